From an optimization exercise on the open Yosys and OpenROAD flow, aimed at small area; shortcuts taken in it are not production practice. RTL that was checked went through simulation tests only; none was proved equivalent to the original. Runs are listed by start time; runs that overlapped did not see each other's results, and the first one shown may already differ from the original design. Some runs may be left out. An edit can pass the tests and still lose a function that they never use. For runs 2 and 6 to 8, only the layout was checked, not whether the RTL still works. No driver is modelled on the clock port, so clocking that relies on it looks cheaper here than on a real chip. No activity file was given, so power comes from the tool's default toggle rates.

==> design/flow/design.v <==
module ethernet_crc32 #(
  parameter DATA_WIDTH = 8,
  parameter POLY_WIDTH = 32,
  parameter POLYNOMIAL = 33'h104C11DB7
  ) (
  input  logic                  clk,
  input  logic                  reset,
  input  logic                  crc_en,
  input  logic [DATA_WIDTH-1:0] data_in,
  output logic [POLY_WIDTH-1:0] crc_out
  );
  function [POLY_WIDTH-1:0] update_crc;
    input [POLY_WIDTH-1:0] old_crc;
    input data_in;
    input [POLY_WIDTH-0:0] polynomial;
    reg [POLY_WIDTH-1:0] new_crc;
    reg feedback;
    begin
      feedback = old_crc[POLY_WIDTH-1] ^ data_in;
      new_crc = old_crc << 1;
      update_crc = feedback ? new_crc ^ polynomial[POLY_WIDTH-1:0] : new_crc;
    end
  endfunction
  function [POLY_WIDTH-1:0] update_crc_parallel;
    input [POLY_WIDTH-1:0] old_crc;
    input [DATA_WIDTH-1:0] data_in;
    input [POLY_WIDTH-0:0] polynomial;
    reg [POLY_WIDTH-1:0] new_crc;
    integer i;
    begin
      new_crc = old_crc;
      for (i=0; i<DATA_WIDTH; i=i+1) begin
        new_crc = update_crc(new_crc, data_in[i], polynomial);
      end
      update_crc_parallel = new_crc;
    end
  endfunction
  always_ff @(posedge clk) begin
    if (reset) begin
      crc_out <= {32{1'b1}};
    end else if (crc_en) begin
      crc_out <= update_crc_parallel(crc_out,data_in,POLYNOMIAL);
    end
  end
endmodule
module ethernet_mac_encap #(
  parameter MIN_PAYLOAD_LENGTH = 46,
  parameter MAX_PAYLOAD_LENGTH = 1500
  ) (
  input  logic        clk,
  input  logic        reset,
  input  logic [7:0]  tdata,
  input  logic        tvalid,
  output logic        tready,
  input  logic        tuser,
  input  logic        tlast,
  input  logic [1:0]  speed_mode,  
  input  logic [47:0] mac_address,
  output logic        clk_enable,  
  output logic [7:0]  gmii_txd,    
  output logic        gmii_txen,   
  output logic        gmii_txer    
  );
  localparam MIN_FRAME_LENGTH = MIN_PAYLOAD_LENGTH+6+6+2;
  localparam MAX_FRAME_LENGTH = MAX_PAYLOAD_LENGTH+6+6+2;
  localparam PREAMBLE_LENGTH = 7;
  localparam FCS_LENGTH = 4;
  localparam IFG_LENGTH = 12;
  localparam PREAMBLE_DATA = 8'h55;
  localparam SFD_DATA = 8'hD5;
  localparam IFG_DATA = 8'h00;
  localparam CLOCK_DIVIDER_100M = 10;
  localparam CLOCK_DIVIDER_10M = 100;
  localparam CLKDIV_WIDTH = $clog2(CLOCK_DIVIDER_10M);
  logic [CLKDIV_WIDTH-1:0] clk_div;
  always_ff @(posedge clk) begin
    if (reset) begin
      clk_div <= {CLKDIV_WIDTH{1'b0}};
    end else begin
      if (clk_div >= CLOCK_DIVIDER_100M-1 && speed_mode[0]) begin
        clk_div <= {CLKDIV_WIDTH{1'b0}};
      end else if (clk_div >= CLOCK_DIVIDER_10M-1) begin
        clk_div <= {CLKDIV_WIDTH{1'b0}};
      end else begin
        clk_div <= clk_div + 1;
      end
    end
  end
  typedef enum {
    IDLE,
    PREAMBLE,
    SFD,
    DATA,
    FCS,
    PAD,
    IFG
  } state_type;
  state_type state;
  localparam COUNT_WDTH = $clog2(MAX_FRAME_LENGTH);
  logic [COUNT_WDTH-1:0] count;
  logic [FCS_LENGTH*8-1:0] crc_cal;
  logic [7:0] fcs [FCS_LENGTH];
  genvar i;
  generate
    for (i=0; i<FCS_LENGTH; i++) begin
      assign fcs[FCS_LENGTH-1-i] = ~{crc_cal[8*i+0],crc_cal[8*i+1],crc_cal[8*i+2],crc_cal[8*i+3],
                                     crc_cal[8*i+4],crc_cal[8*i+5],crc_cal[8*i+6],crc_cal[8*i+7]};
    end
  endgenerate
  logic frame_valid;
  assign frame_valid = state == PREAMBLE 
              | state == SFD 
              | state == DATA 
              | state == FCS 
              | state == PAD 
              | (state == IDLE && ~tready && tvalid);
  assign tready = state == DATA && clk_enable;
  always_ff @(posedge clk) begin
    if (reset) begin
      clk_enable <= 1'b0;
    end else if (speed_mode[1]) begin
      clk_enable <= 1'b1;  
    end else if (speed_mode[0]) begin
      clk_enable <= clk_div >= CLOCK_DIVIDER_100M-1;  
    end else begin
      clk_enable <= clk_div >= CLOCK_DIVIDER_10M-1;  
    end
  end
  always_ff @(posedge clk) begin
    if (reset) begin
      gmii_txd <= IFG_DATA;
    end else if (clk_enable) begin
      case (state)
        IDLE     : gmii_txd <= ~tready && tvalid ? PREAMBLE_DATA : IFG_DATA;
        PREAMBLE : gmii_txd <= PREAMBLE_DATA;
        SFD      : gmii_txd <= SFD_DATA;
        DATA     : gmii_txd <= tready && tvalid ? tdata : IFG_DATA;
        FCS      : gmii_txd <= fcs[count[$clog2(FCS_LENGTH)-1:0]];
        default  : gmii_txd <= IFG_DATA;
      endcase
    end
  end
  always_ff @(posedge clk) begin
    if (reset) begin
      gmii_txen <= 1'b0;
    end else if (clk_enable) begin
      gmii_txen <= frame_valid;
    end
  end
  always_ff @(posedge clk) begin
    if (reset) begin
      gmii_txer <= 1'b0;
    end else if (clk_enable) begin
      gmii_txer <= tready && tvalid && tuser;
    end
  end
  always_ff @(posedge clk) begin
    if (reset) begin
      state <= IDLE;
      count <= {COUNT_WDTH{1'b0}};
    end else if (clk_enable) begin
      case (state)
        IDLE : begin
          if (~tready && tvalid) begin
            state <= PREAMBLE;
          end
        end
        PREAMBLE : begin
          if (count >= PREAMBLE_LENGTH-2) begin
            count <= {COUNT_WDTH{1'b0}};
            state <= SFD;
          end else begin
            count <= count + 1;
          end
        end
        SFD : begin
          state <= DATA;
        end
        DATA : begin
          if (count >= MAX_FRAME_LENGTH-1) begin
            count <= {COUNT_WDTH{1'b0}};
            state <= FCS;
          end else if (tready && tvalid && tlast && count >= MIN_FRAME_LENGTH-1) begin
            count <= {COUNT_WDTH{1'b0}};
            state <= FCS;
          end else if (tready && tvalid && tlast) begin
            count <= count + 1;
            state <= PAD;
          end else begin
            count <= count + 1;
          end
        end
        PAD : begin
          if (count >= MIN_FRAME_LENGTH-1) begin
            count <= {COUNT_WDTH{1'b0}};
            state <= FCS;
          end else begin
            count <= count + 1;
          end
        end
        FCS : begin
          if (count >= FCS_LENGTH-1) begin
            count <= {COUNT_WDTH{1'b0}};
            state <= IFG;
          end else begin
            count <= count + 1;
          end
        end
        IFG : begin
          if (count >= IFG_LENGTH-1) begin
            count <= {COUNT_WDTH{1'b0}};
            state <= IDLE;
          end else begin
            count <= count + 1;
          end
        end
        default : begin
          state <= IDLE;
          count <= {COUNT_WDTH{1'b0}};
        end
      endcase
    end
  end
  ethernet_crc32 ethernet_crc32_inst (
    .clk     (clk),
    .reset   (state == IDLE),
    .crc_en  (clk_enable && (state == DATA || state == PAD)),
    .data_in (tready && tvalid ? tdata : IFG_DATA),
    .crc_out (crc_cal)
  );
endmodule
module ethernet_mac_decap #(
  parameter MIN_PAYLOAD_LENGTH = 46,
  parameter MAX_PAYLOAD_LENGTH = 1500
  ) (
  input  logic        clk,
  input  logic        reset,
  output logic [7:0]  tdata,
  output logic        tvalid,
  output logic        tuser,
  output logic        tlast,
  input  logic [1:0]  speed_mode,  
  input  logic        mac_address_filter,
  input  logic [47:0] mac_address,
  input  logic        clk_enable,
  input  logic [7:0]  gmii_rxd,        
  input  logic        gmii_rxdv,       
  input  logic        gmii_rxer        
  );
  localparam MIN_FRAME_LENGTH = MIN_PAYLOAD_LENGTH+6+6+2;
  localparam MAX_FRAME_LENGTH = MAX_PAYLOAD_LENGTH+6+6+2;
  localparam PREAMBLE_LENGTH = 7;
  localparam FCS_LENGTH = 4;
  localparam IFG_LENGTH = 12;
  localparam PREAMBLE_DATA = 8'h55;
  localparam SFD_DATA = 8'hD5;
  localparam IFG_DATA = 8'h00;
  localparam CRC32_RESIDUE = 32'hC704DD7B;  
  typedef enum {
    IDLE,  
    DATA,
    SKIP_FRAME
  } state_type;
  state_type state;
  localparam COUNT_WDTH = $clog2(MAX_FRAME_LENGTH);
  logic [COUNT_WDTH-1:0] count;
  logic [FCS_LENGTH*8-1:0] crc_cal;
  logic [7:0] hold;
  logic       rx_error;      
  logic       da_mismatch;   
  logic       da_bcast;      
  logic [7:0] mac_byte;
  always_comb begin
    case (count[2:0])
      3'd0    : mac_byte = mac_address[47:40];
      3'd1    : mac_byte = mac_address[39:32];
      3'd2    : mac_byte = mac_address[31:24];
      3'd3    : mac_byte = mac_address[23:16];
      3'd4    : mac_byte = mac_address[15:8];
      default : mac_byte = mac_address[7:0];
    endcase
  end
  always_ff @(posedge clk) begin
    if (reset) begin
      state  <= IDLE;
      count  <= {COUNT_WDTH{1'b0}};
      tvalid <= 1'b0;
      tlast  <= 1'b0;
      tuser  <= 1'b0;
    end else begin
      tvalid <= 1'b0;
      tlast  <= 1'b0;
      tuser  <= 1'b0;
      if (clk_enable) begin
        case (state)
          IDLE : begin
            rx_error    <= 1'b0;
            da_mismatch <= 1'b0;
            da_bcast    <= 1'b1;
            count       <= {COUNT_WDTH{1'b0}};
            if (gmii_rxdv && gmii_rxer) begin
              state <= SKIP_FRAME;
            end else if (gmii_rxdv && gmii_rxd == SFD_DATA) begin
              state <= DATA;
            end else if (gmii_rxdv && gmii_rxd == PREAMBLE_DATA) begin
              state <= IDLE;
            end else if (gmii_rxdv) begin
              state <= SKIP_FRAME;
            end
          end
          DATA : begin
            if (gmii_rxdv && count >= MAX_FRAME_LENGTH+FCS_LENGTH) begin
              state  <= SKIP_FRAME;
              count  <= {COUNT_WDTH{1'b0}};
              tdata  <= hold;
              tvalid <= 1'b1;
              tlast  <= 1'b1;
              tuser  <= 1'b1;
            end else if (gmii_rxdv) begin
              count    <= count + 1;
              hold     <= gmii_rxd;
              rx_error <= rx_error | gmii_rxer;
              if (count < 6) begin
                if (gmii_rxd != mac_byte) da_mismatch <= 1'b1;
                if (gmii_rxd != 8'hFF)    da_bcast    <= 1'b0;
              end
              if (count != 0) begin
                tdata  <= hold;
                tvalid <= 1'b1;
              end
            end else begin
              state <= IDLE;
              count <= {COUNT_WDTH{1'b0}};
              if (count != 0) begin
                tdata  <= hold;
                tvalid <= 1'b1;
                tlast  <= 1'b1;
                tuser  <= rx_error
                        | count < MIN_FRAME_LENGTH+FCS_LENGTH
                        | crc_cal != CRC32_RESIDUE
                        | (mac_address_filter & da_mismatch & ~da_bcast);
              end
            end
          end
          SKIP_FRAME : begin
            if (~gmii_rxdv) begin
              state <= IDLE;
            end
          end
          default : begin
            state <= IDLE;
            count <= {COUNT_WDTH{1'b0}};
          end
        endcase
      end
    end
  end
  ethernet_crc32 ethernet_crc32_inst (
    .clk     (clk),
    .reset   (state == IDLE),
    .crc_en  (clk_enable && gmii_rxdv && state == DATA),
    .data_in (gmii_rxd),
    .crc_out (crc_cal)
  );
endmodule
module ethernet_mac_top #(
  parameter MIN_PAYLOAD_LENGTH = 46,
  parameter MAX_PAYLOAD_LENGTH = 1500
  ) (
  input  logic        clk,
  input  logic        reset,
  output logic [7:0]  rx_tdata,
  output logic        rx_tvalid,
  output logic        rx_tuser,
  output logic        rx_tlast,
  input  logic [7:0]  tx_tdata,
  input  logic        tx_tvalid,
  output logic        tx_tready,
  input  logic        tx_tuser,
  input  logic        tx_tlast,
  input  logic [1:0]  speed_mode,      
  input  logic        mac_address_filter,
  input  logic [47:0] mac_address,
  input  logic        rx_clk_enable,   
  output logic        tx_clk_enable,   
  output logic [7:0]  gmii_txd,        
  output logic        gmii_txen,       
  output logic        gmii_txer,       
  input  logic [7:0]  gmii_rxd,        
  input  logic        gmii_rxdv,       
  input  logic        gmii_rxer        
  );
  ethernet_mac_decap #(
    .MIN_PAYLOAD_LENGTH (MIN_PAYLOAD_LENGTH),
    .MAX_PAYLOAD_LENGTH (MAX_PAYLOAD_LENGTH)
  ) ethernet_mac_decap_inst (
    .clk                (clk),
    .reset              (reset),
    .tdata              (rx_tdata),
    .tvalid             (rx_tvalid),
    .tuser              (rx_tuser),
    .tlast              (rx_tlast),
    .speed_mode         (speed_mode),
    .mac_address_filter (mac_address_filter),
    .mac_address        (mac_address),
    .clk_enable         (rx_clk_enable),
    .gmii_rxd           (gmii_rxd),
    .gmii_rxdv          (gmii_rxdv),
    .gmii_rxer          (gmii_rxer)
  );
  ethernet_mac_encap #(
    .MIN_PAYLOAD_LENGTH (MIN_PAYLOAD_LENGTH),
    .MAX_PAYLOAD_LENGTH (MAX_PAYLOAD_LENGTH)
  ) ethernet_mac_encap_inst (
    .clk                (clk),
    .reset              (reset),
    .tdata              (tx_tdata),
    .tvalid             (tx_tvalid),
    .tready             (tx_tready),
    .tuser              (tx_tuser),
    .tlast              (tx_tlast),
    .speed_mode         (speed_mode),
    .mac_address        (mac_address),
    .clk_enable         (tx_clk_enable),
    .gmii_txd           (gmii_txd),
    .gmii_txen          (gmii_txen),
    .gmii_txer          (gmii_txer)
  );
endmodule
module mdio_clause45_controller #(
  parameter integer CLAUSE_45 = 1,  
  parameter integer ACCESS_LENGTH = 2,
  parameter integer PHYADDR_LENGTH = 5,
  parameter integer DEVTYPE_LENGTH = 5,
  parameter integer DATA_LENGTH = 16,
  parameter integer CLOCK_DIVIDER = 50  
  ) (
  input  logic                      clk,
  input  logic                      reset,
  output logic                      mdc_o,
  input  logic                      mdio_i,
  output logic                      mdio_o,
  output logic                      mdio_oe,
  input  logic                      access_request,
  input  logic [ACCESS_LENGTH-1:0]  access_type,
  input  logic [DEVTYPE_LENGTH-1:0] dev_type,
  input  logic [PHYADDR_LENGTH-1:0] phy_address,
  input  logic [DATA_LENGTH-1:0]    write_data,
  output logic [DATA_LENGTH-1:0]    read_data,
  output logic                      access_complete,
  output logic                      busy
  );
  typedef enum {
    IDLE,
    TX_PREAMBLE,
    TX_COMMAND,
    RX_TURNAROUND_Z,
    RX_TURNAROUND_Z_READLOW,
    RX_DATA,
    TX_TURNAROUND_HIGH,
    TX_TURNAROUND_LOW,
    TX_DATA,
    DONE
  } state_type;
  state_type state;
  localparam PREAMBLE_LENGTH = 32;
  localparam START_LENGTH = 2;
  localparam TURNAROUND_LENGTH = 2;
  localparam COMMAND_LENGTH = START_LENGTH+ACCESS_LENGTH+PHYADDR_LENGTH+DEVTYPE_LENGTH;
  localparam bit [1:0] SOF = CLAUSE_45 ? 2'b00 : 2'b01;
  localparam COUNT_WIDTH = $clog2(PREAMBLE_LENGTH);
  logic [COUNT_WIDTH-1:0] count;
  logic [COMMAND_LENGTH-1:0] command;
  logic [DATA_LENGTH-1:0] data;
  localparam CLKDIV_WIDTH = $clog2(CLOCK_DIVIDER);
  logic [CLKDIV_WIDTH-1:0] clk_div;
  always_ff @(posedge clk) begin
    if (reset) begin
      clk_div <= {CLKDIV_WIDTH{1'b0}};
    end else begin
      if (clk_div >= CLOCK_DIVIDER-1) begin
        clk_div <= {CLKDIV_WIDTH{1'b0}};
      end else begin
        clk_div <= clk_div + 1;
      end
    end
  end
  logic request_pending;
  logic write_operation;
  always_ff @(posedge clk) begin
    if (reset) begin
      request_pending <= 0;
      write_operation <= 0;
    end else if (state == DONE) begin
      request_pending <= 0;
      write_operation <= 0;
    end else if (!request_pending && state == IDLE && access_request) begin
      request_pending <= 1;
      write_operation <= !access_type[1];
    end
  end
  assign busy = request_pending;
  always_ff @(posedge clk) begin
    if (!request_pending && state == IDLE && access_request) begin
      command <= {SOF,access_type,phy_address,dev_type};
    end else if (state == TX_COMMAND && clk_div == CLOCK_DIVIDER-1) begin
      command <= {command[COMMAND_LENGTH-2:0],1'b0};
    end
  end
  always_ff @(posedge clk) begin
    if (!request_pending && state == IDLE && access_request) begin
      data <= write_data;
    end else if (state == TX_DATA && clk_div == CLOCK_DIVIDER-1) begin
      data <= {data[DATA_LENGTH-2:0],1'b0};
    end
  end
  always_ff @(posedge clk) begin
    if (state == RX_DATA && clk_div == CLOCK_DIVIDER/4) begin
      read_data <= {read_data[DATA_LENGTH-2:0],mdio_i};
    end
  end
  always_ff @(posedge clk) begin
    if (state == DONE && clk_div == CLOCK_DIVIDER-1) begin
      access_complete <= 1'b1;
    end else begin
      access_complete <= 1'b0;
    end
  end
  always_ff @(posedge clk) begin
    if (!(state == IDLE | state == DONE) && clk_div >= CLOCK_DIVIDER/2) begin
      mdc_o <= 1'b1;
    end else begin
      mdc_o <= 1'b0;
    end
  end
  always_ff @(posedge clk) begin
    case (state)
      TX_PREAMBLE : begin
        mdio_o  <= 1'b1;
        mdio_oe <= 1'b1;
      end
      TX_COMMAND : begin
        mdio_o  <= command[COMMAND_LENGTH-1];
        mdio_oe <= 1'b1;
      end
      TX_TURNAROUND_HIGH : begin
        mdio_o  <= 1'b1;
        mdio_oe <= 1'b1;
      end
      TX_TURNAROUND_LOW : begin
        mdio_o  <= 1'b0;
        mdio_oe <= 1'b1;
      end
      TX_DATA : begin
        mdio_o  <= data[DATA_LENGTH-1];
        mdio_oe <= 1'b1;
      end
      default : begin
        mdio_o  <= 1'b0;
        mdio_oe <= 1'b0;
      end
    endcase
  end
  always_ff @(posedge clk) begin
    if (reset) begin
      state <= IDLE;
      count <= {COUNT_WIDTH{1'b0}};
    end else if (clk_div == CLOCK_DIVIDER-1) begin
      case (state)
        IDLE : begin
          if (request_pending) begin
            state <= TX_PREAMBLE;
          end
        end
        TX_PREAMBLE : begin
          if (count >= PREAMBLE_LENGTH-1) begin
            state <= TX_COMMAND;
            count <= {COUNT_WIDTH{1'b0}};
          end else begin
            count <= count + 1;
          end
        end
        TX_COMMAND : begin
          if (count >= COMMAND_LENGTH-1 && write_operation) begin
            state <= TX_TURNAROUND_HIGH;
            count <= {COUNT_WIDTH{1'b0}};
          end else if (count >= COMMAND_LENGTH-1) begin
            state <= RX_TURNAROUND_Z;
            count <= {COUNT_WIDTH{1'b0}};
          end else begin
            count <= count + 1;
          end
        end
        RX_TURNAROUND_Z : begin
          state <= RX_TURNAROUND_Z_READLOW;
        end
        RX_TURNAROUND_Z_READLOW : begin
          state <= RX_DATA;
        end
        TX_TURNAROUND_HIGH : begin
          state <= TX_TURNAROUND_LOW;
        end
        TX_TURNAROUND_LOW : begin
          state <= TX_DATA;
        end
        RX_DATA, TX_DATA : begin
          if (count >= DATA_LENGTH-1) begin
            state <= DONE;
            count <= {COUNT_WIDTH{1'b0}};
          end else begin
            count <= count + 1;
          end
        end
        DONE : begin
          state <= IDLE;
        end
        default : begin
          state <= IDLE;
        end
      endcase
    end
  end
endmodule
module tri_mode_mac (
  input  logic        clk,
  input  logic        reset,
  output logic [7:0]  rx_tdata,
  output logic        rx_tvalid,
  output logic        rx_tuser,
  output logic        rx_tlast,
  input  logic [7:0]  tx_tdata,
  input  logic        tx_tvalid,
  output logic        tx_tready,
  input  logic        tx_tuser,
  input  logic        tx_tlast,
  input  logic [1:0]  speed_mode,
  input  logic        mac_address_filter,
  input  logic [47:0] mac_address,
  input  logic        rx_clk_enable,
  output logic        tx_clk_enable,
  output logic [7:0]  gmii_txd,
  output logic        gmii_txen,
  output logic        gmii_txer,
  input  logic [7:0]  gmii_rxd,
  input  logic        gmii_rxdv,
  input  logic        gmii_rxer,
  output logic        mdc_o,
  input  logic        mdio_i,
  output logic        mdio_o,
  output logic        mdio_oe,
  input  logic        mdio_access_request,
  input  logic [1:0]  mdio_access_type,
  input  logic [4:0]  mdio_dev_type,
  input  logic [4:0]  mdio_phy_address,
  input  logic [15:0] mdio_write_data,
  output logic [15:0] mdio_read_data,
  output logic        mdio_access_complete,
  output logic        mdio_busy
  );
  ethernet_mac_top ethernet_mac_top_inst (
    .clk                (clk),
    .reset              (reset),
    .rx_tdata           (rx_tdata),
    .rx_tvalid          (rx_tvalid),
    .rx_tuser           (rx_tuser),
    .rx_tlast           (rx_tlast),
    .tx_tdata           (tx_tdata),
    .tx_tvalid          (tx_tvalid),
    .tx_tready          (tx_tready),
    .tx_tuser           (tx_tuser),
    .tx_tlast           (tx_tlast),
    .speed_mode         (speed_mode),
    .mac_address_filter (mac_address_filter),
    .mac_address        (mac_address),
    .rx_clk_enable      (rx_clk_enable),
    .tx_clk_enable      (tx_clk_enable),
    .gmii_txd           (gmii_txd),
    .gmii_txen          (gmii_txen),
    .gmii_txer          (gmii_txer),
    .gmii_rxd           (gmii_rxd),
    .gmii_rxdv          (gmii_rxdv),
    .gmii_rxer          (gmii_rxer)
  );
  mdio_clause45_controller mdio_inst (
    .clk             (clk),
    .reset           (reset),
    .mdc_o           (mdc_o),
    .mdio_i          (mdio_i),
    .mdio_o          (mdio_o),
    .mdio_oe         (mdio_oe),
    .access_request  (mdio_access_request),
    .access_type     (mdio_access_type),
    .dev_type        (mdio_dev_type),
    .phy_address     (mdio_phy_address),
    .write_data      (mdio_write_data),
    .read_data       (mdio_read_data),
    .access_complete (mdio_access_complete),
    .busy            (mdio_busy)
  );
endmodule
==> design/flow/run.sh <==
#!/bin/bash
# synth_recipe.tcl (not shown) runs the flow's synth.tcl, then flattens the netlist and writes it again
# the make line also repeats each setting of config.mk as NAME=value (left out here)
make -C /OpenROAD-flow-scripts/flow DESIGN_CONFIG=/design/flow/config.mk WORK_HOME=/design/flow/orfs CLKGATE_MAP_FILE= SYNTH_SCRIPT=/design/flow/synth_recipe.tcl finish
==> design/flow/config.mk <==
export PLATFORM = sky130hd
export DESIGN_NAME = tri_mode_mac
export DESIGN_NICKNAME = tri_mode_mac
export VERILOG_FILES = /design/flow/design.v
export SDC_FILE = /design/flow/constraint.sdc
export NUM_CORES = 4
export LEC_CHECK = 0
export CAP_MARGIN = 20
export CORE_MARGIN = 2
export CORE_UTILIZATION = 40
export SLEW_MARGIN = 20
==> design/flow/constraint.sdc <==
create_clock -name core_clock -period 8.0 [get_ports {clk}]
set_input_delay 1.6000 -clock core_clock [delete_from_list [all_inputs] [get_ports {clk}]]
set_output_delay 1.6000 -clock core_clock [all_outputs]
set_load 0.01 [all_outputs]
==> results by group, run 1 <==
Synthesis
  • Top cells by count, synth: nand2_1 (199), dfxtp_1 (165), xnor2_1 (101)
  • Area leader, netlist: dfxtp_1
  • Syn nets: 1361
  • Synth area leaders: dfxtp_1 (29%), edfxtp_1 (16%), xnor2_1 (7.7%), nand2_1 (6.5%), xor2_1 (5.5%)
  • Async SR Flop Fraction: 0
  • Syn avg cell area: 9.27 µm²
  • Flops & latches, synth: 228
  • Number of synthesized flops with an enable pin: 63
  • Sequential-to-total area share from yosys stat: 0.453
  • Mapped cell area: 11500 µm²
  • Warnings from Yosys: 5
  • Count leader, synth: nand2_1
  • Mapped Cells: 1238
  • Unique masters post-synth: 80
  • Top-area cell type share of the netlist area: 0.288
  • Synth Flop Type: dfxtp_1

Final layout
  • Layout cells sized above 1: 0.0584
  • Layout area overhead: 23.3%
  • Layout net count: 1474

Worst hold path
  • Hold WC Path Type: reg -> reg
  • Worst Hold Depth: 0

Placed design
  • Count of buffers from port buffering: 148
  • Placer Congestion: 0.836
  • HPWL after DPL: 19.7 mm

Routing
  • Pre-antenna DRT Iters: 7
  • Via/cell ratio: 5.21
  • DRT iter0 DRCs: 691
  • Antenna Nets Post-Route: 0
  • Via count: 9112
  • Routed wire length: 27.9 mm
  • Wirelength per Cell: 15.9 µm
  • Detailed-route DRC error count: 0

Timing
  • Minimum clock period: 3.87 ns
  • Worst Clk Skew: 0.0254 ns
  • # setup viols final: 0
  • Relative slew slack: 0.332
  • RSZ-0062 raised after global routing: no
  • Period utilization: 0.484
  • Setup TNS: 0 ns
  • Final Hold Viols: 0
  • Hold Slack: 0.418 ns
  • Worst slew pin tran: 1.00 ns
  • Fmax: 258 MHz
  • Final-report max-slew violation count: 0

Clocking
  • Post-cts sizing count: 0
  • CTS buffer count: 26
  • Clock sinks: 228
  • Reg clk slew, reported paths: 0.06 ns
  • Hold-fix buffers, CTS: 0
  • Setup bufs post-CTS: 0
  • H-Tree Depth: 1
  • Clock buffer depth: 3
  • Root buf cell: clkbuf_16
  • Worst-Skew Late Latency: 0.54 ns
  • CTS tree: done

Power
  • Worst vdd ir: 0.191 mV
  • Leak: 5.46 nW
  • PwrDens: 196 nW/µm²
  • Power after layout: 2.77 mW

Floorplan
  • Die Span X: 173 µm
  • Row Count: 61
  • Core area: 28000 µm²
  • Starting density of the core: 0.410
  • Ports: 149
  • Die Y: 173 µm
  • Die area: 30000 µm²

Outcome
  • Status: finished clean

Setup path
  • CP Capture Type: primary output
  • Startpoint Class: register
  • Worst path arrival time: 2.27 ns
  • R2R depth: 9
  • CP max FO: 19
  • Worst EP required: 6.40 ns
  • Kind of critical path: reg -> out
  • R2R Setup Slk: 4.91 ns

Global routing
  • Gr ovfl total: 0
  • Largest net degree at the start of global routing: 45
  • Initial antenna violation count: 0
  • Vias in the first global route: 8763
  • Global-route wire length before repair: 45.2 mm
  • Tot GR Track Use: 0.180

Flow run
  • Max_cap viols: 0
## logic make-up after synthesis
kind of cell,share of synthesized area
AOI/OAI and AO/OA,0.138
xor gates and xnor gates,0.147
adders and majority gates,0.0196
buffers and inverters,0.0335
DFF,0.453
muxes,0.0149
and+or+nand+nor,0.194
## critical path, stage by stage (launching register included)
cell	delay [ns]
dfxtp_1	0.68
and4b_4	0.48
clkdlybuf4s50_1	0.57
## worst max path at each step
stage,from,endpoint,cells past startpoint
2_1_floorplan,gmii_rxd[2],register,6
3_3_place_gp,tx_tvalid,register,7
3_5_place_dp,tx_tvalid,register,7
4_1_cts,register,tx_tready,2
5_1_grt,register,tx_tready,2
6_report,register,tx_tready,2
## report_power, final
group,switching [mW],leakage [nW],internal (mW)
clock,0.484,0.453,0.761
combinational,0.153,3.09,0.130
sequential,0.0195,1.92,1.22
## final cells by class
| cell class | instances | area (µm²) |
|---|---|---|
| Fill cell | 2643 | 13900 |
| Clock buffer | 35 | 756 |
| Multi-Input combinational cell | 914 | 5910 |
| Tap cell | 378 | 473 |
| Timing Repair Buffer | 155 | 1550 |
| Antenna cell | 1 | 2.50 |
| Sequential cell | 228 | 5190 |
| Inverter | 26 | 97.6 |
| Clock inverter | 13 | 156 |
## stage by stage
stage | cell area, µm² | instances | util | worst slack, ns
6_report | 14100 | 1750 | 0.505 | 4.13
5_1_grt | 14100 | 1749 | 0.505 | 4.04
4_1_cts | 14100 | 1749 | 0.505 | 4.13
2_1_floorplan | 11500 | 1238 | - | 4.78
3_5_place_dp | 13200 | 1701 | 0.472 | 3.74
3_3_place_gp | 13200 | 1699 | 0.471 | 3.78
## layout by cell type (no fill, tap or decap), types with 5 or more instances in the layout
cell type	Yosys	final
nor3_1	12	12
nor4_1	12	12
a31oi_1	11	11
edfxtp_1	63	63
o2111ai_1	6	6
and3_1	9	8
mux2i_1	16	16
o21ai_1	4	5
nand2_1	199	199
nor2_1	86	86
o311ai_0	9	9
o211ai_1	61	61
nand3_1	36	34
xnor2_1	101	101
nand2b_1	6	6
xor2_1	72	72
clkbuf_16	0	27
a21oi_1	55	55
and2_1	35	35
dfxtp_1	165	165
inv_1	24	24
clkinv_2	0	5
nand3b_1	12	12
or3_1	9	9
buf_4	0	5
clkdlybuf4s50_1	0	147
a22oi_1	13	13
nand4_1	16	16
ha_1	18	18
o22ai_1	12	12
o21ai_0	23	22
clkbuf_8	0	5
## routing by layer
layer / wire length [µm] / global-route usage / up-vias
li1: - / - / 4573
met1: 12900 / 0.242 / 4314
met2: 13100 / 0.297 / 173
met3: 1150 / 0.0303 / 52
met5: 0 / 0 / -
met4: 797 / 0.0558 / 0
==> run 2: changes to the inputs <==
==> design/flow/design.v (replaced) <==
module ethernet_crc32 (
  input  logic [7:0]  fb,
  output logic [31:0] feedback
  );
  always_comb begin
    feedback = {fb, 24'd0};
    for (int i = 0; i < 8; i++) begin
      feedback = feedback[31] ? ({feedback[30:0], 1'b0} ^ 32'h04C11DB7)
                              : {feedback[30:0], 1'b0};
    end
  end
endmodule
module ethernet_mac_encap (
  input  logic        clk,
  input  logic        reset,
  input  logic [7:0]  tdata,
  input  logic        tvalid,
  output logic        tready,
  input  logic        tuser,
  input  logic        tlast,
  input  logic [1:0]  speed_mode,  
  input  logic        div_u_last,  
  input  logic        div_last,    
  output logic        clk_enable,  
  output logic [7:0]  gmii_txd,    
  output logic        gmii_txen,   
  output logic        gmii_txer    
  );
  localparam logic [2:0] IDLE     = 3'd0,
                         PREAMBLE = 3'd1,
                         SFD      = 3'd2,
                         DATA     = 3'd3,
                         PAD      = 3'd4,
                         FCS      = 3'd5,
                         IFG      = 3'd6;
  logic [2:0]  state;
  logic [10:0] count;
  logic [31:0] crc;
  logic [31:0] crc_fb;
  logic [7:0]  fb;
  logic        accept;
  always_ff @(posedge clk) begin
    if (reset) begin
      clk_enable <= 1'b0;
    end else begin
      clk_enable <= speed_mode[1] | (div_u_last & (speed_mode[0] | div_last));
    end
  end
  assign tready = state == DATA && clk_enable;
  assign accept = state == DATA && tvalid;
  always_ff @(posedge clk) begin
    if (reset) begin
      gmii_txd  <= 8'h00;
      gmii_txen <= 1'b0;
      gmii_txer <= 1'b0;
    end else if (clk_enable) begin
      case (state)
        IDLE     : gmii_txd <= tvalid ? 8'h55 : 8'h00;
        PREAMBLE : gmii_txd <= 8'h55;
        SFD      : gmii_txd <= 8'hD5;
        DATA     : gmii_txd <= tvalid ? tdata : 8'h00;
        FCS      : gmii_txd <= ~{crc[24], crc[25], crc[26], crc[27],
                                 crc[28], crc[29], crc[30], crc[31]};
        default  : gmii_txd <= 8'h00;
      endcase
      gmii_txen <= state == IDLE ? tvalid : state != IFG;
      gmii_txer <= accept & tuser;
    end
  end
  always_ff @(posedge clk) begin
    if (reset) begin
      state <= IDLE;
      count <= 11'd0;
    end else if (clk_enable) begin
      case (state)
        IDLE : begin
          if (tvalid) state <= PREAMBLE;
        end
        PREAMBLE : begin
          if (count[2] & count[0]) begin           
            count <= 11'd0;
            state <= SFD;
          end else begin
            count <= count + 11'd1;
          end
        end
        SFD : begin
          state <= DATA;
        end
        DATA : begin
          if ((count & 11'd1513) == 11'd1513) begin    
            count <= 11'd0;
            state <= FCS;
          end else if (tvalid && tlast && count >= 11'd59) begin
            count <= 11'd0;
            state <= FCS;
          end else begin
            count <= count + 11'd1;
            if (tvalid && tlast) state <= PAD;
          end
        end
        PAD : begin
          if ((count & 11'd59) == 11'd59) begin        
            count <= 11'd0;
            state <= FCS;
          end else begin
            count <= count + 11'd1;
          end
        end
        FCS : begin
          if (count[1] & count[0]) begin           
            count <= 11'd0;
            state <= IFG;
          end else begin
            count <= count + 11'd1;
          end
        end
        IFG : begin
          if (count[3] & count[1] & count[0]) begin   
            count <= 11'd0;
            state <= IDLE;
          end else begin
            count <= count + 11'd1;
          end
        end
        default : begin
          state <= IDLE;
          count <= 11'd0;
        end
      endcase
    end
  end
  always_comb begin
    fb = crc[31:24] ^ (accept ? {tdata[0], tdata[1], tdata[2], tdata[3],
                                 tdata[4], tdata[5], tdata[6], tdata[7]} : 8'h00);
    if (state == FCS) fb = 8'h00;
  end
  ethernet_crc32 ethernet_crc32_inst (
    .fb       (fb),
    .feedback (crc_fb)
  );
  always_ff @(posedge clk) begin
    if (state == IDLE) begin
      crc <= 32'hFFFFFFFF;
    end else if (clk_enable && (state == DATA || state == PAD || state == FCS)) begin
      crc <= {crc[23:0], 8'h00} ^ crc_fb;
    end
  end
endmodule
module ethernet_mac_decap (
  input  logic        clk,
  input  logic        reset,
  output logic [7:0]  tdata,
  output logic        tvalid,
  output logic        tuser,
  output logic        tlast,
  input  logic        mac_address_filter,
  input  logic [47:0] mac_address,
  input  logic        clk_enable,
  input  logic [7:0]  gmii_rxd,        
  input  logic        gmii_rxdv,       
  input  logic        gmii_rxer        
  );
  localparam logic [31:0] CRC32_RESIDUE = 32'hC704DD7B;
  localparam logic [1:0] IDLE       = 2'd0,    
                         DATA       = 2'd1,
                         SKIP_FRAME = 2'd2;
  logic [1:0]  state;
  logic [10:0] count;
  logic [31:0] crc;
  logic [31:0] crc_fb;
  logic [7:0] hold;
  logic       rx_error;      
  logic       da_mismatch;   
  logic       da_bcast;      
  logic [7:0] mac_byte;
  logic       too_long;
  always_comb begin
    case (count[2:0])
      3'd0    : mac_byte = mac_address[47:40];
      3'd1    : mac_byte = mac_address[39:32];
      3'd2    : mac_byte = mac_address[31:24];
      3'd3    : mac_byte = mac_address[23:16];
      3'd4    : mac_byte = mac_address[15:8];
      default : mac_byte = mac_address[7:0];
    endcase
  end
  assign too_long = (count & 11'd1518) == 11'd1518;
  always_ff @(posedge clk) begin
    if (clk_enable) begin
      hold  <= gmii_rxd;
      tdata <= hold;
    end
  end
  always_ff @(posedge clk) begin
    if (reset) begin
      tvalid <= 1'b0;
    end else begin
      tvalid <= clk_enable && state == DATA && count != 11'd0;
    end
  end
  assign tlast = state != DATA;
  assign tuser = state[1]
               | rx_error
               | count < 11'd64
               | crc != CRC32_RESIDUE
               | (mac_address_filter & da_mismatch & ~da_bcast);
  always_ff @(posedge clk) begin
    if (reset) begin
      state <= IDLE;
    end else if (clk_enable) begin
      case (state)
        IDLE : begin
          if (gmii_rxdv && (gmii_rxer || gmii_rxd != 8'hD5 && gmii_rxd != 8'h55)) begin
            state <= SKIP_FRAME;
          end else if (gmii_rxdv && gmii_rxd == 8'hD5) begin
            state <= DATA;
          end
        end
        DATA : begin
          if (!gmii_rxdv) begin
            state <= IDLE;
          end else if (too_long) begin
            state <= SKIP_FRAME;
          end
        end
        default : begin
          if (!gmii_rxdv) begin
            state <= IDLE;
          end
        end
      endcase
    end
  end
  always_ff @(posedge clk) begin
    if (clk_enable) begin
      if (state == IDLE) begin
        count       <= 11'd0;
        rx_error    <= 1'b0;
        da_mismatch <= 1'b0;
        da_bcast    <= 1'b1;
      end else if (state == DATA && gmii_rxdv && !too_long) begin
        count    <= count + 11'd1;
        rx_error <= rx_error | gmii_rxer;
        if (count < 11'd6) begin
          if (gmii_rxd != mac_byte) da_mismatch <= 1'b1;
          if (gmii_rxd != 8'hFF)    da_bcast    <= 1'b0;
        end
      end
    end
  end
  ethernet_crc32 ethernet_crc32_inst (
    .fb       (crc[31:24] ^ {gmii_rxd[0], gmii_rxd[1], gmii_rxd[2], gmii_rxd[3],
                             gmii_rxd[4], gmii_rxd[5], gmii_rxd[6], gmii_rxd[7]}),
    .feedback (crc_fb)
  );
  always_ff @(posedge clk) begin
    if (state == IDLE) begin
      crc <= 32'hFFFFFFFF;
    end else if (clk_enable && gmii_rxdv && state == DATA) begin
      crc <= {crc[23:0], 8'h00} ^ crc_fb;
    end
  end
endmodule
module ethernet_mac_top (
  input  logic        clk,
  input  logic        reset,
  output logic [7:0]  rx_tdata,
  output logic        rx_tvalid,
  output logic        rx_tuser,
  output logic        rx_tlast,
  input  logic [7:0]  tx_tdata,
  input  logic        tx_tvalid,
  output logic        tx_tready,
  input  logic        tx_tuser,
  input  logic        tx_tlast,
  input  logic [1:0]  speed_mode,      
  input  logic        mac_address_filter,
  input  logic [47:0] mac_address,
  input  logic        div_u_last,      
  input  logic        div_last,        
  input  logic        rx_clk_enable,
  output logic        tx_clk_enable,
  output logic [7:0]  gmii_txd,
  output logic        gmii_txen,
  output logic        gmii_txer,
  input  logic [7:0]  gmii_rxd,
  input  logic        gmii_rxdv,
  input  logic        gmii_rxer
  );
  ethernet_mac_decap ethernet_mac_decap_inst (
    .clk                (clk),
    .reset              (reset),
    .tdata              (rx_tdata),
    .tvalid             (rx_tvalid),
    .tuser              (rx_tuser),
    .tlast              (rx_tlast),
    .mac_address_filter (mac_address_filter),
    .mac_address        (mac_address),
    .clk_enable         (rx_clk_enable),
    .gmii_rxd           (gmii_rxd),
    .gmii_rxdv          (gmii_rxdv),
    .gmii_rxer          (gmii_rxer)
  );
  ethernet_mac_encap ethernet_mac_encap_inst (
    .clk                (clk),
    .reset              (reset),
    .tdata              (tx_tdata),
    .tvalid             (tx_tvalid),
    .tready             (tx_tready),
    .tuser              (tx_tuser),
    .tlast              (tx_tlast),
    .speed_mode         (speed_mode),
    .div_u_last         (div_u_last),
    .div_last           (div_last),
    .clk_enable         (tx_clk_enable),
    .gmii_txd           (gmii_txd),
    .gmii_txen          (gmii_txen),
    .gmii_txer          (gmii_txer)
  );
endmodule
module mdio_clause45_controller (
  input  logic        clk,
  input  logic        reset,
  input  logic [3:0]  div_u,           
  input  logic [2:0]  div_t,           
  output logic        mdc_o,
  input  logic        mdio_i,
  output logic        mdio_o,
  output logic        mdio_oe,
  input  logic        access_request,
  input  logic [1:0]  access_type,
  input  logic [4:0]  dev_type,
  input  logic [4:0]  phy_address,
  input  logic [15:0] write_data,
  output logic [15:0] read_data,
  output logic        access_complete,
  output logic        busy
  );
  logic [6:0]  pos;
  logic        request_pending;
  logic        write_operation;
  logic [27:0] shreg;
  logic tick, sample, mdc_high;
  logic st_idle, st_done, active, accept;
  logic in_cmd, in_ta, in_data;
  assign tick     = div_t[2] & div_u[3] & div_u[0];                   
  assign sample   = div_t == 3'd1 && div_u == 4'd2;                    
  assign mdc_high = div_t[2] | (div_t[1] & (div_t[0] | div_u >= 4'd5));  
  assign st_idle = pos[6] & pos[0];
  assign st_done = pos[6] & ~pos[0];
  assign active  = ~pos[6];
  assign in_cmd  = pos[6:4] == 3'b010 && pos[3:1] != 3'b111;
  assign in_ta   = pos[6:1] == 6'b010111;
  assign in_data = pos[6:4] == 3'b011;
  assign accept  = ~request_pending & st_idle & access_request;
  assign busy      = request_pending;
  assign read_data = shreg[15:0];
  always_ff @(posedge clk) begin
    if (reset) begin
      request_pending <= 1'b0;
    end else if (st_done) begin
      request_pending <= 1'b0;
    end else if (accept) begin
      request_pending <= 1'b1;
    end
  end
  always_ff @(posedge clk) begin
    if (accept) begin
      write_operation <= ~access_type[1];
      shreg <= {access_type, phy_address, dev_type, write_data};
    end else if ((tick & ((in_cmd & pos[3:1] != 3'b000) | (in_data & write_operation)))
               | (sample & in_data & ~write_operation)) begin
      shreg <= {shreg[26:0], mdio_i};
    end
  end
  always_ff @(posedge clk) begin
    if (reset) begin
      pos <= 7'd65;
    end else if (tick) begin
      if (st_idle) begin
        if (request_pending) pos <= 7'd0;
      end else begin
        pos <= pos + 7'd1;
      end
    end
  end
  always_ff @(posedge clk) begin
    access_complete <= st_done & tick;
    mdc_o           <= active & mdc_high;
    mdio_oe         <= active & (write_operation | ~(in_ta | in_data));
    mdio_o          <= (active & ~pos[5])
                     | (in_cmd & pos[3:1] != 3'b000 & shreg[27])
                     | (write_operation & ((in_ta & ~pos[0]) | (in_data & shreg[27])));
  end
endmodule
module tri_mode_mac (
  input  logic        clk,
  input  logic        reset,
  output logic [7:0]  rx_tdata,
  output logic        rx_tvalid,
  output logic        rx_tuser,
  output logic        rx_tlast,
  input  logic [7:0]  tx_tdata,
  input  logic        tx_tvalid,
  output logic        tx_tready,
  input  logic        tx_tuser,
  input  logic        tx_tlast,
  input  logic [1:0]  speed_mode,
  input  logic        mac_address_filter,
  input  logic [47:0] mac_address,
  input  logic        rx_clk_enable,
  output logic        tx_clk_enable,
  output logic [7:0]  gmii_txd,
  output logic        gmii_txen,
  output logic        gmii_txer,
  input  logic [7:0]  gmii_rxd,
  input  logic        gmii_rxdv,
  input  logic        gmii_rxer,
  output logic        mdc_o,
  input  logic        mdio_i,
  output logic        mdio_o,
  output logic        mdio_oe,
  input  logic        mdio_access_request,
  input  logic [1:0]  mdio_access_type,
  input  logic [4:0]  mdio_dev_type,
  input  logic [4:0]  mdio_phy_address,
  input  logic [15:0] mdio_write_data,
  output logic [15:0] mdio_read_data,
  output logic        mdio_access_complete,
  output logic        mdio_busy
  );
  logic [3:0] cnt_u;
  logic [2:0] cnt_t;
  logic       cnt_h;
  logic       u_last, t_last;
  assign u_last = cnt_u[3] & cnt_u[0];           
  assign t_last = cnt_t[2];                      
  always_ff @(posedge clk) begin
    if (reset) begin
      cnt_u <= 4'd0;
      cnt_t <= 3'd0;
      cnt_h <= 1'b0;
    end else begin
      cnt_u <= u_last ? 4'd0 : cnt_u + 4'd1;
      if (u_last) begin
        cnt_t <= t_last ? 3'd0 : cnt_t + 3'd1;
        if (t_last) cnt_h <= ~cnt_h;
      end
    end
  end
  ethernet_mac_top ethernet_mac_top_inst (
    .clk                (clk),
    .reset              (reset),
    .rx_tdata           (rx_tdata),
    .rx_tvalid          (rx_tvalid),
    .rx_tuser           (rx_tuser),
    .rx_tlast           (rx_tlast),
    .tx_tdata           (tx_tdata),
    .tx_tvalid          (tx_tvalid),
    .tx_tready          (tx_tready),
    .tx_tuser           (tx_tuser),
    .tx_tlast           (tx_tlast),
    .speed_mode         (speed_mode),
    .mac_address_filter (mac_address_filter),
    .mac_address        (mac_address),
    .div_u_last         (u_last),
    .div_last           (u_last & t_last & cnt_h),
    .rx_clk_enable      (rx_clk_enable),
    .tx_clk_enable      (tx_clk_enable),
    .gmii_txd           (gmii_txd),
    .gmii_txen          (gmii_txen),
    .gmii_txer          (gmii_txer),
    .gmii_rxd           (gmii_rxd),
    .gmii_rxdv          (gmii_rxdv),
    .gmii_rxer          (gmii_rxer)
  );
  mdio_clause45_controller mdio_inst (
    .clk             (clk),
    .reset           (reset),
    .div_u           (cnt_u),
    .div_t           (cnt_t),
    .mdc_o           (mdc_o),
    .mdio_i          (mdio_i),
    .mdio_o          (mdio_o),
    .mdio_oe         (mdio_oe),
    .access_request  (mdio_access_request),
    .access_type     (mdio_access_type),
    .dev_type        (mdio_dev_type),
    .phy_address     (mdio_phy_address),
    .write_data      (mdio_write_data),
    .read_data       (mdio_read_data),
    .access_complete (mdio_access_complete),
    .busy            (mdio_busy)
  );
endmodule
==> run 2 against run 1 <==
Compared with the run above: still clean on timing, DRC and antenna; power is 26% lower; flip-flop and latch count fell by 57; maximum frequency shrank 15%; sequential share of layout area is 1.7 points lower; routed wire length decreased by 19%; clock power fell by 34%; cell count is 22% lower; highest routed layer unchanged.
==> results by group, run 2 <==
Outcome
  • Status: finished clean (unchanged)

Placed design
  • HPWL after DPL: 16.0 mm (was 19.7 mm)
  • Placer Congestion: 0.797 (was 0.836)
  • Count of buffers from port buffering: 148 (unchanged)

Synthesis
  • Synth area leaders: dfxtp_1 (24%), edfxtp_1 (19%), xnor2_1 (8.7%), xor2_1 (5.0%), mux2_2 (4.4%) (was dfxtp_1 (29%), edfxtp_1 (16%), xnor2_1 (7.7%), nand2_1 (6.5%), xor2_1 (5.5%))
  • Top-area cell type share of the netlist area: 0.242 (was 0.288)
  • Warnings from Yosys: 5 (unchanged)
  • Syn avg cell area: 9.58 µm² (was 9.27 µm²)
  • XOR/XNOR Fraction of Synth Area: 0.153 (was 0.147)
  • Top cells by count, synth: dfxtp_1 (112), nand2_1 (102), xnor2_1 (92) (was nand2_1 (199), dfxtp_1 (165), xnor2_1 (101))
  • Largest family of logic cells by synthesized area: simple AND/OR/NAND/NOR gates (unchanged)
  • Mapped Cells: 968 (was 1238)
  • Count leader, synth: dfxtp_1 (was nand2_1)
  • Area leader, netlist: dfxtp_1 (unchanged)
  • Number of synthesized flops with an enable pin: 59 (was 63)
  • Sequential-to-total area share from yosys stat: 0.433 (was 0.453)
  • Synth Area in Compound Gates: 0.151 (was 0.138)
  • Syn nets: 1087 (was 1361)
  • Unique masters post-synth: 64 (was 80)
  • Flops & latches, synth: 171 (was 228)
  • Async SR Flop Fraction: 0 (unchanged)
  • Mapped cell area: 9270 µm² (was 11500 µm²)
  • Synth Flop Type: dfxtp_1 (unchanged)
  • Post-synthesis mux area share: 0.0474 (was 0.0149)
  • Post-synthesis adder-cell area fraction: 0.0189 (was 0.0196)
  • Post-synthesis simple-gate area fraction: 0.154 (was 0.194)

Power
  • Leak: 4.13 nW (was 5.46 nW)
  • Net Switching: 0.548 mW (was 0.657 mW)
  • PwrDens: 178 nW/µm² (was 196 nW/µm²)
  • Logic pwr share: 0.131 (was 0.102)
  • Pint: 1.49 mW (was 2.11 mW)
  • Worst vdd ir: 0.115 mV (was 0.191 mV)
  • Clock share of power: 0.403 (was 0.450)
  • Seq pwr share: 0.465 (was 0.448)
  • Sw Share: 0.269 (was 0.238)
  • Power after layout: 2.04 mW (was 2.77 mW)

Final layout
  • Commonest non-fill, non-tap cell in the layout: clkdlybuf4s50_1 (was nand2_1)
  • Layout net count: 1194 (was 1474)
  • Layout area overhead: 23.5% (was 23.3%)
  • Antenna diodes: 0 (was 1)
  • Largest regs: ethernet_mac_top_inst.ethernet_mac_decap_inst.crc (32), ethernet_mac_top_inst.ethernet_mac_encap_inst.crc (32), mdio_inst.shreg (28)
  • Most frequent cells in the layout: clkdlybuf4s50_1 (148), dfxtp_1 (112), nand2_1 (102) (was nand2_1 (199), dfxtp_1 (165), clkdlybuf4s50_1 (147))
  • Layout cells sized above 1: 0.0882 (was 0.0584)

Setup path
  • R2R Setup Slk: 4.87 ns (was 4.91 ns)
  • Kind of critical path: in -> out (was reg -> out)
  • Most Frequent Cell on Critical Path: clkdlybuf4s50_1
  • CP Capture Type: primary output (unchanged)
  • Slowest cell on crit path: clkdlybuf4s50_1 (was dfxtp_1)
  • CP Launch Point: mac_address_filter
  • CP Cell Sequence: clkdlybuf4s50_1 > nand2_1 > o2111a_1 > nand4_1 > clkdlybuf4s50_1 (was and4b_4 > clkdlybuf4s50_1)
  • Worst EP required: 6.40 ns (about the same)
  • Startpoint Class: input port (was register)
  • CP max FO: 1 (was 19)
  • Worst path max stage delay: 0.54 ns (was 0.68 ns)
  • Worst path arrival time: 2.95 ns (was 2.27 ns)

Routing
  • Routed wire length: 22.7 mm (was 27.9 mm)
  • Antenna Nets Post-Route: 0 (unchanged)
  • Wirelength per Cell: 16.5 µm (was 15.9 µm)
  • Pre-antenna DRT Iters: 6 (was 7)
  • DRT iter0 DRCs: 690 (was 691)
  • Detailed-route DRC error count: 0 (unchanged)
  • Via/cell ratio: 5.33 (was 5.21)
  • Via count: 7321 (was 9112)

Floorplan
  • Die Span X: 156 µm (was 173 µm)
  • Starting density of the core: 0.408 (was 0.410)
  • Die Y: 156 µm (was 173 µm)
  • Ports: 149 (unchanged)
  • Row Count: 55 (was 61)
  • Core area: 22700 µm² (was 28000 µm²)
  • Die area: 24400 µm² (was 30000 µm²)

Clocking
  • CTS tree: done (unchanged)
  • Clock sinks: 171 (was 228)
  • Root buf cell: clkbuf_16 (unchanged)
  • Post-cts sizing count: 0 (unchanged)
  • Reg clk slew, reported paths: 0.07 ns (was 0.06 ns)
  • Setup bufs post-CTS: 0 (unchanged)
  • Hold-fix buffers, CTS: 0 (unchanged)
  • Worst-Skew Late Latency: 0.45 ns (was 0.54 ns)
  • H-Tree Depth: 4 (was 1)
  • Clock buffer depth: 2 (was 3)
  • CTS buffer count: 17 (was 26)

Flow run
  • Max_cap viols: 0 (unchanged)

Global routing
  • Initial antenna violation count: 0 (unchanged)
  • Largest net degree at the start of global routing: 65 (was 45)
  • Gr ovfl total: 0 (unchanged)
  • Tot GR Track Use: 0.185 (was 0.180)
  • Global-route wire length before repair: 35.9 mm (was 45.2 mm)
  • Vias in the first global route: 6718 (was 8763)

Timing
  • Setup TNS: 0 ns (unchanged)
  • Minimum clock period: 4.55 ns (was 3.87 ns)
  • Fmax: 220 MHz (was 258 MHz)
  • RSZ-0062 raised after global routing: no (unchanged)
  • # setup viols final: 0 (unchanged)
  • Period utilization: 0.569 (was 0.484)
  • Final Hold Viols: 0 (unchanged)
  • Worst Clk Skew: 0.0185 ns (was 0.0254 ns)
  • Relative slew slack: 0.354 (was 0.332)
  • Hold Slack: 0.422 ns (was 0.418 ns)
  • Final-report max-slew violation count: 0 (unchanged)
  • Worst slew pin tran: 0.962 ns (was 1.00 ns)

Worst hold path
  • Hold WC Path Type: reg -> reg (unchanged)
==> run 2: layer usage <==
layer | global-route usage | wire length, µm | vias to the layer above
met5 | 0 | 0 | -
met4 | 0.0489 | 244 | 0
met3 | 0.0313 | 1020 | 18
met2 | 0.283 | 10300 | 163
met1 | 0.270 | 11200 | 3461
li1 | - | - | 3679
==> run 2: kinds of logic after synthesis <==
logic type / after synthesis
simple gates: 294
compound gates: 211
flops: 171
xor+xnor: 153
buf+inv: 86
mux: 39
fa+ha+maj: 14
==> run 2: critical path, delay by kind of cell <==
| kind | cells | cell delay [ns] |
|---|---|---|
| compound gates | 1 | 0.23 |
| buf+inv | 2 | 0.99 |
| simple gates | 2 | 0.13 |
==> run 2: power groups by stage <==
stage / clock, mW / sequential (mW) / combinational, mW
final: 0.823 / 0.949 / 0.267
after global routing: 0.875 / 0.953 / 0.293
after CTS: 0.838 / 0.949 / 0.270
after detailed placement: 0 / 0.969 / 0.267
after global placement: 0 / 0.968 / 0.268
after floorplan: 0 / 0.966 / 0.158
==> run 2: cell type report <==
class                      count  area [µm²]
inverter                      16        60.1
fill                        2075       11300
sequential                   171        4010
timing repair buffer         158        1560
clock buffer                  17         425
multi-input combinational    711        4880
clock inverter                15         160
tap                          285         357
==> run 2: final timing paths <==
kind,to,cells past startpoint
worst min register to register,register,0
worst min-delay path,register,0
worst max-delay path,rx_tuser,5
worst max register to register,register,7
==> run 2: stage by stage <==
step           area (µm²)  std cells   util  setup slack, ns
5_1_grt             11400       1373  0.504             3.40
3_3_place_gp        10900       1341  0.478             3.46
2_1_floorplan        9270        968      -             4.43
3_5_place_dp        10900       1341  0.478             3.44
6_report            11400       1373  0.504             3.45
4_1_cts             11400       1373  0.504             3.44
==> run 3: changes to the inputs <==
--- a/design/flow/design.v
+++ b/design/flow/design.v
@@ -187,10 +187,14 @@
   end
   assign too_long = (count & 11'd1518) == 11'd1518;
+  logic [7:0] rxd_q;
+  logic       enable_q;
   always_ff @(posedge clk) begin
-    if (clk_enable) begin
-      hold  <= gmii_rxd;
-      tdata <= hold;
+    rxd_q    <= gmii_rxd;
+    enable_q <= clk_enable;
+    if (enable_q) begin
+      hold <= rxd_q;
     end
   end
+  assign tdata = hold;
   always_ff @(posedge clk) begin
     if (reset) begin
==> design/flow/flow/run.sh (new file) <==
#!/bin/bash
# Standard ORFS layout, with port buffers of the smallest buffer cell and a
# clock tree built from small clock buffers without dummy loads.
set -euo pipefail
export BUFFER_PORTS_ARGS="-buffer_cell sky130_fd_sc_hd__buf_1"
export CTS_ARGS="-sink_clustering_enable -repair_clock_nets -dont_use_dummy_load -buf_list {sky130_fd_sc_hd__clkbuf_4 sky130_fd_sc_hd__clkbuf_8}"
bash standard.sh > flow.log 2>&1
==> design/flow/standard.sh (new file) <==
#!/bin/bash
# synth_recipe.tcl (not shown) runs the flow's synth.tcl, then flattens the netlist and writes it again
# the make line also repeats each setting of config.mk as NAME=value (left out here)
make -C /OpenROAD-flow-scripts/flow DESIGN_CONFIG=/design/flow/config.mk WORK_HOME=/design/flow/orfs CLKGATE_MAP_FILE= SYNTH_SCRIPT=/design/flow/synth_recipe.tcl "${@:-finish}"
--- a/design/flow/config.mk
+++ b/design/flow/config.mk
@@ -8,4 +8,4 @@
 export CAP_MARGIN = 20
 export CORE_MARGIN = 2
-export CORE_UTILIZATION = 40
+export CORE_UTILIZATION = 50
 export SLEW_MARGIN = 20
removed: design/flow/run.sh
==> run 3 against run 2 <==
Compared with the run above: still clean on timing, DRC and antenna; core utilization increased by 5.3 points; sequential share of layout area increased by 4.2 points; first-iteration DRC count down 21%; largest cell class unchanged.
==> results by group, run 3 <==
Clocking
  • Clock buffer depth: 2 (unchanged)
  • Clock sinks: 172 (was 171)
  • Post-cts sizing count: 0 (unchanged)
  • H-Tree Depth: 4 (unchanged)
  • CTS buffer count: 17 (unchanged)
  • Reg clk slew, reported paths: 0.07 ns (about the same)
  • Root buf cell: clkbuf_8 (was clkbuf_16)
  • Worst-Skew Late Latency: 0.46 ns (was 0.45 ns)
  • Hold-fix buffers, CTS: 0 (unchanged)
  • Setup bufs post-CTS: 0 (unchanged)
  • CTS tree: done (unchanged)

Setup path
  • Worst EP required: 6.40 ns (about the same)
  • Top Family by Delay on Critical Path: compound AO/OA/AOI/OAI gates (was buffers and inverters)
  • R2R Setup Slk: 4.95 ns (was 4.87 ns)
  • Most Frequent Cell on Critical Path: buf_1 (was clkdlybuf4s50_1)
  • Worst path max stage delay: 0.25 ns (was 0.54 ns)
  • Worst path arrival time: 2.29 ns (was 2.95 ns)
  • Startpoint Class: input port (unchanged)
  • CP Capture Type: primary output (unchanged)
  • R2R depth: 7 (unchanged)
  • Slowest cell on crit path: o2111a_1 (was clkdlybuf4s50_1)
  • CP max FO: 1 (unchanged)
  • CP Cell Sequence: buf_1 > nand2_1 > o2111a_1 > nand4_1 > buf_1 (was clkdlybuf4s50_1 > nand2_1 > o2111a_1 > nand4_1 > clkdlybuf4s50_1)
  • WP buf/inv: 2 (unchanged)
  • Kind of critical path: in -> out (unchanged)

Synthesis
  • Synth area leaders: dfxtp_1 (26%), edfxtp_1 (16%), xnor2_1 (9.5%), mux2_2 (4.4%), xor2_1 (4.3%) (was dfxtp_1 (24%), edfxtp_1 (19%), xnor2_1 (8.7%), xor2_1 (5.0%), mux2_2 (4.4%))
  • Sequential-to-total area share from yosys stat: 0.426 (was 0.433)
  • Syn avg cell area: 9.42 µm² (was 9.58 µm²)
  • Async SR Flop Fraction: 0 (unchanged)
  • Number of synthesized flops with an enable pin: 51 (was 59)
  • Mapped cell area: 9280 µm² (was 9270 µm²)
  • Count leader, synth: dfxtp_1 (unchanged)
  • Syn nets: 1105 (was 1087)
  • Area leader, netlist: dfxtp_1 (unchanged)
  • Top-area cell type share of the netlist area: 0.261 (was 0.242)
  • Synth Flop Type: dfxtp_1 (unchanged)
  • Unique masters post-synth: 62 (was 64)
  • Warnings from Yosys: 5 (unchanged)
  • Top cells by count, synth: dfxtp_1 (121), nand2_1 (105), xnor2_1 (101) (was dfxtp_1 (112), nand2_1 (102), xnor2_1 (92))
  • Mapped Cells: 986 (was 968)
  • Flops & latches, synth: 172 (was 171)

Timing
  • Relative slew slack: 0.314 (was 0.354)
  • Final Hold Viols: 0 (unchanged)
  • Setup ws final: 4.11 ns (was 3.45 ns)
  • Period utilization: 0.487 (was 0.569)
  • Minimum clock period: 3.89 ns (was 4.55 ns)
  • Worst slew pin tran: 1.03 ns (was 0.962 ns)
  • Setup TNS: 0 ns (unchanged)
  • RSZ-0062 raised after global routing: no (unchanged)
  • # setup viols final: 0 (unchanged)
  • Final-report max-slew violation count: 0 (unchanged)
  • Worst Clk Skew: 0.0248 ns (was 0.0185 ns)
  • Fmax: 257 MHz (was 220 MHz)

Final layout
  • Layout cells sized above 1: 0.0777 (was 0.0882)
  • Most frequent cells in the layout: buf_1 (147), dfxtp_1 (121), nand2_1 (105) (was clkdlybuf4s50_1 (148), dfxtp_1 (112), nand2_1 (102))
  • Finished Cell Area: 10100 µm² (was 11400 µm²)
  • Largest regs: ethernet_mac_top_inst.ethernet_mac_decap_inst.crc (32), ethernet_mac_top_inst.ethernet_mac_encap_inst.crc (32), mdio_inst.shreg (28) (unchanged)
  • Layout area overhead: 8.49% (was 23.5%)
  • Commonest non-fill, non-tap cell in the layout: buf_1 (was clkdlybuf4s50_1)
  • Non-Filler Instances: 1311 (was 1373)
  • Layout net count: 1202 (was 1194)

Floorplan
  • Ports: 149 (unchanged)
  • Die Y: 140 µm (was 156 µm)
  • Die area: 19700 µm² (was 24400 µm²)
  • Starting density of the core: 0.513 (was 0.408)
  • Die Span X: 140 µm (was 156 µm)
  • Core area: 18100 µm² (was 22700 µm²)
  • Row Count: 49 (was 55)

Routing
  • Via count: 7288 (was 7321)
  • Wirelength per Cell: 16.3 µm (was 16.5 µm)
  • Pre-antenna DRT Iters: 5 (was 6)
  • Routed wire length: 21.4 mm (was 22.7 mm)
  • DRT iter0 DRCs: 548 (was 690)
  • Via/cell ratio: 5.56 (was 5.33)
  • Detailed-route DRC error count: 0 (unchanged)
  • Antenna Nets Post-Route: 0 (unchanged)

Power
  • Leak: 3.49 nW (was 4.13 nW)
  • Seq pwr share: 0.585 (was 0.465)
  • Logic pwr share: 0.134 (was 0.131)
  • Pint: 1.21 mW (was 1.49 mW)
  • Worst vdd ir: 0.113 mV (was 0.115 mV)
  • Clock share of power: 0.281 (was 0.403)
  • Sw Share: 0.253 (was 0.269)
  • Power after layout: 1.62 mW (was 2.04 mW)
  • PwrDens: 161 nW/µm² (was 178 nW/µm²)
  • Net Switching: 0.410 mW (was 0.548 mW)

Global routing
  • Gr ovfl total: 0 (unchanged)
  • Vias in the first global route: 6632 (was 6718)
  • Largest net degree at the start of global routing: 50 (was 65)
  • Tot GR Track Use: 0.217 (was 0.185)
  • Initial antenna violation count: 1 (was 0)
  • Global-route wire length before repair: 34.5 mm (was 35.9 mm)

Placed design
  • Post-DP Area: 9840 µm² (was 10900 µm²)
  • Cells after DPL: 1293 (was 1341)
  • Placer Congestion: 0.805 (was 0.797)
  • HPWL after DPL: 15.3 mm (was 16.0 mm)
  • Dpl ws: 3.86 ns (was 3.44 ns)
  • Count of buffers from port buffering: 148 (unchanged)

Worst hold path
  • Hold WC Path Type: reg -> reg (unchanged)
  • Worst Hold Depth: 0 (unchanged)

Flow run
  • Max_cap viols: 0 (unchanged)

Outcome
  • Status: finished clean (unchanged)
-- run 3: kinds of logic after synthesis --
logic type               synth area share
buffers and inverters              0.0491
AO/OA/AOI/OAI                       0.152
XOR/XNOR                            0.155
adder cells (fa/ha/maj)            0.0189
flip-flops                          0.426
AND/OR/NAND/NOR                     0.154
multiplexers                       0.0447
-- run 3: how the worst max path moves through the flow --
stage                  startpoint  cells past startpoint       end
6_report       mac_address_filter                      5  rx_tuser
3_3_place_gp            tx_tvalid                      8  register
4_1_cts        mac_address_filter                      5  rx_tuser
5_1_grt                 tx_tvalid                      8  register
2_1_floorplan  mac_address_filter                      3  rx_tuser
3_5_place_dp            tx_tvalid                      7  register
-- run 3: metrics by stage --
stage	util	hold slack (ns)
final	0.557	0.408
after global routing	0.557	0.402
after CTS	0.557	0.401
after global placement	0.543	0.386
after detailed placement	0.544	0.389
after floorplan	-	0.386
-- run 3: final cells by class --
class	instances	area [µm²]
antenna	1	2.50
clock buffer	17	234
fill	1683	8010
inverter	19	71.3
multi-input combinational	716	4890
sequential	172	3950
tap	229	287
timing repair buffer	157	637
-- run 3: power by group through the flow --
stage               logic [mW]  clock network [mW]  registers (mW)
finish                   0.217               0.456           0.946
global route             0.239               0.506           0.950
CTS                      0.218               0.473           0.947
detailed placement       0.217                   0           0.966
global placement         0.216                   0           0.966
floorplan                0.162                   0           0.961
-- run 3: metal layers --
metal	share of wire	up-vias	GRT usage
met5	0	-	0
met4	0.0067	0	0.0473
met2	0.44	147	0.316
li1	-	3669	-
met1	0.51	3464	0.329
met3	0.041	8	0.0482
==> run 4: changes to the inputs <==
==> design/flow/flow/run.sh (replaced) <==
#!/bin/bash
# Standard ORFS layout, with port buffers of the smallest buffer cell and a
# clock tree built from small clock buffers without dummy loads.
set -euo pipefail
export BUFFER_PORTS_ARGS="-buffer_cell sky130_fd_sc_hd__buf_1"
export CTS_ARGS="-sink_clustering_enable -repair_clock_nets -dont_use_dummy_load -sink_clustering_size 30 -sink_clustering_max_diameter 100 -buf_list {sky130_fd_sc_hd__clkbuf_8 sky130_fd_sc_hd__clkbuf_16}"
bash standard.sh > flow.log 2>&1
==> run 4 against run 3 <==
Compared with the run above: cell count is the same; clock skew fell by 0.013 ns; die area did not move; flip-flop and latch count is the same; sequential power about the same; largest cell class unchanged; still clean; non-clock buffer count stayed put; clock-buffer cell count unchanged; routed wire length grew 0.22%; synthesized area stayed put; global-route usage is 0.072 points higher; combinational power about the same.
==> results by group, run 4 <==
Global routing
  • Initial antenna violation count: 1 (unchanged)
  • Largest net degree at the start of global routing: 50 (unchanged)
  • Tot GR Track Use: 0.218 (was 0.217)
  • Global-route wire length before repair: 34.6 mm (was 34.5 mm)
  • Gr ovfl total: 0 (unchanged)
  • Vias in the first global route: 6651 (was 6632)

Clocking
  • Root buf cell: clkbuf_16 (was clkbuf_8)
  • Clock sinks: 172 (unchanged)
  • CTS tree: done (unchanged)
  • Post-cts sizing count: 0 (unchanged)
  • CTS buffer count: 17 (unchanged)
  • Clock buffer depth: 2 (unchanged)
  • H-Tree Depth: 4 (unchanged)
  • Reg clk slew, reported paths: 0.06 ns (was 0.07 ns)
  • Setup bufs post-CTS: 0 (unchanged)
  • Worst-Skew Late Latency: 0.42 ns (was 0.46 ns)
  • Hold-fix buffers, CTS: 0 (unchanged)

Floorplan
  • Ports: 149 (unchanged)
  • Die Y: 140 µm (unchanged)
  • Core area: 18100 µm² (unchanged)
  • Die area: 19700 µm² (unchanged)
  • Die Span X: 140 µm (unchanged)
  • Starting density of the core: 0.513 (unchanged)
  • Row Count: 49 (unchanged)

Synthesis
  • Top-area cell type share of the netlist area: 0.261 (unchanged)
  • Area leader, netlist: dfxtp_1 (unchanged)
  • Warnings from Yosys: 5 (unchanged)
  • Mapped Cells: 986 (unchanged)
  • Sequential-to-total area share from yosys stat: 0.426 (unchanged)
  • Unique masters post-synth: 62 (unchanged)
  • Syn avg cell area: 9.42 µm² (unchanged)
  • Synth area leaders: dfxtp_1 (26%), edfxtp_1 (16%), xnor2_1 (9.5%), mux2_2 (4.4%), xor2_1 (4.3%) (unchanged)
  • Flops & latches, synth: 172 (unchanged)
  • Top cells by count, synth: dfxtp_1 (121), nand2_1 (105), xnor2_1 (101) (unchanged)
  • Number of synthesized flops with an enable pin: 51 (unchanged)
  • Mapped cell area: 9280 µm² (unchanged)
  • Synth Flop Type: dfxtp_1 (unchanged)
  • Count leader, synth: dfxtp_1 (unchanged)
  • Async SR Flop Fraction: 0 (unchanged)
  • Syn nets: 1105 (unchanged)

Routing
  • Via count: 7316 (was 7288)
  • Via/cell ratio: 5.58 (was 5.56)
  • Routed wire length: 21.4 mm (about the same)
  • Pre-antenna DRT Iters: 6 (was 5)
  • Detailed-route DRC error count: 0 (unchanged)
  • Antenna Nets Post-Route: 0 (unchanged)
  • Wirelength per Cell: 16.3 µm (about the same)
  • DRT iter0 DRCs: 582 (was 548)

Timing
  • Setup TNS: 0 ns (unchanged)
  • Fmax: 257 MHz (about the same)
  • Minimum clock period: 3.89 ns (about the same)
  • Final-report max-slew violation count: 0 (unchanged)
  • Worst slew pin tran: 1.01 ns (was 1.03 ns)
  • Worst Clk Skew: 0.0123 ns (was 0.0248 ns)
  • Relative slew slack: 0.324 (was 0.314)
  • # setup viols final: 0 (unchanged)
  • Period utilization: 0.487 (about the same)
  • Final Hold Viols: 0 (unchanged)
  • RSZ-0062 raised after global routing: no (unchanged)

Final layout
  • Commonest non-fill, non-tap cell in the layout: buf_1 (unchanged)
  • Most frequent cells in the layout: buf_1 (147), dfxtp_1 (121), nand2_1 (105) (unchanged)
  • Fillers: 1668 (was 1683)
  • Reg area: 3950 µm² (unchanged)
  • Layout area overhead: 10.6% (was 8.49%)
  • Layout cells sized above 1: 0.0777 (unchanged)
  • Largest regs: ethernet_mac_top_inst.ethernet_mac_decap_inst.crc (32), ethernet_mac_top_inst.ethernet_mac_encap_inst.crc (32), mdio_inst.shreg (28) (unchanged)
  • Area of the multi-input gates: 4890 µm² (unchanged)
  • Layout net count: 1202 (unchanged)

Setup path
  • Worst EP required: 6.40 ns (about the same)
  • R2R depth: 7 (unchanged)
  • R2R Setup Slk: 4.96 ns (was 4.95 ns)
  • Kind of critical path: in -> out (unchanged)
  • CP max FO: 1 (unchanged)
  • Worst path arrival time: 2.29 ns (about the same)
  • Startpoint Class: input port (unchanged)
  • CP Capture Type: primary output (unchanged)

Placed design
  • Placer Congestion: 0.805 (unchanged)
  • Count of buffers from port buffering: 148 (unchanged)
  • HPWL after DPL: 15.3 mm (unchanged)

Power
  • Leak: 3.57 nW (was 3.49 nW)
  • PwrDens: 178 nW/µm² (was 161 nW/µm²)
  • Power after layout: 1.83 mW (was 1.62 mW)
  • Worst vdd ir: 0.152 mV (was 0.113 mV)

Flow run
  • Max_cap viols: 0 (unchanged)

Worst hold path
  • Worst Hold Depth: 0 (unchanged)
  • Hold WC Path Type: reg -> reg (unchanged)

Outcome
  • Status: finished clean (unchanged)
run 4: cell count changes in the layout (fill, tap and decap cells not counted):
cell,previous run,this run
clkbuf_16,0,17
clkbuf_8,17,0
run 4: through the flow:
stage          cell area, µm²  hold WS (ns)  worst slack [ns]  cells   util
2_1_floorplan            9280         0.386              4.43    986      -
3_3_place_gp             9820         0.386              3.92   1292  0.543
3_5_place_dp             9840         0.389              3.86   1293  0.544
4_1_cts                 10300         0.402              4.12   1310  0.567
5_1_grt                 10300         0.405              4.02   1310  0.567
6_report                10300         0.403              4.11   1311  0.567
run 4: cell type report:
cell class              instances  area share
flip-flops and latches        172       0.385
multi-input cells             716       0.476
repair buffers                157      0.0621
diodes                          1    0.000244
clock buffers                  17      0.0414
inverters                      19     0.00695
well taps                     229      0.0279
run 4: worst max path at each step:
| stage | startpoint | end | slack (ns) | cells after the start |
|---|---|---|---|---|
| floorplan | mac_address_filter | rx_tuser | 4.43 | 3 |
| global placement | tx_tvalid | register | 3.92 | 8 |
| detailed placement | tx_tvalid | register | 3.86 | 7 |
| CTS | mac_address_filter | rx_tuser | 4.12 | 5 |
| global route | tx_tvalid | register | 4.02 | 8 |
| finish | mac_address_filter | rx_tuser | 4.11 | 5 |
run 4: cell families after synthesis:
group                      synth area share
xor gates and xnor gates              0.155
DFF                                   0.426
AOI/OAI and AO/OA                     0.152
and+or+nand+nor                       0.154
adders and majority gates            0.0189
muxes                                0.0447
buffers and inverters                0.0491
run 4: power breakdown:
group,internal [mW],switching [mW]
clock network,0.369,0.293
registers,0.928,0.0193
logic,0.0936,0.123
run 4: worst max-delay path: stages:
cell and delay, ns:
buf_1 0.07, nand2_1 0.06, o2111a_1 0.25, nand4_1 0.14, buf_1 0.16
run 4: metal layers:
metal  routed length, µm  part of all wire  vias to the layer above  track usage
li1                    -                 -                     3674            -
met1               11000              0.51                     3479        0.329
met2                9390              0.44                      149        0.320
met3                 880             0.041                       14       0.0414
met4                 202            0.0094                        0       0.0542
met5                   0                 0                        -            0
==> run 5: changes to the inputs <==
==> design/flow/flow/run.sh (replaced) <==
#!/bin/bash
# ORFS layout with three changes from the standard one:
#  - synthesis is the standard synthesis script, except that ABC maps the
#    logic with an area-oriented script (flow/area.abc); the flip-flops are
#    mapped before ABC runs, so they are the standard synthesis's;
#  - port buffers use the smallest buffer cell;
#  - the clock tree uses small clock buffers and no dummy loads.
set -euo pipefail
WORK=$PWD
FLOW=$WORK/flow

# synthesis script: ORFS's synth.tcl with ABC's script replaced
sed '/^source .*synth_preamble.tcl/a set abc_args [lreplace $abc_args 1 1 '"$FLOW"'/area.abc]' \
  "$FLOW_HOME/scripts/synth.tcl" > "$WORK/area_synth.tcl"
grep -q 'area.abc' "$WORK/area_synth.tcl"
sed "s#\$::env(SCRIPTS_DIR)/synth.tcl#$WORK/area_synth.tcl#" "$WORK/synth_recipe.tcl" > "$WORK/area_synth_recipe.tcl"
grep -q 'area_synth.tcl' "$WORK/area_synth_recipe.tcl"

export BUFFER_PORTS_ARGS="-buffer_cell sky130_fd_sc_hd__buf_1"
export CTS_ARGS="-sink_clustering_enable -repair_clock_nets -dont_use_dummy_load -buf_list {sky130_fd_sc_hd__clkbuf_4 sky130_fd_sc_hd__clkbuf_8}"

make -C "$FLOW_HOME" DESIGN_CONFIG="$WORK/config.mk" WORK_HOME="$WORK/orfs" CLKGATE_MAP_FILE= \
  SYNTH_SCRIPT="$WORK/area_synth_recipe.tcl" synth > synth.log 2>&1
bash standard.sh > flow.log 2>&1
==> design/flow/flow/area.abc (new file) <==
&get -n
&st
&deepsyn -T 60
&nf -R 1000 -p
&put
topo
dnsize -c
==> run 5 against run 4 <==
Compared with the run above: still clean; sequential share of layout area rose by 3.7 points; clock skew rose by 0.026 ns; cell count fell by 5.3%; register-to-register slack got worse by 0.39 ns; combinational power rose by 16%; hold slack improved by 0.0013 ns; power fell by 8.5%; critical path depth rose by 7; core utilization rose by 0.14 points; largest cell class unchanged; highest routed layer unchanged.
==> results by group, run 5 <==
Placed design
  • HPWL after DPL: 15.1 mm (was 15.3 mm)
  • Placer Congestion: 0.895 (was 0.805)
  • Dpl ws: 3.33 ns (was 3.86 ns)
  • Post-DP Area: 9130 µm² (was 9840 µm²)
  • Cells after DPL: 1224 (was 1293)
  • Count of buffers from port buffering: 148 (unchanged)

Clocking
  • Worst-Skew Late Latency: 0.46 ns (was 0.42 ns)
  • CTS buffer count: 17 (unchanged)
  • H-Tree Depth: 4 (unchanged)
  • Clock sinks: 172 (unchanged)
  • Post-cts sizing count: 0 (unchanged)
  • Reg clk slew, reported paths: 0.07 ns (was 0.06 ns)
  • Hold-fix buffers, CTS: 0 (unchanged)
  • CTS tree: done (unchanged)
  • Setup bufs post-CTS: 0 (unchanged)
  • Clock buffer depth: 2 (unchanged)
  • Root buf cell: clkbuf_8 (was clkbuf_16)

Synthesis
  • Synth area leaders: dfxtp_1 (29%), edfxtp_1 (18%), xnor2_1 (4.8%), a21oi_1 (4.4%), xor2_1 (4.0%) (was dfxtp_1 (26%), edfxtp_1 (16%), xnor2_1 (9.5%), mux2_2 (4.4%), xor2_1 (4.3%))
  • Flops & latches, synth: 172 (unchanged)
  • Number of synthesized flops with an enable pin: 51 (unchanged)
  • Mapped cell area: 8350 µm² (was 9280 µm²)
  • Async SR Flop Fraction: 0 (unchanged)
  • Synth Flop Type: dfxtp_1 (unchanged)
  • Warnings from Yosys: 5 (unchanged)
  • Syn nets: 984 (was 1105)
  • Syn avg cell area: 9.65 µm² (was 9.42 µm²)
  • Unique masters post-synth: 57 (was 62)
  • Top cells by count, synth: dfxtp_1 (121), nor2_1 (88), a21oi_1 (74) (was dfxtp_1 (121), nand2_1 (105), xnor2_1 (101))
  • Mapped Cells: 865 (was 986)
  • Top-area cell type share of the netlist area: 0.290 (was 0.261)
  • Count leader, synth: dfxtp_1 (unchanged)
  • Area leader, netlist: dfxtp_1 (unchanged)
  • Sequential-to-total area share from yosys stat: 0.474 (was 0.426)

Floorplan
  • Ports: 149 (unchanged)
  • Row Count: 47 (was 49)
  • Core area: 16500 µm² (was 18100 µm²)
  • Die area: 17700 µm² (was 19700 µm²)
  • Starting density of the core: 0.507 (was 0.513)
  • Die Span X: 133 µm (was 140 µm)
  • Die Y: 133 µm (was 140 µm)

Final layout
  • Layout cells sized above 1: 0.0264 (was 0.0777)
  • Antenna diodes: 0 (was 1)
  • Non-Filler Instances: 1241 (was 1311)
  • Finished Cell Area: 9370 µm² (was 10300 µm²)
  • Commonest non-fill, non-tap cell in the layout: buf_1 (unchanged)
  • Fillers: 1518 (was 1668)
  • Most frequent cells in the layout: buf_1 (148), dfxtp_1 (121), nor2_1 (88) (was buf_1 (147), dfxtp_1 (121), nand2_1 (105))
  • Layout area overhead: 12.2% (was 10.6%)
  • Layout net count: 1142 (was 1202)
  • Largest regs: ethernet_mac_top_inst.ethernet_mac_decap_inst.crc (32), ethernet_mac_top_inst.ethernet_mac_encap_inst.crc (32), mdio_inst.shreg (28) (unchanged)

Timing
  • Worst Clk Skew: 0.0383 ns (was 0.0123 ns)
  • Setup ws final: 3.77 ns (was 4.11 ns)
  • Final-report max-slew violation count: 0 (unchanged)
  • Minimum clock period: 4.23 ns (was 3.89 ns)
  • RSZ-0062 raised after global routing: no (unchanged)
  • Final Hold Viols: 0 (unchanged)
  • Relative slew slack: 0.345 (was 0.324)
  • Setup TNS: 0 ns (unchanged)
  • # setup viols final: 0 (unchanged)
  • Fmax: 236 MHz (was 257 MHz)
  • Worst slew pin tran: 0.979 ns (was 1.01 ns)
  • Period utilization: 0.529 (was 0.487)

Routing
  • DRT iter0 DRCs: 511 (was 582)
  • Detailed-route DRC error count: 0 (unchanged)
  • Pre-antenna DRT Iters: 7 (was 6)
  • Wirelength per Cell: 16.3 µm (about the same)
  • Routed wire length: 20.2 mm (was 21.4 mm)
  • Via/cell ratio: 5.58 (about the same)
  • Via count: 6926 (was 7316)
  • Antenna Nets Post-Route: 0 (unchanged)

Setup path
  • WP buf/inv: 1 (was 2)
  • Most Frequent Cell on Critical Path: xnor2_1 (was buf_1)
  • Startpoint Class: input port (unchanged)
  • Slowest cell on crit path: o22ai_1 (was o2111a_1)
  • CP max FO: 8 (was 1)
  • Worst path max stage delay: 0.48 ns (was 0.25 ns)
  • Worst path arrival time: 4.57 ns (was 2.29 ns)
  • Kind of critical path: in -> reg (was in -> out)
  • CP Capture Type: register (was primary output)
  • Top Family by Delay on Critical Path: simple AND/OR/NAND/NOR gates (was compound AO/OA/AOI/OAI gates)
  • Worst EP required: 8.34 ns (was 6.40 ns)
  • CP Cell Sequence: buf_1 > nor2b_1 > nor2b_1 > nand2_1 > xnor2_1 > xnor2_1 > nand2_1 > o22ai_1 > xnor2_1 > a21oi_1 > o21ai_0 > o21a_1 (was buf_1 > nand2_1 > o2111a_1 > nand4_1 > buf_1)

Global routing
  • Global-route wire length before repair: 33.0 mm (was 34.6 mm)
  • Tot GR Track Use: 0.232 (was 0.218)
  • Largest net degree at the start of global routing: 33 (was 50)
  • Gr ovfl total: 0 (unchanged)
  • Initial antenna violation count: 0 (was 1)
  • Vias in the first global route: 6389 (was 6651)

Power
  • Worst vdd ir: 0.108 mV (was 0.152 mV)
  • Power after layout: 1.67 mW (was 1.83 mW)
  • Leak: 3.16 nW (was 3.57 nW)
  • PwrDens: 178 nW/µm² (about the same)

Worst hold path
  • Hold WC Path Type: reg -> reg (unchanged)

Outcome
  • Status: finished clean (unchanged)

Flow run
  • Max_cap viols: 0 (unchanged)
==> run 5: cell types whose count changed after synthesis, moves of 13 or more <==
cell      change
xnor2_1      -55
clkbuf_1     -49
o211ai_1     -40
nand2_1      -39
mux2_2       -36
o21a_1       +32
mux2_1       +27
nor2_1       +25
a21oi_1      +21
clkinv_1     +18
inv_1        -18
nand3_1      -18
o21ai_0      +18
and2_0       +13
==> run 5: layout make-up <==
type / count / area, µm² / share of cell area
clock buffer: 17 / 234 / 0.0250
inverter: 19 / 71.3 / 0.00761
multi-input combinational: 658 / 4230 / 0.451
sequential: 172 / 3950 / 0.422
tap: 220 / 275 / 0.0294
timing repair buffer: 155 / 608 / 0.0649
==> run 5: path summary, 6_finish.rpt <==
path              from        to  slack [ns]  cells after the start
max          tx_tvalid  register        3.77                     12
min           register  register        0.40                      0
max reg2reg   register  register        4.57                     11
min reg2reg   register  register        0.40                      0
==> run 5: kinds of logic after synthesis <==
family | share of synthesized area
flops | 0.474
simple gates | 0.159
xor+xnor | 0.0881
buf+inv | 0.0229
compound gates | 0.197
mux | 0.0376
fa+ha+maj | 0.0210
==> run 5: worst reg2reg max path: stages (launching register included) <==
cell and delay, ns:
dfxtp_1 0.58, nand2_1 0.17, nor2b_1 0.44, nand2_1 0.21, xnor2_1 0.23, xnor2_1 0.40
nand2_1 0.22, o22ai_1 0.48, xnor2_1 0.21, a21oi_1 0.17, o21ai_0 0.11, o21a_1 0.11
==> run 5: stage by stage <==
step	hold slack, ns	utilization
2_1_floorplan	0.386	-
3_3_place_gp	0.385	0.554
3_5_place_dp	0.389	0.554
4_1_cts	0.404	0.569
5_1_grt	0.416	0.569
6_report	0.404	0.569
==> run 5: metal layers <==
layer  share of wire  track usage  up-vias
met1            0.49        0.333     3198
met5               0            0        -
met2            0.45        0.363      211
met4           0.011       0.0544        0
met3           0.050       0.0457       23
li1                -            -     3494
==> run 5: where the power goes <==
part | switching, mW | leakage (nW) | total, mW | internal [mW]
Clock | 0.266 | 0.122 | 0.454 | 0.188
Sequential | 0.0283 | 1.48 | 0.965 | 0.936
Combinational | 0.159 | 1.56 | 0.252 | 0.0935
==> run 6: changes to the inputs <==
--- a/design/flow/design.v
+++ b/design/flow/design.v
@@ -30,8 +30,8 @@
                          PREAMBLE = 3'd1,
                          SFD      = 3'd2,
-                         DATA     = 3'd3,
-                         PAD      = 3'd4,
-                         FCS      = 3'd5,
-                         IFG      = 3'd6;
+                         DATA     = 3'd4,
+                         PAD      = 3'd5,
+                         FCS      = 3'd6,
+                         IFG      = 3'd7;
   logic [2:0]  state;
   logic [10:0] count;
@@ -141,7 +141,7 @@
   );
   always_ff @(posedge clk) begin
-    if (state == IDLE) begin
+    if (!state[2]) begin
       crc <= 32'hFFFFFFFF;
-    end else if (clk_enable && (state == DATA || state == PAD || state == FCS)) begin
+    end else if (clk_enable) begin
       crc <= {crc[23:0], 8'h00} ^ crc_fb;
     end
==> design/flow/flow/run.sh (replaced) <==
#!/bin/bash
# ORFS layout with three changes from the standard one:
#  - synthesis is the standard synthesis script, except that ABC maps the
#    logic with an area-oriented script (flow/area.abc, &deepsyn). It is run
#    with four random seeds and the smallest result is kept. The flip-flops
#    are mapped before ABC runs, so they are the standard synthesis's;
#  - port buffers use the smallest buffer cell;
#  - the clock tree uses small clock buffers and no dummy loads.
set -euo pipefail
WORK=$PWD
FLOW=$WORK/flow
SEEDS="1 2 3 4"

# synthesis script: ORFS's synth.tcl with ABC's script replaced
for s in $SEEDS; do
  sed "s/@SEED@/$s/" "$FLOW/area.abc" > "$WORK/area_$s.abc"
  sed '/^source .*synth_preamble.tcl/a set abc_args [lreplace $abc_args 1 1 '"$WORK/area_$s.abc"']' \
    "$FLOW_HOME/scripts/synth.tcl" > "$WORK/area_synth_$s.tcl"
  grep -q "area_$s.abc" "$WORK/area_synth_$s.tcl"
  sed "s#\$::env(SCRIPTS_DIR)/synth.tcl#$WORK/area_synth_$s.tcl#" "$WORK/synth_recipe.tcl" > "$WORK/area_synth_recipe_$s.tcl"
  grep -q "area_synth_$s.tcl" "$WORK/area_synth_recipe_$s.tcl"
done

for s in $SEEDS; do
  make -C "$FLOW_HOME" DESIGN_CONFIG="$WORK/config.mk" WORK_HOME="$WORK/orfs_seed$s" CLKGATE_MAP_FILE= \
    SYNTH_SCRIPT="$WORK/area_synth_recipe_$s.tcl" synth > "synth_seed$s.log" 2>&1 &
done
wait

best=""; best_area=""
for s in $SEEDS; do
  stat="$WORK/orfs_seed$s/reports/$FLOW_PLATFORM/tri_mode_mac/base/synth_stat.txt"
  [[ -f "$WORK/orfs_seed$s/results/$FLOW_PLATFORM/tri_mode_mac/base/1_synth.odb" && -f "$stat" ]] || continue
  area=$(sed -nE "s/.*Chip area for module .*: ([0-9.]+).*/\1/p" "$stat" | head -1)
  echo "seed $s: synthesized area $area" | tee -a synth_choice.log
  if [[ -z "$best" ]] || awk -v a="$area" -v b="$best_area" 'BEGIN { exit !(a < b) }'; then
    best=$s; best_area=$area
  fi
done
[[ -n "$best" ]]
echo "kept seed $best" | tee -a synth_choice.log
mv "$WORK/orfs_seed$best" "$WORK/orfs"

export BUFFER_PORTS_ARGS="-buffer_cell sky130_fd_sc_hd__buf_1"
export CTS_ARGS="-sink_clustering_enable -repair_clock_nets -dont_use_dummy_load -buf_list {sky130_fd_sc_hd__clkbuf_4 sky130_fd_sc_hd__clkbuf_8}"
bash standard.sh > flow.log 2>&1
==> design/flow/flow/area.abc (replaced) <==
&get -n
&st
&deepsyn -T 30 -S @SEED@
&nf -R 1000 -p
&put
topo
dnsize -c
==> run 6 against run 5 <==
Compared with the run above: still clean on timing, DRC and antenna; clock skew decreased by 0.010 ns; synthesized area decreased by 0.34%; sequential power decreased by 2%; synthesized cell count decreased by 0.81%; power decreased by 5.6%; cell area decreased by 0.29%; critical path type unchanged; largest cell class unchanged.
==> results by group, run 6 <==
Setup path
  • Kind of critical path: in -> reg (unchanged)
  • CP Capture Type: register (unchanged)
  • Startpoint Class: input port (unchanged)
  • Worst path arrival time: 4.65 ns (was 4.57 ns)
  • R2R depth: 12 (was 11)
  • CP max FO: 9 (was 8)
  • Worst EP required: 8.33 ns (was 8.34 ns)

Worst hold path
  • Worst Hold Depth: 0 (unchanged)
  • Hold WC Path Type: reg -> reg (unchanged)

Global routing
  • Largest net degree at the start of global routing: 32 (was 33)
  • Vias in the first global route: 6242 (was 6389)
  • Gr ovfl total: 0 (unchanged)
  • Tot GR Track Use: 0.228 (was 0.232)
  • Global-route wire length before repair: 32.1 mm (was 33.0 mm)
  • Initial antenna violation count: 0 (unchanged)

Timing
  • Fmax: 231 MHz (was 236 MHz)
  • Relative slew slack: 0.316 (was 0.345)
  • Worst slew pin tran: 1.02 ns (was 0.979 ns)
  • Worst Clk Skew: 0.0280 ns (was 0.0383 ns)
  • Final-report max-slew violation count: 0 (unchanged)
  • Setup TNS: 0 ns (unchanged)
  • RSZ-0062 raised after global routing: no (unchanged)
  • Final Hold Viols: 0 (unchanged)
  • Minimum clock period: 4.33 ns (was 4.23 ns)
  • Setup ws final: 3.67 ns (was 3.77 ns)
  • # setup viols final: 0 (unchanged)
  • Period utilization: 0.541 (was 0.529)

Floorplan
  • Die area: 17700 µm² (about the same)
  • Ports: 149 (unchanged)
  • Row Count: 47 (unchanged)
  • Die Span X: 133 µm (about the same)
  • Core area: 16400 µm² (was 16500 µm²)
  • Starting density of the core: 0.507 (about the same)
  • Die Y: 133 µm (about the same)

Power
  • Leak: 3.12 nW (was 3.16 nW)
  • PwrDens: 169 nW/µm² (was 178 nW/µm²)
  • Logic pwr share: 0.112 (was 0.151)
  • Worst vdd ir: 0.110 mV (was 0.108 mV)
  • Sw Share: 0.249 (was 0.271)
  • Pint: 1.18 mW (was 1.22 mW)
  • Net Switching: 0.392 mW (was 0.453 mW)
  • Clock share of power: 0.288 (was 0.272)
  • Seq pwr share: 0.600 (was 0.577)

Synthesis
  • Top-area cell type share of the netlist area: 0.291 (was 0.290)
  • Warnings from Yosys: 5 (unchanged)
  • Area leader, netlist: dfxtp_1 (unchanged)
  • Syn avg cell area: 9.70 µm² (was 9.65 µm²)
  • Count leader, synth: dfxtp_1 (unchanged)
  • Flops & latches, synth: 172 (unchanged)
  • Async SR Flop Fraction: 0 (unchanged)
  • Synth Flop Type: dfxtp_1 (unchanged)
  • Top cells by count, synth: dfxtp_1 (121), nor2_1 (84), a21oi_1 (77) (was dfxtp_1 (121), nor2_1 (88), a21oi_1 (74))
  • Sequential-to-total area share from yosys stat: 0.475 (was 0.474)
  • Syn nets: 977 (was 984)
  • Unique masters post-synth: 55 (was 57)
  • Synth area leaders: dfxtp_1 (29%), edfxtp_1 (18%), xnor2_1 (5.1%), a21oi_1 (4.6%), xor2_1 (4.2%) (was dfxtp_1 (29%), edfxtp_1 (18%), xnor2_1 (4.8%), a21oi_1 (4.4%), xor2_1 (4.0%))
  • Mapped Cells: 858 (was 865)
  • Number of synthesized flops with an enable pin: 51 (unchanged)
  • Mapped cell area: 8320 µm² (was 8350 µm²)

Final layout
  • Layout area overhead: 12.3% (was 12.2%)
  • Most frequent cells in the layout: buf_1 (148), dfxtp_1 (121), nor2_1 (84) (was buf_1 (148), dfxtp_1 (121), nor2_1 (88))
  • Layout net count: 1136 (was 1142)
  • Largest regs: ethernet_mac_top_inst.ethernet_mac_decap_inst.crc (32), ethernet_mac_top_inst.ethernet_mac_encap_inst.crc (32), mdio_inst.shreg (28) (unchanged)
  • Finished Cell Area: 9340 µm² (was 9370 µm²)
  • Commonest non-fill, non-tap cell in the layout: buf_1 (unchanged)
  • Antenna diodes: 0 (unchanged)
  • Layout cells sized above 1: 0.0266 (was 0.0264)

Outcome
  • Status: finished clean (unchanged)

Routing
  • Routed wire length: 19.9 mm (was 20.2 mm)
  • DRT iter0 DRCs: 503 (was 511)
  • Via count: 6855 (was 6926)
  • Wirelength per Cell: 16.1 µm (was 16.3 µm)
  • Detailed-route DRC error count: 0 (unchanged)
  • Via/cell ratio: 5.55 (was 5.58)
  • Pre-antenna DRT Iters: 7 (unchanged)
  • Antenna Nets Post-Route: 0 (unchanged)

Clocking
  • Worst-Skew Late Latency: 0.45 ns (was 0.46 ns)
  • CTS buffer count: 17 (unchanged)
  • H-Tree Depth: 4 (unchanged)
  • Reg clk slew, reported paths: 0.09 ns (was 0.07 ns)
  • CTS tree: done (unchanged)
  • Hold-fix buffers, CTS: 0 (unchanged)
  • Setup bufs post-CTS: 0 (unchanged)
  • Root buf cell: clkbuf_8 (unchanged)
  • Clock buffer depth: 2 (unchanged)
  • Clock sinks: 172 (unchanged)
  • Post-cts sizing count: 0 (unchanged)

Placed design
  • Post-DP Area: 9110 µm² (was 9130 µm²)
  • Placer Congestion: 0.835 (was 0.895)
  • Dpl ws: 3.24 ns (was 3.33 ns)
  • Count of buffers from port buffering: 148 (unchanged)
  • HPWL after DPL: 14.7 mm (was 15.1 mm)

Flow run
  • Max_cap viols: 0 (unchanged)
run 6: cell count changes after synthesis, sizes merged, moves of 4 or more:
cell / previous run / this run
nor3: 24 / 18
a31oi: 10 / 15
nand2b: 9 / 16
o22ai: 8 / 17
o211ai: 6 / 1
nand3: 16 / 11
nor2b: 17 / 12
nor2: 88 / 84
run 6: cell type report:
type,instances,area [µm²]
Clock buffer,17,234
Fill cell,1541,7070
Inverter,18,67.6
Multi-Input combinational cell,652,4190
Sequential cell,172,3950
Tap cell,220,275
Timing Repair Buffer,156,623
run 6: path summary, 6_finish.rpt:
path / start / to / slack [ns]
max: tx_tvalid / register / 3.67
min: register / register / 0.41
max reg2reg: register / register / 4.19
min reg2reg: register / register / 0.41
run 6: critical path, cell delays in order:
cell	delay (ns)
buf_1	0.18
nor3b_1	0.81
nand2_1	0.28
xor2_1	0.36
nor2_1	0.10
a22o_1	0.28
xor2_1	0.28
xnor2_1	0.21
xnor2_1	0.15
a21oi_1	0.16
o21ai_0	0.12
o21a_1	0.11
run 6: power groups by stage:
| stage | clock network (mW) | logic [mW] | registers, mW |
|---|---|---|---|
| after floorplan | 0 | 0.114 | 0.964 |
| after detailed placement | 0 | 0.177 | 0.966 |
| after global routing | 0.497 | 0.197 | 0.949 |
| after global placement | 0 | 0.176 | 0.965 |
| after CTS | 0.475 | 0.178 | 0.946 |
| final | 0.454 | 0.177 | 0.946 |
run 6: metrics by stage:
step	hold WS, ns	util	cells	power (mW)
2_1_floorplan	0.386	-	858	1.08
3_3_place_gp	0.388	0.554	1217	1.14
3_5_place_dp	0.389	0.555	1218	1.14
4_1_cts	0.410	0.569	1235	1.60
5_1_grt	0.429	0.569	1235	1.64
6_report	0.410	0.569	1235	1.58
run 6: routing by layer:
layer  global-route usage  wire (µm)
met5                    0          0
met3               0.0437       1070
met1                0.328       9720
met4               0.0544        146
met2                0.355       8910
run 6: logic make-up after synthesis:
group,share of synthesized area
compound gates,0.195
mux,0.0429
buf+inv,0.0226
xor+xnor,0.0926
fa+ha+maj,0.0211
simple gates,0.151
flops,0.475
==> run 7: changes to the inputs <==
--- a/design/flow/config.mk
+++ b/design/flow/config.mk
@@ -8,4 +8,4 @@
 export CAP_MARGIN = 20
 export CORE_MARGIN = 2
-export CORE_UTILIZATION = 50
+export CORE_UTILIZATION = 65
 export SLEW_MARGIN = 20
==> run 7 against run 6 <==
Compared with the run above: still clean on timing, DRC and antenna; critical path depth did not move; maximum frequency grew 8.2%; via count up 2.7%; critical path type unchanged; cell count fell by 4.0%; non-clock buffer count down 2; hold slack is essentially flat.
==> results by group, run 7 <==
Synthesis
  • Mapped cell area: 8320 µm² (unchanged)
  • Number of synthesized flops with an enable pin: 51 (unchanged)
  • Top cells by count, synth: dfxtp_1 (121), nor2_1 (84), a21oi_1 (77) (unchanged)
  • Syn avg cell area: 9.70 µm² (unchanged)
  • Count leader, synth: dfxtp_1 (unchanged)
  • Warnings from Yosys: 5 (unchanged)
  • Flops & latches, synth: 172 (unchanged)
  • Area leader, netlist: dfxtp_1 (unchanged)
  • Mapped Cells: 858 (unchanged)
  • Sequential-to-total area share from yosys stat: 0.475 (unchanged)
  • Unique masters post-synth: 55 (unchanged)
  • Syn nets: 977 (unchanged)
  • Async SR Flop Fraction: 0 (unchanged)
  • Top-area cell type share of the netlist area: 0.291 (unchanged)
  • Synth Flop Type: dfxtp_1 (unchanged)
  • Synth area leaders: dfxtp_1 (29%), edfxtp_1 (18%), xnor2_1 (5.1%), a21oi_1 (4.6%), xor2_1 (4.2%) (unchanged)

Routing
  • Via/cell ratio: 5.94 (was 5.55)
  • Pre-antenna DRT Iters: 8 (was 7)
  • Detailed-route DRC error count: 0 (unchanged)
  • Met1 Wirelength: 8.36 mm (was 9.72 mm)
  • Met2 WL: 9.39 mm (was 8.91 mm)
  • Antenna Nets Post-Route: 0 (unchanged)
  • Metal3 WL: 1.34 mm (was 1.07 mm)
  • Top sig layer: met4 (unchanged)
  • Via count: 7037 (was 6855)
  • Routed wire length: 19.5 mm (was 19.9 mm)
  • DRT iter0 DRCs: 586 (was 503)
  • Wirelength per Cell: 16.4 µm (was 16.1 µm)

Timing
  • Fmax: 250 MHz (was 231 MHz)
  • Final Hold Viols: 0 (unchanged)
  • Minimum clock period: 4.00 ns (was 4.33 ns)
  • # setup viols final: 0 (unchanged)
  • Setup TNS: 0 ns (unchanged)
  • Worst Clk Skew: 0.0209 ns (was 0.0280 ns)
  • Period utilization: 0.500 (was 0.541)
  • Final-report max-slew violation count: 0 (unchanged)
  • Relative slew slack: 0.271 (was 0.316)
  • Worst slew pin tran: 1.09 ns (was 1.02 ns)
  • RSZ-0062 raised after global routing: no (unchanged)

Power
  • Pint: 1.18 mW (about the same)
  • Worst vdd ir: 0.125 mV (was 0.110 mV)
  • PwrDens: 169 nW/µm² (about the same)
  • Power after layout: 1.57 mW (was 1.58 mW)
  • Sw Share: 0.246 (was 0.249)
  • Leak: 3.11 nW (was 3.12 nW)
  • Net Switching: 0.385 mW (was 0.392 mW)
  • Clock share of power: 0.286 (was 0.288)
  • Logic pwr share: 0.111 (was 0.112)
  • Seq pwr share: 0.603 (was 0.600)

Setup path
  • CP Capture Type: register (unchanged)
  • Worst EP required: 8.35 ns (was 8.33 ns)
  • Startpoint Class: input port (unchanged)
  • Worst path arrival time: 4.35 ns (was 4.65 ns)
  • CP max FO: 9 (unchanged)
  • Kind of critical path: in -> reg (unchanged)

Floorplan
  • Die Y: 117 µm (was 133 µm)
  • Ports: 149 (unchanged)
  • Row Count: 41 (was 47)
  • Core area: 12600 µm² (was 16400 µm²)
  • Die Span X: 117 µm (was 133 µm)
  • Die area: 13700 µm² (was 17700 µm²)
  • Starting density of the core: 0.662 (was 0.507)

Clocking
  • Root buf cell: clkbuf_8 (unchanged)
  • Worst-Skew Late Latency: 0.46 ns (was 0.45 ns)
  • Reg clk slew, reported paths: 0.08 ns (was 0.09 ns)
  • Hold-fix buffers, CTS: 0 (unchanged)
  • H-Tree Depth: 4 (unchanged)
  • CTS buffer count: 17 (unchanged)
  • CTS tree: done (unchanged)
  • Clock sinks: 172 (unchanged)
  • Clock buffer depth: 2 (unchanged)
  • Setup bufs post-CTS: 0 (unchanged)
  • Post-cts sizing count: 0 (unchanged)

Worst hold path
  • Hold WC Path Type: reg -> reg (unchanged)

Global routing
  • Initial antenna violation count: 0 (unchanged)
  • Largest net degree at the start of global routing: 33 (was 32)
  • Vias in the first global route: 6698 (was 6242)
  • Tot GR Track Use: 0.292 (was 0.228)
  • Global-route wire length before repair: 31.5 mm (was 32.1 mm)
  • Gr ovfl total: 0 (unchanged)

Final layout
  • Largest regs: ethernet_mac_top_inst.ethernet_mac_decap_inst.crc (32), ethernet_mac_top_inst.ethernet_mac_encap_inst.crc (32), mdio_inst.shreg (28) (unchanged)
  • Layout cells sized above 1: 0.0257 (was 0.0266)
  • Commonest non-fill, non-tap cell in the layout: buf_1 (unchanged)
  • Most frequent cells in the layout: buf_1 (148), dfxtp_1 (121), nor2_1 (84) (unchanged)
  • Antenna diodes: 0 (unchanged)
  • Fillers: 960 (was 1541)
  • Layout net count: 1134 (was 1136)
  • Layout area overhead: 11.3% (was 12.3%)

Outcome
  • Status: finished clean (unchanged)

Placed design
  • Placer Congestion: 0.939 (was 0.835)
  • Count of buffers from port buffering: 148 (unchanged)
  • HPWL after DPL: 14.3 mm (was 14.7 mm)

Flow run
  • Max_cap viols: 0 (unchanged)
## run 7: cell counts after synthesis
Identical to the previous run, type by type.
## run 7: power groups by stage
stage | Sequential (mW) | Clock, mW | Combinational [mW]
global route | 0.950 | 0.484 | 0.192
detailed placement | 0.966 | 0 | 0.172
global placement | 0.964 | 0 | 0.166
CTS | 0.947 | 0.458 | 0.173
floorplan | 0.964 | 0 | 0.114
finish | 0.947 | 0.448 | 0.174
## run 7: metrics by stage
stage / worst slack [ns] / hold slack (ns) / cells / instance area (µm²) / util
global placement: 3.37 / 0.392 / 1168 / 9020 / 0.718
floorplan: 3.90 / 0.386 / 858 / 8320 / -
global route: 3.63 / 0.414 / 1185 / 9260 / 0.737
detailed placement: 3.22 / 0.389 / 1168 / 9020 / 0.718
CTS: 3.68 / 0.409 / 1185 / 9250 / 0.736
finish: 4.00 / 0.410 / 1185 / 9260 / 0.737
## run 7: metal layers
layer	up-vias	GRT usage
met5	-	0
met4	0	0.0886
met3	38	0.0644
met2	282	0.500
met1	3268	0.373
li1	3449	-
## run 7: cell families (layout without fill, tap and decap cells)
family,after synthesis,count (layout),share of synthesized area
compound gates,259,259,0.195
simple gates,259,259,0.151
flops,172,172,0.475
xor+xnor,88,88,0.0926
buf+inv,34,189,0.0226
mux,32,32,0.0429
fa+ha+maj,14,14,0.0211
## run 7: layout make-up
| cell class | count | area (µm²) | area share |
|---|---|---|---|
| repair buffers | 154 | 601 | 0.0649 |
| multi-input cells | 652 | 4190 | 0.452 |
| clock buffers | 17 | 234 | 0.0253 |
| flip-flops and latches | 172 | 3950 | 0.427 |
| well taps | 172 | 215 | 0.0232 |
| inverters | 18 | 67.6 | 0.00730 |
## run 7: worst paths after layout
path,startpoint,end,slack [ns],cells past startpoint
setup / recovery,tx_tvalid,register,4.00,12
hold / removal,register,register,0.41,0
setup reg to reg,register,register,4.46,12
hold reg to reg,register,register,0.41,0
## run 7: worst max-delay path, cell delays in order
cell and delay [ns]:
buf_1 0.19, nor3b_2 0.54, nand2_1 0.23, xor2_1 0.38, nor2_1 0.10, a22o_1 0.26
xor2_1 0.27, xnor2_1 0.21, xnor2_1 0.16, a21oi_1 0.18, o21ai_0 0.12, o21a_1 0.11
==> run 8: changes to the inputs <==
--- a/design/flow/flow/run.sh
+++ b/design/flow/flow/run.sh
@@ -2,5 +2,6 @@
 # ORFS layout with three changes from the standard one:
 #  - synthesis is the standard synthesis script, except that ABC maps the
-#    logic with an area-oriented script (flow/area.abc, &deepsyn). It is run
+#    logic with an area-oriented script (flow/area.abc, &deepsyn), and the
+#    adders (counters) are left to ABC instead of half-adder cells. It is run
 #    with four random seeds and the smallest result is kept. The flip-flops
 #    are mapped before ABC runs, so they are the standard synthesis's;
@@ -18,5 +19,6 @@
     "$FLOW_HOME/scripts/synth.tcl" > "$WORK/area_synth_$s.tcl"
   grep -q "area_$s.abc" "$WORK/area_synth_$s.tcl"
-  sed "s#\$::env(SCRIPTS_DIR)/synth.tcl#$WORK/area_synth_$s.tcl#" "$WORK/synth_recipe.tcl" > "$WORK/area_synth_recipe_$s.tcl"
+  { echo 'set ::env(ADDER_MAP_FILE) ""'
+    sed "s#\$::env(SCRIPTS_DIR)/synth.tcl#$WORK/area_synth_$s.tcl#" "$WORK/synth_recipe.tcl"; } > "$WORK/area_synth_recipe_$s.tcl"
   grep -q "area_synth_$s.tcl" "$WORK/area_synth_recipe_$s.tcl"
 done
--- a/design/flow/config.mk
+++ b/design/flow/config.mk
@@ -8,4 +8,4 @@
 export CAP_MARGIN = 20
 export CORE_MARGIN = 2
-export CORE_UTILIZATION = 65
+export CORE_UTILIZATION = 50
 export SLEW_MARGIN = 20
==> run 8 against run 7 <==
Compared with the run above: still clean on timing, DRC and antenna; critical path depth stayed put; synthesized cell count is 2.8% lower; first-iteration DRC count is 23% lower; largest power group unchanged.
==> results by group, run 8 <==
Outcome
  • Status: finished clean (unchanged)

Clocking
  • Clock buffer depth: 2 (unchanged)
  • H-Tree Depth: 4 (unchanged)
  • CTS buffer count: 17 (unchanged)
  • Post-cts sizing count: 0 (unchanged)
  • Clock sinks: 172 (unchanged)
  • Worst-Skew Late Latency: 0.44 ns (was 0.46 ns)
  • Hold-fix buffers, CTS: 0 (unchanged)
  • Root buf cell: clkbuf_8 (unchanged)
  • Reg clk slew, reported paths: 0.08 ns (about the same)
  • Setup bufs post-CTS: 0 (unchanged)
  • CTS tree: done (unchanged)

Timing
  • # setup viols final: 0 (unchanged)
  • Setup ws final: 4.05 ns (was 4.00 ns)
  • Minimum clock period: 3.95 ns (was 4.00 ns)
  • RSZ-0062 raised after global routing: no (unchanged)
  • Period utilization: 0.494 (was 0.500)
  • Worst slew pin tran: 1.09 ns (about the same)
  • Worst Clk Skew: 0.0201 ns (was 0.0209 ns)
  • Final Hold Viols: 0 (unchanged)
  • Setup TNS: 0 ns (unchanged)
  • Fmax: 253 MHz (was 250 MHz)
  • Relative slew slack: 0.272 (was 0.271)
  • Final-report max-slew violation count: 0 (unchanged)

Global routing
  • Largest net degree at the start of global routing: 33 (unchanged)
  • Initial antenna violation count: 0 (unchanged)
  • Gr ovfl total: 0 (unchanged)
  • Tot GR Track Use: 0.218 (was 0.292)
  • Vias in the first global route: 6301 (was 6698)
  • Global-route wire length before repair: 31.0 mm (was 31.5 mm)

Final layout
  • Fillers: 1446 (was 960)
  • Commonest non-fill, non-tap cell in the layout: buf_1 (unchanged)
  • Layout cells sized above 1: 0.0263 (was 0.0257)
  • Largest regs: ethernet_mac_top_inst.ethernet_mac_decap_inst.crc (32), ethernet_mac_top_inst.ethernet_mac_encap_inst.crc (32), mdio_inst.shreg (28) (unchanged)
  • Layout net count: 1095 (was 1134)
  • Finished Cell Area: 9100 µm² (was 9260 µm²)
  • Antenna diodes: 0 (unchanged)
  • Layout area overhead: 12.3% (was 11.3%)
  • Most frequent cells in the layout: buf_1 (148), dfxtp_1 (121), a21oi_1 (83) (was buf_1 (148), dfxtp_1 (121), nor2_1 (84))

Floorplan
  • Die Span X: 131 µm (was 117 µm)
  • Die area: 17300 µm² (was 13700 µm²)
  • Die Y: 131 µm (was 117 µm)
  • Ports: 149 (unchanged)
  • Core area: 15900 µm² (was 12600 µm²)
  • Row Count: 46 (was 41)
  • Starting density of the core: 0.510 (was 0.662)

Synthesis
  • Syn avg cell area: 9.72 µm² (was 9.70 µm²)
  • Top-area cell type share of the netlist area: 0.299 (was 0.291)
  • Synth Flop Type: dfxtp_1 (unchanged)
  • Warnings from Yosys: 5 (unchanged)
  • Number of synthesized flops with an enable pin: 51 (unchanged)
  • Mapped cell area: 8110 µm² (was 8320 µm²)
  • Sequential-to-total area share from yosys stat: 0.488 (was 0.475)
  • Synth area leaders: dfxtp_1 (30%), edfxtp_1 (19%), a21oi_1 (5.1%), xnor2_1 (4.4%), xor2_1 (4.4%) (was dfxtp_1 (29%), edfxtp_1 (18%), xnor2_1 (5.1%), a21oi_1 (4.6%), xor2_1 (4.2%))
  • Top cells by count, synth: dfxtp_1 (121), a21oi_1 (83), nor2_1 (72) (was dfxtp_1 (121), nor2_1 (84), a21oi_1 (77))
  • Unique masters post-synth: 54 (was 55)
  • Area leader, netlist: dfxtp_1 (unchanged)
  • Flops & latches, synth: 172 (unchanged)
  • Syn nets: 939 (was 977)
  • Async SR Flop Fraction: 0 (unchanged)
  • Mapped Cells: 834 (was 858)
  • Count leader, synth: dfxtp_1 (unchanged)

Routing
  • Via count: 6803 (was 7037)
  • Met1 Wirelength: 9.08 mm (was 8.36 mm)
  • Via/cell ratio: 5.65 (was 5.94)
  • DRT iter0 DRCs: 449 (was 586)
  • Metal3 WL: 1.10 mm (was 1.34 mm)
  • Pre-antenna DRT Iters: 5 (was 8)
  • Top sig layer: met4 (unchanged)
  • Routed wire length: 18.9 mm (was 19.5 mm)
  • Wirelength per Cell: 15.7 µm (was 16.4 µm)
  • Met2 WL: 8.46 mm (was 9.39 mm)
  • Detailed-route DRC error count: 0 (unchanged)
  • Antenna Nets Post-Route: 0 (unchanged)

Placed design
  • Count of buffers from port buffering: 148 (unchanged)
  • HPWL after DPL: 13.9 mm (was 14.3 mm)
  • Placer Congestion: 0.950 (was 0.939)
  • Dpl ws: 3.61 ns (was 3.22 ns)
  • Post-DP Area: 8860 µm² (was 9020 µm²)

Setup path
  • Worst path arrival time: 4.29 ns (was 4.35 ns)
  • Kind of critical path: in -> reg (unchanged)
  • CP max FO: 9 (unchanged)
  • WP buf/inv: 1 (unchanged)
  • Top Family by Delay on Critical Path: XOR/XNOR gates (unchanged)
  • CP Cell Sequence: buf_1 > and3_1 > nand2_1 > xor2_1 > nor2_1 > a22o_1 > xnor2_1 > xor2_1 > xnor2_1 > a21oi_1 > o21ai_0 > o21a_1 (was buf_1 > nor3b_2 > nand2_1 > xor2_1 > nor2_1 > a22o_1 > xor2_1 > xnor2_1 > xnor2_1 > a21oi_1 > o21ai_0 > o21a_1)
  • Slowest cell on crit path: a22o_1 (was nor3b_2)
  • Worst EP required: 8.34 ns (was 8.35 ns)
  • Startpoint Class: input port (unchanged)
  • Worst path max stage delay: 0.39 ns (was 0.54 ns)
  • CP Capture Type: register (unchanged)

Power
  • Leak: 3.03 nW (was 3.11 nW)
  • PwrDens: 176 nW/µm² (was 169 nW/µm²)
  • Worst vdd ir: 0.136 mV (was 0.125 mV)

Worst hold path
  • Hold WC Path Type: reg -> reg (unchanged)

Flow run
  • Max_cap viols: 0 (unchanged)
-- run 8: worst paths after layout --
path | from | endpoint | slack (ns) | cells past startpoint
setup / recovery | tx_tvalid | register | 4.05 | 12
hold / removal | register | register | 0.41 | 0
setup reg to reg | register | register | 4.68 | 11
hold reg to reg | register | register | 0.41 | 0
-- run 8: logic make-up after synthesis --
family / after synthesis / share of synthesized area
DFF: 172 / 0.488
AOI/OAI and AO/OA: 284 / 0.221
buffers and inverters: 33 / 0.0227
xor gates and xnor gates: 82 / 0.0886
muxes: 28 / 0.0389
and+or+nand+nor: 235 / 0.141
-- run 8: metal layers --
layer / track usage / vias up
li1: - / 3393
met1: 0.301 / 3174
met2: 0.346 / 220
met3: 0.0513 / 16
met4: 0.0598 / 0
met5: 0 / -
-- run 8: where the power goes --
part	internal (mW)	switching [mW]
combinational	0.0769	0.123
clock	0.188	0.260
sequential	0.935	0.0238
-- run 8: area by class of cell --
cell class                 instances  area [µm²]  area share
tap                              216         270      0.0297
clock buffer                      17         234      0.0257
inverter                          17        63.8     0.00701
multi-input combinational        629        3990       0.438
timing repair buffer             153         593      0.0652
sequential                       172        3950       0.434
-- run 8: per-stage QoR --
stage / utilization / power, mW / std cells / hold slack (ns)
4_1_cts: 0.573 / 1.62 / 1204 / 0.406
6_report: 0.573 / 1.61 / 1204 / 0.405
3_3_place_gp: 0.558 / 1.17 / 1187 / 0.387
2_1_floorplan: - / 1.11 / 834 / 0.386
5_1_grt: 0.573 / 1.69 / 1204 / 0.417
3_5_place_dp: 0.558 / 1.18 / 1187 / 0.390
==> run 9: changes to the inputs <==
--- a/design/flow/design.v
+++ b/design/flow/design.v
@@ -48,9 +48,9 @@
   end
   assign tready = state == DATA && clk_enable;
+  assign gmii_txen = state != IDLE && (state != IFG || count[3:0] == 4'd0);
   assign accept = state == DATA && tvalid;
   always_ff @(posedge clk) begin
     if (reset) begin
       gmii_txd  <= 8'h00;
-      gmii_txen <= 1'b0;
       gmii_txer <= 1'b0;
     end else if (clk_enable) begin
@@ -64,5 +64,4 @@
         default  : gmii_txd <= 8'h00;
       endcase
-      gmii_txen <= state == IDLE ? tvalid : state != IFG;
       gmii_txer <= accept & tuser;
     end
--- a/design/flow/flow/run.sh
+++ b/design/flow/flow/run.sh
@@ -4,5 +4,5 @@
 #    logic with an area-oriented script (flow/area.abc, &deepsyn), and the
 #    adders (counters) are left to ABC instead of half-adder cells. It is run
-#    with four random seeds and the smallest result is kept. The flip-flops
+#    with eight random seeds, four at a time, and the smallest result is kept. The flip-flops
 #    are mapped before ABC runs, so they are the standard synthesis's;
 #  - port buffers use the smallest buffer cell;
@@ -11,5 +11,5 @@
 WORK=$PWD
 FLOW=$WORK/flow
-SEEDS="1 2 3 4"
+SEEDS="1 2 3 4 5 6 7 8"
 
 # synthesis script: ORFS's synth.tcl with ABC's script replaced
@@ -24,7 +24,10 @@
 done
 
+n=0
 for s in $SEEDS; do
   make -C "$FLOW_HOME" DESIGN_CONFIG="$WORK/config.mk" WORK_HOME="$WORK/orfs_seed$s" CLKGATE_MAP_FILE= \
     SYNTH_SCRIPT="$WORK/area_synth_recipe_$s.tcl" synth > "synth_seed$s.log" 2>&1 &
+  n=$((n + 1))
+  if (( n % 4 == 0 )); then wait; fi
 done
 wait
--- a/design/flow/config.mk
+++ b/design/flow/config.mk
@@ -8,4 +8,4 @@
 export CAP_MARGIN = 20
 export CORE_MARGIN = 2
-export CORE_UTILIZATION = 50
+export CORE_UTILIZATION = 60
 export SLEW_MARGIN = 20
==> run 9 against run 8 <==
Compared with the run above: largest cell class is now sequential cells; core utilization grew 11 points; clock skew grew 0.012 ns; cell area shrank 2.2%; sequential power shrank 0.7%; die area shrank 18%; setup slack lost 0.20 ns; synthesized cell count shrank 0.84%; still clean; sequential share of layout area grew 0.76 points; hold slack gained 0.0040 ns.
==> results by group, run 9 <==
Clocking
  • Worst-Skew Late Latency: 0.45 ns (was 0.44 ns)
  • CTS buffer count: 17 (unchanged)
  • Clock sinks: 171 (was 172)
  • Hold-fix buffers, CTS: 0 (unchanged)
  • H-Tree Depth: 4 (unchanged)
  • Clock buffer depth: 2 (unchanged)
  • Reg clk slew, reported paths: 0.07 ns (was 0.08 ns)
  • Setup bufs post-CTS: 0 (unchanged)
  • CTS tree: done (unchanged)
  • Root buf cell: clkbuf_8 (unchanged)
  • Post-cts sizing count: 0 (unchanged)

Timing
  • Final Hold Viols: 0 (unchanged)
  • Hold Slack: 0.409 ns (was 0.405 ns)
  • Worst Clk Skew: 0.0322 ns (was 0.0201 ns)
  • Relative slew slack: 0.314 (was 0.272)
  • Final-report max-slew violation count: 0 (unchanged)
  • Setup TNS: 0 ns (unchanged)
  • RSZ-0062 raised after global routing: no (unchanged)
  • Worst slew pin tran: 1.02 ns (was 1.09 ns)
  • Setup ws final: 3.85 ns (was 4.05 ns)
  • Period utilization: 0.519 (was 0.494)
  • Minimum clock period: 4.15 ns (was 3.95 ns)
  • Fmax: 241 MHz (was 253 MHz)
  • # setup viols final: 0 (unchanged)

Floorplan
  • Core area: 13100 µm² (was 15900 µm²)
  • Die Span X: 119 µm (was 131 µm)
  • Die Y: 119 µm (was 131 µm)
  • Die area: 14200 µm² (was 17300 µm²)
  • Starting density of the core: 0.609 (was 0.510)
  • Row Count: 42 (was 46)
  • Ports: 149 (unchanged)

Setup path
  • CP Cell Sequence: buf_1 > and3_1 > nand2_1 > xor2_1 > xnor2_1 > xor2_1 > xor2_1 > xor2_1 > o21ai_0 > a21oi_1 > nor2_1 (was buf_1 > and3_1 > nand2_1 > xor2_1 > nor2_1 > a22o_1 > xnor2_1 > xor2_1 > xnor2_1 > a21oi_1 > o21ai_0 > o21a_1)
  • Slowest cell on crit path: xnor2_1 (was a22o_1)
  • Worst path max stage delay: 0.65 ns (was 0.39 ns)
  • CP Capture Type: register (unchanged)
  • Top Family by Delay on Critical Path: XOR/XNOR gates (unchanged)
  • Worst EP required: 8.32 ns (was 8.34 ns)
  • Worst path arrival time: 4.47 ns (was 4.29 ns)
  • Crit. path cell count: 11 (was 12)
  • R2R Setup Slk: 4.36 ns (was 4.68 ns)
  • CP max FO: 8 (was 9)
  • WP buf/inv: 1 (unchanged)
  • R2R depth: 11 (unchanged)
  • CP Launch Point: tx_tvalid (unchanged)
  • Kind of critical path: in -> reg (unchanged)
  • Most Frequent Cell on Critical Path: xor2_1
  • Startpoint Class: input port (unchanged)

Power
  • PwrDens: 178 nW/µm² (was 176 nW/µm²)
  • Power after layout: 1.59 mW (was 1.61 mW)
  • Leak: 2.97 nW (was 3.03 nW)
  • Worst vdd ir: 0.163 mV (was 0.136 mV)

Synthesis
  • Syn nets: 932 (was 939)
  • Mapped cell area: 7970 µm² (was 8110 µm²)
  • Async SR Flop Fraction: 0 (unchanged)
  • Synth area leaders: dfxtp_1 (30%), edfxtp_1 (19%), a21oi_1 (5.5%), xor2_1 (4.6%), nor2_1 (4.4%) (was dfxtp_1 (30%), edfxtp_1 (19%), a21oi_1 (5.1%), xnor2_1 (4.4%), xor2_1 (4.4%))
  • Warnings from Yosys: 5 (unchanged)
  • Unique masters post-synth: 49 (was 54)
  • Sequential-to-total area share from yosys stat: 0.493 (was 0.488)
  • Count leader, synth: dfxtp_1 (unchanged)
  • Number of synthesized flops with an enable pin: 51 (unchanged)
  • Syn avg cell area: 9.64 µm² (was 9.72 µm²)
  • Mapped Cells: 827 (was 834)
  • Synth Flop Type: dfxtp_1 (unchanged)
  • Flops & latches, synth: 171 (was 172)
  • Top cells by count, synth: dfxtp_1 (120), nor2_1 (94), a21oi_1 (88) (was dfxtp_1 (121), a21oi_1 (83), nor2_1 (72))
  • Top-area cell type share of the netlist area: 0.301 (was 0.299)
  • Area leader, netlist: dfxtp_1 (unchanged)

Placed design
  • Placer Congestion: 0.888 (was 0.950)
  • HPWL after DPL: 13.8 mm (was 13.9 mm)
  • Cells after DPL: 1139 (was 1187)
  • Post-DP Area: 8660 µm² (was 8860 µm²)
  • Count of buffers from port buffering: 148 (unchanged)
  • Dpl ws: 3.50 ns (was 3.61 ns)

Final layout
  • Layout net count: 1087 (was 1095)
  • Antenna diodes: 0 (unchanged)
  • Layout area overhead: 11.6% (was 12.3%)
  • Reg area: 3930 µm² (was 3950 µm²)
  • Largest regs: ethernet_mac_top_inst.ethernet_mac_decap_inst.crc (32), ethernet_mac_top_inst.ethernet_mac_encap_inst.crc (32), mdio_inst.shreg (28) (unchanged)
  • Final core occ: 0.680 (was 0.573)
  • Layout cells sized above 1: 0.0245 (was 0.0263)
  • Most frequent cells in the layout: buf_1 (148), dfxtp_1 (120), nor2_1 (94) (was buf_1 (148), dfxtp_1 (121), a21oi_1 (83))
  • Commonest non-fill, non-tap cell in the layout: buf_1 (unchanged)
  • Fillers: 1070 (was 1446)
  • Non-Filler Instances: 1156 (was 1204)
  • Finished Cell Area: 8900 µm² (was 9100 µm²)
  • Area of the multi-input gates: 3890 µm² (was 3990 µm²)

Routing
  • DRT iter0 DRCs: 492 (was 449)
  • Detailed-route DRC error count: 0 (unchanged)
  • Routed wire length: 18.7 mm (was 18.9 mm)
  • Antenna Nets Post-Route: 0 (unchanged)
  • Via count: 6724 (was 6803)
  • Wirelength per Cell: 16.2 µm (was 15.7 µm)
  • Via/cell ratio: 5.82 (was 5.65)
  • Pre-antenna DRT Iters: 5 (unchanged)

Global routing
  • Initial antenna violation count: 0 (unchanged)
  • Tot GR Track Use: 0.267 (was 0.218)
  • Met2 Resource Use GR: 0.432 (was 0.346)
  • GRT met1 Usage: 0.365 (was 0.301)
  • Global-route wire length before repair: 30.6 mm (was 31.0 mm)
  • Largest net degree at the start of global routing: 33 (unchanged)
  • GRT Max-Usage Layer: met2 (unchanged)
  • Gr ovfl total: 0 (unchanged)
  • GR Layer Usage met3: 0.0584 (was 0.0513)
  • Vias in the first global route: 6333 (was 6301)

Flow run
  • Max_cap viols: 0 (unchanged)

Worst hold path
  • Hold WC Path Type: reg -> reg (unchanged)

Outcome
  • Status: finished clean (unchanged)
-- run 9: cell count changes after synthesis, sizes merged, moves of 5 or more --
cell,before,now
nor2b,12,5
o21a,41,31
a22oi,29,16
nand3,21,13
o22a,2,7
o21ai,70,63
clkinv,17,10
a31oi,5,10
a21oi,83,88
nor2,72,94
a221oi,1,8
o22ai,8,13
-- run 9: how the worst min path moves through the flow --
| stage | start | endpoint | slack, ns | cells past startpoint |
|---|---|---|---|---|
| after floorplan | register | register | 0.39 | 0 |
| after global placement | register | register | 0.39 | 0 |
| after detailed placement | register | register | 0.39 | 0 |
| after CTS | register | register | 0.41 | 0 |
| after global routing | register | register | 0.42 | 0 |
| final | register | register | 0.41 | 0 |
-- run 9: metal layers --
layer	vias up	wire [µm]
met5	-	0
met3	15	1170
met1	3162	8550
met2	215	8800
met4	0	155
li1	3332	-
-- run 9: layout make-up --
cell class / count / area share
multi-input cells: 630 / 0.437
clock buffers: 17 / 0.0263
inverters: 10 / 0.00422
repair buffers: 152 / 0.0658
well taps: 176 / 0.0247
flip-flops and latches: 171 / 0.442
-- run 9: power breakdown --
group	internal, mW	switching, mW	leakage (nW)
Combinational	0.0721	0.116	1.38
Clock	0.188	0.261	0.122
Sequential	0.927	0.0237	1.47
-- run 9: kinds of logic after synthesis --
family                 after synthesis  synth area share
buffers and inverters               26            0.0198
AND/OR/NAND/NOR                    259             0.158
flip-flops                         171             0.493
AO/OA/AOI/OAI                      263             0.202
XOR/XNOR                            81            0.0890
multiplexers                        27            0.0381
==> run 10: changes to the inputs <==
--- a/design/flow/flow/run.sh
+++ b/design/flow/flow/run.sh
@@ -48,4 +48,4 @@
 
 export BUFFER_PORTS_ARGS="-buffer_cell sky130_fd_sc_hd__buf_1"
-export CTS_ARGS="-sink_clustering_enable -repair_clock_nets -dont_use_dummy_load -buf_list {sky130_fd_sc_hd__clkbuf_4 sky130_fd_sc_hd__clkbuf_8}"
+export CTS_ARGS="-repair_clock_nets -dont_use_dummy_load -sink_clustering_size 30 -buf_list {sky130_fd_sc_hd__clkbuf_16}"
 bash standard.sh > flow.log 2>&1
==> run 10 against run 9 <==
Compared with the run above: still clean; routed wire length is 0.30% higher; global-route usage is 0.096 points higher; maximum frequency hardly changed; first-iteration DRC count is 11% higher; clock-buffer cell count stayed put; critical path type unchanged.
==> results by group, run 10 <==
Synthesis
  • Syn avg cell area: 9.64 µm² (unchanged)
  • Count leader, synth: dfxtp_1 (unchanged)
  • Number of synthesized flops with an enable pin: 51 (unchanged)
  • Syn nets: 932 (unchanged)
  • Warnings from Yosys: 5 (unchanged)
  • Synth Flop Type: dfxtp_1 (unchanged)
  • Area leader, netlist: dfxtp_1 (unchanged)
  • Top cells by count, synth: dfxtp_1 (120), nor2_1 (94), a21oi_1 (88) (unchanged)
  • Mapped Cells: 827 (unchanged)
  • Async SR Flop Fraction: 0 (unchanged)
  • Mapped cell area: 7970 µm² (unchanged)
  • Synth area leaders: dfxtp_1 (30%), edfxtp_1 (19%), a21oi_1 (5.5%), xor2_1 (4.6%), nor2_1 (4.4%) (unchanged)
  • Flops & latches, synth: 171 (unchanged)
  • Sequential-to-total area share from yosys stat: 0.493 (unchanged)
  • Unique masters post-synth: 49 (unchanged)
  • Top-area cell type share of the netlist area: 0.301 (unchanged)

Routing
  • Via count: 6786 (was 6724)
  • Detailed-route DRC error count: 0 (unchanged)
  • Wirelength per Cell: 16.2 µm (about the same)
  • DRT iter0 DRCs: 547 (was 492)
  • Routed wire length: 18.7 mm (about the same)
  • Pre-antenna DRT Iters: 7 (was 5)
  • Via/cell ratio: 5.87 (was 5.82)
  • Antenna Nets Post-Route: 0 (unchanged)

Power
  • Worst vdd ir: 0.151 mV (was 0.163 mV)
  • Clock share of power: 0.364 (was 0.283)
  • PwrDens: 197 nW/µm² (was 178 nW/µm²)
  • Logic pwr share: 0.105 (was 0.118)
  • Pint: 1.37 mW (was 1.19 mW)
  • Seq pwr share: 0.531 (was 0.599)
  • Leak: 3.06 nW (was 2.97 nW)
  • Net Switching: 0.424 mW (was 0.401 mW)
  • Sw Share: 0.237 (was 0.253)

Global routing
  • Initial antenna violation count: 0 (unchanged)
  • Tot GR Track Use: 0.268 (was 0.267)
  • Global-route wire length before repair: 30.7 mm (was 30.6 mm)
  • Largest net degree at the start of global routing: 33 (unchanged)
  • Vias in the first global route: 6336 (was 6333)
  • Gr ovfl total: 0 (unchanged)

Final layout
  • Largest regs: ethernet_mac_top_inst.ethernet_mac_decap_inst.crc (32), ethernet_mac_top_inst.ethernet_mac_encap_inst.crc (32), mdio_inst.shreg (28) (unchanged)
  • Most frequent cells in the layout: buf_1 (148), dfxtp_1 (120), nor2_1 (94) (unchanged)
  • Reg area: 3930 µm² (unchanged)
  • Final core occ: 0.695 (was 0.680)
  • Layout net count: 1087 (unchanged)
  • Area of the multi-input gates: 3890 µm² (unchanged)
  • Commonest non-fill, non-tap cell in the layout: buf_1 (unchanged)
  • Layout area overhead: 14.0% (was 11.6%)
  • Antenna diodes: 0 (unchanged)
  • Layout cells sized above 1: 0.0245 (unchanged)
  • Fillers: 1047 (was 1070)

Flow run
  • Max_cap viols: 0 (unchanged)

Setup path
  • Startpoint Class: input port (unchanged)
  • Worst path arrival time: 4.44 ns (was 4.47 ns)
  • CP Capture Type: register (unchanged)
  • CP max FO: 8 (unchanged)
  • Worst EP required: 8.29 ns (was 8.32 ns)
  • R2R depth: 11 (unchanged)
  • R2R Setup Slk: 4.41 ns (was 4.36 ns)
  • Kind of critical path: in -> reg (unchanged)

Outcome
  • Status: finished clean (unchanged)

Clocking
  • Reg clk slew, reported paths: 0.05 ns (was 0.07 ns)
  • Post-cts sizing count: 0 (unchanged)
  • CTS tree: done (unchanged)
  • CTS buffer count: 17 (unchanged)
  • Clock buffer depth: 2 (unchanged)
  • Clock sinks: 171 (unchanged)
  • Root buf cell: clkbuf_16 (was clkbuf_8)
  • Worst-Skew Late Latency: 0.42 ns (was 0.45 ns)
  • Setup bufs post-CTS: 0 (unchanged)
  • Hold-fix buffers, CTS: 0 (unchanged)
  • H-Tree Depth: 4 (unchanged)

Floorplan
  • Starting density of the core: 0.609 (unchanged)
  • Die area: 14200 µm² (unchanged)
  • Die Y: 119 µm (unchanged)
  • Die Span X: 119 µm (unchanged)
  • Core area: 13100 µm² (unchanged)
  • Ports: 149 (unchanged)
  • Row Count: 42 (unchanged)

Timing
  • Fmax: 241 MHz (about the same)
  • Minimum clock period: 4.15 ns (about the same)
  • Hold Slack: 0.405 ns (was 0.409 ns)
  • Period utilization: 0.519 (about the same)
  • RSZ-0062 raised after global routing: no (unchanged)
  • Worst slew pin tran: 1.01 ns (was 1.02 ns)
  • Relative slew slack: 0.321 (was 0.314)
  • # setup viols final: 0 (unchanged)
  • Final-report max-slew violation count: 0 (unchanged)
  • Setup TNS: 0 ns (unchanged)
  • Worst Clk Skew: 0.0221 ns (was 0.0322 ns)
  • Final Hold Viols: 0 (unchanged)

Placed design
  • Count of buffers from port buffering: 148 (unchanged)
  • Placer Congestion: 0.888 (unchanged)
  • HPWL after DPL: 13.8 mm (unchanged)

Worst hold path
  • Worst Hold Depth: 0 (unchanged)
  • Hold WC Path Type: reg -> reg (unchanged)
[run 10: area by class of cell]
cell class	instances	share of cell area
sequential	171	0.433
multi-input combinational	630	0.428
timing repair buffer	152	0.0644
clock buffer	17	0.0468
tap	176	0.0242
inverter	10	0.00413
[run 10: cell families after synthesis]
family	count (synthesis)	synth area share
AOI/OAI and AO/OA	263	0.202
xor gates and xnor gates	81	0.0890
buffers and inverters	26	0.0198
DFF	171	0.493
muxes	27	0.0381
and+or+nand+nor	259	0.158
[run 10: worst max-delay path by stage]
stage               depth (start not counted)  slack (ns)                  to                start
finish                                     11        3.85            register            tx_tvalid
global route                               11        3.55            register            tx_tvalid
CTS                                        11        3.90            register            tx_tvalid
detailed placement                         11        3.50            register            tx_tvalid
global placement                           11        3.64            register            tx_tvalid
floorplan                                   3        3.02  mdio_inst.shreg[0]  mdio_access_request
[run 10: per-layer routing]
layer  GRT usage  vias up  wire length [µm]
met5           0        -                 0
met2       0.436      238              8920
li1            -     3336                 -
met3      0.0560       19              1140
met1       0.368     3193              8510
met4      0.0670        0               158
[run 10: metrics by stage]
stage	cells	power (mW)	instance area, µm²	setup WS, ns
global placement	1139	1.15	8660	3.64
detailed placement	1139	1.16	8660	3.50
global route	1156	1.86	9090	3.55
CTS	1156	1.80	9090	3.90
finish	1156	1.79	9090	3.85
floorplan	827	1.09	7970	3.02
[run 10: power groups by stage]
stage	Sequential, mW	Clock (mW)	Combinational [mW]
after floorplan	0.967	0	0.125
after global placement	0.968	0	0.181
after detailed placement	0.970	0	0.185
after CTS	0.952	0.665	0.187
after global routing	0.957	0.695	0.208
final	0.952	0.653	0.188
[run 10: worst max-delay path, cell delays in order]
cell	delay, ns
buf_1	0.20
and3_1	0.36
nand2_1	0.13
xor2_1	0.22
xnor2_1	0.63
xor2_1	0.35
xor2_1	0.32
xor2_1	0.30
o21ai_0	0.12
a21oi_1	0.16
nor2_1	0.05
==> run 11: changes to the inputs <==
--- a/design/flow/flow/run.sh
+++ b/design/flow/flow/run.sh
@@ -7,5 +7,6 @@
 #    are mapped before ABC runs, so they are the standard synthesis's;
 #  - port buffers use the smallest buffer cell;
-#  - the clock tree uses small clock buffers and no dummy loads.
+#  - the clock tree uses small clock buffers and no dummy loads; after CTS,
+#    flow/post_cts.tcl upsizes the clock buffers whose loads see a slow edge.
 set -euo pipefail
 WORK=$PWD
@@ -48,4 +49,5 @@
 
 export BUFFER_PORTS_ARGS="-buffer_cell sky130_fd_sc_hd__buf_1"
-export CTS_ARGS="-repair_clock_nets -dont_use_dummy_load -sink_clustering_size 30 -buf_list {sky130_fd_sc_hd__clkbuf_16}"
+export CTS_ARGS="-sink_clustering_enable -repair_clock_nets -dont_use_dummy_load -root_buf sky130_fd_sc_hd__clkbuf_8 -buf_list {sky130_fd_sc_hd__clkbuf_4}"
+export POST_CTS_TCL="$FLOW/post_cts.tcl"
 bash standard.sh > flow.log 2>&1
==> design/flow/flow/post_cts.tcl (new file) <==
# Runs at the end of ORFS's CTS step (POST_CTS_TCL). The clock tree is built
# from clkbuf_4 cells; here each clock buffer whose loads would see a clock
# edge slower than the limits below is swapped for a stronger one, the root
# first, and the placement is legalized again.
estimate_parasitics -placement

proc worst_load_slew { name } {
  set worst 0.0
  set net [get_nets -of_objects [get_pins $name/X]]
  foreach p [get_pins -of_objects $net -filter "direction==input"] {
    set s [get_property $p slew_max]
    if { $s > $worst } { set worst $s }
  }
  return $worst
}

set block [ord::get_db_block]
set root {}
set leaves {}
foreach inst [$block getInsts] {
  if { ![string match "sky130_fd_sc_hd__clkbuf_*" [[$inst getMaster] getName]] } { continue }
  set in_net [[$inst findITerm A] getNet]
  if { $in_net ne "NULL" && [$in_net getName] eq "clk" } {
    lappend root $inst
  } else {
    lappend leaves $inst
  }
}

set sizes {sky130_fd_sc_hd__clkbuf_4 sky130_fd_sc_hd__clkbuf_8 sky130_fd_sc_hd__clkbuf_16}
proc upsize { inst limit sizes } {
  set name [$inst getName]
  while { [worst_load_slew $name] > $limit } {
    set m [[$inst getMaster] getName]
    set i [lsearch $sizes $m]
    if { $i < 0 || $i + 1 >= [llength $sizes] } { break }
    set next [lindex $sizes [expr { $i + 1 }]]
    puts "post_cts: $name $m -> $next (load slew [worst_load_slew $name])"
    replace_cell $name $next
    estimate_parasitics -placement
  }
}

foreach inst $root { upsize $inst 0.12 $sizes }
foreach inst $leaves { upsize $inst 0.10 $sizes }

detailed_placement
check_placement -verbose
estimate_parasitics -placement
report_clock_skew
==> run 11 against run 10 <==
Compared with the run above: cell count is the same; largest power group unchanged; power shrank 13%; cell area shrank 2.3%; clock-buffer cell count is the same; maximum frequency shrank 0.93%; die area is the same; register-to-register slack is essentially flat; clock skew grew 0.0048 ns; core utilization shrank 1.6 points; flip-flop and latch count is the same.
==> results by group, run 11 <==
Synthesis
  • Top cells by count, synth: dfxtp_1 (120), nor2_1 (94), a21oi_1 (88) (unchanged)
  • Warnings from Yosys: 5 (unchanged)
  • Flops & latches, synth: 171 (unchanged)
  • Post-synthesis adder-cell area fraction: 0 (unchanged)
  • Number of synthesized flops with an enable pin: 51 (unchanged)
  • Synth Flop Type: dfxtp_1 (unchanged)
  • Mapped cell area: 7970 µm² (unchanged)
  • Async SR Flop Fraction: 0 (unchanged)
  • Top-area cell type share of the netlist area: 0.301 (unchanged)
  • Area leader, netlist: dfxtp_1 (unchanged)
  • Sequential-to-total area share from yosys stat: 0.493 (unchanged)
  • Mapped Cells: 827 (unchanged)
  • XOR/XNOR Fraction of Synth Area: 0.0890 (unchanged)
  • Synth area leaders: dfxtp_1 (30%), edfxtp_1 (19%), a21oi_1 (5.5%), xor2_1 (4.6%), nor2_1 (4.4%) (unchanged)
  • Synth Area in Compound Gates: 0.202 (unchanged)
  • Syn nets: 932 (unchanged)
  • Post-synthesis mux area share: 0.0381 (unchanged)
  • Count leader, synth: dfxtp_1 (unchanged)
  • Unique masters post-synth: 49 (unchanged)
  • Syn avg cell area: 9.64 µm² (unchanged)
  • Post-synthesis simple-gate area fraction: 0.158 (unchanged)
  • Largest family of logic cells by synthesized area: compound AO/OA/AOI/OAI gates (unchanged)

Global routing
  • Met2 Resource Use GR: 0.431 (was 0.436)
  • Initial antenna violation count: 0 (unchanged)
  • Vias in the first global route: 6322 (was 6336)
  • GRT Max-Usage Layer: met2 (unchanged)
  • GRT met1 Usage: 0.367 (was 0.368)
  • Gr ovfl total: 0 (unchanged)
  • Largest net degree at the start of global routing: 33 (unchanged)
  • GR Layer Usage met3: 0.0589 (was 0.0560)
  • Tot GR Track Use: 0.267 (was 0.268)
  • Global-route wire length before repair: 30.5 mm (was 30.7 mm)

Routing
  • Wirelength per Cell: 16.1 µm (was 16.2 µm)
  • Detailed-route DRC error count: 0 (unchanged)
  • Routed wire length: 18.7 mm (about the same)
  • Pre-antenna DRT Iters: 8 (was 7)
  • Via count: 6686 (was 6786)
  • Antenna Nets Post-Route: 0 (unchanged)
  • Via/cell ratio: 5.78 (was 5.87)
  • DRT iter0 DRCs: 515 (was 547)

Power
  • PwrDens: 177 nW/µm² (was 197 nW/µm²)
  • Power after layout: 1.57 mW (was 1.79 mW)
  • Leak: 2.96 nW (was 3.06 nW)
  • Worst vdd ir: 0.233 mV (was 0.151 mV)

Final layout
  • Most frequent cells in the layout: buf_1 (148), dfxtp_1 (120), nor2_1 (94) (unchanged)
  • Layout net count: 1087 (unchanged)
  • Antenna diodes: 0 (unchanged)
  • Layout area overhead: 11.4% (was 14.0%)
  • Layout cells sized above 1: 0.0245 (unchanged)
  • Finished Cell Area: 8880 µm² (was 9090 µm²)
  • Largest regs: ethernet_mac_top_inst.ethernet_mac_decap_inst.crc (32), ethernet_mac_top_inst.ethernet_mac_encap_inst.crc (32), mdio_inst.shreg (28) (unchanged)
  • Fillers: 1073 (was 1047)
  • Commonest non-fill, non-tap cell in the layout: buf_1 (unchanged)
  • Non-Filler Instances: 1156 (unchanged)

Setup path
  • Startpoint Class: input port (unchanged)
  • Most Frequent Cell on Critical Path: xor2_1 (unchanged)
  • R2R depth: 11 (unchanged)
  • Top Family by Delay on Critical Path: XOR/XNOR gates (unchanged)
  • CP Cell Sequence: buf_1 > and3_1 > nand2_1 > xor2_1 > xnor2_1 > xor2_1 > xor2_1 > xor2_1 > o21ai_0 > a21oi_1 > nor2_1 (unchanged)
  • Worst path arrival time: 4.46 ns (was 4.44 ns)
  • WP buf/inv: 1 (unchanged)
  • Worst path max stage delay: 0.64 ns (was 0.63 ns)
  • Worst EP required: 8.27 ns (was 8.29 ns)
  • Kind of critical path: in -> reg (unchanged)
  • CP Launch Point: tx_tvalid (unchanged)
  • CP max FO: 8 (unchanged)
  • Slowest cell on crit path: xnor2_1 (unchanged)
  • CP Capture Type: register (unchanged)
  • Crit. path cell count: 11 (unchanged)

Placed design
  • Count of buffers from port buffering: 148 (unchanged)
  • Placer Congestion: 0.888 (unchanged)
  • HPWL after DPL: 13.8 mm (unchanged)
  • Dpl ws: 3.50 ns (unchanged)
  • Post-DP Area: 8660 µm² (unchanged)
  • Cells after DPL: 1139 (unchanged)

Timing
  • Period utilization: 0.524 (was 0.519)
  • RSZ-0062 raised after global routing: no (unchanged)
  • Final-report max-slew violation count: 0 (unchanged)
  • Relative slew slack: 0.316 (was 0.321)
  • Worst Clk Skew: 0.0269 ns (was 0.0221 ns)
  • Minimum clock period: 4.19 ns (was 4.15 ns)
  • Worst slew pin tran: 1.02 ns (was 1.01 ns)
  • Final Hold Viols: 0 (unchanged)
  • Fmax: 239 MHz (was 241 MHz)
  • Setup ws final: 3.81 ns (was 3.85 ns)
  • # setup viols final: 0 (unchanged)
  • Setup TNS: 0 ns (unchanged)

Floorplan
  • Ports: 149 (unchanged)
  • Core area: 13100 µm² (unchanged)
  • Die Span X: 119 µm (unchanged)
  • Starting density of the core: 0.609 (unchanged)
  • Die Y: 119 µm (unchanged)
  • Row Count: 42 (unchanged)
  • Die area: 14200 µm² (unchanged)

Clocking
  • Clock sinks: 171 (unchanged)
  • Reg clk slew, reported paths: 0.08 ns (was 0.05 ns)
  • CTS tree: done (unchanged)
  • Worst-Skew Late Latency: 0.38 ns (was 0.42 ns)

Outcome
  • Status: finished clean (unchanged)

Flow run
  • Max_cap viols: 0 (unchanged)

Worst hold path
  • Worst Hold Depth: 0 (unchanged)
  • Hold WC Path Type: reg -> reg (unchanged)
[run 11: changes by cell type in the layout (fill, tap and decap cells not counted)]
cell,previous run,this run
clkbuf_16,17,1
clkbuf_8,0,11
clkbuf_4,0,5
[run 11: cell families after synthesis]
| family | count (synthesis) |
|---|---|
| AND/OR/NAND/NOR | 259 |
| buffers and inverters | 26 |
| multiplexers | 27 |
| AO/OA/AOI/OAI | 263 |
| XOR/XNOR | 81 |
| flip-flops | 171 |
[run 11: stage by stage]
step | hold WS, ns | util
global placement | 0.386 | 0.662
floorplan | 0.386 | -
finish | 0.409 | 0.679
detailed placement | 0.391 | 0.662
global route | 0.416 | 0.679
[run 11: path summary, 6_finish.rpt]
path / to / slack, ns
max: register / 3.81
min: register / 0.41
min reg2reg: register / 0.41
max reg2reg: register / 4.40
[run 11: power breakdown]
part / internal [mW] / switching, mW
sequential: 0.927 / 0.0237
combinational: 0.0721 / 0.115
clock: 0.175 / 0.257
total: 1.17 / 0.395
[run 11: layout make-up]
cell class,count,area (µm²),share of cell area
Sequential cell,171,3930,0.443
Clock buffer,17,214,0.0241
Inverter,10,37.5,0.00423
Multi-Input combinational cell,630,3890,0.438
Tap cell,176,220,0.0248
Timing Repair Buffer,152,586,0.0659
[run 11: routing by layer]
metal | vias to the layer above | wire length [µm]
met5 | - | 0
met4 | 0 | 167
met3 | 16 | 1170
met2 | 223 | 8810
met1 | 3116 | 8510
li1 | 3331 | -
==> run 12: changes to the inputs <==
--- a/design/flow/flow/run.sh
+++ b/design/flow/flow/run.sh
@@ -4,13 +4,12 @@
 #    logic with an area-oriented script (flow/area.abc, &deepsyn), and the
 #    adders (counters) are left to ABC instead of half-adder cells. It is run
-#    with eight random seeds, four at a time, and the smallest result is kept. The flip-flops
+#    with twelve random seeds, four at a time, and the smallest result is kept. The flip-flops
 #    are mapped before ABC runs, so they are the standard synthesis's;
 #  - port buffers use the smallest buffer cell;
-#  - the clock tree uses small clock buffers and no dummy loads; after CTS,
-#    flow/post_cts.tcl upsizes the clock buffers whose loads see a slow edge.
+#  - the clock tree uses small clock buffers and no dummy loads.
 set -euo pipefail
 WORK=$PWD
 FLOW=$WORK/flow
-SEEDS="1 2 3 4 5 6 7 8"
+SEEDS="1 2 3 4 5 6 7 8 9 10 11 12"
 
 # synthesis script: ORFS's synth.tcl with ABC's script replaced
@@ -49,5 +48,4 @@
 
 export BUFFER_PORTS_ARGS="-buffer_cell sky130_fd_sc_hd__buf_1"
-export CTS_ARGS="-sink_clustering_enable -repair_clock_nets -dont_use_dummy_load -root_buf sky130_fd_sc_hd__clkbuf_8 -buf_list {sky130_fd_sc_hd__clkbuf_4}"
-export POST_CTS_TCL="$FLOW/post_cts.tcl"
+export CTS_ARGS="-sink_clustering_enable -repair_clock_nets -dont_use_dummy_load -buf_list {sky130_fd_sc_hd__clkbuf_4 sky130_fd_sc_hd__clkbuf_8}"
 bash standard.sh > flow.log 2>&1
--- a/design/flow/config.mk
+++ b/design/flow/config.mk
@@ -8,4 +8,4 @@
 export CAP_MARGIN = 20
 export CORE_MARGIN = 2
-export CORE_UTILIZATION = 60
+export CORE_UTILIZATION = 65
 export SLEW_MARGIN = 20
removed: design/flow/flow/post_cts.tcl
==> run 12 against run 11 <==
Compared with the run above: still clean on timing, DRC and antenna; setup slack gained 0.077 ns; clock power increased by 4%; clock skew shrank 0.0022 ns; sequential power hardly changed; largest cell class unchanged.
==> results by group, run 12 <==
Outcome
  • Status: finished clean (unchanged)

Final layout
  • Fillers: 955 (was 1073)
  • Largest regs: ethernet_mac_top_inst.ethernet_mac_decap_inst.crc (32), ethernet_mac_top_inst.ethernet_mac_encap_inst.crc (32), mdio_inst.shreg (28) (unchanged)
  • Area of the multi-input gates: 3890 µm² (unchanged)
  • Antenna diodes: 0 (unchanged)
  • Layout net count: 1087 (unchanged)
  • Commonest non-fill, non-tap cell in the layout: buf_1 (unchanged)
  • Layout cells sized above 1: 0.0245 (unchanged)
  • Most frequent cells in the layout: buf_1 (148), dfxtp_1 (120), nor2_1 (94) (unchanged)
  • Reg area: 3930 µm² (unchanged)
  • Layout area overhead: 11.2% (was 11.4%)
  • Finished Cell Area: 8860 µm² (was 8880 µm²)

Clocking
  • Clock buffer depth: 2
  • Post-cts sizing count: 0
  • H-Tree Depth: 4
  • Clock sinks: 171 (unchanged)
  • Hold-fix buffers, CTS: 0
  • Reg clk slew, reported paths: 0.07 ns (was 0.08 ns)
  • Worst-Skew Late Latency: 0.46 ns (was 0.38 ns)
  • Setup bufs post-CTS: 0
  • CTS buffer count: 17
  • Root buf cell: clkbuf_8
  • CTS tree: done (unchanged)

Synthesis
  • Number of synthesized flops with an enable pin: 51 (unchanged)
  • Mapped Cells: 827 (unchanged)
  • Flops & latches, synth: 171 (unchanged)
  • Top cells by count, synth: dfxtp_1 (120), nor2_1 (94), a21oi_1 (88) (unchanged)
  • Synth area leaders: dfxtp_1 (30%), edfxtp_1 (19%), a21oi_1 (5.5%), xor2_1 (4.6%), nor2_1 (4.4%) (unchanged)
  • Syn nets: 932 (unchanged)
  • Syn avg cell area: 9.64 µm² (unchanged)
  • Count leader, synth: dfxtp_1 (unchanged)
  • Synth Flop Type: dfxtp_1 (unchanged)
  • Unique masters post-synth: 49 (unchanged)
  • Warnings from Yosys: 5 (unchanged)
  • Area leader, netlist: dfxtp_1 (unchanged)
  • Top-area cell type share of the netlist area: 0.301 (unchanged)
  • Sequential-to-total area share from yosys stat: 0.493 (unchanged)
  • Async SR Flop Fraction: 0 (unchanged)
  • Mapped cell area: 7970 µm² (unchanged)

Power
  • Power after layout: 1.59 mW (was 1.57 mW)
  • Worst vdd ir: 0.152 mV (was 0.233 mV)
  • PwrDens: 179 nW/µm² (was 177 nW/µm²)
  • Leak: 2.97 nW (was 2.96 nW)

Global routing
  • Initial antenna violation count: 0 (unchanged)
  • Tot GR Track Use: 0.294 (was 0.267)
  • Gr ovfl total: 0 (unchanged)
  • Global-route wire length before repair: 30.5 mm (about the same)
  • Vias in the first global route: 6357 (was 6322)
  • Largest net degree at the start of global routing: 33 (unchanged)

Worst hold path
  • Hold WC Path Type: reg -> reg (unchanged)

Routing
  • Routed wire length: 18.8 mm (was 18.7 mm)
  • Wirelength per Cell: 16.7 µm (was 16.1 µm)
  • Detailed-route DRC error count: 0 (unchanged)
  • Via/cell ratio: 6.03 (was 5.78)
  • DRT iter0 DRCs: 574 (was 515)
  • Via count: 6799 (was 6686)
  • Pre-antenna DRT Iters: 6 (was 8)
  • Antenna Nets Post-Route: 0 (unchanged)

Timing
  • Fmax: 243 MHz (was 239 MHz)
  • RSZ-0062 raised after global routing: no (unchanged)
  • Relative slew slack: 0.286 (was 0.316)
  • Worst slew pin tran: 1.06 ns (was 1.02 ns)
  • Final-report max-slew violation count: 0 (unchanged)
  • Setup TNS: 0 ns (unchanged)
  • Period utilization: 0.514 (was 0.524)
  • Setup ws final: 3.89 ns (was 3.81 ns)
  • Hold Slack: 0.407 ns (was 0.409 ns)
  • Minimum clock period: 4.11 ns (was 4.19 ns)
  • Worst Clk Skew: 0.0247 ns (was 0.0269 ns)
  • Final Hold Viols: 0 (unchanged)
  • # setup viols final: 0 (unchanged)

Setup path
  • Worst EP required: 8.34 ns (was 8.27 ns)
  • Kind of critical path: in -> reg (unchanged)
  • Top Family by Delay on Critical Path: XOR/XNOR gates (unchanged)
  • CP Cell Sequence: buf_1 > and3_1 > nand2_1 > xor2_1 > xnor2_1 > xor2_1 > xor2_1 > xor2_1 > o21ai_0 > a21oi_1 > nor2_1 (unchanged)
  • WP buf/inv: 1 (unchanged)
  • Slowest cell on crit path: xnor2_1 (unchanged)
  • CP Capture Type: register (unchanged)
  • CP max FO: 8 (unchanged)
  • Startpoint Class: input port (unchanged)
  • Most Frequent Cell on Critical Path: xor2_1 (unchanged)
  • Worst path arrival time: 4.45 ns (was 4.46 ns)
  • Worst path max stage delay: 0.61 ns (was 0.64 ns)

Placed design
  • Count of buffers from port buffering: 148 (unchanged)
  • Placer Congestion: 0.922 (was 0.888)
  • HPWL after DPL: 13.9 mm (was 13.8 mm)
  • Dpl ws: 3.50 ns (about the same)
  • Post-DP Area: 8630 µm² (was 8660 µm²)

Floorplan
  • Starting density of the core: 0.664 (was 0.609)
  • Ports: 149 (unchanged)
  • Die area: 13200 µm² (was 14200 µm²)
  • Core area: 12000 µm² (was 13100 µm²)
  • Die Span X: 115 µm (was 119 µm)
  • Row Count: 40 (was 42)
  • Die Y: 115 µm (was 119 µm)

Flow run
  • Max_cap viols: 0 (unchanged)
==> run 12: path summary, 6_finish.rpt <==
kind / from / to / slack [ns] / cells past startpoint
max: tx_tvalid / register / 3.89 / 11
min: register / register / 0.41 / 0
max reg2reg: register / register / 4.33 / 11
min reg2reg: register / register / 0.41 / 0
==> run 12: cell type report <==
cell class	instances	area share
Sequential cell	171	0.444
Multi-Input combinational cell	630	0.439
Timing Repair Buffer	152	0.0661
Clock buffer	17	0.0264
Tap cell	147	0.0207
Inverter	10	0.00423
==> run 12: stage by stage <==
step | cells | util
global route | 1127 | 0.738
finish | 1127 | 0.738
global placement | 1110 | 0.718
floorplan | 827 | -
detailed placement | 1110 | 0.718
CTS | 1127 | 0.738
==> run 12: cell families (layout without fill, tap and decap cells) <==
| kind of cell | Yosys count | count (layout) | synth area share |
|---|---|---|---|
| AOI/OAI and AO/OA | 263 | 263 | 0.202 |
| and+or+nand+nor | 259 | 259 | 0.158 |
| DFF | 171 | 171 | 0.493 |
| xor gates and xnor gates | 81 | 81 | 0.0890 |
| muxes | 27 | 27 | 0.0381 |
| buffers and inverters | 26 | 179 | 0.0198 |
==> run 12: metal layers <==
layer	part of all wire	global-route usage
met3	0.062	0.0585
met2	0.48	0.474
met4	0.021	0.116
met1	0.44	0.393
met5	0	0
==> run 12: worst reg2reg max path, delay by kind of cell, from the launching register on <==
kind                      cells  cell delay, ns
AOI/OAI and AO/OA             2            0.32
xor gates and xnor gates      5            1.83
and+or+nand+nor               4            0.91
DFF                           1            0.49
==> run 12: where the power goes <==
part           switching (mW)  leakage (nW)  internal [mW]
Clock                   0.261         0.122          0.188
Combinational           0.116          1.38         0.0721
Sequential             0.0240          1.47          0.927
==> run 13: changes to the inputs <==
--- a/design/flow/flow/run.sh
+++ b/design/flow/flow/run.sh
@@ -7,5 +7,6 @@
 #    are mapped before ABC runs, so they are the standard synthesis's;
 #  - port buffers use the smallest buffer cell;
-#  - the clock tree uses small clock buffers and no dummy loads.
+#  - the clock tree uses small clock buffers and no dummy loads; after CTS,
+#    flow/post_cts.tcl upsizes the clock buffers whose loads see a slow edge.
 set -euo pipefail
 WORK=$PWD
@@ -48,4 +49,5 @@
 
 export BUFFER_PORTS_ARGS="-buffer_cell sky130_fd_sc_hd__buf_1"
-export CTS_ARGS="-sink_clustering_enable -repair_clock_nets -dont_use_dummy_load -buf_list {sky130_fd_sc_hd__clkbuf_4 sky130_fd_sc_hd__clkbuf_8}"
+export CTS_ARGS="-sink_clustering_enable -repair_clock_nets -dont_use_dummy_load -root_buf sky130_fd_sc_hd__clkbuf_8 -buf_list {sky130_fd_sc_hd__clkbuf_4}"
+export POST_CTS_TCL="$FLOW/post_cts.tcl"
 bash standard.sh > flow.log 2>&1
==> design/flow/flow/post_cts.tcl (new file) <==
# Runs at the end of ORFS's CTS step (POST_CTS_TCL). The clock tree is built
# from clkbuf_4 cells; here each clock buffer whose loads would see a clock
# edge slower than the limits below is swapped for a stronger one, the root
# first, and the placement is legalized again.
estimate_parasitics -placement

proc worst_load_slew { name } {
  set worst 0.0
  set net [get_nets -of_objects [get_pins $name/X]]
  foreach p [get_pins -of_objects $net -filter "direction==input"] {
    set s [get_property $p slew_max]
    if { $s > $worst } { set worst $s }
  }
  return $worst
}

set block [ord::get_db_block]
set root {}
set leaves {}
foreach inst [$block getInsts] {
  if { ![string match "sky130_fd_sc_hd__clkbuf_*" [[$inst getMaster] getName]] } { continue }
  set in_net [[$inst findITerm A] getNet]
  if { $in_net ne "NULL" && [$in_net getName] eq "clk" } {
    lappend root $inst
  } else {
    lappend leaves $inst
  }
}

set sizes {sky130_fd_sc_hd__clkbuf_4 sky130_fd_sc_hd__clkbuf_8 sky130_fd_sc_hd__clkbuf_16}
proc upsize { inst limit sizes } {
  set name [$inst getName]
  while { [worst_load_slew $name] > $limit } {
    set m [[$inst getMaster] getName]
    set i [lsearch $sizes $m]
    if { $i < 0 || $i + 1 >= [llength $sizes] } { break }
    set next [lindex $sizes [expr { $i + 1 }]]
    puts "post_cts: $name $m -> $next (load slew [worst_load_slew $name])"
    replace_cell $name $next
    estimate_parasitics -placement
  }
}

foreach inst $root { upsize $inst 0.25 $sizes }
foreach inst $leaves { upsize $inst 0.115 $sizes }

detailed_placement
check_placement -verbose
estimate_parasitics -placement
report_clock_skew
==> run 13 against run 12 <==
Compared with the run above: still clean; sequential power is essentially flat; die area is the same; cell area shrank 0.58%; setup slack lost 0.012 ns; cell count is essentially flat; flip-flop and latch count is the same; core utilization shrank 0.43 points; largest cell class unchanged.
==> results by group, run 13 <==
Outcome
  • Status: finished clean (unchanged)

Floorplan
  • Die Span X: 115 µm (unchanged)
  • Die Y: 115 µm (unchanged)
  • Row Count: 40 (unchanged)
  • Core area: 12000 µm² (unchanged)
  • Die area: 13200 µm² (unchanged)
  • Starting density of the core: 0.664 (unchanged)
  • Ports: 149 (unchanged)

Synthesis
  • Mapped cell area: 7970 µm² (unchanged)
  • Flops & latches, synth: 171 (unchanged)
  • Syn nets: 932 (unchanged)
  • Count leader, synth: dfxtp_1 (unchanged)
  • Syn avg cell area: 9.64 µm² (unchanged)
  • Unique masters post-synth: 49 (unchanged)
  • Sequential-to-total area share from yosys stat: 0.493 (unchanged)
  • Warnings from Yosys: 5 (unchanged)
  • Synth area leaders: dfxtp_1 (30%), edfxtp_1 (19%), a21oi_1 (5.5%), xor2_1 (4.6%), nor2_1 (4.4%) (unchanged)
  • Async SR Flop Fraction: 0 (unchanged)
  • Mapped Cells: 827 (unchanged)
  • Synth Flop Type: dfxtp_1 (unchanged)
  • Top cells by count, synth: dfxtp_1 (120), nor2_1 (94), a21oi_1 (88) (unchanged)
  • Area leader, netlist: dfxtp_1 (unchanged)
  • Top-area cell type share of the netlist area: 0.301 (unchanged)
  • Number of synthesized flops with an enable pin: 51 (unchanged)

Worst hold path
  • Worst Hold Depth: 0 (unchanged)
  • Hold WC Path Type: reg -> reg (unchanged)

Global routing
  • Initial antenna violation count: 0 (unchanged)
  • Global-route wire length before repair: 30.4 mm (was 30.5 mm)
  • Largest net degree at the start of global routing: 33 (unchanged)
  • GRT met1 Usage: 0.396 (was 0.393)
  • Met2 Resource Use GR: 0.470 (was 0.474)
  • Tot GR Track Use: 0.293 (was 0.294)
  • Gr ovfl total: 0 (unchanged)
  • Vias in the first global route: 6345 (was 6357)
  • GRT Max-Usage Layer: met2 (unchanged)
  • GR Layer Usage met3: 0.0575 (was 0.0585)

Timing
  • # setup viols final: 0 (unchanged)
  • Minimum clock period: 4.12 ns (was 4.11 ns)
  • Relative slew slack: 0.328 (was 0.286)
  • Worst slew pin tran: 1.01 ns (was 1.06 ns)
  • Setup TNS: 0 ns (unchanged)
  • Fmax: 243 MHz (about the same)
  • Setup ws final: 3.88 ns (was 3.89 ns)
  • Hold Slack: 0.410 ns (was 0.407 ns)
  • RSZ-0062 raised after global routing: no (unchanged)
  • Final-report max-slew violation count: 0 (unchanged)
  • Worst Clk Skew: 0.0368 ns (was 0.0247 ns)
  • Final Hold Viols: 0 (unchanged)
  • Period utilization: 0.515 (was 0.514)

Setup path
  • Kind of critical path: in -> reg (unchanged)
  • CP Cell Sequence: buf_1 > and3_1 > nand2_1 > xor2_1 > xnor2_1 > xor2_1 > xor2_1 > xor2_1 > o21ai_0 > a21oi_1 > nor2_1 (unchanged)
  • Worst EP required: 8.35 ns (was 8.34 ns)
  • R2R Setup Slk: 4.33 ns (about the same)
  • Worst path max stage delay: 0.60 ns (was 0.61 ns)
  • R2R depth: 11 (unchanged)
  • WP buf/inv: 1 (unchanged)
  • CP max FO: 8 (unchanged)
  • Worst path arrival time: 4.47 ns (was 4.45 ns)
  • Startpoint Class: input port (unchanged)
  • Slowest cell on crit path: xnor2_1 (unchanged)
  • CP Capture Type: register (unchanged)
  • Top Family by Delay on Critical Path: XOR/XNOR gates (unchanged)
  • Most Frequent Cell on Critical Path: xor2_1 (unchanged)

Routing
  • Routed wire length: 18.7 mm (was 18.8 mm)
  • Via/cell ratio: 6.03 (about the same)
  • DRT iter0 DRCs: 535 (was 574)
  • Pre-antenna DRT Iters: 5 (was 6)
  • Via count: 6807 (was 6799)
  • Detailed-route DRC error count: 0 (unchanged)
  • Antenna Nets Post-Route: 0 (unchanged)
  • Wirelength per Cell: 16.6 µm (was 16.7 µm)

Final layout
  • Area of the multi-input gates: 3890 µm² (unchanged)
  • Layout cells sized above 1: 0.0255 (was 0.0245)
  • Fillers: 964 (was 955)
  • Final core occ: 0.734 (was 0.738)
  • Antenna diodes: 0 (unchanged)
  • Layout net count: 1088 (was 1087)
  • Commonest non-fill, non-tap cell in the layout: buf_1 (unchanged)
  • Most frequent cells in the layout: buf_1 (148), dfxtp_1 (120), nor2_1 (94) (unchanged)
  • Layout area overhead: 10.5% (was 11.2%)
  • Reg area: 3930 µm² (unchanged)
  • Largest regs: ethernet_mac_top_inst.ethernet_mac_decap_inst.crc (32), ethernet_mac_top_inst.ethernet_mac_encap_inst.crc (32), mdio_inst.shreg (28) (unchanged)

Clocking
  • CTS tree: done (unchanged)
  • Worst-Skew Late Latency: 0.45 ns (was 0.46 ns)
  • Clock sinks: 171 (unchanged)
  • Reg clk slew, reported paths: 0.11 ns (was 0.07 ns)

Power
  • Worst vdd ir: 0.145 mV (was 0.152 mV)
  • Seq pwr share: 0.619 (was 0.599)
  • Logic pwr share: 0.123 (was 0.119)
  • Pint: 1.14 mW (was 1.19 mW)
  • Net Switching: 0.395 mW (was 0.401 mW)
  • PwrDens: 174 nW/µm² (was 179 nW/µm²)
  • Leak: 2.95 nW (was 2.97 nW)
  • Clock share of power: 0.258 (was 0.282)
  • Sw Share: 0.257 (was 0.252)

Placed design
  • Placer Congestion: 0.922 (unchanged)
  • HPWL after DPL: 13.9 mm (unchanged)
  • Count of buffers from port buffering: 148 (unchanged)
  • Dpl ws: 3.50 ns (unchanged)

Flow run
  • Max_cap viols: 0 (unchanged)
-- run 13: cell count changes in the layout (fill, tap and decap cells not counted) --
cell	previous run	this run
clkbuf_8	17	8
clkbuf_2	0	1
clkbuf_4	0	9
-- run 13: logic make-up after synthesis --
logic type	synth area share
AO/OA/AOI/OAI	0.202
multiplexers	0.0381
flip-flops	0.493
buffers and inverters	0.0198
XOR/XNOR	0.0890
AND/OR/NAND/NOR	0.158
-- run 13: worst reg2reg max path, stage by stage, from the launching register on --
cell and delay [ns]:
dfxtp_1 0.51, nand2b_1 0.27, nand2b_1 0.45, nand2_1 0.13, xor2_1 0.21, xnor2_1 0.60
xor2_1 0.34, xor2_1 0.37, xor2_1 0.30, o21ai_0 0.13, a21oi_1 0.20, nor2_1 0.06
-- run 13: power groups by stage --
| stage | logic (mW) | registers [mW] | clock network, mW |
|---|---|---|---|
| 6_report | 0.189 | 0.951 | 0.396 |
| 5_1_grt | 0.209 | 0.956 | 0.434 |
| 3_5_place_dp | 0.186 | 0.970 | 0 |
| 3_3_place_gp | 0.181 | 0.968 | 0 |
| 2_1_floorplan | 0.125 | 0.967 | 0 |
-- run 13: layout make-up --
type / instances / share of cell area
Clock buffer: 17 / 0.0202
Inverter: 10 / 0.00426
Multi-Input combinational cell: 630 / 0.441
Sequential cell: 171 / 0.446
Tap cell: 147 / 0.0209
Timing Repair Buffer: 153 / 0.0670
-- run 13: through the flow --
stage / power (mW) / instance area [µm²] / cells
floorplan: 1.09 / 7970 / 827
global placement: 1.15 / 8630 / 1110
detailed placement: 1.16 / 8630 / 1110
global route: 1.60 / 8810 / 1128
finish: 1.54 / 8810 / 1128
-- run 13: worst max-delay path by stage --
stage | from | depth (start not counted) | end | slack [ns]
global placement | tx_tvalid | 11 | register | 3.67
floorplan | mdio_access_request | 3 | mdio_inst.shreg[0] | 3.02
detailed placement | tx_tvalid | 11 | register | 3.50
global route | tx_tvalid | 11 | register | 3.61
finish | tx_tvalid | 11 | register | 3.88
-- run 13: routing by layer --
layer / routed length, µm / up-vias
li1: - / 3328
met1: 8210 / 3186
met2: 8890 / 262
met3: 1220 / 31
met4: 423 / 0
met5: 0 / -
==> run 14: changes to the inputs <==
--- a/design/flow/design.v
+++ b/design/flow/design.v
@@ -344,5 +344,6 @@
   logic        request_pending;
   logic        write_operation;
-  logic [27:0] shreg;
+  logic [1:0]  op;
+  logic [25:0] shreg;
   logic tick, sample, mdc_high;
   logic st_idle, st_done, active, accept;
@@ -360,4 +361,5 @@
   assign busy      = request_pending;
   assign read_data = shreg[15:0];
+  assign write_operation = ~op[1];
   always_ff @(posedge clk) begin
     if (reset) begin
@@ -371,9 +373,9 @@
   always_ff @(posedge clk) begin
     if (accept) begin
-      write_operation <= ~access_type[1];
-      shreg <= {access_type, phy_address, dev_type, write_data};
-    end else if ((tick & ((in_cmd & pos[3:1] != 3'b000) | (in_data & write_operation)))
+      op    <= access_type;
+      shreg <= {phy_address, dev_type, write_data};
+    end else if ((tick & ((in_cmd & pos[3:2] != 2'b00) | (in_data & write_operation)))
                | (sample & in_data & ~write_operation)) begin
-      shreg <= {shreg[26:0], mdio_i};
+      shreg <= {shreg[24:0], mdio_i};
     end
   end
@@ -394,6 +396,7 @@
     mdio_oe         <= active & (write_operation | ~(in_ta | in_data));
     mdio_o          <= (active & ~pos[5])
-                     | (in_cmd & pos[3:1] != 3'b000 & shreg[27])
-                     | (write_operation & ((in_ta & ~pos[0]) | (in_data & shreg[27])));
+                     | (in_cmd & pos[3:1] == 3'b001 & (pos[0] ? op[0] : op[1]))
+                     | (in_cmd & pos[3:2] != 2'b00 & shreg[25])
+                     | (write_operation & ((in_ta & ~pos[0]) | (in_data & shreg[25])));
   end
 endmodule
==> run 14 against run 13 <==
Compared with the run above: synthesized area shrank 0.71%; clock power is 7.8% lower; largest cell class unchanged; maximum frequency fell by 8.9%; non-clock buffer count down 1; combinational power increased by 74%; sequential share of layout area up 0.078 points; via count shrank 0.40%.
==> results by group, run 14 <==
Placed design
  • Cells after DPL: 1080 (was 1110)
  • Count of buffers from port buffering: 148 (unchanged)
  • Post-DP Area: 8560 µm² (was 8630 µm²)
  • Placer Congestion: 0.982 (was 0.922)
  • HPWL after DPL: 14.2 mm (was 13.9 mm)

Synthesis
  • Synth Area in Compound Gates: 0.212 (was 0.202)
  • Post-synthesis simple-gate area fraction: 0.141 (was 0.158)
  • Post-synthesis adder-cell area fraction: 0 (unchanged)
  • Number of synthesized flops with an enable pin: 50 (was 51)
  • Sequential-to-total area share from yosys stat: 0.493 (about the same)
  • XOR/XNOR Fraction of Synth Area: 0.0907 (was 0.0890)
  • Async SR Flop Fraction: 0 (unchanged)
  • Largest family of logic cells by synthesized area: compound AO/OA/AOI/OAI gates (unchanged)
  • Top-area cell type share of the netlist area: 0.303 (was 0.301)
  • Mapped cell area: 7920 µm² (was 7970 µm²)
  • Flops & latches, synth: 170 (was 171)
  • Area leader, netlist: dfxtp_1 (unchanged)
  • Post-synthesis mux area share: 0.0438 (was 0.0381)
  • Mapped Cells: 798 (was 827)
  • Synth area leaders: dfxtp_1 (30%), edfxtp_1 (19%), a21oi_1 (5.3%), xnor2_1 (4.6%), xor2_1 (4.4%) (was dfxtp_1 (30%), edfxtp_1 (19%), a21oi_1 (5.5%), xor2_1 (4.6%), nor2_1 (4.4%))
  • Warnings from Yosys: 5 (unchanged)
  • Count leader, synth: dfxtp_1 (unchanged)
  • Top cells by count, synth: dfxtp_1 (120), a21oi_1 (84), nor2_1 (65), o21ai_0 (65), edfxtp_1 (50) (was dfxtp_1 (120), nor2_1 (94), a21oi_1 (88))
  • Synth Flop Type: dfxtp_1 (unchanged)
  • Unique masters post-synth: 51 (was 49)
  • Syn nets: 903 (was 932)
  • Syn avg cell area: 9.92 µm² (was 9.64 µm²)

Final layout
  • Layout cells sized above 1: 0.0242 (was 0.0255)
  • Area of the multi-input gates: 3860 µm² (was 3890 µm²)
  • Antenna diodes: 0 (unchanged)
  • Commonest non-fill, non-tap cell in the layout: buf_1 (unchanged)
  • Layout net count: 1058 (was 1088)
  • Layout area overhead: 10.3% (was 10.5%)
  • Finished Cell Area: 8730 µm² (was 8810 µm²)
  • Non-Filler Instances: 1098 (was 1128)
  • Most frequent cells in the layout: buf_1 (148), dfxtp_1 (120), a21oi_1 (84) (was buf_1 (148), dfxtp_1 (120), nor2_1 (94))
  • Largest regs: ethernet_mac_top_inst.ethernet_mac_decap_inst.crc (32), ethernet_mac_top_inst.ethernet_mac_encap_inst.crc (32), mdio_inst.shreg (26) (was ethernet_mac_top_inst.ethernet_mac_decap_inst.crc (32), ethernet_mac_top_inst.ethernet_mac_encap_inst.crc (32), mdio_inst.shreg (28))
  • Reg area: 3900 µm² (was 3930 µm²)
  • Fillers: 927 (was 964)

Floorplan
  • Die area: 13100 µm² (was 13200 µm²)
  • Die Span X: 114 µm (was 115 µm)
  • Starting density of the core: 0.662 (was 0.664)
  • Die Y: 114 µm (was 115 µm)
  • Row Count: 40 (unchanged)
  • Ports: 149 (unchanged)
  • Core area: 12000 µm² (about the same)

Global routing
  • Initial antenna violation count: 0 (unchanged)
  • Vias in the first global route: 6391 (was 6345)
  • Gr ovfl total: 0 (unchanged)
  • Tot GR Track Use: 0.300 (was 0.293)
  • Largest net degree at the start of global routing: 34 (was 33)
  • Global-route wire length before repair: 31.0 mm (was 30.4 mm)

Setup path
  • R2R Setup Slk: 3.90 ns (was 4.33 ns)
  • CP Capture Type: register (unchanged)
  • Startpoint Class: input port (unchanged)
  • Kind of critical path: in -> reg (unchanged)
  • Worst path arrival time: 4.90 ns (was 4.47 ns)
  • CP max FO: 9 (was 8)
  • Worst EP required: 8.38 ns (was 8.35 ns)

Routing
  • DRT iter0 DRCs: 480 (was 535)
  • Via count: 6780 (was 6807)
  • Via/cell ratio: 6.17 (was 6.03)
  • Routed wire length: 19.0 mm (was 18.7 mm)
  • Wirelength per Cell: 17.3 µm (was 16.6 µm)
  • Antenna Nets Post-Route: 0 (unchanged)
  • Detailed-route DRC error count: 0 (unchanged)
  • Pre-antenna DRT Iters: 5 (unchanged)

Timing
  • Hold Slack: 0.407 ns (was 0.410 ns)
  • Final-report max-slew violation count: 0 (unchanged)
  • Period utilization: 0.566 (was 0.515)
  • Relative slew slack: 0.296 (was 0.328)
  • Minimum clock period: 4.52 ns (was 4.12 ns)
  • RSZ-0062 raised after global routing: no (unchanged)
  • Worst slew pin tran: 1.05 ns (was 1.01 ns)
  • # setup viols final: 0 (unchanged)
  • Setup TNS: 0 ns (unchanged)
  • Final Hold Viols: 0 (unchanged)
  • Fmax: 221 MHz (was 243 MHz)
  • Worst Clk Skew: 0.0366 ns (was 0.0368 ns)

Power
  • Leak: 3.00 nW (was 2.95 nW)
  • PwrDens: 191 nW/µm² (was 174 nW/µm²)
  • Power after layout: 1.67 mW (was 1.54 mW)
  • Worst vdd ir: 0.144 mV (was 0.145 mV)

Flow run
  • Max_cap viols: 0 (unchanged)

Clocking
  • Reg clk slew, reported paths: 0.10 ns (was 0.11 ns)
  • Worst-Skew Late Latency: 0.43 ns (was 0.45 ns)
  • Clock sinks: 170 (was 171)
  • CTS tree: done (unchanged)

Outcome
  • Status: finished clean (unchanged)

Worst hold path
  • Hold WC Path Type: reg -> reg (unchanged)
run 14: cell type report:
cell class / instances / area share
sequential: 170 / 0.447
inverter: 9 / 0.00387
multi-input combinational: 603 / 0.443
tap: 147 / 0.0211
clock buffer: 17 / 0.0175
timing repair buffer: 152 / 0.0679
run 14: cells by family after synthesis:
group                     count (synthesis)
AOI/OAI and AO/OA                       269
xor gates and xnor gates                 82
buffers and inverters                    25
DFF                                     170
muxes                                    31
and+or+nand+nor                         221
run 14: routing by layer:
layer,track usage,wire (µm),vias to the layer above
met4,0.106,375,0
met3,0.0720,1350,35
li1,-,-,3257
met1,0.402,8320,3188
met5,0,0,-
met2,0.480,8920,300
run 14: path summary, 6_finish.rpt:
path	start	end	cells after the start
setup / recovery	tx_tvalid	register	12
hold / removal	register	register	0
setup reg to reg	register	register	12
hold reg to reg	register	register	0
run 14: critical path, cell delays in order:
cell and delay (ns):
buf_1 0.12, nor3b_1 0.78, and2_0 0.24, o21ai_0 0.07, o21ai_0 0.35, xor2_1 0.35
xnor2_1 0.39, xor2_1 0.30, xor2_1 0.30, a21oi_1 0.11, o21ai_0 0.13, o21a_1 0.15
run 14: where the power goes:
group          switching [mW]  internal [mW]
registers              0.0397          0.937
clock network           0.245          0.120
logic                   0.206          0.123
total                   0.491           1.18
run 14: metrics by stage:
step	util	setup slack [ns]
floorplan	-	3.86
global placement	0.715	3.30
detailed placement	0.716	3.12
global route	0.730	3.08
finish	0.730	3.48
==> run 15: changes to the inputs <==
--- a/design/flow/config.mk
+++ b/design/flow/config.mk
@@ -6,6 +6,6 @@
 export NUM_CORES = 4
 export LEC_CHECK = 0
-export CAP_MARGIN = 20
+export CAP_MARGIN = 0
 export CORE_MARGIN = 2
 export CORE_UTILIZATION = 65
-export SLEW_MARGIN = 20
+export SLEW_MARGIN = 0
==> run 15 against run 14 <==
Compared with the run above: die area is the same; still clean; critical path type unchanged; clock-buffer cell count is the same; clock skew grew 0.00066 ns; combinational power is essentially flat; cell area shrank 0.16%.
==> results by group, run 15 <==
Synthesis
  • Unique masters post-synth: 51 (unchanged)
  • Area leader, netlist: dfxtp_1 (unchanged)
  • Synth area leaders: dfxtp_1 (30%), edfxtp_1 (19%), a21oi_1 (5.3%), xnor2_1 (4.6%), xor2_1 (4.4%) (unchanged)
  • Flops & latches, synth: 170 (unchanged)
  • Sequential-to-total area share from yosys stat: 0.493 (unchanged)
  • Warnings from Yosys: 5 (unchanged)
  • Async SR Flop Fraction: 0 (unchanged)
  • Syn nets: 903 (unchanged)
  • Mapped Cells: 798 (unchanged)
  • Top-area cell type share of the netlist area: 0.303 (unchanged)
  • Mapped cell area: 7920 µm² (unchanged)
  • Number of synthesized flops with an enable pin: 50 (unchanged)
  • Count leader, synth: dfxtp_1 (unchanged)
  • Top cells by count, synth: dfxtp_1 (120), a21oi_1 (84), nor2_1 (65), o21ai_0 (65), edfxtp_1 (50) (unchanged)
  • Synth Flop Type: dfxtp_1 (unchanged)
  • Syn avg cell area: 9.92 µm² (unchanged)

Final layout
  • Non-Filler Instances: 1097 (was 1098)
  • Layout net count: 1057 (was 1058)
  • Antenna diodes: 0 (unchanged)
  • Finished Cell Area: 8720 µm² (was 8730 µm²)
  • Commonest non-fill, non-tap cell in the layout: buf_1 (unchanged)
  • Layout cells sized above 1: 0.0211 (was 0.0242)
  • Fillers: 944 (was 927)
  • Final core occ: 0.729 (was 0.730)
  • Area of the multi-input gates: 3860 µm² (about the same)
  • Layout area overhead: 10.1% (was 10.3%)
  • Reg area: 3900 µm² (unchanged)
  • Largest regs: ethernet_mac_top_inst.ethernet_mac_decap_inst.crc (32), ethernet_mac_top_inst.ethernet_mac_encap_inst.crc (32), mdio_inst.shreg (26) (unchanged)
  • Most frequent cells in the layout: buf_1 (148), dfxtp_1 (120), a21oi_1 (84) (unchanged)

Global routing
  • Initial antenna violation count: 0 (unchanged)
  • Global-route wire length before repair: 31.0 mm (about the same)
  • Tot GR Track Use: 0.299 (was 0.300)
  • Vias in the first global route: 6349 (was 6391)
  • Largest net degree at the start of global routing: 34 (unchanged)
  • GRT Max-Usage Layer: met2 (unchanged)
  • GRT met1 Usage: 0.402 (about the same)
  • GR Layer Usage met3: 0.0693 (was 0.0720)
  • Gr ovfl total: 0 (unchanged)
  • Met2 Resource Use GR: 0.487 (was 0.480)

Timing
  • Final Hold Viols: 0 (unchanged)
  • Worst Clk Skew: 0.0373 ns (was 0.0366 ns)
  • Final-report max-slew violation count: 0 (unchanged)
  • Setup ws final: 3.47 ns (was 3.48 ns)
  • Fmax: 221 MHz (about the same)
  • Minimum clock period: 4.53 ns (was 4.52 ns)
  • Period utilization: 0.566 (about the same)
  • # setup viols final: 0 (unchanged)
  • Relative slew slack: 0.169 (was 0.296)
  • RSZ-0062 raised after global routing: no (unchanged)
  • Hold Slack: 0.386 ns (was 0.407 ns)
  • Worst slew pin tran: 1.25 ns (was 1.05 ns)
  • Setup TNS: 0 ns (unchanged)

Power
  • PwrDens: 193 nW/µm² (was 191 nW/µm²)
  • Worst vdd ir: 0.143 mV (was 0.144 mV)
  • Power after layout: 1.68 mW (was 1.67 mW)
  • Leak: 3.00 nW (about the same)

Routing
  • Antenna Nets Post-Route: 0 (unchanged)
  • Via/cell ratio: 6.17 (about the same)
  • Routed wire length: 19.0 mm (about the same)
  • Pre-antenna DRT Iters: 5 (unchanged)
  • Wirelength per Cell: 17.3 µm (about the same)
  • DRT iter0 DRCs: 501 (was 480)
  • Detailed-route DRC error count: 0 (unchanged)
  • Via count: 6766 (was 6780)

Placed design
  • Dpl ws: 3.14 ns (was 3.12 ns)
  • Placer Congestion: 0.982 (unchanged)
  • Cells after DPL: 1080 (unchanged)
  • HPWL after DPL: 14.2 mm (about the same)
  • Post-DP Area: 8560 µm² (about the same)
  • Count of buffers from port buffering: 148 (unchanged)

Clocking
  • CTS tree: done (unchanged)
  • Reg clk slew, reported paths: 0.11 ns (was 0.10 ns)
  • Worst-Skew Late Latency: 0.44 ns (was 0.43 ns)
  • Clock sinks: 170 (unchanged)

Setup path
  • Startpoint Class: input port (unchanged)
  • WP buf/inv: 1 (unchanged)
  • Slowest cell on crit path: nor3b_1 (unchanged)
  • Top Family by Delay on Critical Path: XOR/XNOR gates (unchanged)
  • Kind of critical path: in -> reg (unchanged)
  • CP Cell Sequence: buf_1 > nor3b_1 > and2_0 > o21ai_0 > o21ai_0 > xor2_1 > xnor2_1 > xor2_1 > xor2_1 > a21oi_1 > o21ai_0 > o21a_1 (unchanged)
  • Worst path max stage delay: 0.78 ns (about the same)
  • Worst EP required: 8.39 ns (was 8.38 ns)
  • Worst path arrival time: 4.91 ns (was 4.90 ns)
  • CP Capture Type: register (unchanged)
  • CP max FO: 9 (unchanged)

Floorplan
  • Core area: 12000 µm² (unchanged)
  • Ports: 149 (unchanged)
  • Die Span X: 114 µm (unchanged)
  • Row Count: 40 (unchanged)
  • Starting density of the core: 0.662 (unchanged)
  • Die area: 13100 µm² (unchanged)
  • Die Y: 114 µm (unchanged)

Worst hold path
  • Hold WC Path Type: reg -> reg (unchanged)

Flow run
  • Max_cap viols: 0 (unchanged)

Outcome
  • Status: finished clean (unchanged)
-- run 15: layout make-up --
type                            count  share of cell area
Sequential cell                   170               0.448
Multi-Input combinational cell    603               0.443
Inverter                            9             0.00388
Clock buffer                       17              0.0182
Timing Repair Buffer              151              0.0663
Tap cell                          147              0.0211
-- run 15: final timing paths --
check,from,cells after the start,end,slack (ns)
max reg2reg,register,12,register,3.92
min reg2reg,register,0,register,0.39
max,tx_tvalid,12,register,3.47
min,register,0,register,0.39
-- run 15: per-layer routing --
metal	up-vias	part of all wire	routed length, µm
li1	3262	-	-
met1	3212	0.44	8340
met5	-	0	0
met2	260	0.47	9000
met4	0	0.019	352
met3	32	0.069	1320
-- run 15: cell families after synthesis --
| logic type | Yosys count | share of synthesized area |
|---|---|---|
| buf+inv | 25 | 0.0194 |
| flops | 170 | 0.493 |
| xor+xnor | 82 | 0.0907 |
| mux | 31 | 0.0438 |
| simple gates | 221 | 0.141 |
| compound gates | 269 | 0.212 |
-- run 15: power by group --
| group | total, mW | internal [mW] | switching, mW | leakage (nW) |
|---|---|---|---|---|
| Sequential | 0.977 | 0.938 | 0.0397 | 1.46 |
| Combinational | 0.329 | 0.122 | 0.207 | 1.45 |
| Clock | 0.374 | 0.126 | 0.248 | 0.0912 |
==> run 16: changes to the inputs <==
--- a/design/flow/config.mk
+++ b/design/flow/config.mk
@@ -6,6 +6,6 @@
 export NUM_CORES = 4
 export LEC_CHECK = 0
-export CAP_MARGIN = 0
+export CAP_MARGIN = 20
 export CORE_MARGIN = 2
-export CORE_UTILIZATION = 65
-export SLEW_MARGIN = 0
+export CORE_UTILIZATION = 75
+export SLEW_MARGIN = 20
==> run 16 against run 15 <==
Compared with the run above: cell count fell by 1.1%; setup slack improved by 0.019 ns; clock power rose by 2%; critical path type unchanged; hold slack got worse by 0.013 ns; largest cell class unchanged; power rose by 0.72%; global-route usage rose by 5.0 points; sequential share of layout area rose by 0.097 points.
==> results by group, run 16 <==
Outcome
  • Status: finished clean (unchanged)

Synthesis
  • Mapped cell area: 7920 µm² (unchanged)
  • Syn nets: 903 (unchanged)
  • Area leader, netlist: dfxtp_1 (unchanged)
  • Syn avg cell area: 9.92 µm² (unchanged)
  • Post-synthesis mux area share: 0.0438 (unchanged)
  • Flops & latches, synth: 170 (unchanged)
  • Top-area cell type share of the netlist area: 0.303 (unchanged)
  • Sequential-to-total area share from yosys stat: 0.493 (unchanged)
  • Largest family of logic cells by synthesized area: compound AO/OA/AOI/OAI gates (unchanged)
  • XOR/XNOR Fraction of Synth Area: 0.0907 (unchanged)
  • Warnings from Yosys: 5 (unchanged)
  • Synth Flop Type: dfxtp_1 (unchanged)
  • Unique masters post-synth: 51 (unchanged)
  • Synth area leaders: dfxtp_1 (30%), edfxtp_1 (19%), a21oi_1 (5.3%), xnor2_1 (4.6%), xor2_1 (4.4%) (unchanged)
  • Mapped Cells: 798 (unchanged)
  • Number of synthesized flops with an enable pin: 50 (unchanged)
  • Top cells by count, synth: dfxtp_1 (120), a21oi_1 (84), nor2_1 (65), o21ai_0 (65), edfxtp_1 (50) (unchanged)
  • Async SR Flop Fraction: 0 (unchanged)
  • Synth Area in Compound Gates: 0.212 (unchanged)
  • Count leader, synth: dfxtp_1 (unchanged)
  • Post-synthesis adder-cell area fraction: 0 (unchanged)
  • Post-synthesis simple-gate area fraction: 0.141 (unchanged)

Final layout
  • Layout cells sized above 1: 0.0221 (was 0.0211)
  • Layout area overhead: 9.88% (was 10.1%)
  • Commonest non-fill, non-tap cell in the layout: buf_1 (unchanged)
  • Antenna diodes: 0 (unchanged)
  • Layout net count: 1056 (was 1057)
  • Final core occ: 0.846 (was 0.729)
  • Largest regs: ethernet_mac_top_inst.ethernet_mac_decap_inst.crc (32), ethernet_mac_top_inst.ethernet_mac_encap_inst.crc (32), mdio_inst.shreg (26) (unchanged)
  • Non-Filler Instances: 1085 (was 1097)
  • Finished Cell Area: 8700 µm² (was 8720 µm²)
  • Most frequent cells in the layout: buf_1 (148), dfxtp_1 (120), a21oi_1 (84) (unchanged)

Timing
  • Final Hold Viols: 0 (unchanged)
  • Minimum clock period: 4.51 ns (was 4.53 ns)
  • Final-report max-slew violation count: 0 (unchanged)
  • Worst Clk Skew: 0.0383 ns (was 0.0373 ns)
  • # setup viols final: 0 (unchanged)
  • Relative slew slack: 0.236 (was 0.169)
  • RSZ-0062 raised after global routing: no (unchanged)
  • Worst slew pin tran: 1.14 ns (was 1.25 ns)
  • Period utilization: 0.564 (was 0.566)
  • Setup TNS: 0 ns (unchanged)
  • Fmax: 222 MHz (was 221 MHz)

Placed design
  • Placer Congestion: 0.952 (was 0.982)
  • Cells after DPL: 1068 (was 1080)
  • HPWL after DPL: 14.5 mm (was 14.2 mm)
  • Post-DP Area: 8540 µm² (was 8560 µm²)
  • Count of buffers from port buffering: 148 (unchanged)

Setup path
  • Worst EP required: 8.38 ns (was 8.39 ns)
  • Top Family by Delay on Critical Path: XOR/XNOR gates (unchanged)
  • WP buf/inv: 1 (unchanged)
  • CP Capture Type: register (unchanged)
  • CP max FO: 9 (unchanged)
  • Worst path max stage delay: 0.82 ns (was 0.78 ns)
  • Slowest cell on crit path: nor3b_1 (unchanged)
  • Startpoint Class: input port (unchanged)
  • Kind of critical path: in -> reg (unchanged)
  • Worst path arrival time: 4.89 ns (was 4.91 ns)
  • CP Cell Sequence: buf_1 > nor3b_1 > and2_0 > o21ai_0 > o21ai_0 > xor2_1 > xnor2_1 > xor2_1 > xor2_1 > a21oi_1 > o21ai_0 > o21a_1 (unchanged)

Worst hold path
  • Hold WC Path Type: reg -> reg (unchanged)

Global routing
  • Gr ovfl total: 0 (unchanged)
  • Vias in the first global route: 6607 (was 6349)
  • Tot GR Track Use: 0.350 (was 0.299)
  • Largest net degree at the start of global routing: 34 (unchanged)
  • Initial antenna violation count: 0 (unchanged)
  • Global-route wire length before repair: 31.3 mm (was 31.0 mm)

Power
  • Leak: 3.00 nW (about the same)
  • Worst vdd ir: 0.150 mV (was 0.143 mV)
  • PwrDens: 195 nW/µm² (was 193 nW/µm²)

Routing
  • Antenna Nets Post-Route: 0 (unchanged)
  • Pre-antenna DRT Iters: 6 (was 5)
  • Via/cell ratio: 6.41 (was 6.17)
  • Routed wire length: 19.8 mm (was 19.0 mm)
  • Wirelength per Cell: 18.3 µm (was 17.3 µm)
  • DRT iter0 DRCs: 720 (was 501)
  • Via count: 6951 (was 6766)
  • Detailed-route DRC error count: 0 (unchanged)

Flow run
  • Max_cap viols: 0 (unchanged)

Clocking
  • Clock sinks: 170 (unchanged)
  • Reg clk slew, reported paths: 0.11 ns (about the same)
  • CTS tree: done (unchanged)
  • Worst-Skew Late Latency: 0.45 ns (was 0.44 ns)

Floorplan
  • Core area: 10300 µm² (was 12000 µm²)
  • Starting density of the core: 0.770 (was 0.662)
  • Die area: 11400 µm² (was 13100 µm²)
  • Row Count: 37 (was 40)
  • Die Y: 107 µm (was 114 µm)
  • Die Span X: 107 µm (was 114 µm)
  • Ports: 149 (unchanged)
==> run 16: cell count changes in the layout (fill, tap and decap cells not counted), sizes merged <==
cell	previous run	this run
buf	151	150
==> run 16: layout make-up <==
cell class                 instances  area [µm²]
sequential                       170        3900
fill                             618        1580
tap                              136         170
inverter                           9        33.8
timing repair buffer             150         571
clock buffer                      17         159
multi-input combinational        603        3860
==> run 16: worst register-to-register path: cells and delay by family, from the launching register on <==
family           cells  cell delay, ns
AND/OR/NAND/NOR      3            1.42
flip-flops           1            0.57
AO/OA/AOI/OAI        5            0.78
XOR/XNOR             4            1.34
==> run 16: cells by family (layout without fill, tap and decap cells) <==
family / count (synthesis) / after routing
mux: 31 / 31
buf+inv: 25 / 176
xor+xnor: 82 / 82
compound gates: 269 / 269
flops: 170 / 170
simple gates: 221 / 221
==> run 16: where the power goes <==
group,switching [mW],internal (mW),total (mW)
Combinational,0.211,0.122,0.333
Clock,0.257,0.126,0.382
Sequential,0.0400,0.938,0.978
==> run 16: per-layer routing <==
layer,global-route usage,vias up,share of wire
met1,0.419,3233,0.38
met3,0.0888,60,0.099
met2,0.602,424,0.49
met5,0,-,0
met4,0.142,0,0.027
li1,-,3234,-
==> run 16: stage by stage <==
stage	total power, mW	hold slack, ns	setup slack, ns
finish	1.69	0.373	3.49
floorplan	1.22	0.386	3.86
global placement	1.30	0.387	3.33
global route	1.76	0.375	3.12
detailed placement	1.32	0.389	3.18
==> run 16: path summary, 6_finish.rpt <==
| path | cells past startpoint | end | from | slack, ns |
|---|---|---|---|---|
| max reg2reg | 12 | register | register | 3.82 |
| max | 12 | register | tx_tvalid | 3.49 |
| min reg2reg | 0 | register | register | 0.37 |
| min | 0 | register | register | 0.37 |

afterwards: timing with drivers on the ports:
No port has a modelled driver above. Below, the same layouts with a new extraction and two added sets of constraints.
Step 1 assumes that a clkbuf_16 drives the clock port and a buf_2 every other input.
Step 2 also shifts input and output timing later by t, the mid clock arrival at the registers, as if the neighbouring blocks saw the same clock.
Slacks: ideal ports / drivers / drivers and shift; pairs: ideal ports / drivers.
run	t (ns)	setup WS [ns]	hold slack, ns	latest minus earliest clock arrival (ns)	slew at the worst register clock pin (ns)
run 1	0.579	4.130 / 4.079 / 3.724	0.418 / 0.418 / 0.418	0.026 / 0.027	0.06 / 0.06
run 2	0.485	3.452 / 3.425 / 3.425	0.422 / 0.422 / 0.422	0.019 / 0.020	0.08 / 0.08
run 3	0.487	4.108 / 4.060 / 3.819	0.408 / 0.408 / 0.408	0.028 / 0.029	0.10 / 0.10
run 4	0.466	4.107 / 4.060 / 3.798	0.403 / 0.403 / 0.403	0.016 / 0.016	0.07 / 0.07
run 5	0.484	3.767 / 3.777 / 3.293	0.404 / 0.404 / 0.404	0.039 / 0.039	0.11 / 0.11
run 6	0.476	3.673 / 3.686 / 3.210	0.410 / 0.410 / 0.410	0.030 / 0.030	0.09 / 0.09
run 7	0.483	3.999 / 4.013 / 3.530	0.410 / 0.410 / 0.410	0.022 / 0.022	0.08 / 0.08
run 8	0.469	4.048 / 4.043 / 3.588	0.405 / 0.405 / 0.405	0.021 / 0.021	0.08 / 0.08
run 9	0.475	3.850 / 3.864 / 3.389	0.409 / 0.409 / 0.409	0.032 / 0.032	0.10 / 0.10
run 10	0.450	3.850 / 3.869 / 3.420	0.405 / 0.405 / 0.405	0.022 / 0.023	0.07 / 0.07
run 11	0.405	3.811 / 3.830 / 3.425	0.409 / 0.409 / 0.409	0.027 / 0.027	0.09 / 0.09
run 12	0.486	3.888 / 3.893 / 3.407	0.407 / 0.407 / 0.407	0.025 / 0.025	0.09 / 0.09
run 13	0.470	3.877 / 3.884 / 3.414	0.410 / 0.410 / 0.410	0.042 / 0.042	0.12 / 0.12
run 14	0.451	3.475 / 3.489 / 3.038	0.407 / 0.407 / 0.407	0.037 / 0.037	0.11 / 0.11
run 15	0.457	3.473 / 3.482 / 3.025	0.386 / 0.386 / 0.386	0.039 / 0.038	0.11 / 0.11
run 16	0.464	3.492 / 3.504 / 3.040	0.373 / 0.373 / 0.373	0.039 / 0.038	0.12 / 0.12
After both steps setup and hold are still met in every run listed. The setup slack of run 12, which loses most, moves by +0.005 ns with the drivers and by -0.481 ns with both steps.
